Background: an optimization exercise with open tools, aiming at small area, a short achievable clock period and few clock cycles. Do not read the settings as production practice. Where RTL was checked, it was by simulation tests only, not by an equivalence proof against the original. The runs stand in the order in which they began. Some may have run side by side, so a run need not build on the results above it, and the first need not be the original design. Not every run is shown, and edits may drop behaviour that the tests do not exercise. No functional check of the RTL was part of runs 1, 3 and 5.

==> design/flow/design.v <==
module exu(
	input wire clk,
	input wire rstn,
	input wire [19:0] ex_sig,
	input wire [31:0] ex_src1,
	input wire [31:0] ex_src2,
	input wire ex_out_valid,
	output reg [31:0] ex_result,
	output wire [2:0] ex_exception,
	output reg ex_in_valid
	);
	assign ex_exception = 3'd0;
	reg st_mul, st_fa1, st_fa2, st_dneg, st_dnorm, st_diter, st_dfix,
	    st_x0, st_lm1, st_lm2;
	wire idle = ~(st_mul | st_fa1 | st_fa2 | st_dneg | st_dnorm | st_diter |
	              st_dfix | st_x0 | st_lm1 | st_lm2);
	reg ph_sq, ph_m1;      
	reg m_ai, m_af, m_bf, m_x;  
	reg [31:0] A, B, Q;
	reg [32:0] P;
	reg [12:0] X;
	reg [7:0] EY0, EY1;
	reg SY, SWP, F1, FSUB, SGL;
	reg [4:0] cnt;
	reg sA, sB;
	reg o_fdiv, o_div, o_rem, o_sdiv;
	reg SIGX, SIGD;
	reg [4:0] osel;        
	reg os_cmp, os_sg, R0;
	wire [31:0] i1 = ex_src1;
	wire [31:0] i2 = ex_src2;
	wire eq31 = i1[30:0] == i2[30:0];
	wire lt31 = i1[30:0] < i2[30:0];
	wire gt31 = ~lt31 & ~eq31;
	wire feq = eq31 & (i1[31] == i2[31]);
	wire flt = (i1[31] & ~i2[31]) | (~i1[31] & ~i2[31] & lt31) | (i1[31] & i2[31] & gt31);
	wire flt_r = (i2[31] & ~i1[31]) | (~i2[31] & ~i1[31] & gt31) | (i2[31] & i1[31] & lt31);
	wire fle = ~flt_r;
	wire cmp_bit = (ex_sig[12] & feq) | (ex_sig[13] & flt) | (ex_sig[14] & fle) |
	               (ex_sig[15] & i2[31]) | (ex_sig[16] & ~i2[31]);
	wire is_cmp = |ex_sig[16:12];
	wire is_imul = |ex_sig[3:0];
	wire is_div = |ex_sig[7:4];
	wire is_fadd = ex_sig[8] | ex_sig[9];
	wire [8:0] ed = {1'b0, i1[30:23]} - {1'b0, i2[30:23]};
	wire [7:0] sm_i = ed[8] ? (i2[30:23] - i1[30:23]) : ed[7:0];
	wire fa_sy = gt31 ? i1[31] : (i2[31] ^ ex_sig[9]);
	wire [32:0] ma = ({33{m_ai}} & {sA & A[31], A}) |
	                 ({33{m_af}} & {10'd1, A[22:0]}) |
	                 ({33{m_bf}} & {10'd1, B[22:0]}) |
	                 ({33{m_x}}  & {9'd0, X, 11'd0});
	wire last = cnt == 5'd0;
	wire sd = last & sB & Q[7];
	wire [40:0] t;
	mstep mstep_u (.ma(ma), .d({sd, Q[7:0]}), .P(P), .t(t));
	wire [22:0] mymux = P[23] ? P[22:0] : {P[21:0], Q[31]};
	wire [31:0] dmin = A;
	wire [32:0] dsub = {1'b0, dmin} - {1'b0, Q};
	wire dge = ~dsub[32];
	wire [31:0] dr1 = dge ? dsub[31:0] : dmin;
	wire [32:0] dsub2 = {1'b0, dr1} - {2'b0, Q[31:1]};
	wire dge2 = ~dsub2[32];
	wire [31:0] dr2 = SGL ? dr1 : (dge2 ? dsub2[31:0] : dr1);
	wire [31:0] dq2 = SGL ? {1'b0, Q[31:1]} : {2'b0, Q[31:2]};
	wire [31:0] negA = ~A + 32'd1;
	wire [31:0] negB = ~B + 32'd1;
	function [5:0] clz32(input [31:0] v);
		integer k;
		begin
			clz32 = 6'd32;
			for (k = 0; k < 32; k = k + 1)
				if (v[k]) clz32 = 6'd31 - k[5:0];
		end
	endfunction
	wire [5:0] clzA = clz32(A);
	wire [5:0] clzB = clz32(B);
	wire [6:0] nsh = {1'b0, clzB} - {1'b0, clzA};
	wire [31:0] Bsh = B << nsh[4:0];
	wire [7:0] SM = EY0;
	wire [22:0] m1a = SWP ? B[22:0] : A[22:0];
	wire [22:0] m2a = SWP ? A[22:0] : B[22:0];
	wire [7:0] e1a = SWP ? B[30:23] : A[30:23];
	wire pm = A[31] ^ B[31] ^ FSUB;
	wire flag1 = (SM[7:1] == 7'd0) & pm;
	wire [24:0] m2b = {1'b1, m2a, 1'b0} >> SM;
	wire [25:0] mya2 = {2'b01, m1a, 1'b0} + ({1'b0, m2b} ^ {26{pm}}) + {25'd0, pm};
	wire [22:0] my2 = mya2[25] ? mya2[24:2] : (mya2[24] ? mya2[23:1] : mya2[22:0]);
		wire [7:0] ey2 = mya2[25] ? e1a + 8'd1 : (mya2[24] ? e1a : ((|e1a) ? e1a - 8'd1 : 8'd0));
	wire [24:0] m2c = SM[0] ? {2'b01, m2a} : {1'b1, m2a, 1'b0};
	wire [24:0] m1c = {1'b1, m1a, 1'b0} - m2c;
	function [4:0] lzc25(input [24:0] v);
		integer k;
		begin
			lzc25 = 5'd25;
			for (k = 0; k < 25; k = k + 1)
				if (v[k]) lzc25 = 5'd24 - k[4:0];
		end
	endfunction
	wire [4:0] lz = lzc25(m1c);
	wire [24:0] m1s = m1c << lz;
	wire [8:0] ey1a = {1'b0, e1a} - {4'd0, lz};
	wire [7:0] ey1 = (ey1a[8] | ~|m1c) ? 8'd0 : ey1a[7:0];
	wire [31:0] fa_res = flag1 ? {SY, ey1, m1s[23:1]} : {SY, ey2, my2};
	wire [8:0] fm_eya0 = (A[30:0] == 31'd0 || B[30:0] == 31'd0) ? 9'd0 : {1'b0, A[30:23]} + {1'b0, B[30:23]};
	wire [9:0] fm_e0 = {1'b0, fm_eya0} - 10'd127;
	wire [9:0] fm_e1 = {1'b0, fm_eya0} - 10'd126;
	wire [8:0] fd_eya0 = (P[30:23] == 8'd0) ? 9'd0 : {1'b0, P[30:23]} + 9'd126;
	wire [8:0] fd_eya1 = (P[30:23] == 8'd0) ? 9'd0 : {1'b0, P[30:23]} + 9'd127;
	wire [8:0] fd_e0 = fd_eya0 - {1'b0, B[30:23]};
	wire [8:0] fd_e1 = fd_eya1 - {1'b0, B[30:23]};
	wire [7:0] ey0_n = o_fdiv ? ((fd_eya0 > {1'b0, B[30:23]}) ? fd_e0[7:0] : 8'd0) : (fm_e0[9] ? 8'd0 : fm_e0[7:0]);
	wire [7:0] ey1_n = o_fdiv ? ((fd_eya1 > {1'b0, B[30:23]}) ? fd_e1[7:0] : 8'd0) : (fm_e1[9] ? 8'd0 : fm_e1[7:0]);
	wire [22:0] mix2 = {X[10:0], 12'd0} - mymux;
	always @(posedge clk) begin
		if (~rstn) begin
			{st_mul, st_fa1, st_fa2, st_dneg, st_dnorm, st_diter, st_dfix, st_x0, st_lm1, st_lm2} <= 10'd0;
			ex_in_valid <= 1'b0;
		end else begin
			ex_in_valid <= 1'b0;
			if (idle & ex_out_valid) begin
				A <= ex_sig[11] ? {7'd0, 1'b1, 13'd0, 11'd0} + {22'd0, 1'b1, ex_src2[22:13]} + 32'd1 : ex_src1;
				B <= ex_src2;
				sA <= ex_sig[1] | ex_sig[2];
				sB <= ex_sig[1];
				m_ai <= is_imul;
				m_af <= ex_sig[10];
				m_bf <= 1'b0;
				m_x <= 1'b0;
				ph_sq <= 1'b0;
				ph_m1 <= 1'b0;
				o_fdiv <= ex_sig[11];
				o_div <= ex_sig[4] | ex_sig[5];
				o_rem <= ex_sig[6] | ex_sig[7];
				o_sdiv <= ex_sig[4] | ex_sig[6];
				SIGX <= ex_src1[31];
				SIGD <= ex_src2[31];
				FSUB <= ex_sig[9];
				SY <= is_fadd ? fa_sy : (ex_src1[31] ^ ex_src2[31]);
				SWP <= lt31;
				EY0 <= sm_i;
				R0 <= cmp_bit;
				P <= ex_sig[11] ? {1'b0, ex_src1} : 33'd0;
				Q <= ex_sig[10] ? {8'd0, 1'b1, ex_src2[22:0]} :
				     ex_sig[11] ? {8'd0, 1'b1, ex_src2[22:13], 1'b1, 12'd0} : ex_src2;
				X <= 13'd0;
				cnt <= ex_sig[10] ? 5'd2 : ex_sig[11] ? 5'd6 : 5'd3;
				SGL <= 1'b1;
				os_cmp <= |ex_sig[14:12];
				os_sg <= ex_sig[15] | ex_sig[16];
				osel <= {ex_sig[10] | ex_sig[11], ex_sig[4] | ex_sig[5], ex_sig[6] | ex_sig[7], ex_sig[0], ~(ex_sig[0] | is_div | ex_sig[10] | ex_sig[11] | is_cmp)};
				ex_in_valid <= is_cmp;
				st_mul <= is_imul | ex_sig[10];
				st_fa1 <= is_fadd;
				st_dneg <= is_div & (ex_sig[4] | ex_sig[6]) & (ex_src1[31] | ex_src2[31]);
				st_dnorm <= is_div & ~((ex_sig[4] | ex_sig[6]) & (ex_src1[31] | ex_src2[31]));
				st_x0 <= ex_sig[11];
			end
			if (st_mul) begin
				P <= t[40:8];
				Q <= {t[7:0], Q[31:8]};
				if (~o_fdiv) EY0 <= ey0_n;
				if (~o_fdiv) EY1 <= ey1_n;
				cnt <= cnt - 5'd1;
				if (last) begin
					st_mul <= 1'b0;
					if (ph_sq) st_lm1 <= 1'b1;
					else if (ph_m1) st_lm2 <= 1'b1;
					else ex_in_valid <= 1'b1;
				end
			end
			if (st_fa1) begin
				P <= {1'b0, fa_res};
				st_fa1 <= 1'b0;
				ex_in_valid <= 1'b1;
			end
			if (st_dneg) begin
				if (o_sdiv & A[31]) A <= negA;
				if (o_sdiv & B[31]) B <= negB;
				st_dneg <= 1'b0;
				st_dnorm <= 1'b1;
			end
			if (st_dnorm) begin
				st_dnorm <= 1'b0;
				if (B == 32'd0) begin
					B <= 32'hffffffff;
					st_dfix <= 1'b1;
				end else if (nsh[6]) begin
					B <= 32'd0;
					st_dfix <= 1'b1;
				end else begin
					Q <= Bsh;
					B <= 32'd0;
					cnt <= {1'b0, nsh[4:1]};
					SGL <= ~nsh[0];
					st_diter <= 1'b1;
				end
			end
			if (st_diter) begin
				A <= dr2;
				B <= SGL ? {B[30:0], dge} : {B[29:0], dge, dge2};
				Q <= dq2;
				SGL <= 1'b0;
				cnt <= cnt - 5'd1;
				if (last) begin
					st_diter <= 1'b0;
					if ((o_sdiv & o_div & (SIGX ^ SIGD)) | (o_sdiv & o_rem & SIGX))
						st_dfix <= 1'b1;
					else
						ex_in_valid <= 1'b1;
				end
			end
			if (st_dfix) begin
				if (o_sdiv & o_div & (SIGX ^ SIGD)) B <= negB;
				if (o_sdiv & o_rem & SIGX) A <= negA;
				st_dfix <= 1'b0;
				ex_in_valid <= 1'b1;
			end
			if (st_x0) begin
				A <= dr2;
				X <= SGL ? {X[11:0], dge} : {X[10:0], dge, dge2};
				Q <= dq2;
				SGL <= 1'b0;
				EY0 <= ey0_n;
				EY1 <= ey1_n;
				cnt <= cnt - 5'd1;
				if (last) begin
					A <= P[31:0];
					P <= 33'd0;
					Q <= {16'd0, X[10:0], dge, dge2, 3'd0};
					cnt <= 5'd1;
					st_x0 <= 1'b0;
					st_mul <= 1'b1;
					m_x <= 1'b1;
					ph_sq <= 1'b1;
				end
			end
			if (st_lm1) begin
				P <= 33'd0;
				Q <= {8'd0, 1'b1, mymux};
				cnt <= 5'd2;
				m_x <= 1'b0;
				m_bf <= 1'b1;
				ph_sq <= 1'b0;
				ph_m1 <= 1'b1;
				st_lm1 <= 1'b0;
				st_mul <= 1'b1;
			end
			if (st_lm2) begin
				P <= 33'd0;
				Q <= {8'd0, 1'b1, mix2};
				cnt <= 5'd2;
				m_bf <= 1'b0;
				m_af <= 1'b1;
				ph_m1 <= 1'b0;
				st_lm2 <= 1'b0;
				st_mul <= 1'b1;
			end
		end
	end
	wire [31:0] fpack = {SY, P[23] ? EY1 : EY0, mymux};
	always @(*) begin
		ex_result = ({32{osel[0]}} & P[31:0]) |
		            ({32{osel[1]}} & Q) |
		            ({32{osel[2]}} & A) |
		            ({32{osel[3]}} & B) |
		            ({32{osel[4]}} & fpack) |
		            {os_sg & R0, {31{os_sg}} & A[30:0]} |
		            {31'd0, os_cmp & R0};
	end
endmodule
module mstep(input [32:0] ma, input [8:0] d, input [32:0] P, output [40:0] t);
wire one0 = d[0] ^ 1'b0;
wire two0 = (d[1] & ~d[0] & ~1'b0) | (~d[1] & d[0] & 1'b0);
wire neg0 = d[1];
wire pp0_0 = ((one0 & ma[0]) | (two0 & 1'b0)) ^ neg0;
wire pp0_1 = ((one0 & ma[1]) | (two0 & ma[0])) ^ neg0;
wire pp0_2 = ((one0 & ma[2]) | (two0 & ma[1])) ^ neg0;
wire pp0_3 = ((one0 & ma[3]) | (two0 & ma[2])) ^ neg0;
wire pp0_4 = ((one0 & ma[4]) | (two0 & ma[3])) ^ neg0;
wire pp0_5 = ((one0 & ma[5]) | (two0 & ma[4])) ^ neg0;
wire pp0_6 = ((one0 & ma[6]) | (two0 & ma[5])) ^ neg0;
wire pp0_7 = ((one0 & ma[7]) | (two0 & ma[6])) ^ neg0;
wire pp0_8 = ((one0 & ma[8]) | (two0 & ma[7])) ^ neg0;
wire pp0_9 = ((one0 & ma[9]) | (two0 & ma[8])) ^ neg0;
wire pp0_10 = ((one0 & ma[10]) | (two0 & ma[9])) ^ neg0;
wire pp0_11 = ((one0 & ma[11]) | (two0 & ma[10])) ^ neg0;
wire pp0_12 = ((one0 & ma[12]) | (two0 & ma[11])) ^ neg0;
wire pp0_13 = ((one0 & ma[13]) | (two0 & ma[12])) ^ neg0;
wire pp0_14 = ((one0 & ma[14]) | (two0 & ma[13])) ^ neg0;
wire pp0_15 = ((one0 & ma[15]) | (two0 & ma[14])) ^ neg0;
wire pp0_16 = ((one0 & ma[16]) | (two0 & ma[15])) ^ neg0;
wire pp0_17 = ((one0 & ma[17]) | (two0 & ma[16])) ^ neg0;
wire pp0_18 = ((one0 & ma[18]) | (two0 & ma[17])) ^ neg0;
wire pp0_19 = ((one0 & ma[19]) | (two0 & ma[18])) ^ neg0;
wire pp0_20 = ((one0 & ma[20]) | (two0 & ma[19])) ^ neg0;
wire pp0_21 = ((one0 & ma[21]) | (two0 & ma[20])) ^ neg0;
wire pp0_22 = ((one0 & ma[22]) | (two0 & ma[21])) ^ neg0;
wire pp0_23 = ((one0 & ma[23]) | (two0 & ma[22])) ^ neg0;
wire pp0_24 = ((one0 & ma[24]) | (two0 & ma[23])) ^ neg0;
wire pp0_25 = ((one0 & ma[25]) | (two0 & ma[24])) ^ neg0;
wire pp0_26 = ((one0 & ma[26]) | (two0 & ma[25])) ^ neg0;
wire pp0_27 = ((one0 & ma[27]) | (two0 & ma[26])) ^ neg0;
wire pp0_28 = ((one0 & ma[28]) | (two0 & ma[27])) ^ neg0;
wire pp0_29 = ((one0 & ma[29]) | (two0 & ma[28])) ^ neg0;
wire pp0_30 = ((one0 & ma[30]) | (two0 & ma[29])) ^ neg0;
wire pp0_31 = ((one0 & ma[31]) | (two0 & ma[30])) ^ neg0;
wire pp0_32 = ((one0 & ma[32]) | (two0 & ma[31])) ^ neg0;
wire pp0_33 = ((one0 & ma[32]) | (two0 & ma[32])) ^ neg0;
wire npp0_33 = ~pp0_33;
wire one1 = d[2] ^ d[1];
wire two1 = (d[3] & ~d[2] & ~d[1]) | (~d[3] & d[2] & d[1]);
wire neg1 = d[3];
wire pp1_0 = ((one1 & ma[0]) | (two1 & 1'b0)) ^ neg1;
wire pp1_1 = ((one1 & ma[1]) | (two1 & ma[0])) ^ neg1;
wire pp1_2 = ((one1 & ma[2]) | (two1 & ma[1])) ^ neg1;
wire pp1_3 = ((one1 & ma[3]) | (two1 & ma[2])) ^ neg1;
wire pp1_4 = ((one1 & ma[4]) | (two1 & ma[3])) ^ neg1;
wire pp1_5 = ((one1 & ma[5]) | (two1 & ma[4])) ^ neg1;
wire pp1_6 = ((one1 & ma[6]) | (two1 & ma[5])) ^ neg1;
wire pp1_7 = ((one1 & ma[7]) | (two1 & ma[6])) ^ neg1;
wire pp1_8 = ((one1 & ma[8]) | (two1 & ma[7])) ^ neg1;
wire pp1_9 = ((one1 & ma[9]) | (two1 & ma[8])) ^ neg1;
wire pp1_10 = ((one1 & ma[10]) | (two1 & ma[9])) ^ neg1;
wire pp1_11 = ((one1 & ma[11]) | (two1 & ma[10])) ^ neg1;
wire pp1_12 = ((one1 & ma[12]) | (two1 & ma[11])) ^ neg1;
wire pp1_13 = ((one1 & ma[13]) | (two1 & ma[12])) ^ neg1;
wire pp1_14 = ((one1 & ma[14]) | (two1 & ma[13])) ^ neg1;
wire pp1_15 = ((one1 & ma[15]) | (two1 & ma[14])) ^ neg1;
wire pp1_16 = ((one1 & ma[16]) | (two1 & ma[15])) ^ neg1;
wire pp1_17 = ((one1 & ma[17]) | (two1 & ma[16])) ^ neg1;
wire pp1_18 = ((one1 & ma[18]) | (two1 & ma[17])) ^ neg1;
wire pp1_19 = ((one1 & ma[19]) | (two1 & ma[18])) ^ neg1;
wire pp1_20 = ((one1 & ma[20]) | (two1 & ma[19])) ^ neg1;
wire pp1_21 = ((one1 & ma[21]) | (two1 & ma[20])) ^ neg1;
wire pp1_22 = ((one1 & ma[22]) | (two1 & ma[21])) ^ neg1;
wire pp1_23 = ((one1 & ma[23]) | (two1 & ma[22])) ^ neg1;
wire pp1_24 = ((one1 & ma[24]) | (two1 & ma[23])) ^ neg1;
wire pp1_25 = ((one1 & ma[25]) | (two1 & ma[24])) ^ neg1;
wire pp1_26 = ((one1 & ma[26]) | (two1 & ma[25])) ^ neg1;
wire pp1_27 = ((one1 & ma[27]) | (two1 & ma[26])) ^ neg1;
wire pp1_28 = ((one1 & ma[28]) | (two1 & ma[27])) ^ neg1;
wire pp1_29 = ((one1 & ma[29]) | (two1 & ma[28])) ^ neg1;
wire pp1_30 = ((one1 & ma[30]) | (two1 & ma[29])) ^ neg1;
wire pp1_31 = ((one1 & ma[31]) | (two1 & ma[30])) ^ neg1;
wire pp1_32 = ((one1 & ma[32]) | (two1 & ma[31])) ^ neg1;
wire pp1_33 = ((one1 & ma[32]) | (two1 & ma[32])) ^ neg1;
wire npp1_33 = ~pp1_33;
wire one2 = d[4] ^ d[3];
wire two2 = (d[5] & ~d[4] & ~d[3]) | (~d[5] & d[4] & d[3]);
wire neg2 = d[5];
wire pp2_0 = ((one2 & ma[0]) | (two2 & 1'b0)) ^ neg2;
wire pp2_1 = ((one2 & ma[1]) | (two2 & ma[0])) ^ neg2;
wire pp2_2 = ((one2 & ma[2]) | (two2 & ma[1])) ^ neg2;
wire pp2_3 = ((one2 & ma[3]) | (two2 & ma[2])) ^ neg2;
wire pp2_4 = ((one2 & ma[4]) | (two2 & ma[3])) ^ neg2;
wire pp2_5 = ((one2 & ma[5]) | (two2 & ma[4])) ^ neg2;
wire pp2_6 = ((one2 & ma[6]) | (two2 & ma[5])) ^ neg2;
wire pp2_7 = ((one2 & ma[7]) | (two2 & ma[6])) ^ neg2;
wire pp2_8 = ((one2 & ma[8]) | (two2 & ma[7])) ^ neg2;
wire pp2_9 = ((one2 & ma[9]) | (two2 & ma[8])) ^ neg2;
wire pp2_10 = ((one2 & ma[10]) | (two2 & ma[9])) ^ neg2;
wire pp2_11 = ((one2 & ma[11]) | (two2 & ma[10])) ^ neg2;
wire pp2_12 = ((one2 & ma[12]) | (two2 & ma[11])) ^ neg2;
wire pp2_13 = ((one2 & ma[13]) | (two2 & ma[12])) ^ neg2;
wire pp2_14 = ((one2 & ma[14]) | (two2 & ma[13])) ^ neg2;
wire pp2_15 = ((one2 & ma[15]) | (two2 & ma[14])) ^ neg2;
wire pp2_16 = ((one2 & ma[16]) | (two2 & ma[15])) ^ neg2;
wire pp2_17 = ((one2 & ma[17]) | (two2 & ma[16])) ^ neg2;
wire pp2_18 = ((one2 & ma[18]) | (two2 & ma[17])) ^ neg2;
wire pp2_19 = ((one2 & ma[19]) | (two2 & ma[18])) ^ neg2;
wire pp2_20 = ((one2 & ma[20]) | (two2 & ma[19])) ^ neg2;
wire pp2_21 = ((one2 & ma[21]) | (two2 & ma[20])) ^ neg2;
wire pp2_22 = ((one2 & ma[22]) | (two2 & ma[21])) ^ neg2;
wire pp2_23 = ((one2 & ma[23]) | (two2 & ma[22])) ^ neg2;
wire pp2_24 = ((one2 & ma[24]) | (two2 & ma[23])) ^ neg2;
wire pp2_25 = ((one2 & ma[25]) | (two2 & ma[24])) ^ neg2;
wire pp2_26 = ((one2 & ma[26]) | (two2 & ma[25])) ^ neg2;
wire pp2_27 = ((one2 & ma[27]) | (two2 & ma[26])) ^ neg2;
wire pp2_28 = ((one2 & ma[28]) | (two2 & ma[27])) ^ neg2;
wire pp2_29 = ((one2 & ma[29]) | (two2 & ma[28])) ^ neg2;
wire pp2_30 = ((one2 & ma[30]) | (two2 & ma[29])) ^ neg2;
wire pp2_31 = ((one2 & ma[31]) | (two2 & ma[30])) ^ neg2;
wire pp2_32 = ((one2 & ma[32]) | (two2 & ma[31])) ^ neg2;
wire pp2_33 = ((one2 & ma[32]) | (two2 & ma[32])) ^ neg2;
wire npp2_33 = ~pp2_33;
wire one3 = d[6] ^ d[5];
wire two3 = (d[7] & ~d[6] & ~d[5]) | (~d[7] & d[6] & d[5]);
wire neg3 = d[7];
wire pp3_0 = ((one3 & ma[0]) | (two3 & 1'b0)) ^ neg3;
wire pp3_1 = ((one3 & ma[1]) | (two3 & ma[0])) ^ neg3;
wire pp3_2 = ((one3 & ma[2]) | (two3 & ma[1])) ^ neg3;
wire pp3_3 = ((one3 & ma[3]) | (two3 & ma[2])) ^ neg3;
wire pp3_4 = ((one3 & ma[4]) | (two3 & ma[3])) ^ neg3;
wire pp3_5 = ((one3 & ma[5]) | (two3 & ma[4])) ^ neg3;
wire pp3_6 = ((one3 & ma[6]) | (two3 & ma[5])) ^ neg3;
wire pp3_7 = ((one3 & ma[7]) | (two3 & ma[6])) ^ neg3;
wire pp3_8 = ((one3 & ma[8]) | (two3 & ma[7])) ^ neg3;
wire pp3_9 = ((one3 & ma[9]) | (two3 & ma[8])) ^ neg3;
wire pp3_10 = ((one3 & ma[10]) | (two3 & ma[9])) ^ neg3;
wire pp3_11 = ((one3 & ma[11]) | (two3 & ma[10])) ^ neg3;
wire pp3_12 = ((one3 & ma[12]) | (two3 & ma[11])) ^ neg3;
wire pp3_13 = ((one3 & ma[13]) | (two3 & ma[12])) ^ neg3;
wire pp3_14 = ((one3 & ma[14]) | (two3 & ma[13])) ^ neg3;
wire pp3_15 = ((one3 & ma[15]) | (two3 & ma[14])) ^ neg3;
wire pp3_16 = ((one3 & ma[16]) | (two3 & ma[15])) ^ neg3;
wire pp3_17 = ((one3 & ma[17]) | (two3 & ma[16])) ^ neg3;
wire pp3_18 = ((one3 & ma[18]) | (two3 & ma[17])) ^ neg3;
wire pp3_19 = ((one3 & ma[19]) | (two3 & ma[18])) ^ neg3;
wire pp3_20 = ((one3 & ma[20]) | (two3 & ma[19])) ^ neg3;
wire pp3_21 = ((one3 & ma[21]) | (two3 & ma[20])) ^ neg3;
wire pp3_22 = ((one3 & ma[22]) | (two3 & ma[21])) ^ neg3;
wire pp3_23 = ((one3 & ma[23]) | (two3 & ma[22])) ^ neg3;
wire pp3_24 = ((one3 & ma[24]) | (two3 & ma[23])) ^ neg3;
wire pp3_25 = ((one3 & ma[25]) | (two3 & ma[24])) ^ neg3;
wire pp3_26 = ((one3 & ma[26]) | (two3 & ma[25])) ^ neg3;
wire pp3_27 = ((one3 & ma[27]) | (two3 & ma[26])) ^ neg3;
wire pp3_28 = ((one3 & ma[28]) | (two3 & ma[27])) ^ neg3;
wire pp3_29 = ((one3 & ma[29]) | (two3 & ma[28])) ^ neg3;
wire pp3_30 = ((one3 & ma[30]) | (two3 & ma[29])) ^ neg3;
wire pp3_31 = ((one3 & ma[31]) | (two3 & ma[30])) ^ neg3;
wire pp3_32 = ((one3 & ma[32]) | (two3 & ma[31])) ^ neg3;
wire pp3_33 = ((one3 & ma[32]) | (two3 & ma[32])) ^ neg3;
wire npp3_33 = ~pp3_33;
wire u = d[7] & ~d[8];
wire ur_0 = u & ma[0];
wire ur_1 = u & ma[1];
wire ur_2 = u & ma[2];
wire ur_3 = u & ma[3];
wire ur_4 = u & ma[4];
wire ur_5 = u & ma[5];
wire ur_6 = u & ma[6];
wire ur_7 = u & ma[7];
wire ur_8 = u & ma[8];
wire ur_9 = u & ma[9];
wire ur_10 = u & ma[10];
wire ur_11 = u & ma[11];
wire ur_12 = u & ma[12];
wire ur_13 = u & ma[13];
wire ur_14 = u & ma[14];
wire ur_15 = u & ma[15];
wire ur_16 = u & ma[16];
wire ur_17 = u & ma[17];
wire ur_18 = u & ma[18];
wire ur_19 = u & ma[19];
wire ur_20 = u & ma[20];
wire ur_21 = u & ma[21];
wire ur_22 = u & ma[22];
wire ur_23 = u & ma[23];
wire ur_24 = u & ma[24];
wire ur_25 = u & ma[25];
wire ur_26 = u & ma[26];
wire ur_27 = u & ma[27];
wire ur_28 = u & ma[28];
wire ur_29 = u & ma[29];
wire ur_30 = u & ma[30];
wire ur_31 = u & ma[31];
wire nur_32 = ~(u & ma[32]);
wire nP32 = ~P[32];
wire r1 = pp0_32 ^ pp1_30;
wire r2 = pp0_32 & pp1_30;
wire r3 = pp0_4 ^ pp1_2;
wire r4 = pp0_4 & pp1_2;
wire r5 = pp0_5 ^ pp1_3;
wire r6 = pp0_5 & pp1_3;
wire r7 = pp0_6 ^ pp1_4 ^ pp2_2;
wire r8 = (pp0_6 & pp1_4) | (pp0_6 & pp2_2) | (pp1_4 & pp2_2);
wire r9 = pp3_0 ^ neg3;
wire r10 = pp3_0 & neg3;
wire r11 = pp0_7 ^ pp1_5 ^ pp2_3;
wire r12 = (pp0_7 & pp1_5) | (pp0_7 & pp2_3) | (pp1_5 & pp2_3);
wire r13 = pp3_1 ^ P[7];
wire r14 = pp3_1 & P[7];
wire r15 = pp0_8 ^ pp1_6 ^ pp2_4;
wire r16 = (pp0_8 & pp1_6) | (pp0_8 & pp2_4) | (pp1_6 & pp2_4);
wire r17 = pp3_2 ^ ur_0 ^ P[8];
wire r18 = (pp3_2 & ur_0) | (pp3_2 & P[8]) | (ur_0 & P[8]);
wire r19 = pp0_9 ^ pp1_7 ^ pp2_5;
wire r20 = (pp0_9 & pp1_7) | (pp0_9 & pp2_5) | (pp1_7 & pp2_5);
wire r21 = pp3_3 ^ ur_1 ^ P[9];
wire r22 = (pp3_3 & ur_1) | (pp3_3 & P[9]) | (ur_1 & P[9]);
wire r23 = pp0_10 ^ pp1_8 ^ pp2_6;
wire r24 = (pp0_10 & pp1_8) | (pp0_10 & pp2_6) | (pp1_8 & pp2_6);
wire r25 = pp3_4 ^ ur_2 ^ P[10];
wire r26 = (pp3_4 & ur_2) | (pp3_4 & P[10]) | (ur_2 & P[10]);
wire r27 = pp0_11 ^ pp1_9 ^ pp2_7;
wire r28 = (pp0_11 & pp1_9) | (pp0_11 & pp2_7) | (pp1_9 & pp2_7);
wire r29 = pp3_5 ^ ur_3 ^ P[11];
wire r30 = (pp3_5 & ur_3) | (pp3_5 & P[11]) | (ur_3 & P[11]);
wire r31 = pp0_12 ^ pp1_10 ^ pp2_8;
wire r32 = (pp0_12 & pp1_10) | (pp0_12 & pp2_8) | (pp1_10 & pp2_8);
wire r33 = pp3_6 ^ ur_4 ^ P[12];
wire r34 = (pp3_6 & ur_4) | (pp3_6 & P[12]) | (ur_4 & P[12]);
wire r35 = pp0_13 ^ pp1_11 ^ pp2_9;
wire r36 = (pp0_13 & pp1_11) | (pp0_13 & pp2_9) | (pp1_11 & pp2_9);
wire r37 = pp3_7 ^ ur_5 ^ P[13];
wire r38 = (pp3_7 & ur_5) | (pp3_7 & P[13]) | (ur_5 & P[13]);
wire r39 = pp0_14 ^ pp1_12 ^ pp2_10;
wire r40 = (pp0_14 & pp1_12) | (pp0_14 & pp2_10) | (pp1_12 & pp2_10);
wire r41 = pp3_8 ^ ur_6 ^ P[14];
wire r42 = (pp3_8 & ur_6) | (pp3_8 & P[14]) | (ur_6 & P[14]);
wire r43 = pp0_15 ^ pp1_13 ^ pp2_11;
wire r44 = (pp0_15 & pp1_13) | (pp0_15 & pp2_11) | (pp1_13 & pp2_11);
wire r45 = pp3_9 ^ ur_7 ^ P[15];
wire r46 = (pp3_9 & ur_7) | (pp3_9 & P[15]) | (ur_7 & P[15]);
wire r47 = pp0_16 ^ pp1_14 ^ pp2_12;
wire r48 = (pp0_16 & pp1_14) | (pp0_16 & pp2_12) | (pp1_14 & pp2_12);
wire r49 = pp3_10 ^ ur_8 ^ P[16];
wire r50 = (pp3_10 & ur_8) | (pp3_10 & P[16]) | (ur_8 & P[16]);
wire r51 = pp0_17 ^ pp1_15 ^ pp2_13;
wire r52 = (pp0_17 & pp1_15) | (pp0_17 & pp2_13) | (pp1_15 & pp2_13);
wire r53 = pp3_11 ^ ur_9 ^ P[17];
wire r54 = (pp3_11 & ur_9) | (pp3_11 & P[17]) | (ur_9 & P[17]);
wire r55 = pp0_18 ^ pp1_16 ^ pp2_14;
wire r56 = (pp0_18 & pp1_16) | (pp0_18 & pp2_14) | (pp1_16 & pp2_14);
wire r57 = pp3_12 ^ ur_10 ^ P[18];
wire r58 = (pp3_12 & ur_10) | (pp3_12 & P[18]) | (ur_10 & P[18]);
wire r59 = pp0_19 ^ pp1_17 ^ pp2_15;
wire r60 = (pp0_19 & pp1_17) | (pp0_19 & pp2_15) | (pp1_17 & pp2_15);
wire r61 = pp3_13 ^ ur_11 ^ P[19];
wire r62 = (pp3_13 & ur_11) | (pp3_13 & P[19]) | (ur_11 & P[19]);
wire r63 = pp0_20 ^ pp1_18 ^ pp2_16;
wire r64 = (pp0_20 & pp1_18) | (pp0_20 & pp2_16) | (pp1_18 & pp2_16);
wire r65 = pp3_14 ^ ur_12 ^ P[20];
wire r66 = (pp3_14 & ur_12) | (pp3_14 & P[20]) | (ur_12 & P[20]);
wire r67 = pp0_21 ^ pp1_19 ^ pp2_17;
wire r68 = (pp0_21 & pp1_19) | (pp0_21 & pp2_17) | (pp1_19 & pp2_17);
wire r69 = pp3_15 ^ ur_13 ^ P[21];
wire r70 = (pp3_15 & ur_13) | (pp3_15 & P[21]) | (ur_13 & P[21]);
wire r71 = pp0_22 ^ pp1_20 ^ pp2_18;
wire r72 = (pp0_22 & pp1_20) | (pp0_22 & pp2_18) | (pp1_20 & pp2_18);
wire r73 = pp3_16 ^ ur_14 ^ P[22];
wire r74 = (pp3_16 & ur_14) | (pp3_16 & P[22]) | (ur_14 & P[22]);
wire r75 = pp0_23 ^ pp1_21 ^ pp2_19;
wire r76 = (pp0_23 & pp1_21) | (pp0_23 & pp2_19) | (pp1_21 & pp2_19);
wire r77 = pp3_17 ^ ur_15 ^ P[23];
wire r78 = (pp3_17 & ur_15) | (pp3_17 & P[23]) | (ur_15 & P[23]);
wire r79 = pp0_24 ^ pp1_22 ^ pp2_20;
wire r80 = (pp0_24 & pp1_22) | (pp0_24 & pp2_20) | (pp1_22 & pp2_20);
wire r81 = pp3_18 ^ ur_16 ^ P[24];
wire r82 = (pp3_18 & ur_16) | (pp3_18 & P[24]) | (ur_16 & P[24]);
wire r83 = pp0_25 ^ pp1_23 ^ pp2_21;
wire r84 = (pp0_25 & pp1_23) | (pp0_25 & pp2_21) | (pp1_23 & pp2_21);
wire r85 = pp3_19 ^ ur_17 ^ P[25];
wire r86 = (pp3_19 & ur_17) | (pp3_19 & P[25]) | (ur_17 & P[25]);
wire r87 = pp0_26 ^ pp1_24 ^ pp2_22;
wire r88 = (pp0_26 & pp1_24) | (pp0_26 & pp2_22) | (pp1_24 & pp2_22);
wire r89 = pp3_20 ^ ur_18 ^ P[26];
wire r90 = (pp3_20 & ur_18) | (pp3_20 & P[26]) | (ur_18 & P[26]);
wire r91 = pp0_27 ^ pp1_25 ^ pp2_23;
wire r92 = (pp0_27 & pp1_25) | (pp0_27 & pp2_23) | (pp1_25 & pp2_23);
wire r93 = pp3_21 ^ ur_19 ^ P[27];
wire r94 = (pp3_21 & ur_19) | (pp3_21 & P[27]) | (ur_19 & P[27]);
wire r95 = pp0_28 ^ pp1_26 ^ pp2_24;
wire r96 = (pp0_28 & pp1_26) | (pp0_28 & pp2_24) | (pp1_26 & pp2_24);
wire r97 = pp3_22 ^ ur_20 ^ P[28];
wire r98 = (pp3_22 & ur_20) | (pp3_22 & P[28]) | (ur_20 & P[28]);
wire r99 = pp0_29 ^ pp1_27 ^ pp2_25;
wire r100 = (pp0_29 & pp1_27) | (pp0_29 & pp2_25) | (pp1_27 & pp2_25);
wire r101 = pp3_23 ^ ur_21 ^ P[29];
wire r102 = (pp3_23 & ur_21) | (pp3_23 & P[29]) | (ur_21 & P[29]);
wire r103 = pp0_30 ^ pp1_28 ^ pp2_26;
wire r104 = (pp0_30 & pp1_28) | (pp0_30 & pp2_26) | (pp1_28 & pp2_26);
wire r105 = pp3_24 ^ ur_22 ^ P[30];
wire r106 = (pp3_24 & ur_22) | (pp3_24 & P[30]) | (ur_22 & P[30]);
wire r107 = pp0_31 ^ pp1_29 ^ pp2_27;
wire r108 = (pp0_31 & pp1_29) | (pp0_31 & pp2_27) | (pp1_29 & pp2_27);
wire r109 = pp3_25 ^ ur_23 ^ P[31];
wire r110 = (pp3_25 & ur_23) | (pp3_25 & P[31]) | (ur_23 & P[31]);
wire r111 = r1 ^ pp2_28 ^ pp3_26;
wire r112 = (r1 & pp2_28) | (r1 & pp3_26) | (pp2_28 & pp3_26);
wire r113 = ur_24 ^ nP32 ^ 1'b1;
wire r114 = (ur_24 & nP32) | (ur_24 & 1'b1) | (nP32 & 1'b1);
wire r115 = r2 ^ npp0_33 ^ pp1_31;
wire r116 = (r2 & npp0_33) | (r2 & pp1_31) | (npp0_33 & pp1_31);
wire r117 = pp2_29 ^ pp3_27 ^ ur_25;
wire r118 = (pp2_29 & pp3_27) | (pp2_29 & ur_25) | (pp3_27 & ur_25);
wire r119 = pp1_32 ^ pp2_30 ^ pp3_28;
wire r120 = (pp1_32 & pp2_30) | (pp1_32 & pp3_28) | (pp2_30 & pp3_28);
wire r121 = ur_26 ^ 1'b1;
wire r122 = ur_26 & 1'b1;
wire r123 = npp1_33 ^ pp2_31 ^ pp3_29;
wire r124 = (npp1_33 & pp2_31) | (npp1_33 & pp3_29) | (pp2_31 & pp3_29);
wire r125 = pp2_32 ^ pp3_30;
wire r126 = pp2_32 & pp3_30;
wire r127 = pp0_2 ^ pp1_0;
wire r128 = pp0_2 & pp1_0;
wire r129 = pp0_3 ^ pp1_1;
wire r130 = pp0_3 & pp1_1;
wire r131 = r3 ^ pp2_0 ^ neg2;
wire r132 = (r3 & pp2_0) | (r3 & neg2) | (pp2_0 & neg2);
wire r133 = r4 ^ r5 ^ pp2_1;
wire r134 = (r4 & r5) | (r4 & pp2_1) | (r5 & pp2_1);
wire r135 = r6 ^ r7 ^ r9;
wire r136 = (r6 & r7) | (r6 & r9) | (r7 & r9);
wire r137 = r8 ^ r10 ^ r11;
wire r138 = (r8 & r10) | (r8 & r11) | (r10 & r11);
wire r139 = r12 ^ r14 ^ r15;
wire r140 = (r12 & r14) | (r12 & r15) | (r14 & r15);
wire r141 = r16 ^ r18 ^ r19;
wire r142 = (r16 & r18) | (r16 & r19) | (r18 & r19);
wire r143 = r20 ^ r22 ^ r23;
wire r144 = (r20 & r22) | (r20 & r23) | (r22 & r23);
wire r145 = r24 ^ r26 ^ r27;
wire r146 = (r24 & r26) | (r24 & r27) | (r26 & r27);
wire r147 = r28 ^ r30 ^ r31;
wire r148 = (r28 & r30) | (r28 & r31) | (r30 & r31);
wire r149 = r32 ^ r34 ^ r35;
wire r150 = (r32 & r34) | (r32 & r35) | (r34 & r35);
wire r151 = r36 ^ r38 ^ r39;
wire r152 = (r36 & r38) | (r36 & r39) | (r38 & r39);
wire r153 = r40 ^ r42 ^ r43;
wire r154 = (r40 & r42) | (r40 & r43) | (r42 & r43);
wire r155 = r44 ^ r46 ^ r47;
wire r156 = (r44 & r46) | (r44 & r47) | (r46 & r47);
wire r157 = r48 ^ r50 ^ r51;
wire r158 = (r48 & r50) | (r48 & r51) | (r50 & r51);
wire r159 = r52 ^ r54 ^ r55;
wire r160 = (r52 & r54) | (r52 & r55) | (r54 & r55);
wire r161 = r56 ^ r58 ^ r59;
wire r162 = (r56 & r58) | (r56 & r59) | (r58 & r59);
wire r163 = r60 ^ r62 ^ r63;
wire r164 = (r60 & r62) | (r60 & r63) | (r62 & r63);
wire r165 = r64 ^ r66 ^ r67;
wire r166 = (r64 & r66) | (r64 & r67) | (r66 & r67);
wire r167 = r68 ^ r70 ^ r71;
wire r168 = (r68 & r70) | (r68 & r71) | (r70 & r71);
wire r169 = r72 ^ r74 ^ r75;
wire r170 = (r72 & r74) | (r72 & r75) | (r74 & r75);
wire r171 = r76 ^ r78 ^ r79;
wire r172 = (r76 & r78) | (r76 & r79) | (r78 & r79);
wire r173 = r80 ^ r82 ^ r83;
wire r174 = (r80 & r82) | (r80 & r83) | (r82 & r83);
wire r175 = r84 ^ r86 ^ r87;
wire r176 = (r84 & r86) | (r84 & r87) | (r86 & r87);
wire r177 = r88 ^ r90 ^ r91;
wire r178 = (r88 & r90) | (r88 & r91) | (r90 & r91);
wire r179 = r92 ^ r94 ^ r95;
wire r180 = (r92 & r94) | (r92 & r95) | (r94 & r95);
wire r181 = r96 ^ r98 ^ r99;
wire r182 = (r96 & r98) | (r96 & r99) | (r98 & r99);
wire r183 = r100 ^ r102 ^ r103;
wire r184 = (r100 & r102) | (r100 & r103) | (r102 & r103);
wire r185 = r104 ^ r106 ^ r107;
wire r186 = (r104 & r106) | (r104 & r107) | (r106 & r107);
wire r187 = r108 ^ r110 ^ r111;
wire r188 = (r108 & r110) | (r108 & r111) | (r110 & r111);
wire r189 = r112 ^ r114 ^ r115;
wire r190 = (r112 & r114) | (r112 & r115) | (r114 & r115);
wire r191 = r116 ^ r118 ^ r119;
wire r192 = (r116 & r118) | (r116 & r119) | (r118 & r119);
wire r193 = r120 ^ r122 ^ r123;
wire r194 = (r120 & r122) | (r120 & r123) | (r122 & r123);
wire r195 = r124 ^ r125 ^ ur_28;
wire r196 = (r124 & r125) | (r124 & ur_28) | (r125 & ur_28);
wire r197 = r126 ^ npp2_33 ^ pp3_31;
wire r198 = (r126 & npp2_33) | (r126 & pp3_31) | (npp2_33 & pp3_31);
wire r199 = pp3_32 ^ ur_30;
wire r200 = pp3_32 & ur_30;
wire r201 = pp0_0 ^ neg0;
wire r202 = pp0_0 & neg0;
wire r203 = pp0_1 ^ P[1];
wire r204 = pp0_1 & P[1];
wire r205 = r127 ^ neg1 ^ P[2];
wire r206 = (r127 & neg1) | (r127 & P[2]) | (neg1 & P[2]);
wire r207 = r128 ^ r129 ^ P[3];
wire r208 = (r128 & r129) | (r128 & P[3]) | (r129 & P[3]);
wire r209 = r130 ^ r131 ^ P[4];
wire r210 = (r130 & r131) | (r130 & P[4]) | (r131 & P[4]);
wire r211 = r132 ^ r133 ^ P[5];
wire r212 = (r132 & r133) | (r132 & P[5]) | (r133 & P[5]);
wire r213 = r134 ^ r135 ^ P[6];
wire r214 = (r134 & r135) | (r134 & P[6]) | (r135 & P[6]);
wire r215 = r136 ^ r137 ^ r13;
wire r216 = (r136 & r137) | (r136 & r13) | (r137 & r13);
wire r217 = r138 ^ r139 ^ r17;
wire r218 = (r138 & r139) | (r138 & r17) | (r139 & r17);
wire r219 = r140 ^ r141 ^ r21;
wire r220 = (r140 & r141) | (r140 & r21) | (r141 & r21);
wire r221 = r142 ^ r143 ^ r25;
wire r222 = (r142 & r143) | (r142 & r25) | (r143 & r25);
wire r223 = r144 ^ r145 ^ r29;
wire r224 = (r144 & r145) | (r144 & r29) | (r145 & r29);
wire r225 = r146 ^ r147 ^ r33;
wire r226 = (r146 & r147) | (r146 & r33) | (r147 & r33);
wire r227 = r148 ^ r149 ^ r37;
wire r228 = (r148 & r149) | (r148 & r37) | (r149 & r37);
wire r229 = r150 ^ r151 ^ r41;
wire r230 = (r150 & r151) | (r150 & r41) | (r151 & r41);
wire r231 = r152 ^ r153 ^ r45;
wire r232 = (r152 & r153) | (r152 & r45) | (r153 & r45);
wire r233 = r154 ^ r155 ^ r49;
wire r234 = (r154 & r155) | (r154 & r49) | (r155 & r49);
wire r235 = r156 ^ r157 ^ r53;
wire r236 = (r156 & r157) | (r156 & r53) | (r157 & r53);
wire r237 = r158 ^ r159 ^ r57;
wire r238 = (r158 & r159) | (r158 & r57) | (r159 & r57);
wire r239 = r160 ^ r161 ^ r61;
wire r240 = (r160 & r161) | (r160 & r61) | (r161 & r61);
wire r241 = r162 ^ r163 ^ r65;
wire r242 = (r162 & r163) | (r162 & r65) | (r163 & r65);
wire r243 = r164 ^ r165 ^ r69;
wire r244 = (r164 & r165) | (r164 & r69) | (r165 & r69);
wire r245 = r166 ^ r167 ^ r73;
wire r246 = (r166 & r167) | (r166 & r73) | (r167 & r73);
wire r247 = r168 ^ r169 ^ r77;
wire r248 = (r168 & r169) | (r168 & r77) | (r169 & r77);
wire r249 = r170 ^ r171 ^ r81;
wire r250 = (r170 & r171) | (r170 & r81) | (r171 & r81);
wire r251 = r172 ^ r173 ^ r85;
wire r252 = (r172 & r173) | (r172 & r85) | (r173 & r85);
wire r253 = r174 ^ r175 ^ r89;
wire r254 = (r174 & r175) | (r174 & r89) | (r175 & r89);
wire r255 = r176 ^ r177 ^ r93;
wire r256 = (r176 & r177) | (r176 & r93) | (r177 & r93);
wire r257 = r178 ^ r179 ^ r97;
wire r258 = (r178 & r179) | (r178 & r97) | (r179 & r97);
wire r259 = r180 ^ r181 ^ r101;
wire r260 = (r180 & r181) | (r180 & r101) | (r181 & r101);
wire r261 = r182 ^ r183 ^ r105;
wire r262 = (r182 & r183) | (r182 & r105) | (r183 & r105);
wire r263 = r184 ^ r185 ^ r109;
wire r264 = (r184 & r185) | (r184 & r109) | (r185 & r109);
wire r265 = r186 ^ r187 ^ r113;
wire r266 = (r186 & r187) | (r186 & r113) | (r187 & r113);
wire r267 = r188 ^ r189 ^ r117;
wire r268 = (r188 & r189) | (r188 & r117) | (r189 & r117);
wire r269 = r190 ^ r191 ^ r121;
wire r270 = (r190 & r191) | (r190 & r121) | (r191 & r121);
wire r271 = r192 ^ r193 ^ ur_27;
wire r272 = (r192 & r193) | (r192 & ur_27) | (r193 & ur_27);
wire r273 = r194 ^ r195 ^ 1'b1;
wire r274 = (r194 & r195) | (r194 & 1'b1) | (r195 & 1'b1);
wire r275 = r196 ^ r197 ^ ur_29;
wire r276 = (r196 & r197) | (r196 & ur_29) | (r197 & ur_29);
wire r277 = r198 ^ r199 ^ 1'b1;
wire r278 = (r198 & r199) | (r198 & 1'b1) | (r199 & 1'b1);
wire r279 = r200 ^ npp3_33 ^ ur_31;
wire r280 = (r200 & npp3_33) | (r200 & ur_31) | (npp3_33 & ur_31);
wire [40:0] sx = {r280,r278,r276,r274,r272,r270,r268,r266,r264,r262,r260,r258,r256,r254,r252,r250,r248,r246,r244,r242,r240,r238,r236,r234,r232,r230,r228,r226,r224,r222,r220,r218,r216,r214,r212,r210,r208,r206,r204,r202,r201};
wire [40:0] sy = {nur_32,r279,r277,r275,r273,r271,r269,r267,r265,r263,r261,r259,r257,r255,r253,r251,r249,r247,r245,r243,r241,r239,r237,r235,r233,r231,r229,r227,r225,r223,r221,r219,r217,r215,r213,r211,r209,r207,r205,r203,P[0]};
assign t = sx + sy;
endmodule
==> design/flow/run.sh <==
#!/bin/bash
# synth_recipe.tcl (not shown) runs the flow's synth.tcl, then flattens the netlist and writes it again
# the make line also repeats each setting of config.mk as NAME=value (left out here)
make -C /OpenROAD-flow-scripts/flow DESIGN_CONFIG=/design/flow/config.mk WORK_HOME=/design/flow/orfs CLKGATE_MAP_FILE= SYNTH_SCRIPT=/design/flow/synth_recipe.tcl finish
==> design/flow/config.mk <==
export PLATFORM = sky130hd
export DESIGN_NAME = exu
export DESIGN_NICKNAME = exu
export VERILOG_FILES = /design/flow/design.v
export SDC_FILE = /design/flow/constraint.sdc
export NUM_CORES = 4
export LEC_CHECK = 0
export ABC_CLOCK_PERIOD_IN_PS = 5000
export CAP_MARGIN = 20
export CORE_MARGIN = 2
export CORE_UTILIZATION = 50
export SETUP_SLACK_MARGIN = 4
export SLEW_MARGIN = 20
export TNS_END_PERCENT = 10
==> design/flow/constraint.sdc <==
create_clock -name core_clock -period 10.0 [get_ports {clk}]
set_input_delay 2.0000 -clock core_clock [delete_from_list [all_inputs] [get_ports {clk}]]
set_output_delay 2.0000 -clock core_clock [all_outputs]
set_load 0.01 [all_outputs]
==> summary.txt, run 1 <==
status=finished with violations; layout check faults=max-capacitance violations, max-slew violations; Max Cap Violations=1; Crit path buffers/inverters=2; largest net degree at the start of global routing=90; Critical Path Fanout Max=12; Setup TNS Final=0 ps; CTS tree=built; max incr delay on CP=1280 ps; crit share post-route=67.1%; Ys Warns=1; drt first-iter violations=9713; Via density=7.25; Critical Path AT=7100 ps; Core Region=0.0868 mm^2; area grow syn2layout=16.7%; FILL cells=8210; cts bufs inserted=17; Initial Util=50.4%; register area share after synthesis=13.2%; cell taking the most area after synthesis=edfxtp_1; port bufs=116; critical path's slowest cell=a211oi_1; H-tree Lvls=4; clock latency (worst-skew pair)=550 ps; worst-path cell chain=buf_4 > or2_4 > nand2_1 > nand2_2 > o21ai_0 > a22oi_1 > fa_1 > inv_1 > fa_1 > fa_1 > ha_1 > a21oi_1 > o21bai_1 > a21oi_1 > o21ai_1 > a221oi_2 > nand2_1 > a21oi_1 > xor2_1 > a211oi_1 > a21o_1; Longest Clk Path Bufs=2; vias in the first global route=46800; FP Rows=108; Slew @ Worst Pin=1550 ps; initial antenna violation count=20; CP Class=reg2reg; most common library cells after synthesis=nand2_1, a21oi_1, o21ai_0, clkbuf_1, nor2_1; die width=300 um; RSZ-0062 raised after global routing=yes; post-synthesis cell type count=111; Die Ht=300 um; final worst path period need=6710 ps; wire per inst=32.9 um; cell area after synthesis=0.0437 mm^2; hold buffers post-CTS=0; post-layout util=58.8%; Post-synth top flop=edfxtp_1; Detailed Routing Iterations Pass 1=10; worst hold-check path type=reg2reg; largest cells by area after synthesis=edfxtp_1, ha_1, a21oi_1; die area=0.0898 mm^2; GP Congestion=1.10; Post-synth EDFFs=186; CP required=10390 ps; first-pass GRT wire length=336 mm; Startpoint Class=flip-flop; endpoints failing hold=0; hpwl dp=171 mm; clk sinks=196; max-slew violations=2; Clock Skew=33.4 ps; CP Capture Type=flip-flop; total track usage=51.1%; gr ovfl total=0; CTS clock-pin slew for the worst setup and hold paths=90 ps; share of layout cells above drive strength 1=15.4%; # IOs=123; fin nets=6609; most frequent cell after synthesis=nand2_1; ANT nets after route=0; Remaining DRCs=0; routed wire length=240 mm; CTS root buf=clkbuf_16; slew margin rel.=-4.21%; Fmax=149 MHz; top-area cell type share of the netlist area=12.8%; setup violators final=0; ys async rst share=0%; Top delay family on crit path=compound AO/OA/AOI/OAI gates; vias=52800; Mapped Cells=6059; flops & latches, synth=196; Avg Cell Area, Syn=7.21 um^2
==> worst paths after layout <==
kind,end,slack (ps),startpoint,cells past startpoint
worst max-delay path,P[18],3290,m_af,21
worst min-delay path,st_dfix,530,st_dfix,1
worst max register to register,P[18],3290,m_af,21
worst min register to register,st_dfix,530,st_dfix,1
==> cell families after synthesis <==
kind of cell | synth area share (%)
adders and majority gates | 14.0
and+or+nand+nor | 18.6
other | 0.00858
muxes | 6.63
AOI/OAI and AO/OA | 33.5
buffers and inverters | 8.03
DFF | 13.2
xor gates and xnor gates | 5.94
==> through the flow <==
stage | instance area [um^2] | hold WS, ps | std cells | setup slack [ps]
floorplan | 44000 | 459 | 6061 | 3840
global placement | 45800 | 491 | 6974 | 2200
detailed placement | 45800 | 505 | 6974 | 2120
CTS | 50100 | 523 | 7234 | 3540
global route | 51000 | 548 | 7281 | 3220
finish | 51000 | 533 | 7283 | 3290
==> area by class of cell <==
type | count | area (um^2) | area share, %
antenna | 2 | 5.00 | 0.00981
timing repair inverter | 1 | 8.76 | 0.0172
clock inverter | 15 | 190 | 0.373
inverter | 398 | 1550 | 3.04
multi-input combinational | 4961 | 36500 | 71.5
clock buffer | 17 | 425 | 0.834
timing repair buffer | 538 | 5110 | 10.0
tap | 1155 | 1450 | 2.83
sequential | 196 | 5790 | 11.4
==> state kept, by name, summed over array words and instances, names as in the netlist, 5 cells and up <==
name	flops
A	32
B	32
EY0	8
EY1	8
P	33
Q	32
X	13
cnt	5
osel	5
==> cells in the final DEF (no fill, tap or decap), types with 36 or more instances in the layout <==
| cell type | count |
|---|---|
| a211oi_1 | 125 |
| a21o_1 | 119 |
| a21oi_1 | 562 |
| a221oi_1 | 50 |
| a222oi_1 | 42 |
| a22oi_1 | 112 |
| a31oi_1 | 45 |
| and2_1 | 38 |
| and3_1 | 53 |
| buf_4 | 354 |
| clkdlybuf4s50_1 | 114 |
| edfxtp_1 | 186 |
| fa_1 | 130 |
| ha_1 | 241 |
| inv_1 | 375 |
| mux2_2 | 39 |
| mux2i_1 | 157 |
| nand2_1 | 615 |
| nand3_1 | 124 |
| nand4_1 | 47 |
| nor2_1 | 412 |
| nor2b_1 | 48 |
| nor3_1 | 146 |
| nor4_1 | 36 |
| o211ai_1 | 105 |
| o21a_1 | 48 |
| o21ai_0 | 478 |
| o21ai_1 | 40 |
| o21bai_1 | 38 |
| o22ai_1 | 64 |
| xnor2_1 | 193 |
| xor2_1 | 84 |
==> routing by layer <==
layer | track usage (%) | part of all wire (%) | wire length, um | up-vias
met3 | 18.6 | 15 | 36300 | 1044
met2 | 71.0 | 39 | 94100 | 4261
met5 | 0 | 0.075 | 179 | -
met4 | 39.1 | 9.9 | 23800 | 26
met1 | 64.1 | 36 | 85600 | 25000
li1 | - | - | - | 22500
==> what timing repair did <==
action                                  4_1_cts  5_1_grt
gates resized for setup                     379      108
pin swaps                                   128       52
cloned                                       21        4
setup buffers                               207       43
endpoints found under the setup margin      101      100
Power of run 1 is not shown: default switching activity piles up to over one toggle a cycle in this logic, so the estimate is an artifact.
==> run 2, diff against run 1 <==
--- a/design/flow/design.v
+++ b/design/flow/design.v
@@ -101,15 +101,14 @@
 	wire [8:0] ey1a = {1'b0, e1a} - {4'd0, lz};
 	wire [7:0] ey1 = (ey1a[8] | ~|m1c) ? 8'd0 : ey1a[7:0];
 	wire [31:0] fa_res = flag1 ? {SY, ey1, m1s[23:1]} : {SY, ey2, my2};
-	wire [8:0] fm_eya0 = (A[30:0] == 31'd0 || B[30:0] == 31'd0) ? 9'd0 : {1'b0, A[30:23]} + {1'b0, B[30:23]};
-	wire [9:0] fm_e0 = {1'b0, fm_eya0} - 10'd127;
-	wire [9:0] fm_e1 = {1'b0, fm_eya0} - 10'd126;
-	wire [8:0] fd_eya0 = (P[30:23] == 8'd0) ? 9'd0 : {1'b0, P[30:23]} + 9'd126;
-	wire [8:0] fd_eya1 = (P[30:23] == 8'd0) ? 9'd0 : {1'b0, P[30:23]} + 9'd127;
-	wire [8:0] fd_e0 = fd_eya0 - {1'b0, B[30:23]};
-	wire [8:0] fd_e1 = fd_eya1 - {1'b0, B[30:23]};
-	wire [7:0] ey0_n = o_fdiv ? ((fd_eya0 > {1'b0, B[30:23]}) ? fd_e0[7:0] : 8'd0) : (fm_e0[9] ? 8'd0 : fm_e0[7:0]);
-	wire [7:0] ey1_n = o_fdiv ? ((fd_eya1 > {1'b0, B[30:23]}) ? fd_e1[7:0] : 8'd0) : (fm_e1[9] ? 8'd0 : fm_e1[7:0]);
+	wire [7:0] xe = o_fdiv ? P[30:23] : A[30:23];
+	wire fzero = o_fdiv ? (P[30:23] == 8'd0) : 1'b0;
+	wire mzero = ~o_fdiv & ((A[30:0] == 31'd0) | (B[30:0] == 31'd0));
+	wire [9:0] D0 = mzero ? 10'h381 :
+	                {2'b0, xe} + (o_fdiv ? ~{2'b0, B[30:23]} : {2'b0, B[30:23]}) + (o_fdiv ? 10'd127 : 10'h381);
+	wire [9:0] D1 = D0 + 10'd1;
+	wire [7:0] ey0_n = (D0[9] | fzero) ? 8'd0 : D0[7:0];
+	wire [7:0] ey1_n = (D1[9] | fzero) ? 8'd0 : D1[7:0];
 	wire [22:0] mix2 = {X[10:0], 12'd0} - mymux;
 	always @(posedge clk) begin
 		if (~rstn) begin
--- a/design/flow/config.mk
+++ b/design/flow/config.mk
@@ -6,9 +6,9 @@
 export NUM_CORES = 4
 export LEC_CHECK = 0
 export ABC_CLOCK_PERIOD_IN_PS = 5000
-export CAP_MARGIN = 20
+export CAP_MARGIN = 30
 export CORE_MARGIN = 2
-export CORE_UTILIZATION = 50
+export CORE_UTILIZATION = 45
 export SETUP_SLACK_MARGIN = 4
-export SLEW_MARGIN = 20
+export SLEW_MARGIN = 30
 export TNS_END_PERCENT = 10
==> summary.txt, run 2 <==
die width=312 um; Ys Warns=1; slew margin rel.=24.0%; Detailed Routing Iterations Pass 1=11; CP Capture Type=flip-flop; crit share post-route=70.2%; fin nets=6442; clock latency (worst-skew pair)=550 ps; CTS root buf=clkbuf_16; CTS clock-pin slew for the worst setup and hold paths=110 ps; Slew @ Worst Pin=1130 ps; endpoints failing hold=0; Core Region=0.0946 mm^2; Initial Util=45.3%; share of layout cells above drive strength 1=15.6%; vias in the first global route=44800; most common cell after layout, fill and taps aside=nand2_1; CTS tree=built; top-area cell type share of the netlist area=13.0%; Remaining DRCs=0; final worst path period need=7020 ps; total track usage=46.3%; port bufs=116; Die Ht=312 um; Setup TNS Final=0 ps; clk sinks=196; placed cell area=0.0452 mm^2; Fmax=142 MHz; status=complete, no violations; H-tree Lvls=4; Reg with most FFs=P; Mapped Cells=5889; Avg Cell Area, Syn=7.27 um^2; drt first-iter violations=8645; Startpoint Class=flip-flop; CP Class=reg2reg; max reg flops=33; most frequent cell after synthesis=nand2_1; flops & latches, synth=196; post-route cell area=0.0506 mm^2; # IOs=123; CP required=10320 ps; most common library cells after synthesis=nand2_1, a21oi_1, o21ai_0, clkbuf_1, inv_1; cts bufs inserted=17; wire per inst=33.2 um; largest cells by area after synthesis=edfxtp_1, ha_1, a21oi_1; vias=51200; Critical Path Fanout Max=20; setup violators final=0; largest net degree at the start of global routing=116; cell taking the most area after synthesis=edfxtp_1; ys async rst share=0%; first-pass GRT wire length=329 mm; register area share after synthesis=13.5%; routed wire length=241 mm; max-slew violations=0; FP Rows=113; RSZ-0062 raised after global routing=yes; cell area after synthesis=0.0428 mm^2; Max Cap Violations=0; die area=0.0976 mm^2; initial antenna violation count=16; Post-synth EDFFs=186; Via density=7.05; area grow syn2layout=18.2%; Critical Path AT=7340 ps; Post-synth top flop=edfxtp_1; gr ovfl total=0; hpwl dp=177 mm; GP Congestion=1.13; post-synthesis cell type count=92; ANT nets after route=0; Longest Clk Path Bufs=2; most frequent cells in the layout=nand2_1, a21oi_1, o21ai_0; Clock Skew=42.9 ps; worst hold-check path type=reg2reg
## run 2: final timing paths
path / start / end / slack [ps] / cells past startpoint
worst max-delay path: B[0] / Q[3] / 2980 / 27
worst min-delay path: P[32] / P[32] / 630 / 2
worst max register to register: B[0] / Q[3] / 2980 / 27
worst min register to register: P[32] / P[32] / 630 / 2
## run 2: through the flow
stage / utilization [%] / worst slack, ps / cells / hold WS, ps
floorplan: - / 3510 / 5891 / 460
global placement: 47.8 / 1610 / 6939 / 582
detailed placement: 47.8 / 1580 / 6939 / 596
CTS: 50.2 / 3150 / 7069 / 611
global route: 53.5 / 2780 / 7247 / 635
finish: 53.5 / 2980 / 7260 / 626
## run 2: worst max-delay path, stage by stage, from the launching register on
cell      delay (ps)
edfxtp_1         520
buf_4            360
inv_1            130
ha_1             240
inv_1             80
ha_1             140
nand2b_1          60
a211oi_1         240
nor3_1            70
nor3_1           170
nor3_1            70
o31a_1           250
o31a_1           250
o31ai_1          190
nand2_1           90
a211oi_1         560
fa_2             400
a21o_1           130
a21oi_1          120
nor2b_1          130
o21ai_0           80
a21oi_1          410
nand2_1          550
nor3_1           710
a21oi_1           80
o22ai_1          270
a211oi_1         130
o31ai_1          370
## run 2: what timing repair did
action                     in CTS  in global routing
gates cloned                    5                 17
gates resized for setup       193                318
pin swaps                      38                116
setup endpoints to repair      99                108
hold endpoints to repair        0                  0
buffers inserted               93                160
hold buffers                    0                  0
## run 2: cell families (layout without fill, tap and decap cells)
logic type                 after synthesis  count (layout)  share of synthesized area [%]
AOI/OAI and AO/OA                     2174            2174                           33.2
and+or+nand+nor                       1648            1655                           18.1
buffers and inverters                  921            1005                           8.16
adders and majority gates              386             386                           13.6
muxes                                  285             285                           7.75
xor gates and xnor gates               278             278                           5.69
DFF                                    196             196                           13.5
other                                    1              16                        0.00876
## run 2: cell type report
class                      count  area, um^2
fill                        9199       44000
multi-input combinational   4781       35600
sequential                   196        5790
timing repair buffer         561        5380
inverter                     411        1620
tap                         1265        1580
clock buffer                  17         425
clock inverter                15         199
antenna                       13        32.5
timing repair inverter         1        8.76
## run 2: metal layers
layer	track usage [%]	vias up	wire length [um]
met2	64.9	4004	96200
met4	30.4	14	20800
met5	1.74	-	292
li1	-	21900	-
met1	59.1	24300	89200
met3	17.1	949	34400
Testbench counts for the RTL of run 2, summed over its fixed seeds: cycles 125,594.
Power of run 2 is left out for the same reason.
==> run 3, diff against run 2 <==
--- a/design/flow/design.v
+++ b/design/flow/design.v
@@ -15,7 +15,7 @@
 	wire idle = ~(st_mul | st_fa1 | st_fa2 | st_dneg | st_dnorm | st_diter |
 	              st_dfix | st_x0 | st_lm1 | st_lm2);
 	reg ph_sq, ph_m1;      
-	reg m_ai, m_af, m_bf, m_x;  
+	reg [32:0] MA;         
 	reg [31:0] A, B, Q;
 	reg [32:0] P;
 	reg [12:0] X;
@@ -45,22 +45,24 @@
 	wire [8:0] ed = {1'b0, i1[30:23]} - {1'b0, i2[30:23]};
 	wire [7:0] sm_i = ed[8] ? (i2[30:23] - i1[30:23]) : ed[7:0];
 	wire fa_sy = gt31 ? i1[31] : (i2[31] ^ ex_sig[9]);
-	wire [32:0] ma = ({33{m_ai}} & {sA & A[31], A}) |
-	                 ({33{m_af}} & {10'd1, A[22:0]}) |
-	                 ({33{m_bf}} & {10'd1, B[22:0]}) |
-	                 ({33{m_x}}  & {9'd0, X, 11'd0});
+	wire [32:0] ma = MA;
 	wire last = cnt == 5'd0;
-	wire sd = last & sB & Q[7];
+	reg [3:0] BO, BT, BN;
+	reg BU;
 	wire [40:0] t;
-	mstep mstep_u (.ma(ma), .d({sd, Q[7:0]}), .P(P), .t(t));
+	mstep2 mstep_u (.ma(ma), .one(BO), .two(BT), .neg(BN), .u(BU), .P(P), .t(t));
 	wire [22:0] mymux = P[23] ? P[22:0] : {P[21:0], Q[31]};
 	wire [31:0] dmin = A;
 	wire [32:0] dsub = {1'b0, dmin} - {1'b0, Q};
 	wire dge = ~dsub[32];
+	wire [32:0] dsubh = {1'b0, dmin} - {2'b0, Q[31:1]};
+	wire [33:0] c3a = {2'b0, dmin}, c3b = ~{2'b0, Q}, c3c = ~{3'b0, Q[31:1]};
+	wire [33:0] c3s = c3a ^ c3b ^ c3c;
+	wire [33:0] c3c2 = {(c3a[32:0] & c3b[32:0]) | (c3a[32:0] & c3c[32:0]) | (c3b[32:0] & c3c[32:0]), 1'b1};
+	wire [33:0] dsub3 = c3s + c3c2 + 34'd1;
+	wire dge2 = dge ? ~dsub3[33] : ~dsubh[32];
 	wire [31:0] dr1 = dge ? dsub[31:0] : dmin;
-	wire [32:0] dsub2 = {1'b0, dr1} - {2'b0, Q[31:1]};
-	wire dge2 = ~dsub2[32];
-	wire [31:0] dr2 = SGL ? dr1 : (dge2 ? dsub2[31:0] : dr1);
+	wire [31:0] dr2 = SGL ? dr1 : (dge ? (dge2 ? dsub3[31:0] : dsub[31:0]) : (dge2 ? dsubh[31:0] : dmin));
 	wire [31:0] dq2 = SGL ? {1'b0, Q[31:1]} : {2'b0, Q[31:2]};
 	wire [31:0] negA = ~A + 32'd1;
 	wire [31:0] negB = ~B + 32'd1;
@@ -72,9 +74,15 @@
 				if (v[k]) clz32 = 6'd31 - k[5:0];
 		end
 	endfunction
-	wire [5:0] clzA = clz32(A);
-	wire [5:0] clzB = clz32(B);
-	wire [6:0] nsh = {1'b0, clzB} - {1'b0, clzA};
+	wire [31:0] Ap = (o_sdiv & A[31]) ? negA : A;
+	wire [31:0] Bp = (o_sdiv & B[31]) ? negB : B;
+	wire [31:0] lzA_in = idle ? ex_src1 : Ap;
+	wire [31:0] lzB_in = idle ? ex_src2 : Bp;
+	wire [5:0] clzA = clz32(lzA_in);
+	wire [5:0] clzB = clz32(lzB_in);
+	reg [6:0] NSH;
+	reg BZ;
+	wire [6:0] nsh = NSH;
 	wire [31:0] Bsh = B << nsh[4:0];
 	wire [7:0] SM = EY0;
 	wire [22:0] m1a = SWP ? B[22:0] : A[22:0];
@@ -110,6 +118,29 @@
 	wire [7:0] ey0_n = (D0[9] | fzero) ? 8'd0 : D0[7:0];
 	wire [7:0] ey1_n = (D1[9] | fzero) ? 8'd0 : D1[7:0];
 	wire [22:0] mix2 = {X[10:0], 12'd0} - mymux;
+	reg [7:0] dn;
+	always @(*) begin
+		if (st_mul) dn = Q[15:8];
+		else if (st_x0) dn = {X[2:0], dge, dge2, 3'd0};
+		else if (st_lm1) dn = mymux[7:0];
+		else if (st_lm2) dn = mix2[7:0];
+		else dn = ex_src2[7:0];
+	end
+	wire [8:0] dd = {dn, 1'b0};
+	wire [3:0] bo_n, bt_n, bn_n;
+	genvar gj;
+	generate for (gj = 0; gj < 4; gj = gj + 1) begin : benc
+		assign bo_n[gj] = dd[2*gj+1] ^ dd[2*gj];
+		assign bt_n[gj] = (dd[2*gj+2] & ~dd[2*gj+1] & ~dd[2*gj]) | (~dd[2*gj+2] & dd[2*gj+1] & dd[2*gj]);
+		assign bn_n[gj] = dd[2*gj+2];
+	end endgenerate
+	wire bu_n = dn[7] & ~(st_mul & (cnt == 5'd1) & sB);
+	always @(posedge clk) begin
+		BO <= bo_n;
+		BT <= bt_n;
+		BN <= bn_n;
+		BU <= bu_n;
+	end
 	always @(posedge clk) begin
 		if (~rstn) begin
 			{st_mul, st_fa1, st_fa2, st_dneg, st_dnorm, st_diter, st_dfix, st_x0, st_lm1, st_lm2} <= 10'd0;
@@ -121,10 +152,7 @@
 				B <= ex_src2;
 				sA <= ex_sig[1] | ex_sig[2];
 				sB <= ex_sig[1];
-				m_ai <= is_imul;
-				m_af <= ex_sig[10];
-				m_bf <= 1'b0;
-				m_x <= 1'b0;
+				MA <= ex_sig[10] ? {10'd1, ex_src1[22:0]} : {(ex_sig[1] | ex_sig[2]) & ex_src1[31], ex_src1};
 				ph_sq <= 1'b0;
 				ph_m1 <= 1'b0;
 				o_fdiv <= ex_sig[11];
@@ -132,6 +160,8 @@
 				o_rem <= ex_sig[6] | ex_sig[7];
 				o_sdiv <= ex_sig[4] | ex_sig[6];
 				SIGX <= ex_src1[31];
+				NSH <= {1'b0, clzB} - {1'b0, clzA};
+				BZ <= ex_src2 == 32'd0;
 				SIGD <= ex_src2[31];
 				FSUB <= ex_sig[9];
 				SY <= is_fadd ? fa_sy : (ex_src1[31] ^ ex_src2[31]);
@@ -173,14 +203,16 @@
 				ex_in_valid <= 1'b1;
 			end
 			if (st_dneg) begin
-				if (o_sdiv & A[31]) A <= negA;
-				if (o_sdiv & B[31]) B <= negB;
+				A <= Ap;
+				B <= Bp;
+				NSH <= {1'b0, clzB} - {1'b0, clzA};
+				BZ <= Bp == 32'd0;
 				st_dneg <= 1'b0;
 				st_dnorm <= 1'b1;
 			end
 			if (st_dnorm) begin
 				st_dnorm <= 1'b0;
-				if (B == 32'd0) begin
+				if (BZ) begin
 					B <= 32'hffffffff;
 					st_dfix <= 1'b1;
 				end else if (nsh[6]) begin
@@ -229,7 +261,7 @@
 					cnt <= 5'd1;
 					st_x0 <= 1'b0;
 					st_mul <= 1'b1;
-					m_x <= 1'b1;
+					MA <= {9'd0, X[10:0], dge, dge2, 11'd0};
 					ph_sq <= 1'b1;
 				end
 			end
@@ -237,8 +269,7 @@
 				P <= 33'd0;
 				Q <= {8'd0, 1'b1, mymux};
 				cnt <= 5'd2;
-				m_x <= 1'b0;
-				m_bf <= 1'b1;
+				MA <= {10'd1, B[22:0]};
 				ph_sq <= 1'b0;
 				ph_m1 <= 1'b1;
 				st_lm1 <= 1'b0;
@@ -248,8 +279,7 @@
 				P <= 33'd0;
 				Q <= {8'd0, 1'b1, mix2};
 				cnt <= 5'd2;
-				m_bf <= 1'b0;
-				m_af <= 1'b1;
+				MA <= {10'd1, A[22:0]};
 				ph_m1 <= 1'b0;
 				st_lm2 <= 1'b0;
 				st_mul <= 1'b1;
@@ -267,160 +297,147 @@
 		            {31'd0, os_cmp & R0};
 	end
 endmodule
-module mstep(input [32:0] ma, input [8:0] d, input [32:0] P, output [40:0] t);
-wire one0 = d[0] ^ 1'b0;
-wire two0 = (d[1] & ~d[0] & ~1'b0) | (~d[1] & d[0] & 1'b0);
-wire neg0 = d[1];
-wire pp0_0 = ((one0 & ma[0]) | (two0 & 1'b0)) ^ neg0;
-wire pp0_1 = ((one0 & ma[1]) | (two0 & ma[0])) ^ neg0;
-wire pp0_2 = ((one0 & ma[2]) | (two0 & ma[1])) ^ neg0;
-wire pp0_3 = ((one0 & ma[3]) | (two0 & ma[2])) ^ neg0;
-wire pp0_4 = ((one0 & ma[4]) | (two0 & ma[3])) ^ neg0;
-wire pp0_5 = ((one0 & ma[5]) | (two0 & ma[4])) ^ neg0;
-wire pp0_6 = ((one0 & ma[6]) | (two0 & ma[5])) ^ neg0;
-wire pp0_7 = ((one0 & ma[7]) | (two0 & ma[6])) ^ neg0;
-wire pp0_8 = ((one0 & ma[8]) | (two0 & ma[7])) ^ neg0;
-wire pp0_9 = ((one0 & ma[9]) | (two0 & ma[8])) ^ neg0;
-wire pp0_10 = ((one0 & ma[10]) | (two0 & ma[9])) ^ neg0;
-wire pp0_11 = ((one0 & ma[11]) | (two0 & ma[10])) ^ neg0;
-wire pp0_12 = ((one0 & ma[12]) | (two0 & ma[11])) ^ neg0;
-wire pp0_13 = ((one0 & ma[13]) | (two0 & ma[12])) ^ neg0;
-wire pp0_14 = ((one0 & ma[14]) | (two0 & ma[13])) ^ neg0;
-wire pp0_15 = ((one0 & ma[15]) | (two0 & ma[14])) ^ neg0;
-wire pp0_16 = ((one0 & ma[16]) | (two0 & ma[15])) ^ neg0;
-wire pp0_17 = ((one0 & ma[17]) | (two0 & ma[16])) ^ neg0;
-wire pp0_18 = ((one0 & ma[18]) | (two0 & ma[17])) ^ neg0;
-wire pp0_19 = ((one0 & ma[19]) | (two0 & ma[18])) ^ neg0;
-wire pp0_20 = ((one0 & ma[20]) | (two0 & ma[19])) ^ neg0;
-wire pp0_21 = ((one0 & ma[21]) | (two0 & ma[20])) ^ neg0;
-wire pp0_22 = ((one0 & ma[22]) | (two0 & ma[21])) ^ neg0;
-wire pp0_23 = ((one0 & ma[23]) | (two0 & ma[22])) ^ neg0;
-wire pp0_24 = ((one0 & ma[24]) | (two0 & ma[23])) ^ neg0;
-wire pp0_25 = ((one0 & ma[25]) | (two0 & ma[24])) ^ neg0;
-wire pp0_26 = ((one0 & ma[26]) | (two0 & ma[25])) ^ neg0;
-wire pp0_27 = ((one0 & ma[27]) | (two0 & ma[26])) ^ neg0;
-wire pp0_28 = ((one0 & ma[28]) | (two0 & ma[27])) ^ neg0;
-wire pp0_29 = ((one0 & ma[29]) | (two0 & ma[28])) ^ neg0;
-wire pp0_30 = ((one0 & ma[30]) | (two0 & ma[29])) ^ neg0;
-wire pp0_31 = ((one0 & ma[31]) | (two0 & ma[30])) ^ neg0;
-wire pp0_32 = ((one0 & ma[32]) | (two0 & ma[31])) ^ neg0;
-wire pp0_33 = ((one0 & ma[32]) | (two0 & ma[32])) ^ neg0;
+module mstep2(input [32:0] ma, input [3:0] one, input [3:0] two, input [3:0] neg, input u, input [32:0] P, output [40:0] t);
+wire pp0_0 = ((one[0] & ma[0]) | (two[0] & 1'b0)) ^ neg[0];
+wire pp0_1 = ((one[0] & ma[1]) | (two[0] & ma[0])) ^ neg[0];
+wire pp0_2 = ((one[0] & ma[2]) | (two[0] & ma[1])) ^ neg[0];
+wire pp0_3 = ((one[0] & ma[3]) | (two[0] & ma[2])) ^ neg[0];
+wire pp0_4 = ((one[0] & ma[4]) | (two[0] & ma[3])) ^ neg[0];
+wire pp0_5 = ((one[0] & ma[5]) | (two[0] & ma[4])) ^ neg[0];
+wire pp0_6 = ((one[0] & ma[6]) | (two[0] & ma[5])) ^ neg[0];
+wire pp0_7 = ((one[0] & ma[7]) | (two[0] & ma[6])) ^ neg[0];
+wire pp0_8 = ((one[0] & ma[8]) | (two[0] & ma[7])) ^ neg[0];
+wire pp0_9 = ((one[0] & ma[9]) | (two[0] & ma[8])) ^ neg[0];
+wire pp0_10 = ((one[0] & ma[10]) | (two[0] & ma[9])) ^ neg[0];
+wire pp0_11 = ((one[0] & ma[11]) | (two[0] & ma[10])) ^ neg[0];
+wire pp0_12 = ((one[0] & ma[12]) | (two[0] & ma[11])) ^ neg[0];
+wire pp0_13 = ((one[0] & ma[13]) | (two[0] & ma[12])) ^ neg[0];
+wire pp0_14 = ((one[0] & ma[14]) | (two[0] & ma[13])) ^ neg[0];
+wire pp0_15 = ((one[0] & ma[15]) | (two[0] & ma[14])) ^ neg[0];
+wire pp0_16 = ((one[0] & ma[16]) | (two[0] & ma[15])) ^ neg[0];
+wire pp0_17 = ((one[0] & ma[17]) | (two[0] & ma[16])) ^ neg[0];
+wire pp0_18 = ((one[0] & ma[18]) | (two[0] & ma[17])) ^ neg[0];
+wire pp0_19 = ((one[0] & ma[19]) | (two[0] & ma[18])) ^ neg[0];
+wire pp0_20 = ((one[0] & ma[20]) | (two[0] & ma[19])) ^ neg[0];
+wire pp0_21 = ((one[0] & ma[21]) | (two[0] & ma[20])) ^ neg[0];
+wire pp0_22 = ((one[0] & ma[22]) | (two[0] & ma[21])) ^ neg[0];
+wire pp0_23 = ((one[0] & ma[23]) | (two[0] & ma[22])) ^ neg[0];
+wire pp0_24 = ((one[0] & ma[24]) | (two[0] & ma[23])) ^ neg[0];
+wire pp0_25 = ((one[0] & ma[25]) | (two[0] & ma[24])) ^ neg[0];
+wire pp0_26 = ((one[0] & ma[26]) | (two[0] & ma[25])) ^ neg[0];
+wire pp0_27 = ((one[0] & ma[27]) | (two[0] & ma[26])) ^ neg[0];
+wire pp0_28 = ((one[0] & ma[28]) | (two[0] & ma[27])) ^ neg[0];
+wire pp0_29 = ((one[0] & ma[29]) | (two[0] & ma[28])) ^ neg[0];
+wire pp0_30 = ((one[0] & ma[30]) | (two[0] & ma[29])) ^ neg[0];
+wire pp0_31 = ((one[0] & ma[31]) | (two[0] & ma[30])) ^ neg[0];
+wire pp0_32 = ((one[0] & ma[32]) | (two[0] & ma[31])) ^ neg[0];
+wire pp0_33 = ((one[0] & ma[32]) | (two[0] & ma[32])) ^ neg[0];
 wire npp0_33 = ~pp0_33;
-wire one1 = d[2] ^ d[1];
-wire two1 = (d[3] & ~d[2] & ~d[1]) | (~d[3] & d[2] & d[1]);
-wire neg1 = d[3];
-wire pp1_0 = ((one1 & ma[0]) | (two1 & 1'b0)) ^ neg1;
-wire pp1_1 = ((one1 & ma[1]) | (two1 & ma[0])) ^ neg1;
-wire pp1_2 = ((one1 & ma[2]) | (two1 & ma[1])) ^ neg1;
-wire pp1_3 = ((one1 & ma[3]) | (two1 & ma[2])) ^ neg1;
-wire pp1_4 = ((one1 & ma[4]) | (two1 & ma[3])) ^ neg1;
-wire pp1_5 = ((one1 & ma[5]) | (two1 & ma[4])) ^ neg1;
-wire pp1_6 = ((one1 & ma[6]) | (two1 & ma[5])) ^ neg1;
-wire pp1_7 = ((one1 & ma[7]) | (two1 & ma[6])) ^ neg1;
-wire pp1_8 = ((one1 & ma[8]) | (two1 & ma[7])) ^ neg1;
-wire pp1_9 = ((one1 & ma[9]) | (two1 & ma[8])) ^ neg1;
-wire pp1_10 = ((one1 & ma[10]) | (two1 & ma[9])) ^ neg1;
-wire pp1_11 = ((one1 & ma[11]) | (two1 & ma[10])) ^ neg1;
-wire pp1_12 = ((one1 & ma[12]) | (two1 & ma[11])) ^ neg1;
-wire pp1_13 = ((one1 & ma[13]) | (two1 & ma[12])) ^ neg1;
-wire pp1_14 = ((one1 & ma[14]) | (two1 & ma[13])) ^ neg1;
-wire pp1_15 = ((one1 & ma[15]) | (two1 & ma[14])) ^ neg1;
-wire pp1_16 = ((one1 & ma[16]) | (two1 & ma[15])) ^ neg1;
-wire pp1_17 = ((one1 & ma[17]) | (two1 & ma[16])) ^ neg1;
-wire pp1_18 = ((one1 & ma[18]) | (two1 & ma[17])) ^ neg1;
-wire pp1_19 = ((one1 & ma[19]) | (two1 & ma[18])) ^ neg1;
-wire pp1_20 = ((one1 & ma[20]) | (two1 & ma[19])) ^ neg1;
-wire pp1_21 = ((one1 & ma[21]) | (two1 & ma[20])) ^ neg1;
-wire pp1_22 = ((one1 & ma[22]) | (two1 & ma[21])) ^ neg1;
-wire pp1_23 = ((one1 & ma[23]) | (two1 & ma[22])) ^ neg1;
-wire pp1_24 = ((one1 & ma[24]) | (two1 & ma[23])) ^ neg1;
-wire pp1_25 = ((one1 & ma[25]) | (two1 & ma[24])) ^ neg1;
-wire pp1_26 = ((one1 & ma[26]) | (two1 & ma[25])) ^ neg1;
-wire pp1_27 = ((one1 & ma[27]) | (two1 & ma[26])) ^ neg1;
-wire pp1_28 = ((one1 & ma[28]) | (two1 & ma[27])) ^ neg1;
-wire pp1_29 = ((one1 & ma[29]) | (two1 & ma[28])) ^ neg1;
-wire pp1_30 = ((one1 & ma[30]) | (two1 & ma[29])) ^ neg1;
-wire pp1_31 = ((one1 & ma[31]) | (two1 & ma[30])) ^ neg1;
-wire pp1_32 = ((one1 & ma[32]) | (two1 & ma[31])) ^ neg1;
-wire pp1_33 = ((one1 & ma[32]) | (two1 & ma[32])) ^ neg1;
+wire pp1_0 = ((one[1] & ma[0]) | (two[1] & 1'b0)) ^ neg[1];
+wire pp1_1 = ((one[1] & ma[1]) | (two[1] & ma[0])) ^ neg[1];
+wire pp1_2 = ((one[1] & ma[2]) | (two[1] & ma[1])) ^ neg[1];
+wire pp1_3 = ((one[1] & ma[3]) | (two[1] & ma[2])) ^ neg[1];
+wire pp1_4 = ((one[1] & ma[4]) | (two[1] & ma[3])) ^ neg[1];
+wire pp1_5 = ((one[1] & ma[5]) | (two[1] & ma[4])) ^ neg[1];
+wire pp1_6 = ((one[1] & ma[6]) | (two[1] & ma[5])) ^ neg[1];
+wire pp1_7 = ((one[1] & ma[7]) | (two[1] & ma[6])) ^ neg[1];
+wire pp1_8 = ((one[1] & ma[8]) | (two[1] & ma[7])) ^ neg[1];
+wire pp1_9 = ((one[1] & ma[9]) | (two[1] & ma[8])) ^ neg[1];
+wire pp1_10 = ((one[1] & ma[10]) | (two[1] & ma[9])) ^ neg[1];
+wire pp1_11 = ((one[1] & ma[11]) | (two[1] & ma[10])) ^ neg[1];
+wire pp1_12 = ((one[1] & ma[12]) | (two[1] & ma[11])) ^ neg[1];
+wire pp1_13 = ((one[1] & ma[13]) | (two[1] & ma[12])) ^ neg[1];
+wire pp1_14 = ((one[1] & ma[14]) | (two[1] & ma[13])) ^ neg[1];
+wire pp1_15 = ((one[1] & ma[15]) | (two[1] & ma[14])) ^ neg[1];
+wire pp1_16 = ((one[1] & ma[16]) | (two[1] & ma[15])) ^ neg[1];
+wire pp1_17 = ((one[1] & ma[17]) | (two[1] & ma[16])) ^ neg[1];
+wire pp1_18 = ((one[1] & ma[18]) | (two[1] & ma[17])) ^ neg[1];
+wire pp1_19 = ((one[1] & ma[19]) | (two[1] & ma[18])) ^ neg[1];
+wire pp1_20 = ((one[1] & ma[20]) | (two[1] & ma[19])) ^ neg[1];
+wire pp1_21 = ((one[1] & ma[21]) | (two[1] & ma[20])) ^ neg[1];
+wire pp1_22 = ((one[1] & ma[22]) | (two[1] & ma[21])) ^ neg[1];
+wire pp1_23 = ((one[1] & ma[23]) | (two[1] & ma[22])) ^ neg[1];
+wire pp1_24 = ((one[1] & ma[24]) | (two[1] & ma[23])) ^ neg[1];
+wire pp1_25 = ((one[1] & ma[25]) | (two[1] & ma[24])) ^ neg[1];
+wire pp1_26 = ((one[1] & ma[26]) | (two[1] & ma[25])) ^ neg[1];
+wire pp1_27 = ((one[1] & ma[27]) | (two[1] & ma[26])) ^ neg[1];
+wire pp1_28 = ((one[1] & ma[28]) | (two[1] & ma[27])) ^ neg[1];
+wire pp1_29 = ((one[1] & ma[29]) | (two[1] & ma[28])) ^ neg[1];
+wire pp1_30 = ((one[1] & ma[30]) | (two[1] & ma[29])) ^ neg[1];
+wire pp1_31 = ((one[1] & ma[31]) | (two[1] & ma[30])) ^ neg[1];
+wire pp1_32 = ((one[1] & ma[32]) | (two[1] & ma[31])) ^ neg[1];
+wire pp1_33 = ((one[1] & ma[32]) | (two[1] & ma[32])) ^ neg[1];
 wire npp1_33 = ~pp1_33;
-wire one2 = d[4] ^ d[3];
-wire two2 = (d[5] & ~d[4] & ~d[3]) | (~d[5] & d[4] & d[3]);
-wire neg2 = d[5];
-wire pp2_0 = ((one2 & ma[0]) | (two2 & 1'b0)) ^ neg2;
-wire pp2_1 = ((one2 & ma[1]) | (two2 & ma[0])) ^ neg2;
-wire pp2_2 = ((one2 & ma[2]) | (two2 & ma[1])) ^ neg2;
-wire pp2_3 = ((one2 & ma[3]) | (two2 & ma[2])) ^ neg2;
-wire pp2_4 = ((one2 & ma[4]) | (two2 & ma[3])) ^ neg2;
-wire pp2_5 = ((one2 & ma[5]) | (two2 & ma[4])) ^ neg2;
-wire pp2_6 = ((one2 & ma[6]) | (two2 & ma[5])) ^ neg2;
-wire pp2_7 = ((one2 & ma[7]) | (two2 & ma[6])) ^ neg2;
-wire pp2_8 = ((one2 & ma[8]) | (two2 & ma[7])) ^ neg2;
-wire pp2_9 = ((one2 & ma[9]) | (two2 & ma[8])) ^ neg2;
-wire pp2_10 = ((one2 & ma[10]) | (two2 & ma[9])) ^ neg2;
-wire pp2_11 = ((one2 & ma[11]) | (two2 & ma[10])) ^ neg2;
-wire pp2_12 = ((one2 & ma[12]) | (two2 & ma[11])) ^ neg2;
-wire pp2_13 = ((one2 & ma[13]) | (two2 & ma[12])) ^ neg2;
-wire pp2_14 = ((one2 & ma[14]) | (two2 & ma[13])) ^ neg2;
-wire pp2_15 = ((one2 & ma[15]) | (two2 & ma[14])) ^ neg2;
-wire pp2_16 = ((one2 & ma[16]) | (two2 & ma[15])) ^ neg2;
-wire pp2_17 = ((one2 & ma[17]) | (two2 & ma[16])) ^ neg2;
-wire pp2_18 = ((one2 & ma[18]) | (two2 & ma[17])) ^ neg2;
-wire pp2_19 = ((one2 & ma[19]) | (two2 & ma[18])) ^ neg2;
-wire pp2_20 = ((one2 & ma[20]) | (two2 & ma[19])) ^ neg2;
-wire pp2_21 = ((one2 & ma[21]) | (two2 & ma[20])) ^ neg2;
-wire pp2_22 = ((one2 & ma[22]) | (two2 & ma[21])) ^ neg2;
-wire pp2_23 = ((one2 & ma[23]) | (two2 & ma[22])) ^ neg2;
-wire pp2_24 = ((one2 & ma[24]) | (two2 & ma[23])) ^ neg2;
-wire pp2_25 = ((one2 & ma[25]) | (two2 & ma[24])) ^ neg2;
-wire pp2_26 = ((one2 & ma[26]) | (two2 & ma[25])) ^ neg2;
-wire pp2_27 = ((one2 & ma[27]) | (two2 & ma[26])) ^ neg2;
-wire pp2_28 = ((one2 & ma[28]) | (two2 & ma[27])) ^ neg2;
-wire pp2_29 = ((one2 & ma[29]) | (two2 & ma[28])) ^ neg2;
-wire pp2_30 = ((one2 & ma[30]) | (two2 & ma[29])) ^ neg2;
-wire pp2_31 = ((one2 & ma[31]) | (two2 & ma[30])) ^ neg2;
-wire pp2_32 = ((one2 & ma[32]) | (two2 & ma[31])) ^ neg2;
-wire pp2_33 = ((one2 & ma[32]) | (two2 & ma[32])) ^ neg2;
+wire pp2_0 = ((one[2] & ma[0]) | (two[2] & 1'b0)) ^ neg[2];
+wire pp2_1 = ((one[2] & ma[1]) | (two[2] & ma[0])) ^ neg[2];
+wire pp2_2 = ((one[2] & ma[2]) | (two[2] & ma[1])) ^ neg[2];
+wire pp2_3 = ((one[2] & ma[3]) | (two[2] & ma[2])) ^ neg[2];
+wire pp2_4 = ((one[2] & ma[4]) | (two[2] & ma[3])) ^ neg[2];
+wire pp2_5 = ((one[2] & ma[5]) | (two[2] & ma[4])) ^ neg[2];
+wire pp2_6 = ((one[2] & ma[6]) | (two[2] & ma[5])) ^ neg[2];
+wire pp2_7 = ((one[2] & ma[7]) | (two[2] & ma[6])) ^ neg[2];
+wire pp2_8 = ((one[2] & ma[8]) | (two[2] & ma[7])) ^ neg[2];
+wire pp2_9 = ((one[2] & ma[9]) | (two[2] & ma[8])) ^ neg[2];
+wire pp2_10 = ((one[2] & ma[10]) | (two[2] & ma[9])) ^ neg[2];
+wire pp2_11 = ((one[2] & ma[11]) | (two[2] & ma[10])) ^ neg[2];
+wire pp2_12 = ((one[2] & ma[12]) | (two[2] & ma[11])) ^ neg[2];
+wire pp2_13 = ((one[2] & ma[13]) | (two[2] & ma[12])) ^ neg[2];
+wire pp2_14 = ((one[2] & ma[14]) | (two[2] & ma[13])) ^ neg[2];
+wire pp2_15 = ((one[2] & ma[15]) | (two[2] & ma[14])) ^ neg[2];
+wire pp2_16 = ((one[2] & ma[16]) | (two[2] & ma[15])) ^ neg[2];
+wire pp2_17 = ((one[2] & ma[17]) | (two[2] & ma[16])) ^ neg[2];
+wire pp2_18 = ((one[2] & ma[18]) | (two[2] & ma[17])) ^ neg[2];
+wire pp2_19 = ((one[2] & ma[19]) | (two[2] & ma[18])) ^ neg[2];
+wire pp2_20 = ((one[2] & ma[20]) | (two[2] & ma[19])) ^ neg[2];
+wire pp2_21 = ((one[2] & ma[21]) | (two[2] & ma[20])) ^ neg[2];
+wire pp2_22 = ((one[2] & ma[22]) | (two[2] & ma[21])) ^ neg[2];
+wire pp2_23 = ((one[2] & ma[23]) | (two[2] & ma[22])) ^ neg[2];
+wire pp2_24 = ((one[2] & ma[24]) | (two[2] & ma[23])) ^ neg[2];
+wire pp2_25 = ((one[2] & ma[25]) | (two[2] & ma[24])) ^ neg[2];
+wire pp2_26 = ((one[2] & ma[26]) | (two[2] & ma[25])) ^ neg[2];
+wire pp2_27 = ((one[2] & ma[27]) | (two[2] & ma[26])) ^ neg[2];
+wire pp2_28 = ((one[2] & ma[28]) | (two[2] & ma[27])) ^ neg[2];
+wire pp2_29 = ((one[2] & ma[29]) | (two[2] & ma[28])) ^ neg[2];
+wire pp2_30 = ((one[2] & ma[30]) | (two[2] & ma[29])) ^ neg[2];
+wire pp2_31 = ((one[2] & ma[31]) | (two[2] & ma[30])) ^ neg[2];
+wire pp2_32 = ((one[2] & ma[32]) | (two[2] & ma[31])) ^ neg[2];
+wire pp2_33 = ((one[2] & ma[32]) | (two[2] & ma[32])) ^ neg[2];
 wire npp2_33 = ~pp2_33;
-wire one3 = d[6] ^ d[5];
-wire two3 = (d[7] & ~d[6] & ~d[5]) | (~d[7] & d[6] & d[5]);
-wire neg3 = d[7];
-wire pp3_0 = ((one3 & ma[0]) | (two3 & 1'b0)) ^ neg3;
-wire pp3_1 = ((one3 & ma[1]) | (two3 & ma[0])) ^ neg3;
-wire pp3_2 = ((one3 & ma[2]) | (two3 & ma[1])) ^ neg3;
-wire pp3_3 = ((one3 & ma[3]) | (two3 & ma[2])) ^ neg3;
-wire pp3_4 = ((one3 & ma[4]) | (two3 & ma[3])) ^ neg3;
-wire pp3_5 = ((one3 & ma[5]) | (two3 & ma[4])) ^ neg3;
-wire pp3_6 = ((one3 & ma[6]) | (two3 & ma[5])) ^ neg3;
-wire pp3_7 = ((one3 & ma[7]) | (two3 & ma[6])) ^ neg3;
-wire pp3_8 = ((one3 & ma[8]) | (two3 & ma[7])) ^ neg3;
-wire pp3_9 = ((one3 & ma[9]) | (two3 & ma[8])) ^ neg3;
-wire pp3_10 = ((one3 & ma[10]) | (two3 & ma[9])) ^ neg3;
-wire pp3_11 = ((one3 & ma[11]) | (two3 & ma[10])) ^ neg3;
-wire pp3_12 = ((one3 & ma[12]) | (two3 & ma[11])) ^ neg3;
-wire pp3_13 = ((one3 & ma[13]) | (two3 & ma[12])) ^ neg3;
-wire pp3_14 = ((one3 & ma[14]) | (two3 & ma[13])) ^ neg3;
-wire pp3_15 = ((one3 & ma[15]) | (two3 & ma[14])) ^ neg3;
-wire pp3_16 = ((one3 & ma[16]) | (two3 & ma[15])) ^ neg3;
-wire pp3_17 = ((one3 & ma[17]) | (two3 & ma[16])) ^ neg3;
-wire pp3_18 = ((one3 & ma[18]) | (two3 & ma[17])) ^ neg3;
-wire pp3_19 = ((one3 & ma[19]) | (two3 & ma[18])) ^ neg3;
-wire pp3_20 = ((one3 & ma[20]) | (two3 & ma[19])) ^ neg3;
-wire pp3_21 = ((one3 & ma[21]) | (two3 & ma[20])) ^ neg3;
-wire pp3_22 = ((one3 & ma[22]) | (two3 & ma[21])) ^ neg3;
-wire pp3_23 = ((one3 & ma[23]) | (two3 & ma[22])) ^ neg3;
-wire pp3_24 = ((one3 & ma[24]) | (two3 & ma[23])) ^ neg3;
-wire pp3_25 = ((one3 & ma[25]) | (two3 & ma[24])) ^ neg3;
-wire pp3_26 = ((one3 & ma[26]) | (two3 & ma[25])) ^ neg3;
-wire pp3_27 = ((one3 & ma[27]) | (two3 & ma[26])) ^ neg3;
-wire pp3_28 = ((one3 & ma[28]) | (two3 & ma[27])) ^ neg3;
-wire pp3_29 = ((one3 & ma[29]) | (two3 & ma[28])) ^ neg3;
-wire pp3_30 = ((one3 & ma[30]) | (two3 & ma[29])) ^ neg3;
-wire pp3_31 = ((one3 & ma[31]) | (two3 & ma[30])) ^ neg3;
-wire pp3_32 = ((one3 & ma[32]) | (two3 & ma[31])) ^ neg3;
-wire pp3_33 = ((one3 & ma[32]) | (two3 & ma[32])) ^ neg3;
+wire pp3_0 = ((one[3] & ma[0]) | (two[3] & 1'b0)) ^ neg[3];
+wire pp3_1 = ((one[3] & ma[1]) | (two[3] & ma[0])) ^ neg[3];
+wire pp3_2 = ((one[3] & ma[2]) | (two[3] & ma[1])) ^ neg[3];
+wire pp3_3 = ((one[3] & ma[3]) | (two[3] & ma[2])) ^ neg[3];
+wire pp3_4 = ((one[3] & ma[4]) | (two[3] & ma[3])) ^ neg[3];
+wire pp3_5 = ((one[3] & ma[5]) | (two[3] & ma[4])) ^ neg[3];
+wire pp3_6 = ((one[3] & ma[6]) | (two[3] & ma[5])) ^ neg[3];
+wire pp3_7 = ((one[3] & ma[7]) | (two[3] & ma[6])) ^ neg[3];
+wire pp3_8 = ((one[3] & ma[8]) | (two[3] & ma[7])) ^ neg[3];
+wire pp3_9 = ((one[3] & ma[9]) | (two[3] & ma[8])) ^ neg[3];
+wire pp3_10 = ((one[3] & ma[10]) | (two[3] & ma[9])) ^ neg[3];
+wire pp3_11 = ((one[3] & ma[11]) | (two[3] & ma[10])) ^ neg[3];
+wire pp3_12 = ((one[3] & ma[12]) | (two[3] & ma[11])) ^ neg[3];
+wire pp3_13 = ((one[3] & ma[13]) | (two[3] & ma[12])) ^ neg[3];
+wire pp3_14 = ((one[3] & ma[14]) | (two[3] & ma[13])) ^ neg[3];
+wire pp3_15 = ((one[3] & ma[15]) | (two[3] & ma[14])) ^ neg[3];
+wire pp3_16 = ((one[3] & ma[16]) | (two[3] & ma[15])) ^ neg[3];
+wire pp3_17 = ((one[3] & ma[17]) | (two[3] & ma[16])) ^ neg[3];
+wire pp3_18 = ((one[3] & ma[18]) | (two[3] & ma[17])) ^ neg[3];
+wire pp3_19 = ((one[3] & ma[19]) | (two[3] & ma[18])) ^ neg[3];
+wire pp3_20 = ((one[3] & ma[20]) | (two[3] & ma[19])) ^ neg[3];
+wire pp3_21 = ((one[3] & ma[21]) | (two[3] & ma[20])) ^ neg[3];
+wire pp3_22 = ((one[3] & ma[22]) | (two[3] & ma[21])) ^ neg[3];
+wire pp3_23 = ((one[3] & ma[23]) | (two[3] & ma[22])) ^ neg[3];
+wire pp3_24 = ((one[3] & ma[24]) | (two[3] & ma[23])) ^ neg[3];
+wire pp3_25 = ((one[3] & ma[25]) | (two[3] & ma[24])) ^ neg[3];
+wire pp3_26 = ((one[3] & ma[26]) | (two[3] & ma[25])) ^ neg[3];
+wire pp3_27 = ((one[3] & ma[27]) | (two[3] & ma[26])) ^ neg[3];
+wire pp3_28 = ((one[3] & ma[28]) | (two[3] & ma[27])) ^ neg[3];
+wire pp3_29 = ((one[3] & ma[29]) | (two[3] & ma[28])) ^ neg[3];
+wire pp3_30 = ((one[3] & ma[30]) | (two[3] & ma[29])) ^ neg[3];
+wire pp3_31 = ((one[3] & ma[31]) | (two[3] & ma[30])) ^ neg[3];
+wire pp3_32 = ((one[3] & ma[32]) | (two[3] & ma[31])) ^ neg[3];
+wire pp3_33 = ((one[3] & ma[32]) | (two[3] & ma[32])) ^ neg[3];
 wire npp3_33 = ~pp3_33;
-wire u = d[7] & ~d[8];
 wire ur_0 = u & ma[0];
 wire ur_1 = u & ma[1];
 wire ur_2 = u & ma[2];
@@ -463,8 +480,8 @@
 wire r6 = pp0_5 & pp1_3;
 wire r7 = pp0_6 ^ pp1_4 ^ pp2_2;
 wire r8 = (pp0_6 & pp1_4) | (pp0_6 & pp2_2) | (pp1_4 & pp2_2);
-wire r9 = pp3_0 ^ neg3;
-wire r10 = pp3_0 & neg3;
+wire r9 = pp3_0 ^ neg[3];
+wire r10 = pp3_0 & neg[3];
 wire r11 = pp0_7 ^ pp1_5 ^ pp2_3;
 wire r12 = (pp0_7 & pp1_5) | (pp0_7 & pp2_3) | (pp1_5 & pp2_3);
 wire r13 = pp3_1 ^ P[7];
@@ -585,8 +602,8 @@
 wire r128 = pp0_2 & pp1_0;
 wire r129 = pp0_3 ^ pp1_1;
 wire r130 = pp0_3 & pp1_1;
-wire r131 = r3 ^ pp2_0 ^ neg2;
-wire r132 = (r3 & pp2_0) | (r3 & neg2) | (pp2_0 & neg2);
+wire r131 = r3 ^ pp2_0 ^ neg[2];
+wire r132 = (r3 & pp2_0) | (r3 & neg[2]) | (pp2_0 & neg[2]);
 wire r133 = r4 ^ r5 ^ pp2_1;
 wire r134 = (r4 & r5) | (r4 & pp2_1) | (r5 & pp2_1);
 wire r135 = r6 ^ r7 ^ r9;
@@ -655,12 +672,12 @@
 wire r198 = (r126 & npp2_33) | (r126 & pp3_31) | (npp2_33 & pp3_31);
 wire r199 = pp3_32 ^ ur_30;
 wire r200 = pp3_32 & ur_30;
-wire r201 = pp0_0 ^ neg0;
-wire r202 = pp0_0 & neg0;
+wire r201 = pp0_0 ^ neg[0];
+wire r202 = pp0_0 & neg[0];
 wire r203 = pp0_1 ^ P[1];
 wire r204 = pp0_1 & P[1];
-wire r205 = r127 ^ neg1 ^ P[2];
-wire r206 = (r127 & neg1) | (r127 & P[2]) | (neg1 & P[2]);
+wire r205 = r127 ^ neg[1] ^ P[2];
+wire r206 = (r127 & neg[1]) | (r127 & P[2]) | (neg[1] & P[2]);
 wire r207 = r128 ^ r129 ^ P[3];
 wire r208 = (r128 & r129) | (r128 & P[3]) | (r129 & P[3]);
 wire r209 = r130 ^ r131 ^ P[4];
==> summary.txt, run 3 <==
cell area after synthesis=0.0466 mm^2; met2 WL=95.8 mm; crit share post-route=65.2%; share of layout cells above drive strength 1=13.1%; Post-synth top flop=edfxtp_1; hold buffers post-CTS=0; largest net degree at the start of global routing=96; Slew @ Worst Pin=1180 ps; reg2reg start=B[2]; RSZ-0062 raised after global routing=yes; R2R Path End=P[23]; register area share after synthesis=15.2%; cts bufs inserted=35; wire per inst=32.2 um; endpoints failing hold=0; CTS tree=built; clock latency (worst-skew pair)=620 ps; area grow syn2layout=15.0%; worst-path cell chain=clkdlybuf4s50_1 > buf_6 > clkinvlp_4 > o21ai_0 > a21oi_1 > o211ai_1 > buf_4 > o21ai_0 > o21ai_0 > a41oi_1 > o21ai_1 > a21o_1 > a21boi_0 > o311a_1 > a221o_1 > ha_1 > fa_1 > nor2b_1 > o21ai_0 > nand2b_1 > a21o_1 > a21oi_1; # IOs=123; first-pass GRT wire length=346 mm; Initial Util=45.2%; Die Ht=326 um; FILL cells=10100; Reg2Reg Setup Slack=3480 ps; Critical Path Fanout Max=4; multiplexer share of the synthesized area=7.79%; Detailed Routing Iterations Pass 1=11; status=complete, no violations; most frequent cells in the layout=nand2_1, a21oi_1, nor2_1; Largest regs=MA: 33 flops, P: 33 flops; Clock Skew=49.0 ps; uppermost layer routed=met5; top-area cell type share of the netlist area=14.2%; final worst path period need=6520 ps; Multi-input gate area=0.0376 mm^2; CTS clock-pin slew for the worst setup and hold paths=70 ps; Ys Warns=1; fin nets=6737; storage element area=0.00709 mm^2; Via density=6.88; initial antenna violation count=16; max incr delay on CP=480 ps; Min-Delay Path Depth=1; critical path's slowest cell=clkdlybuf4s50_1; FP Rows=118; Fmax=153 MHz; most common cell after layout, fill and taps aside=nand2_1; Max Cap Violations=0; ys async rst share=0%; Top delay family on crit path=compound AO/OA/AOI/OAI gates; Avg Cell Area, Syn=7.57 um^2; slew margin rel.=20.8%; gr ovfl total=0; Critical Path AT=6900 ps; dpl cells=7354; clk sinks=243; drt first-iter violations=8440; CP Class=in2reg; Startpoint Class=input pin; flops & latches, synth=243; end point of the worst hold path=st_lm2; max-slew violations=0; total track usage=44.5%; cell taking the most area after synthesis=edfxtp_1; Hold Startpoint=ph_sq; Post-synth EDFFs=220; GP Congestion=1.07; adder-cell area share of the yosys netlist=14.6%; Synth Area in Compound Gates=28.5%; hpwl dp=185 mm; Synth Area in XOR/XNOR=9.39%; vias in the first global route=47600; most used cell, CP=o21ai_0; M1 WL=92.9 mm; non-filler cells, final=7632; Longest Clk Path Bufs=3; Mapped Cells=6165; post-synthesis cell type count=104; largest family of logic cells by synthesized area=compound AO/OA/AOI/OAI gates; Reg2Reg Depth=29; Remaining DRCs=0; routed wire length=246 mm; largest cells by area after synthesis=edfxtp_1, ha_1, fa_1; CP Capture Type=flip-flop; post-synthesis simple-gate area fraction=17.4%; ANT nets after route=0; most common library cells after synthesis=nand2_1, a21oi_1, nor2_1, clkbuf_1, inv_1; CP required=10380 ps; Core Region=0.103 mm^2; port bufs=116; vias=52500; Crit path buffers/inverters=4; most frequent cell after synthesis=nand2_1; die width=326 um; H-tree Lvls=2; CTS root buf=clkbuf_16; routed wl met3=35.5 mm; Setup TNS Final=0 ps; setup violators final=0; die area=0.106 mm^2; worst hold-check path type=reg2reg
run 3: cell types whose count changed after synthesis, moves of 32 or more:
cell	previous run	this run
a211oi_1	153	110
edfxtp_1	186	220
fa_1	134	166
nor2_1	359	494
o211ai_1	102	57
o21ai_0	481	385
xnor2_1	194	289
xor2_1	84	211
run 3: cells by family (layout without fill, tap and decap cells):
group,Yosys count,in the layout
AOI/OAI and AO/OA,2025,2025
muxes,304,304
other,1,21
xor gates and xnor gates,500,500
buffers and inverters,888,955
and+or+nand+nor,1761,1761
DFF,243,243
adders and majority gates,443,443
run 3: through the flow:
stage | area [um^2] | utilization [%] | hold WS, ps | setup WS (ps)
finish | 53600 | 52.0 | 497 | 3480
global placement | 49200 | 47.7 | 473 | 2000
detailed placement | 49300 | 47.8 | 474 | 2110
CTS | 52800 | 51.2 | 488 | 3800
floorplan | 46700 | - | 456 | 4010
global route | 53600 | 51.9 | 523 | 3390
run 3: worst max-delay path by stage:
stage             end  startpoint  slack, ps  cells past startpoint
2_1_floorplan   P[21]         SWP       4010                     25
3_3_place_gp    P[30]       BN[1]       2000                     20
3_5_place_dp    P[28]        B[3]       2110                     27
4_1_cts         P[28]      EY0[0]       3800                     26
5_1_grt         P[23]      EY0[0]       3390                     29
6_report       NSH[6]  ex_src2[4]       3480                     22
run 3: final cells by class:
| type | instances | share of cell area (%) |
|---|---|---|
| multi-input cells | 5036 | 70.0 |
| flip-flops and latches | 243 | 13.2 |
| repair buffers | 487 | 8.24 |
| well taps | 1380 | 3.22 |
| inverters | 404 | 2.89 |
| clock buffers | 45 | 1.88 |
| clock inverters | 19 | 0.425 |
| diodes | 18 | 0.0840 |
run 3: per-layer routing:
metal / global-route usage, % / vias to the layer above
met2: 60.5 / 3802
met5: 0 / -
met1: 57.1 / 25300
li1: - / 22600
met3: 16.7 / 780
met4: 32.4 / 14
run 3: what timing repair did:
item	in CTS	in global routing
pin swaps	68	51
cloned	5	1
buffers inserted	139	50
gates resized for setup	235	59
endpoints found under the setup margin	57	77
Power of run 3 is left out for the same reason.
==> run 4, diff against run 3 <==
--- a/design/flow/design.v
+++ b/design/flow/design.v
@@ -47,10 +47,9 @@
 	wire fa_sy = gt31 ? i1[31] : (i2[31] ^ ex_sig[9]);
 	wire [32:0] ma = MA;
 	wire last = cnt == 5'd0;
-	reg [3:0] BO, BT, BN;
-	reg BU;
+	wire sd = last & sB & Q[7];
 	wire [40:0] t;
-	mstep2 mstep_u (.ma(ma), .one(BO), .two(BT), .neg(BN), .u(BU), .P(P), .t(t));
+	mstep mstep_u (.ma(ma), .d({sd, Q[7:0]}), .P(P), .t(t));
 	wire [22:0] mymux = P[23] ? P[22:0] : {P[21:0], Q[31]};
 	wire [31:0] dmin = A;
 	wire [32:0] dsub = {1'b0, dmin} - {1'b0, Q};
@@ -74,15 +73,9 @@
 				if (v[k]) clz32 = 6'd31 - k[5:0];
 		end
 	endfunction
-	wire [31:0] Ap = (o_sdiv & A[31]) ? negA : A;
-	wire [31:0] Bp = (o_sdiv & B[31]) ? negB : B;
-	wire [31:0] lzA_in = idle ? ex_src1 : Ap;
-	wire [31:0] lzB_in = idle ? ex_src2 : Bp;
-	wire [5:0] clzA = clz32(lzA_in);
-	wire [5:0] clzB = clz32(lzB_in);
-	reg [6:0] NSH;
-	reg BZ;
-	wire [6:0] nsh = NSH;
+	wire [5:0] clzA = clz32(A);
+	wire [5:0] clzB = clz32(B);
+	wire [6:0] nsh = {1'b0, clzB} - {1'b0, clzA};
 	wire [31:0] Bsh = B << nsh[4:0];
 	wire [7:0] SM = EY0;
 	wire [22:0] m1a = SWP ? B[22:0] : A[22:0];
@@ -118,29 +111,6 @@
 	wire [7:0] ey0_n = (D0[9] | fzero) ? 8'd0 : D0[7:0];
 	wire [7:0] ey1_n = (D1[9] | fzero) ? 8'd0 : D1[7:0];
 	wire [22:0] mix2 = {X[10:0], 12'd0} - mymux;
-	reg [7:0] dn;
-	always @(*) begin
-		if (st_mul) dn = Q[15:8];
-		else if (st_x0) dn = {X[2:0], dge, dge2, 3'd0};
-		else if (st_lm1) dn = mymux[7:0];
-		else if (st_lm2) dn = mix2[7:0];
-		else dn = ex_src2[7:0];
-	end
-	wire [8:0] dd = {dn, 1'b0};
-	wire [3:0] bo_n, bt_n, bn_n;
-	genvar gj;
-	generate for (gj = 0; gj < 4; gj = gj + 1) begin : benc
-		assign bo_n[gj] = dd[2*gj+1] ^ dd[2*gj];
-		assign bt_n[gj] = (dd[2*gj+2] & ~dd[2*gj+1] & ~dd[2*gj]) | (~dd[2*gj+2] & dd[2*gj+1] & dd[2*gj]);
-		assign bn_n[gj] = dd[2*gj+2];
-	end endgenerate
-	wire bu_n = dn[7] & ~(st_mul & (cnt == 5'd1) & sB);
-	always @(posedge clk) begin
-		BO <= bo_n;
-		BT <= bt_n;
-		BN <= bn_n;
-		BU <= bu_n;
-	end
 	always @(posedge clk) begin
 		if (~rstn) begin
 			{st_mul, st_fa1, st_fa2, st_dneg, st_dnorm, st_diter, st_dfix, st_x0, st_lm1, st_lm2} <= 10'd0;
@@ -160,8 +130,6 @@
 				o_rem <= ex_sig[6] | ex_sig[7];
 				o_sdiv <= ex_sig[4] | ex_sig[6];
 				SIGX <= ex_src1[31];
-				NSH <= {1'b0, clzB} - {1'b0, clzA};
-				BZ <= ex_src2 == 32'd0;
 				SIGD <= ex_src2[31];
 				FSUB <= ex_sig[9];
 				SY <= is_fadd ? fa_sy : (ex_src1[31] ^ ex_src2[31]);
@@ -203,16 +171,14 @@
 				ex_in_valid <= 1'b1;
 			end
 			if (st_dneg) begin
-				A <= Ap;
-				B <= Bp;
-				NSH <= {1'b0, clzB} - {1'b0, clzA};
-				BZ <= Bp == 32'd0;
+				if (o_sdiv & A[31]) A <= negA;
+				if (o_sdiv & B[31]) B <= negB;
 				st_dneg <= 1'b0;
 				st_dnorm <= 1'b1;
 			end
 			if (st_dnorm) begin
 				st_dnorm <= 1'b0;
-				if (BZ) begin
+				if (B == 32'd0) begin
 					B <= 32'hffffffff;
 					st_dfix <= 1'b1;
 				end else if (nsh[6]) begin
@@ -297,147 +263,160 @@
 		            {31'd0, os_cmp & R0};
 	end
 endmodule
-module mstep2(input [32:0] ma, input [3:0] one, input [3:0] two, input [3:0] neg, input u, input [32:0] P, output [40:0] t);
-wire pp0_0 = ((one[0] & ma[0]) | (two[0] & 1'b0)) ^ neg[0];
-wire pp0_1 = ((one[0] & ma[1]) | (two[0] & ma[0])) ^ neg[0];
-wire pp0_2 = ((one[0] & ma[2]) | (two[0] & ma[1])) ^ neg[0];
-wire pp0_3 = ((one[0] & ma[3]) | (two[0] & ma[2])) ^ neg[0];
-wire pp0_4 = ((one[0] & ma[4]) | (two[0] & ma[3])) ^ neg[0];
-wire pp0_5 = ((one[0] & ma[5]) | (two[0] & ma[4])) ^ neg[0];
-wire pp0_6 = ((one[0] & ma[6]) | (two[0] & ma[5])) ^ neg[0];
-wire pp0_7 = ((one[0] & ma[7]) | (two[0] & ma[6])) ^ neg[0];
-wire pp0_8 = ((one[0] & ma[8]) | (two[0] & ma[7])) ^ neg[0];
-wire pp0_9 = ((one[0] & ma[9]) | (two[0] & ma[8])) ^ neg[0];
-wire pp0_10 = ((one[0] & ma[10]) | (two[0] & ma[9])) ^ neg[0];
-wire pp0_11 = ((one[0] & ma[11]) | (two[0] & ma[10])) ^ neg[0];
-wire pp0_12 = ((one[0] & ma[12]) | (two[0] & ma[11])) ^ neg[0];
-wire pp0_13 = ((one[0] & ma[13]) | (two[0] & ma[12])) ^ neg[0];
-wire pp0_14 = ((one[0] & ma[14]) | (two[0] & ma[13])) ^ neg[0];
-wire pp0_15 = ((one[0] & ma[15]) | (two[0] & ma[14])) ^ neg[0];
-wire pp0_16 = ((one[0] & ma[16]) | (two[0] & ma[15])) ^ neg[0];
-wire pp0_17 = ((one[0] & ma[17]) | (two[0] & ma[16])) ^ neg[0];
-wire pp0_18 = ((one[0] & ma[18]) | (two[0] & ma[17])) ^ neg[0];
-wire pp0_19 = ((one[0] & ma[19]) | (two[0] & ma[18])) ^ neg[0];
-wire pp0_20 = ((one[0] & ma[20]) | (two[0] & ma[19])) ^ neg[0];
-wire pp0_21 = ((one[0] & ma[21]) | (two[0] & ma[20])) ^ neg[0];
-wire pp0_22 = ((one[0] & ma[22]) | (two[0] & ma[21])) ^ neg[0];
-wire pp0_23 = ((one[0] & ma[23]) | (two[0] & ma[22])) ^ neg[0];
-wire pp0_24 = ((one[0] & ma[24]) | (two[0] & ma[23])) ^ neg[0];
-wire pp0_25 = ((one[0] & ma[25]) | (two[0] & ma[24])) ^ neg[0];
-wire pp0_26 = ((one[0] & ma[26]) | (two[0] & ma[25])) ^ neg[0];
-wire pp0_27 = ((one[0] & ma[27]) | (two[0] & ma[26])) ^ neg[0];
-wire pp0_28 = ((one[0] & ma[28]) | (two[0] & ma[27])) ^ neg[0];
-wire pp0_29 = ((one[0] & ma[29]) | (two[0] & ma[28])) ^ neg[0];
-wire pp0_30 = ((one[0] & ma[30]) | (two[0] & ma[29])) ^ neg[0];
-wire pp0_31 = ((one[0] & ma[31]) | (two[0] & ma[30])) ^ neg[0];
-wire pp0_32 = ((one[0] & ma[32]) | (two[0] & ma[31])) ^ neg[0];
-wire pp0_33 = ((one[0] & ma[32]) | (two[0] & ma[32])) ^ neg[0];
+module mstep(input [32:0] ma, input [8:0] d, input [32:0] P, output [40:0] t);
+wire one0 = d[0] ^ 1'b0;
+wire two0 = (d[1] & ~d[0] & ~1'b0) | (~d[1] & d[0] & 1'b0);
+wire neg0 = d[1];
+wire pp0_0 = ((one0 & ma[0]) | (two0 & 1'b0)) ^ neg0;
+wire pp0_1 = ((one0 & ma[1]) | (two0 & ma[0])) ^ neg0;
+wire pp0_2 = ((one0 & ma[2]) | (two0 & ma[1])) ^ neg0;
+wire pp0_3 = ((one0 & ma[3]) | (two0 & ma[2])) ^ neg0;
+wire pp0_4 = ((one0 & ma[4]) | (two0 & ma[3])) ^ neg0;
+wire pp0_5 = ((one0 & ma[5]) | (two0 & ma[4])) ^ neg0;
+wire pp0_6 = ((one0 & ma[6]) | (two0 & ma[5])) ^ neg0;
+wire pp0_7 = ((one0 & ma[7]) | (two0 & ma[6])) ^ neg0;
+wire pp0_8 = ((one0 & ma[8]) | (two0 & ma[7])) ^ neg0;
+wire pp0_9 = ((one0 & ma[9]) | (two0 & ma[8])) ^ neg0;
+wire pp0_10 = ((one0 & ma[10]) | (two0 & ma[9])) ^ neg0;
+wire pp0_11 = ((one0 & ma[11]) | (two0 & ma[10])) ^ neg0;
+wire pp0_12 = ((one0 & ma[12]) | (two0 & ma[11])) ^ neg0;
+wire pp0_13 = ((one0 & ma[13]) | (two0 & ma[12])) ^ neg0;
+wire pp0_14 = ((one0 & ma[14]) | (two0 & ma[13])) ^ neg0;
+wire pp0_15 = ((one0 & ma[15]) | (two0 & ma[14])) ^ neg0;
+wire pp0_16 = ((one0 & ma[16]) | (two0 & ma[15])) ^ neg0;
+wire pp0_17 = ((one0 & ma[17]) | (two0 & ma[16])) ^ neg0;
+wire pp0_18 = ((one0 & ma[18]) | (two0 & ma[17])) ^ neg0;
+wire pp0_19 = ((one0 & ma[19]) | (two0 & ma[18])) ^ neg0;
+wire pp0_20 = ((one0 & ma[20]) | (two0 & ma[19])) ^ neg0;
+wire pp0_21 = ((one0 & ma[21]) | (two0 & ma[20])) ^ neg0;
+wire pp0_22 = ((one0 & ma[22]) | (two0 & ma[21])) ^ neg0;
+wire pp0_23 = ((one0 & ma[23]) | (two0 & ma[22])) ^ neg0;
+wire pp0_24 = ((one0 & ma[24]) | (two0 & ma[23])) ^ neg0;
+wire pp0_25 = ((one0 & ma[25]) | (two0 & ma[24])) ^ neg0;
+wire pp0_26 = ((one0 & ma[26]) | (two0 & ma[25])) ^ neg0;
+wire pp0_27 = ((one0 & ma[27]) | (two0 & ma[26])) ^ neg0;
+wire pp0_28 = ((one0 & ma[28]) | (two0 & ma[27])) ^ neg0;
+wire pp0_29 = ((one0 & ma[29]) | (two0 & ma[28])) ^ neg0;
+wire pp0_30 = ((one0 & ma[30]) | (two0 & ma[29])) ^ neg0;
+wire pp0_31 = ((one0 & ma[31]) | (two0 & ma[30])) ^ neg0;
+wire pp0_32 = ((one0 & ma[32]) | (two0 & ma[31])) ^ neg0;
+wire pp0_33 = ((one0 & ma[32]) | (two0 & ma[32])) ^ neg0;
 wire npp0_33 = ~pp0_33;
-wire pp1_0 = ((one[1] & ma[0]) | (two[1] & 1'b0)) ^ neg[1];
-wire pp1_1 = ((one[1] & ma[1]) | (two[1] & ma[0])) ^ neg[1];
-wire pp1_2 = ((one[1] & ma[2]) | (two[1] & ma[1])) ^ neg[1];
-wire pp1_3 = ((one[1] & ma[3]) | (two[1] & ma[2])) ^ neg[1];
-wire pp1_4 = ((one[1] & ma[4]) | (two[1] & ma[3])) ^ neg[1];
-wire pp1_5 = ((one[1] & ma[5]) | (two[1] & ma[4])) ^ neg[1];
-wire pp1_6 = ((one[1] & ma[6]) | (two[1] & ma[5])) ^ neg[1];
-wire pp1_7 = ((one[1] & ma[7]) | (two[1] & ma[6])) ^ neg[1];
-wire pp1_8 = ((one[1] & ma[8]) | (two[1] & ma[7])) ^ neg[1];
-wire pp1_9 = ((one[1] & ma[9]) | (two[1] & ma[8])) ^ neg[1];
-wire pp1_10 = ((one[1] & ma[10]) | (two[1] & ma[9])) ^ neg[1];
-wire pp1_11 = ((one[1] & ma[11]) | (two[1] & ma[10])) ^ neg[1];
-wire pp1_12 = ((one[1] & ma[12]) | (two[1] & ma[11])) ^ neg[1];
-wire pp1_13 = ((one[1] & ma[13]) | (two[1] & ma[12])) ^ neg[1];
-wire pp1_14 = ((one[1] & ma[14]) | (two[1] & ma[13])) ^ neg[1];
-wire pp1_15 = ((one[1] & ma[15]) | (two[1] & ma[14])) ^ neg[1];
-wire pp1_16 = ((one[1] & ma[16]) | (two[1] & ma[15])) ^ neg[1];
-wire pp1_17 = ((one[1] & ma[17]) | (two[1] & ma[16])) ^ neg[1];
-wire pp1_18 = ((one[1] & ma[18]) | (two[1] & ma[17])) ^ neg[1];
-wire pp1_19 = ((one[1] & ma[19]) | (two[1] & ma[18])) ^ neg[1];
-wire pp1_20 = ((one[1] & ma[20]) | (two[1] & ma[19])) ^ neg[1];
-wire pp1_21 = ((one[1] & ma[21]) | (two[1] & ma[20])) ^ neg[1];
-wire pp1_22 = ((one[1] & ma[22]) | (two[1] & ma[21])) ^ neg[1];
-wire pp1_23 = ((one[1] & ma[23]) | (two[1] & ma[22])) ^ neg[1];
-wire pp1_24 = ((one[1] & ma[24]) | (two[1] & ma[23])) ^ neg[1];
-wire pp1_25 = ((one[1] & ma[25]) | (two[1] & ma[24])) ^ neg[1];
-wire pp1_26 = ((one[1] & ma[26]) | (two[1] & ma[25])) ^ neg[1];
-wire pp1_27 = ((one[1] & ma[27]) | (two[1] & ma[26])) ^ neg[1];
-wire pp1_28 = ((one[1] & ma[28]) | (two[1] & ma[27])) ^ neg[1];
-wire pp1_29 = ((one[1] & ma[29]) | (two[1] & ma[28])) ^ neg[1];
-wire pp1_30 = ((one[1] & ma[30]) | (two[1] & ma[29])) ^ neg[1];
-wire pp1_31 = ((one[1] & ma[31]) | (two[1] & ma[30])) ^ neg[1];
-wire pp1_32 = ((one[1] & ma[32]) | (two[1] & ma[31])) ^ neg[1];
-wire pp1_33 = ((one[1] & ma[32]) | (two[1] & ma[32])) ^ neg[1];
+wire one1 = d[2] ^ d[1];
+wire two1 = (d[3] & ~d[2] & ~d[1]) | (~d[3] & d[2] & d[1]);
+wire neg1 = d[3];
+wire pp1_0 = ((one1 & ma[0]) | (two1 & 1'b0)) ^ neg1;
+wire pp1_1 = ((one1 & ma[1]) | (two1 & ma[0])) ^ neg1;
+wire pp1_2 = ((one1 & ma[2]) | (two1 & ma[1])) ^ neg1;
+wire pp1_3 = ((one1 & ma[3]) | (two1 & ma[2])) ^ neg1;
+wire pp1_4 = ((one1 & ma[4]) | (two1 & ma[3])) ^ neg1;
+wire pp1_5 = ((one1 & ma[5]) | (two1 & ma[4])) ^ neg1;
+wire pp1_6 = ((one1 & ma[6]) | (two1 & ma[5])) ^ neg1;
+wire pp1_7 = ((one1 & ma[7]) | (two1 & ma[6])) ^ neg1;
+wire pp1_8 = ((one1 & ma[8]) | (two1 & ma[7])) ^ neg1;
+wire pp1_9 = ((one1 & ma[9]) | (two1 & ma[8])) ^ neg1;
+wire pp1_10 = ((one1 & ma[10]) | (two1 & ma[9])) ^ neg1;
+wire pp1_11 = ((one1 & ma[11]) | (two1 & ma[10])) ^ neg1;
+wire pp1_12 = ((one1 & ma[12]) | (two1 & ma[11])) ^ neg1;
+wire pp1_13 = ((one1 & ma[13]) | (two1 & ma[12])) ^ neg1;
+wire pp1_14 = ((one1 & ma[14]) | (two1 & ma[13])) ^ neg1;
+wire pp1_15 = ((one1 & ma[15]) | (two1 & ma[14])) ^ neg1;
+wire pp1_16 = ((one1 & ma[16]) | (two1 & ma[15])) ^ neg1;
+wire pp1_17 = ((one1 & ma[17]) | (two1 & ma[16])) ^ neg1;
+wire pp1_18 = ((one1 & ma[18]) | (two1 & ma[17])) ^ neg1;
+wire pp1_19 = ((one1 & ma[19]) | (two1 & ma[18])) ^ neg1;
+wire pp1_20 = ((one1 & ma[20]) | (two1 & ma[19])) ^ neg1;
+wire pp1_21 = ((one1 & ma[21]) | (two1 & ma[20])) ^ neg1;
+wire pp1_22 = ((one1 & ma[22]) | (two1 & ma[21])) ^ neg1;
+wire pp1_23 = ((one1 & ma[23]) | (two1 & ma[22])) ^ neg1;
+wire pp1_24 = ((one1 & ma[24]) | (two1 & ma[23])) ^ neg1;
+wire pp1_25 = ((one1 & ma[25]) | (two1 & ma[24])) ^ neg1;
+wire pp1_26 = ((one1 & ma[26]) | (two1 & ma[25])) ^ neg1;
+wire pp1_27 = ((one1 & ma[27]) | (two1 & ma[26])) ^ neg1;
+wire pp1_28 = ((one1 & ma[28]) | (two1 & ma[27])) ^ neg1;
+wire pp1_29 = ((one1 & ma[29]) | (two1 & ma[28])) ^ neg1;
+wire pp1_30 = ((one1 & ma[30]) | (two1 & ma[29])) ^ neg1;
+wire pp1_31 = ((one1 & ma[31]) | (two1 & ma[30])) ^ neg1;
+wire pp1_32 = ((one1 & ma[32]) | (two1 & ma[31])) ^ neg1;
+wire pp1_33 = ((one1 & ma[32]) | (two1 & ma[32])) ^ neg1;
 wire npp1_33 = ~pp1_33;
-wire pp2_0 = ((one[2] & ma[0]) | (two[2] & 1'b0)) ^ neg[2];
-wire pp2_1 = ((one[2] & ma[1]) | (two[2] & ma[0])) ^ neg[2];
-wire pp2_2 = ((one[2] & ma[2]) | (two[2] & ma[1])) ^ neg[2];
-wire pp2_3 = ((one[2] & ma[3]) | (two[2] & ma[2])) ^ neg[2];
-wire pp2_4 = ((one[2] & ma[4]) | (two[2] & ma[3])) ^ neg[2];
-wire pp2_5 = ((one[2] & ma[5]) | (two[2] & ma[4])) ^ neg[2];
-wire pp2_6 = ((one[2] & ma[6]) | (two[2] & ma[5])) ^ neg[2];
-wire pp2_7 = ((one[2] & ma[7]) | (two[2] & ma[6])) ^ neg[2];
-wire pp2_8 = ((one[2] & ma[8]) | (two[2] & ma[7])) ^ neg[2];
-wire pp2_9 = ((one[2] & ma[9]) | (two[2] & ma[8])) ^ neg[2];
-wire pp2_10 = ((one[2] & ma[10]) | (two[2] & ma[9])) ^ neg[2];
-wire pp2_11 = ((one[2] & ma[11]) | (two[2] & ma[10])) ^ neg[2];
-wire pp2_12 = ((one[2] & ma[12]) | (two[2] & ma[11])) ^ neg[2];
-wire pp2_13 = ((one[2] & ma[13]) | (two[2] & ma[12])) ^ neg[2];
-wire pp2_14 = ((one[2] & ma[14]) | (two[2] & ma[13])) ^ neg[2];
-wire pp2_15 = ((one[2] & ma[15]) | (two[2] & ma[14])) ^ neg[2];
-wire pp2_16 = ((one[2] & ma[16]) | (two[2] & ma[15])) ^ neg[2];
-wire pp2_17 = ((one[2] & ma[17]) | (two[2] & ma[16])) ^ neg[2];
-wire pp2_18 = ((one[2] & ma[18]) | (two[2] & ma[17])) ^ neg[2];
-wire pp2_19 = ((one[2] & ma[19]) | (two[2] & ma[18])) ^ neg[2];
-wire pp2_20 = ((one[2] & ma[20]) | (two[2] & ma[19])) ^ neg[2];
-wire pp2_21 = ((one[2] & ma[21]) | (two[2] & ma[20])) ^ neg[2];
-wire pp2_22 = ((one[2] & ma[22]) | (two[2] & ma[21])) ^ neg[2];
-wire pp2_23 = ((one[2] & ma[23]) | (two[2] & ma[22])) ^ neg[2];
-wire pp2_24 = ((one[2] & ma[24]) | (two[2] & ma[23])) ^ neg[2];
-wire pp2_25 = ((one[2] & ma[25]) | (two[2] & ma[24])) ^ neg[2];
-wire pp2_26 = ((one[2] & ma[26]) | (two[2] & ma[25])) ^ neg[2];
-wire pp2_27 = ((one[2] & ma[27]) | (two[2] & ma[26])) ^ neg[2];
-wire pp2_28 = ((one[2] & ma[28]) | (two[2] & ma[27])) ^ neg[2];
-wire pp2_29 = ((one[2] & ma[29]) | (two[2] & ma[28])) ^ neg[2];
-wire pp2_30 = ((one[2] & ma[30]) | (two[2] & ma[29])) ^ neg[2];
-wire pp2_31 = ((one[2] & ma[31]) | (two[2] & ma[30])) ^ neg[2];
-wire pp2_32 = ((one[2] & ma[32]) | (two[2] & ma[31])) ^ neg[2];
-wire pp2_33 = ((one[2] & ma[32]) | (two[2] & ma[32])) ^ neg[2];
+wire one2 = d[4] ^ d[3];
+wire two2 = (d[5] & ~d[4] & ~d[3]) | (~d[5] & d[4] & d[3]);
+wire neg2 = d[5];
+wire pp2_0 = ((one2 & ma[0]) | (two2 & 1'b0)) ^ neg2;
+wire pp2_1 = ((one2 & ma[1]) | (two2 & ma[0])) ^ neg2;
+wire pp2_2 = ((one2 & ma[2]) | (two2 & ma[1])) ^ neg2;
+wire pp2_3 = ((one2 & ma[3]) | (two2 & ma[2])) ^ neg2;
+wire pp2_4 = ((one2 & ma[4]) | (two2 & ma[3])) ^ neg2;
+wire pp2_5 = ((one2 & ma[5]) | (two2 & ma[4])) ^ neg2;
+wire pp2_6 = ((one2 & ma[6]) | (two2 & ma[5])) ^ neg2;
+wire pp2_7 = ((one2 & ma[7]) | (two2 & ma[6])) ^ neg2;
+wire pp2_8 = ((one2 & ma[8]) | (two2 & ma[7])) ^ neg2;
+wire pp2_9 = ((one2 & ma[9]) | (two2 & ma[8])) ^ neg2;
+wire pp2_10 = ((one2 & ma[10]) | (two2 & ma[9])) ^ neg2;
+wire pp2_11 = ((one2 & ma[11]) | (two2 & ma[10])) ^ neg2;
+wire pp2_12 = ((one2 & ma[12]) | (two2 & ma[11])) ^ neg2;
+wire pp2_13 = ((one2 & ma[13]) | (two2 & ma[12])) ^ neg2;
+wire pp2_14 = ((one2 & ma[14]) | (two2 & ma[13])) ^ neg2;
+wire pp2_15 = ((one2 & ma[15]) | (two2 & ma[14])) ^ neg2;
+wire pp2_16 = ((one2 & ma[16]) | (two2 & ma[15])) ^ neg2;
+wire pp2_17 = ((one2 & ma[17]) | (two2 & ma[16])) ^ neg2;
+wire pp2_18 = ((one2 & ma[18]) | (two2 & ma[17])) ^ neg2;
+wire pp2_19 = ((one2 & ma[19]) | (two2 & ma[18])) ^ neg2;
+wire pp2_20 = ((one2 & ma[20]) | (two2 & ma[19])) ^ neg2;
+wire pp2_21 = ((one2 & ma[21]) | (two2 & ma[20])) ^ neg2;
+wire pp2_22 = ((one2 & ma[22]) | (two2 & ma[21])) ^ neg2;
+wire pp2_23 = ((one2 & ma[23]) | (two2 & ma[22])) ^ neg2;
+wire pp2_24 = ((one2 & ma[24]) | (two2 & ma[23])) ^ neg2;
+wire pp2_25 = ((one2 & ma[25]) | (two2 & ma[24])) ^ neg2;
+wire pp2_26 = ((one2 & ma[26]) | (two2 & ma[25])) ^ neg2;
+wire pp2_27 = ((one2 & ma[27]) | (two2 & ma[26])) ^ neg2;
+wire pp2_28 = ((one2 & ma[28]) | (two2 & ma[27])) ^ neg2;
+wire pp2_29 = ((one2 & ma[29]) | (two2 & ma[28])) ^ neg2;
+wire pp2_30 = ((one2 & ma[30]) | (two2 & ma[29])) ^ neg2;
+wire pp2_31 = ((one2 & ma[31]) | (two2 & ma[30])) ^ neg2;
+wire pp2_32 = ((one2 & ma[32]) | (two2 & ma[31])) ^ neg2;
+wire pp2_33 = ((one2 & ma[32]) | (two2 & ma[32])) ^ neg2;
 wire npp2_33 = ~pp2_33;
-wire pp3_0 = ((one[3] & ma[0]) | (two[3] & 1'b0)) ^ neg[3];
-wire pp3_1 = ((one[3] & ma[1]) | (two[3] & ma[0])) ^ neg[3];
-wire pp3_2 = ((one[3] & ma[2]) | (two[3] & ma[1])) ^ neg[3];
-wire pp3_3 = ((one[3] & ma[3]) | (two[3] & ma[2])) ^ neg[3];
-wire pp3_4 = ((one[3] & ma[4]) | (two[3] & ma[3])) ^ neg[3];
-wire pp3_5 = ((one[3] & ma[5]) | (two[3] & ma[4])) ^ neg[3];
-wire pp3_6 = ((one[3] & ma[6]) | (two[3] & ma[5])) ^ neg[3];
-wire pp3_7 = ((one[3] & ma[7]) | (two[3] & ma[6])) ^ neg[3];
-wire pp3_8 = ((one[3] & ma[8]) | (two[3] & ma[7])) ^ neg[3];
-wire pp3_9 = ((one[3] & ma[9]) | (two[3] & ma[8])) ^ neg[3];
-wire pp3_10 = ((one[3] & ma[10]) | (two[3] & ma[9])) ^ neg[3];
-wire pp3_11 = ((one[3] & ma[11]) | (two[3] & ma[10])) ^ neg[3];
-wire pp3_12 = ((one[3] & ma[12]) | (two[3] & ma[11])) ^ neg[3];
-wire pp3_13 = ((one[3] & ma[13]) | (two[3] & ma[12])) ^ neg[3];
-wire pp3_14 = ((one[3] & ma[14]) | (two[3] & ma[13])) ^ neg[3];
-wire pp3_15 = ((one[3] & ma[15]) | (two[3] & ma[14])) ^ neg[3];
-wire pp3_16 = ((one[3] & ma[16]) | (two[3] & ma[15])) ^ neg[3];
-wire pp3_17 = ((one[3] & ma[17]) | (two[3] & ma[16])) ^ neg[3];
-wire pp3_18 = ((one[3] & ma[18]) | (two[3] & ma[17])) ^ neg[3];
-wire pp3_19 = ((one[3] & ma[19]) | (two[3] & ma[18])) ^ neg[3];
-wire pp3_20 = ((one[3] & ma[20]) | (two[3] & ma[19])) ^ neg[3];
-wire pp3_21 = ((one[3] & ma[21]) | (two[3] & ma[20])) ^ neg[3];
-wire pp3_22 = ((one[3] & ma[22]) | (two[3] & ma[21])) ^ neg[3];
-wire pp3_23 = ((one[3] & ma[23]) | (two[3] & ma[22])) ^ neg[3];
-wire pp3_24 = ((one[3] & ma[24]) | (two[3] & ma[23])) ^ neg[3];
-wire pp3_25 = ((one[3] & ma[25]) | (two[3] & ma[24])) ^ neg[3];
-wire pp3_26 = ((one[3] & ma[26]) | (two[3] & ma[25])) ^ neg[3];
-wire pp3_27 = ((one[3] & ma[27]) | (two[3] & ma[26])) ^ neg[3];
-wire pp3_28 = ((one[3] & ma[28]) | (two[3] & ma[27])) ^ neg[3];
-wire pp3_29 = ((one[3] & ma[29]) | (two[3] & ma[28])) ^ neg[3];
-wire pp3_30 = ((one[3] & ma[30]) | (two[3] & ma[29])) ^ neg[3];
-wire pp3_31 = ((one[3] & ma[31]) | (two[3] & ma[30])) ^ neg[3];
-wire pp3_32 = ((one[3] & ma[32]) | (two[3] & ma[31])) ^ neg[3];
-wire pp3_33 = ((one[3] & ma[32]) | (two[3] & ma[32])) ^ neg[3];
+wire one3 = d[6] ^ d[5];
+wire two3 = (d[7] & ~d[6] & ~d[5]) | (~d[7] & d[6] & d[5]);
+wire neg3 = d[7];
+wire pp3_0 = ((one3 & ma[0]) | (two3 & 1'b0)) ^ neg3;
+wire pp3_1 = ((one3 & ma[1]) | (two3 & ma[0])) ^ neg3;
+wire pp3_2 = ((one3 & ma[2]) | (two3 & ma[1])) ^ neg3;
+wire pp3_3 = ((one3 & ma[3]) | (two3 & ma[2])) ^ neg3;
+wire pp3_4 = ((one3 & ma[4]) | (two3 & ma[3])) ^ neg3;
+wire pp3_5 = ((one3 & ma[5]) | (two3 & ma[4])) ^ neg3;
+wire pp3_6 = ((one3 & ma[6]) | (two3 & ma[5])) ^ neg3;
+wire pp3_7 = ((one3 & ma[7]) | (two3 & ma[6])) ^ neg3;
+wire pp3_8 = ((one3 & ma[8]) | (two3 & ma[7])) ^ neg3;
+wire pp3_9 = ((one3 & ma[9]) | (two3 & ma[8])) ^ neg3;
+wire pp3_10 = ((one3 & ma[10]) | (two3 & ma[9])) ^ neg3;
+wire pp3_11 = ((one3 & ma[11]) | (two3 & ma[10])) ^ neg3;
+wire pp3_12 = ((one3 & ma[12]) | (two3 & ma[11])) ^ neg3;
+wire pp3_13 = ((one3 & ma[13]) | (two3 & ma[12])) ^ neg3;
+wire pp3_14 = ((one3 & ma[14]) | (two3 & ma[13])) ^ neg3;
+wire pp3_15 = ((one3 & ma[15]) | (two3 & ma[14])) ^ neg3;
+wire pp3_16 = ((one3 & ma[16]) | (two3 & ma[15])) ^ neg3;
+wire pp3_17 = ((one3 & ma[17]) | (two3 & ma[16])) ^ neg3;
+wire pp3_18 = ((one3 & ma[18]) | (two3 & ma[17])) ^ neg3;
+wire pp3_19 = ((one3 & ma[19]) | (two3 & ma[18])) ^ neg3;
+wire pp3_20 = ((one3 & ma[20]) | (two3 & ma[19])) ^ neg3;
+wire pp3_21 = ((one3 & ma[21]) | (two3 & ma[20])) ^ neg3;
+wire pp3_22 = ((one3 & ma[22]) | (two3 & ma[21])) ^ neg3;
+wire pp3_23 = ((one3 & ma[23]) | (two3 & ma[22])) ^ neg3;
+wire pp3_24 = ((one3 & ma[24]) | (two3 & ma[23])) ^ neg3;
+wire pp3_25 = ((one3 & ma[25]) | (two3 & ma[24])) ^ neg3;
+wire pp3_26 = ((one3 & ma[26]) | (two3 & ma[25])) ^ neg3;
+wire pp3_27 = ((one3 & ma[27]) | (two3 & ma[26])) ^ neg3;
+wire pp3_28 = ((one3 & ma[28]) | (two3 & ma[27])) ^ neg3;
+wire pp3_29 = ((one3 & ma[29]) | (two3 & ma[28])) ^ neg3;
+wire pp3_30 = ((one3 & ma[30]) | (two3 & ma[29])) ^ neg3;
+wire pp3_31 = ((one3 & ma[31]) | (two3 & ma[30])) ^ neg3;
+wire pp3_32 = ((one3 & ma[32]) | (two3 & ma[31])) ^ neg3;
+wire pp3_33 = ((one3 & ma[32]) | (two3 & ma[32])) ^ neg3;
 wire npp3_33 = ~pp3_33;
+wire u = d[7] & ~d[8];
 wire ur_0 = u & ma[0];
 wire ur_1 = u & ma[1];
 wire ur_2 = u & ma[2];
@@ -480,8 +459,8 @@
 wire r6 = pp0_5 & pp1_3;
 wire r7 = pp0_6 ^ pp1_4 ^ pp2_2;
 wire r8 = (pp0_6 & pp1_4) | (pp0_6 & pp2_2) | (pp1_4 & pp2_2);
-wire r9 = pp3_0 ^ neg[3];
-wire r10 = pp3_0 & neg[3];
+wire r9 = pp3_0 ^ neg3;
+wire r10 = pp3_0 & neg3;
 wire r11 = pp0_7 ^ pp1_5 ^ pp2_3;
 wire r12 = (pp0_7 & pp1_5) | (pp0_7 & pp2_3) | (pp1_5 & pp2_3);
 wire r13 = pp3_1 ^ P[7];
@@ -602,8 +581,8 @@
 wire r128 = pp0_2 & pp1_0;
 wire r129 = pp0_3 ^ pp1_1;
 wire r130 = pp0_3 & pp1_1;
-wire r131 = r3 ^ pp2_0 ^ neg[2];
-wire r132 = (r3 & pp2_0) | (r3 & neg[2]) | (pp2_0 & neg[2]);
+wire r131 = r3 ^ pp2_0 ^ neg2;
+wire r132 = (r3 & pp2_0) | (r3 & neg2) | (pp2_0 & neg2);
 wire r133 = r4 ^ r5 ^ pp2_1;
 wire r134 = (r4 & r5) | (r4 & pp2_1) | (r5 & pp2_1);
 wire r135 = r6 ^ r7 ^ r9;
@@ -672,12 +651,12 @@
 wire r198 = (r126 & npp2_33) | (r126 & pp3_31) | (npp2_33 & pp3_31);
 wire r199 = pp3_32 ^ ur_30;
 wire r200 = pp3_32 & ur_30;
-wire r201 = pp0_0 ^ neg[0];
-wire r202 = pp0_0 & neg[0];
+wire r201 = pp0_0 ^ neg0;
+wire r202 = pp0_0 & neg0;
 wire r203 = pp0_1 ^ P[1];
 wire r204 = pp0_1 & P[1];
-wire r205 = r127 ^ neg[1] ^ P[2];
-wire r206 = (r127 & neg[1]) | (r127 & P[2]) | (neg[1] & P[2]);
+wire r205 = r127 ^ neg1 ^ P[2];
+wire r206 = (r127 & neg1) | (r127 & P[2]) | (neg1 & P[2]);
 wire r207 = r128 ^ r129 ^ P[3];
 wire r208 = (r128 & r129) | (r128 & P[3]) | (r129 & P[3]);
 wire r209 = r130 ^ r131 ^ P[4];
==> summary.txt, run 4 <==
Top delay family on crit path=compound AO/OA/AOI/OAI gates; ANT nets after route=0; largest net degree at the start of global routing=115; most common library cells after synthesis=nand2_1, a21oi_1, inv_1, clkbuf_1, nor2_1; Mapped Cells=5760; CTS clock-pin slew for the worst setup and hold paths=80 ps; slew margin rel.=29.7%; flops & latches, synth=223; final worst path period need=6410 ps; Max Cap Violations=0; FP Rows=114; drt first-iter violations=7591; routed wire length=237 mm; hpwl dp=176 mm; post-route cell area=0.0506 mm^2; port bufs=116; Reg2Reg Depth=25; CP Class=reg2reg; total track usage=45.5%; gr ovfl total=0; GP Congestion=1.06; clk sinks=223; Die Ht=316 um; Fmax=156 MHz; register area share after synthesis=15.0%; vias=49100; cts bufs inserted=30; die area=0.100 mm^2; Setup TNS Final=0 ps; Ys Warns=1; CTS root buf=clkbuf_16; Critical Path End=P[31]; clock latency (worst-skew pair)=640 ps; Slew @ Worst Pin=1050 ps; Post-synth EDFFs=213; Post-synth top flop=edfxtp_1; Clock Skew=31.2 ps; most frequent cells in the layout=nand2_1, a21oi_1, inv_1; Core Region=0.0967 mm^2; vias in the first global route=44400; Critical Path AT=6810 ps; ys async rst share=0%; max incr delay on CP=550 ps; cell taking the most area after synthesis=edfxtp_1; largest cells by area after synthesis=edfxtp_1, ha_1, fa_1; placed cell area=0.0465 mm^2; post-layout util=52.3%; H-tree Lvls=1; CP Launch Point=Q[4]; most common cell after layout, fill and taps aside=nand2_1; initial antenna violation count=22; Longest Clk Path Bufs=3; Initial Util=45.4%; Reg2Reg Setup Slack=3590 ps; wire per inst=33.4 um; Min-Delay Path Depth=1; Largest regs=MA: 33 flops, P: 33 flops; R2R Path End=P[31]; fin nets=6322; top-area cell type share of the netlist area=14.6%; die width=316 um; Crit path buffers/inverters=4; CP Capture Type=flip-flop; share of layout cells above drive strength 1=12.7%; most frequent cell after synthesis=nand2_1; post-synthesis cell type count=103; status=complete, no violations; endpoints failing hold=0; # IOs=123; crit share post-route=64.1%; max-slew violations=0; cell area after synthesis=0.0439 mm^2; Critical Path Fanout Max=8; Startpoint Class=flip-flop; Stages on worst setup path=25; Remaining DRCs=0; Detailed Routing Iterations Pass 1=7; RSZ-0062 raised after global routing=yes; area grow syn2layout=15.4%; FILL cells=9490; setup violators final=0; CTS tree=built; reg2reg start=Q[4]; first-pass GRT wire length=328 mm; CP required=10400 ps; hold buffers post-CTS=0; critical path's slowest cell=fa_1; Via density=6.93; worst hold-check path type=reg2reg; Avg Cell Area, Syn=7.61 um^2
run 4: cell count changes after synthesis, sizes merged, moves of 21 or more:
cell,delta
xor2,-130
o311ai,-25
nor2,-117
xnor2,+32
a21oi,-91
a221oi,-21
a211oi,+64
nor3,-26
nand2,+23
o21ai,-21
o22ai,-33
o211ai,+33
clkbuf,-31
run 4: per-stage QoR:
stage	instances	setup slack (ps)	hold WS [ps]
after global placement	6869	2130	475
after CTS	7020	3690	497
after floorplan	5762	3920	451
after detailed placement	6869	2090	487
after global routing	7082	3460	506
final	7090	3590	502
run 4: kinds of logic after synthesis:
logic type,synth area share [%]
AO/OA/AOI/OAI,28.7
AND/OR/NAND/NOR,16.9
buffers and inverters,7.52
adder cells (fa/ha/maj),15.8
XOR/XNOR,8.04
multiplexers,8.08
flip-flops,15.0
other,0.00855
run 4: how the worst min path moves through the flow:
stage                from     end  slack, ps
CTS                 ph_sq  st_lm2        500
global route        ph_sq  st_lm2        510
finish              ph_sq  st_lm2        500
floorplan           ph_sq  st_lm2        450
global placement    ph_sq  st_lm2        470
detailed placement  ph_sq  st_lm2        490
run 4: area by class of cell:
| class | count | area [um^2] | share of cell area (%) |
|---|---|---|---|
| Clock inverter | 18 | 243 | 0.480 |
| Timing Repair inverter | 2 | 17.5 | 0.0346 |
| Multi-Input combinational cell | 4674 | 35500 | 70.2 |
| Tap cell | 1276 | 1600 | 3.15 |
| Inverter | 419 | 1660 | 3.28 |
| Timing Repair Buffer | 432 | 4090 | 8.08 |
| Sequential cell | 223 | 6610 | 13.1 |
| Clock buffer | 38 | 832 | 1.64 |
| Antenna cell | 8 | 20.0 | 0.0395 |
run 4: worst reg2reg max path, stage by stage (launching register included):
cell and delay, ps:
edfxtp_1 490, clkinvlp_4 170, buf_6 140, ha_4 340, a22oi_2 120, xnor2_2 160, fa_1 500, inv_1 50
fa_1 450, fa_1 550, ha_4 220, a21o_1 160, a2111o_1 390, a21oi_2 170, nor3_1 50, a31oi_1 140
buf_4 160, a31oi_4 120, o2111ai_4 270, a31oi_4 150, o2111ai_4 250, a31oi_4 140, a221oi_2 350, xor2_2 300
a2111oi_2 120, a21o_1 190
run 4: per-layer routing:
metal	vias up	wire length, um	track usage (%)
met3	804	34400	17.4
met1	23600	90100	58.9
met2	3594	92400	62.9
li1	21100	-	-
met5	-	751	1.56
met4	30	19300	29.1
run 4: what timing repair did:
item | in CTS | in global routing
endpoints found under the setup margin | 108 | 107
buffers inserted | 87 | 55
cloned | 8 | 5
gates resized for setup | 166 | 186
pin swaps | 36 | 90
Testbench counts for the RTL of run 4, summed over its fixed seeds: cycles 125,594.
Power of run 4 is left out for the same reason.
==> run 5, diff against run 4 <==
--- a/design/flow/design.v
+++ b/design/flow/design.v
@@ -20,7 +20,7 @@
 	reg [32:0] P;
 	reg [12:0] X;
 	reg [7:0] EY0, EY1;
-	reg SY, SWP, F1, FSUB, SGL;
+	reg SY, SGL;
 	reg [4:0] cnt;
 	reg sA, sB;
 	reg o_fdiv, o_div, o_rem, o_sdiv;
@@ -78,10 +78,10 @@
 	wire [6:0] nsh = {1'b0, clzB} - {1'b0, clzA};
 	wire [31:0] Bsh = B << nsh[4:0];
 	wire [7:0] SM = EY0;
-	wire [22:0] m1a = SWP ? B[22:0] : A[22:0];
-	wire [22:0] m2a = SWP ? A[22:0] : B[22:0];
-	wire [7:0] e1a = SWP ? B[30:23] : A[30:23];
-	wire pm = A[31] ^ B[31] ^ FSUB;
+	wire [22:0] m1a = A[22:0];
+	wire [22:0] m2a = B[22:0];
+	wire [7:0] e1a = A[30:23];
+	wire pm = A[31] ^ B[31];
 	wire flag1 = (SM[7:1] == 7'd0) & pm;
 	wire [24:0] m2b = {1'b1, m2a, 1'b0} >> SM;
 	wire [25:0] mya2 = {2'b01, m1a, 1'b0} + ({1'b0, m2b} ^ {26{pm}}) + {25'd0, pm};
@@ -118,8 +118,9 @@
 		end else begin
 			ex_in_valid <= 1'b0;
 			if (idle & ex_out_valid) begin
-				A <= ex_sig[11] ? {7'd0, 1'b1, 13'd0, 11'd0} + {22'd0, 1'b1, ex_src2[22:13]} + 32'd1 : ex_src1;
-				B <= ex_src2;
+				A <= ex_sig[11] ? {7'd0, 1'b1, 13'd0, 11'd0} + {22'd0, 1'b1, ex_src2[22:13]} + 32'd1 :
+				     (is_fadd & lt31) ? {ex_src2[31] ^ ex_sig[9], ex_src2[30:0]} : ex_src1;
+				B <= (is_fadd & lt31) ? ex_src1 : is_fadd ? {ex_src2[31] ^ ex_sig[9], ex_src2[30:0]} : ex_src2;
 				sA <= ex_sig[1] | ex_sig[2];
 				sB <= ex_sig[1];
 				MA <= ex_sig[10] ? {10'd1, ex_src1[22:0]} : {(ex_sig[1] | ex_sig[2]) & ex_src1[31], ex_src1};
@@ -131,9 +132,7 @@
 				o_sdiv <= ex_sig[4] | ex_sig[6];
 				SIGX <= ex_src1[31];
 				SIGD <= ex_src2[31];
-				FSUB <= ex_sig[9];
 				SY <= is_fadd ? fa_sy : (ex_src1[31] ^ ex_src2[31]);
-				SWP <= lt31;
 				EY0 <= sm_i;
 				R0 <= cmp_bit;
 				P <= ex_sig[11] ? {1'b0, ex_src1} : 33'd0;
==> summary.txt, run 5 <==
cts bufs inserted=29; most frequent cells in the layout=nand2_1, a21oi_1, nor2_1; Top delay family on crit path=compound AO/OA/AOI/OAI gates; area grow syn2layout=17.2%; largest cells by area after synthesis=edfxtp_1, ha_1, fa_1; slew margin rel.=28.5%; post-synthesis cell type count=106; vias=50000; register area share after synthesis=15.0%; final worst path period need=6940 ps; Post-synth top flop=edfxtp_1; ANT nets after route=0; Post-synth EDFFs=211; cell area after synthesis=0.0436 mm^2; Mapped Cells=5777; Crit path buffers/inverters=3; Ys Warns=1; clock latency (worst-skew pair)=650 ps; GP Congestion=1.05; most common library cells after synthesis=a21oi_1, nand2_1, nor2_1, clkbuf_1, o21ai_0; CP required=10360 ps; worst-path cell chain=clkinvlp_4 > ha_4 > buf_6 > a22oi_2 > xnor2_1 > fa_1 > inv_2 > fa_1 > fa_1 > ha_4 > a21o_1 > a21o_1 > a2111oi_4 > o311ai_4 > o221ai_4 > o21ai_2 > a41oi_2 > a21oi_2 > a211oi_2 > nor3_4 > a221oi_2 > xor2_2 > a2111oi_2 > a31o_2; critical path's slowest cell=fa_1; flops & latches, synth=221; first-pass GRT wire length=337 mm; Avg Cell Area, Syn=7.54 um^2; vias in the first global route=45200; hpwl dp=182 mm; die area=0.0993 mm^2; CP Class=reg2reg; crit share post-route=69.4%; endpoints failing hold=0; Initial Util=45.3%; Slew @ Worst Pin=1060 ps; Reg2Reg Setup Slack=3060 ps; fin nets=6388; most used cell, CP=fa_1; RSZ-0062 raised after global routing=yes; setup violators final=0; drt first-iter violations=7334; H-tree Lvls=1; Critical Path AT=7300 ps; Detailed Routing Iterations Pass 1=9; die width=315 um; Largest regs=MA: 33 flops, P: 33 flops; Critical Path Fanout Max=4; Max Cap Violations=0; status=complete, no violations; most common cell after layout, fill and taps aside=nand2_1; ys async rst share=0%; worst hold-check path type=reg2reg; gr ovfl total=0; max-slew violations=0; initial antenna violation count=22; # IOs=123; wire per inst=34.0 um; Die Ht=315 um; Clock Skew=43.9 ps; cell taking the most area after synthesis=edfxtp_1; routed wire length=244 mm; max incr delay on CP=550 ps; share of layout cells above drive strength 1=13.7%; clk sinks=221; most frequent cell after synthesis=a21oi_1; CTS clock-pin slew for the worst setup and hold paths=60 ps; Longest Clk Path Bufs=3; CTS root buf=clkbuf_16; port bufs=116; Startpoint Class=flip-flop; Via density=6.98; CP Capture Type=flip-flop; top-area cell type share of the netlist area=14.5%; Core Region=0.0963 mm^2; FP Rows=114; largest net degree at the start of global routing=108; Fmax=144 MHz; Remaining DRCs=0; CTS tree=built; Setup TNS Final=0 ps; total track usage=47.0%
[run 5: cell types whose count changed after synthesis, sizes merged, moves of 20 or more]
cell	before	now
a221oi	44	15
o22ai	26	48
nand3	103	125
mux4	34	3
a21oi	491	556
mux2i	223	243
nand2	612	543
a22oi	153	128
a221o	13	49
inv	416	357
nor2	377	436
xnor2	321	296
[run 5: cells by family (layout without fill, tap and decap cells)]
family	Yosys count	after routing	synth area share [%]
compound gates	1995	1996	30.3
buf+inv	816	900	7.15
flops	221	221	15.0
simple gates	1617	1620	17.1
other cells	1	20	0.00861
fa+ha+maj	453	453	15.9
xor+xnor	390	392	7.84
mux	284	284	6.74
[run 5: layer usage]
metal / wire length (um) / up-vias / global-route usage (%)
met5: 237 / - / 0
li1: - / 21400 / -
met3: 32200 / 783 / 15.0
met1: 92600 / 24300 / 60.5
met4: 20700 / 10 / 31.6
met2: 98100 / 3573 / 66.7
[run 5: layout make-up]
| cell class | instances | area, um^2 |
|---|---|---|
| Timing Repair inverter | 4 | 25.0 |
| Tap cell | 1276 | 1600 |
| Antenna cell | 17 | 42.5 |
| Fill cell | 9422 | 45200 |
| Clock inverter | 14 | 123 |
| Timing Repair Buffer | 482 | 4550 |
| Multi-Input combinational cell | 4748 | 36000 |
| Sequential cell | 221 | 6550 |
| Inverter | 362 | 1420 |
| Clock buffer | 38 | 779 |
[run 5: worst reg2reg max path: stages (launching register included)]
cell,delay [ps]
edfxtp_1,540
clkinvlp_4,280
ha_4,380
buf_6,150
a22oi_2,80
xnor2_1,180
fa_1,550
inv_2,50
fa_1,460
fa_1,550
ha_4,210
a21o_1,160
a21o_1,190
a2111oi_4,460
o311ai_4,230
o221ai_4,150
o21ai_2,100
a41oi_2,240
a21oi_2,140
a211oi_2,370
nor3_4,90
a221oi_2,330
xor2_2,380
a2111oi_2,130
a31o_2,260
[run 5: worst paths after layout]
check              from  endpoint  cells after the start
setup reg to reg   Q[2]     P[31]                     24
setup / recovery   Q[2]     P[31]                     24
hold reg to reg   ph_sq    st_lm2                      1
hold / removal    ph_sq    st_lm2                      1
[run 5: stage by stage]
step / instance area, um^2 / std cells / setup slack [ps] / hold slack (ps) / util, %
6_report: 51100 / 7162 / 3060 / 499 / 53.0
5_1_grt: 51000 / 7146 / 3040 / 513 / 53.0
4_1_cts: 49800 / 7078 / 3200 / 494 / 51.7
3_5_place_dp: 46400 / 6897 / 1750 / 486 / 48.2
3_3_place_gp: 46300 / 6896 / 1740 / 483 / 48.1
2_1_floorplan: 43900 / 5779 / 3970 / 458 / -
[run 5: timing repair]
action / CTS / global route
gates resized for setup: 265 / 144
cloned: 11 / 6
pin swaps: 79 / 31
hold buffers: 0 / 0
setup endpoints to repair: 135 / 140
setup buffers: 118 / 61
Power of run 5 is left out for the same reason.
==> run 6, diff against run 5 <==
--- a/design/flow/design.v
+++ b/design/flow/design.v
@@ -20,7 +20,7 @@
 	reg [32:0] P;
 	reg [12:0] X;
 	reg [7:0] EY0, EY1;
-	reg SY, SGL;
+	reg SY, SWP, F1, FSUB, SGL;
 	reg [4:0] cnt;
 	reg sA, sB;
 	reg o_fdiv, o_div, o_rem, o_sdiv;
@@ -78,10 +78,10 @@
 	wire [6:0] nsh = {1'b0, clzB} - {1'b0, clzA};
 	wire [31:0] Bsh = B << nsh[4:0];
 	wire [7:0] SM = EY0;
-	wire [22:0] m1a = A[22:0];
-	wire [22:0] m2a = B[22:0];
-	wire [7:0] e1a = A[30:23];
-	wire pm = A[31] ^ B[31];
+	wire [22:0] m1a = SWP ? B[22:0] : A[22:0];
+	wire [22:0] m2a = SWP ? A[22:0] : B[22:0];
+	wire [7:0] e1a = SWP ? B[30:23] : A[30:23];
+	wire pm = A[31] ^ B[31] ^ FSUB;
 	wire flag1 = (SM[7:1] == 7'd0) & pm;
 	wire [24:0] m2b = {1'b1, m2a, 1'b0} >> SM;
 	wire [25:0] mya2 = {2'b01, m1a, 1'b0} + ({1'b0, m2b} ^ {26{pm}}) + {25'd0, pm};
@@ -118,9 +118,8 @@
 		end else begin
 			ex_in_valid <= 1'b0;
 			if (idle & ex_out_valid) begin
-				A <= ex_sig[11] ? {7'd0, 1'b1, 13'd0, 11'd0} + {22'd0, 1'b1, ex_src2[22:13]} + 32'd1 :
-				     (is_fadd & lt31) ? {ex_src2[31] ^ ex_sig[9], ex_src2[30:0]} : ex_src1;
-				B <= (is_fadd & lt31) ? ex_src1 : is_fadd ? {ex_src2[31] ^ ex_sig[9], ex_src2[30:0]} : ex_src2;
+				A <= ex_sig[11] ? {7'd0, 1'b1, 13'd0, 11'd0} + {22'd0, 1'b1, ex_src2[22:13]} + 32'd1 : ex_src1;
+				B <= ex_src2;
 				sA <= ex_sig[1] | ex_sig[2];
 				sB <= ex_sig[1];
 				MA <= ex_sig[10] ? {10'd1, ex_src1[22:0]} : {(ex_sig[1] | ex_sig[2]) & ex_src1[31], ex_src1};
@@ -132,7 +131,9 @@
 				o_sdiv <= ex_sig[4] | ex_sig[6];
 				SIGX <= ex_src1[31];
 				SIGD <= ex_src2[31];
+				FSUB <= ex_sig[9];
 				SY <= is_fadd ? fa_sy : (ex_src1[31] ^ ex_src2[31]);
+				SWP <= lt31;
 				EY0 <= sm_i;
 				R0 <= cmp_bit;
 				P <= ex_sig[11] ? {1'b0, ex_src1} : 33'd0;
==> design/flow/flow/run.sh (new file) <==
#!/bin/bash
# The standard layout (standard.sh: ORFS synthesis to finish, unchanged
# scripts and settings), with two changes to how the layout is made:
#  - port buffers are buf_2 cells (buffer_ports otherwise picks the slow
#    clkdlybuf4s50 delay cell for every input and output port);
#  - the resizer may swap cells of different footprints when it repairs
#    timing (the platform sets MATCH_CELL_FOOTPRINT = 1).
# make's full output goes to orfs_make.log in the work folder; ORFS keeps
# each tool's log under orfs/logs/.
set -euo pipefail
bash standard.sh MATCH_CELL_FOOTPRINT=0 "BUFFER_PORTS_ARGS=-buffer_cell sky130_fd_sc_hd__buf_2" finish > orfs_make.log 2>&1
==> design/flow/standard.sh (new file) <==
#!/bin/bash
# synth_recipe.tcl (not shown) runs the flow's synth.tcl, then flattens the netlist and writes it again
# the make line also repeats each setting of config.mk as NAME=value (left out here)
make -C /OpenROAD-flow-scripts/flow DESIGN_CONFIG=/design/flow/config.mk WORK_HOME=/design/flow/orfs CLKGATE_MAP_FILE= SYNTH_SCRIPT=/design/flow/synth_recipe.tcl "${@:-finish}"
removed: design/flow/run.sh
==> summary.txt, run 6 <==
placed cell area=0.0459 mm^2; largest net degree at the start of global routing=124; hold buffers post-CTS=0; area grow syn2layout=13.7%; reg2reg start=Q[1]; most frequent cells in the layout=nand2_1, a21oi_1, inv_1; cts bufs inserted=29; FILL cells=9563; Longest Clk Path Bufs=3; worst hold-check path type=reg2reg; largest family of logic cells by synthesized area=compound AO/OA/AOI/OAI gates; largest cells by area after synthesis=edfxtp_1, ha_1, fa_1; share of layout cells above drive strength 1=14.6%; uppermost layer routed=met5; post-layout util=51.6%; H-tree Lvls=1; cell area after synthesis=0.0439 mm^2; setup violators final=0; Synth Area in Compound Gates=28.7%; RSZ-0062 raised after global routing=yes; port bufs=116; CP Class=reg2reg; Ys Warns=1; hold slack=484 ps; CP required=10360 ps; critical path's slowest cell=fa_1; ys async rst share=0%; clk sinks=223; GP Congestion=1.08; post-synthesis simple-gate area fraction=16.9%; vias in the first global route=44000; die width=316 um; Post-synth EDFFs=213; Via density=6.93; register area share after synthesis=15.0%; CTS root buf=clkbuf_16; Initial Util=45.4%; gr ovfl total=0; endpoints failing hold=0; clock latency (worst-skew pair)=650 ps; slew margin rel.=21.5%; Max Cap Violations=0; # IOs=123; Setup TNS Final=0 ps; post-route cell area=0.0499 mm^2; CTS clock-pin slew for the worst setup and hold paths=70 ps; cell taking the most area after synthesis=edfxtp_1; post-synthesis cell type count=103; most frequent cell after synthesis=nand2_1; CTS tree=built; Post-synth top flop=edfxtp_1; fin nets=6314; Die Ht=316 um; vias=49100; Startpoint Class=flip-flop; most common cell after layout, fill and taps aside=nand2_1; drt first-iter violations=7441; Core Region=0.0967 mm^2; Crit path buffers/inverters=5; total track usage=44.4%; Detailed Routing Iterations Pass 1=12; Hold Startpoint=ph_sq; first-pass GRT wire length=321 mm; Top delay family on crit path=compound AO/OA/AOI/OAI gates; CP Capture Type=flip-flop; Synth Area in XOR/XNOR=8.04%; Mapped Cells=5760; ANT nets after route=0; Slew @ Worst Pin=1180 ps; Multi-input gate area=0.0356 mm^2; routed wire length=231 mm; wire per inst=32.6 um; CP Launch Point=Q[1]; die area=0.100 mm^2; Critical Path Fanout Max=5; met2 WL=90.8 mm; max-slew violations=0; routed wl met3=32.9 mm; storage element area=0.00661 mm^2; flops & latches, synth=223; Remaining DRCs=0; crit share post-route=65.4%; status=complete, no violations; top-area cell type share of the netlist area=14.6%; Clock Skew=37.9 ps; M1 WL=88.6 mm; multiplexer share of the synthesized area=8.08%; Critical Path AT=6900 ps; final worst path period need=6540 ps; Avg Cell Area, Syn=7.61 um^2; initial antenna violation count=12; Fmax=153 MHz; Largest regs=MA: 33 flops, P: 33 flops; hpwl dp=172 mm; most common library cells after synthesis=nand2_1, a21oi_1, inv_1, clkbuf_1, nor2_1; FP Rows=114; adder-cell area share of the yosys netlist=15.8%; max incr delay on CP=530 ps
## run 6: layout make-up
| class | count | share of cell area [%] |
|---|---|---|
| Clock inverter | 22 | 0.449 |
| Timing Repair Buffer | 427 | 6.95 |
| Multi-Input combinational cell | 4674 | 71.3 |
| Sequential cell | 223 | 13.3 |
| Antenna cell | 10 | 0.0502 |
| Inverter | 419 | 3.28 |
| Clock buffer | 32 | 1.50 |
| Tap cell | 1276 | 3.20 |
## run 6: logic make-up after synthesis
logic type / Yosys count
buffers and inverters: 867
adder cells (fa/ha/maj): 453
multiplexers: 305
AND/OR/NAND/NOR: 1605
flip-flops: 223
XOR/XNOR: 402
other: 1
AO/OA/AOI/OAI: 1904
## run 6: worst reg2reg max path: stages (launching register included)
cell and delay, ps:
edfxtp_1 400, buf_4 170, inv_2 100, nand3_1 140, o21ai_4 130, buf_12 160
a22oi_2 70, xnor2_2 180, fa_1 510, inv_1 50, fa_1 450, fa_1 530
ha_4 210, a21o_1 170, a2111o_1 450, a21oi_2 150, nor3_1 70, a31oi_2 270
a31oi_4 170, o2111ai_4 270, a31oi_4 150, o2111ai_4 270, a31oi_4 150, buf_4 170
o21a_1 190, nor2_4 140, mux2i_4 380, o22ai_2 150
## run 6: final timing paths
kind                            endpoint  slack [ps]  cells past startpoint
worst max-delay path               P[29]        3460                     27
worst min-delay path              st_lm2         480                      1
worst max register to register     P[29]        3460                     27
worst min register to register    st_lm2         480                      1
## run 6: timing repair
| action | in CTS | in global routing |
|---|---|---|
| resized for setup | 230 | 114 |
| buffers inserted | 98 | 48 |
| setup endpoints to repair | 107 | 106 |
| pin swaps | 69 | 53 |
| cloned | 4 | 4 |
## run 6: layer usage
layer,global-route usage (%),up-vias
met5,0.473,-
met4,26.8,16
met3,16.1,812
met2,62.2,3690
met1,57.9,23500
li1,-,21000
## run 6: metrics by stage
step / instances / worst slack (ps)
after floorplan: 5762 / 3980
after global placement: 6864 / 2030
after detailed placement: 6864 / 1970
after CTS: 7020 / 3530
after global routing: 7073 / 3290
final: 7083 / 3460
Testbench counts for the RTL of run 6, summed over its fixed seeds: cycles 125,594.
Power of run 6 is left out for the same reason.
==> run 7, diff against run 6 <==
--- a/design/flow/design.v
+++ b/design/flow/design.v
@@ -180,10 +180,16 @@
 				st_dnorm <= 1'b0;
 				if (B == 32'd0) begin
 					B <= 32'hffffffff;
-					st_dfix <= 1'b1;
+					if (o_sdiv & ((o_div & (SIGX ^ SIGD)) | (o_rem & SIGX)))
+						st_dfix <= 1'b1;
+					else
+						ex_in_valid <= 1'b1;
 				end else if (nsh[6]) begin
 					B <= 32'd0;
-					st_dfix <= 1'b1;
+					if (o_sdiv & o_rem & SIGX)
+						st_dfix <= 1'b1;
+					else
+						ex_in_valid <= 1'b1;
 				end else begin
 					Q <= Bsh;
 					B <= 32'd0;
==> design/flow/run.sh (new file) <==
#!/bin/bash
# synth_recipe.tcl (not shown) runs the flow's synth.tcl, then flattens the netlist and writes it again
# the make line also repeats each setting of config.mk as NAME=value (left out here)
make -C /OpenROAD-flow-scripts/flow DESIGN_CONFIG=/design/flow/config.mk WORK_HOME=/design/flow/orfs CLKGATE_MAP_FILE= SYNTH_SCRIPT=/design/flow/synth_recipe.tcl finish
removed: design/flow/flow/run.sh
removed: design/flow/standard.sh
==> summary.txt, run 7 <==
FP Rows=114; FILL cells=9281; most frequent cells in the layout=nand2_1, a21oi_1, inv_1; CP Class=reg2reg; crit share post-route=61.8%; most common cell after layout, fill and taps aside=nand2_1; hold buffers post-CTS=0; Fmax=162 MHz; port bufs=116; Via density=6.88; Top delay family on crit path=adder cells; initial antenna violation count=13; most frequent cell after synthesis=nand2_1; Initial Util=45.2%; critical path's slowest cell=fa_1; final worst path period need=6180 ps; Post-synth EDFFs=213; register area share after synthesis=15.2%; CP required=10470 ps; Crit path buffers/inverters=5; drt first-iter violations=7061; die area=0.0992 mm^2; routed wire length=229 mm; Ys Warns=1; ys async rst share=0%; Critical Path AT=6650 ps; cell taking the most area after synthesis=edfxtp_1; Detailed Routing Iterations Pass 1=13; CP Capture Type=flip-flop; Mapped Cells=5723; dpl cells=6832; CTS root buf=clkbuf_16; RSZ-0062 raised after global routing=yes; Avg Cell Area, Syn=7.60 um^2; vias in the first global route=44100; worst hold-check path type=reg2reg; Core Region=0.0963 mm^2; fin nets=6350; cell area after synthesis=0.0435 mm^2; Startpoint Class=flip-flop; status=complete, no violations; largest net degree at the start of global routing=181; clock latency (worst-skew pair)=640 ps; endpoints failing hold=0; slew margin rel.=25.3%; flops & latches, synth=223; # IOs=123; hpwl dp=166 mm; die width=315 um; first-pass GRT wire length=317 mm; vias=49000; Max Cap Violations=0; Reg2Reg Setup Slack=3820 ps; CTS clock-pin slew for the worst setup and hold paths=60 ps; Longest Clk Path Bufs=3; Die Ht=315 um; cts bufs inserted=31; GP Congestion=1.10; gr ovfl total=0; non-filler cells, final=7121; Clock Skew=17.7 ps; post-synthesis cell type count=100; setup violators final=0; wire per inst=32.1 um; Post-synth top flop=edfxtp_1; share of layout cells above drive strength 1=14.0%; CTS tree=built; most common library cells after synthesis=nand2_1, a21oi_1, inv_1, nor2_1, clkbuf_1; Remaining DRCs=0; max-slew violations=0; ANT nets after route=0; Slew @ Worst Pin=1110 ps; H-tree Lvls=1; largest cells by area after synthesis=edfxtp_1, ha_1, fa_1; Critical Path Fanout Max=6; top-area cell type share of the netlist area=14.7%; Setup TNS Final=0 ps; Largest regs=MA: 33 flops, P: 33 flops; clk sinks=223; area grow syn2layout=17.3%; max incr delay on CP=530 ps; total track usage=43.8%
[run 7: cell count changes after synthesis, moves of 17 or more]
cell | previous run | this run
a211oi_1 | 173 | 156
a21oi_1 | 490 | 554
a221o_1 | 13 | 34
a221oi_1 | 44 | 22
a311oi_1 | 37 | 16
a31oi_1 | 59 | 79
nand2_1 | 611 | 574
nand4_1 | 47 | 23
o21ai_0 | 361 | 331
o22ai_1 | 26 | 46
[run 7: final timing paths]
check / start / to / cells after the start
min reg2reg: ph_sq / st_lm2 / 1
max: Q[3] / P[27] / 25
min: ph_sq / st_lm2 / 1
max reg2reg: Q[3] / P[27] / 25
[run 7: what timing repair did]
item / 4_1_cts / 5_1_grt
cloned: 13 / 10
pin swaps: 39 / 106
hold endpoints to repair: 0 / 0
endpoints found under the setup margin: 106 / 92
resized for setup: 209 / 192
setup buffers: 109 / 89
[run 7: layer usage]
layer	vias to the layer above	track usage, %	wire length, um
li1	21100	-	-
met1	23400	56.7	86600
met2	3715	60.8	89600
met3	800	17.1	34300
met4	16	26.9	18100
met5	-	0	182
[run 7: through the flow]
stage / utilization, % / area, um^2 / hold WS [ps] / setup slack [ps]
2_1_floorplan: - / 43800 / 457 / 3810
3_3_place_gp: 47.8 / 46100 / 497 / 2220
3_5_place_dp: 47.8 / 46100 / 498 / 2220
4_1_cts: 51.1 / 49200 / 511 / 3750
5_1_grt: 53.0 / 51000 / 530 / 3700
6_report: 53.0 / 51100 / 521 / 3820
[run 7: final cells by class]
| class | count | area (um^2) | share of cell area (%) |
|---|---|---|---|
| timing repair buffer | 490 | 4860 | 9.53 |
| tap | 1276 | 1600 | 3.13 |
| inverter | 423 | 1690 | 3.30 |
| clock buffer | 38 | 842 | 1.65 |
| sequential | 223 | 6610 | 12.9 |
| clock inverter | 19 | 188 | 0.368 |
| multi-input combinational | 4641 | 35300 | 69.0 |
| antenna | 11 | 27.5 | 0.0539 |
[run 7: logic make-up (layout without fill, tap and decap cells)]
| kind of cell | Yosys count | count (layout) | share of synthesized area, % |
|---|---|---|---|
| muxes | 310 | 310 | 8.18 |
| buffers and inverters | 864 | 970 | 7.54 |
| other | 1 | 14 | 0.00862 |
| DFF | 223 | 223 | 15.2 |
| xor gates and xnor gates | 401 | 401 | 8.10 |
| and+or+nand+nor | 1555 | 1556 | 16.4 |
| adders and majority gates | 453 | 453 | 15.9 |
| AOI/OAI and AO/OA | 1916 | 1918 | 28.7 |
[run 7: worst reg2reg max path, stage by stage (launching register included)]
cell       delay (ps)
edfxtp_1          410
bufinv_16         240
buf_12            110
ha_4              210
buf_8             150
a22oi_2           210
xnor2_2           100
fa_1              530
inv_1              60
fa_2              530
fa_2              460
ha_4              320
and4_4            210
and2_4            140
nand3_2            90
o2111ai_2         230
a31oi_2           110
buf_4             180
nor4b_4           350
o211ai_1          180
a21boi_2          250
o21a_1            170
nor2_2             50
xnor2_2           370
a211oi_2          170
nor3_1            200
Testbench counts for the RTL of run 7, summed over its fixed seeds: cycles 123,756.
Power of run 7 is left out for the same reason.
==> run 8, diff against run 7 <==
--- a/design/flow/config.mk
+++ b/design/flow/config.mk
@@ -9,6 +9,6 @@
 export CAP_MARGIN = 30
 export CORE_MARGIN = 2
 export CORE_UTILIZATION = 45
-export SETUP_SLACK_MARGIN = 4
+export SETUP_SLACK_MARGIN = 4.5
 export SLEW_MARGIN = 30
 export TNS_END_PERCENT = 10
==> summary.txt, run 8 <==
Slew @ Worst Pin=1070 ps; top-area cell type share of the netlist area=14.7%; H-tree Lvls=1; most frequent cells in the layout=nand2_1, a21oi_1, inv_1; placed cell area=0.0461 mm^2; most common cell after layout, fill and taps aside=nand2_1; max-slew violations=0; CTS root buf=clkbuf_16; gr ovfl total=0; port bufs=116; critical path's slowest cell=fa_1; area grow syn2layout=19.0%; GP Congestion=1.06; CP Class=reg2reg; total track usage=44.7%; vias=49300; wire per inst=32.5 um; Core Region=0.0963 mm^2; endpoints failing hold=0; CP Capture Type=flip-flop; Die Ht=315 um; Clock Skew=25.8 ps; Via density=6.91; Reg2Reg Setup Slack=3760 ps; ys async rst share=0%; FP Rows=114; cell taking the most area after synthesis=edfxtp_1; vias in the first global route=44200; Startpoint Class=flip-flop; CTS tree=built; CTS clock-pin slew for the worst setup and hold paths=70 ps; die area=0.0992 mm^2; worst hold-check path type=reg2reg; fin nets=6363; post-synthesis cell type count=100; Ys Warns=1; initial antenna violation count=14; Avg Cell Area, Syn=7.60 um^2; RSZ-0062 raised after global routing=yes; CP required=10350 ps; flops & latches, synth=223; Setup TNS Final=0 ps; Top delay family on crit path=adder cells; setup violators final=0; drt first-iter violations=7422; largest net degree at the start of global routing=140; first-pass GRT wire length=323 mm; Mapped Cells=5723; share of layout cells above drive strength 1=15.2%; Crit path buffers/inverters=5; Largest regs=MA: 33 flops, P: 33 flops; hpwl dp=169 mm; cell area after synthesis=0.0435 mm^2; routed wire length=232 mm; crit share post-route=62.4%; Critical Path AT=6600 ps; die width=315 um; status=complete, no violations; clock latency (worst-skew pair)=640 ps; cts bufs inserted=31; register area share after synthesis=15.2%; slew margin rel.=28.6%; Fmax=160 MHz; clk sinks=223; most frequent cell after synthesis=nand2_1; Critical Path Fanout Max=5; post-route cell area=0.0518 mm^2; max incr delay on CP=560 ps; Initial Util=45.2%; Max Cap Violations=0; Remaining DRCs=0; most common library cells after synthesis=nand2_1, a21oi_1, inv_1, nor2_1, clkbuf_1; Detailed Routing Iterations Pass 1=9; Post-synth EDFFs=213; ANT nets after route=0; final worst path period need=6240 ps; Post-synth top flop=edfxtp_1; largest cells by area after synthesis=edfxtp_1, ha_1, fa_1; # IOs=123; most used cell, CP=fa_1; Longest Clk Path Bufs=3
-- run 8: cell counts after synthesis --
Identical to the previous run, type by type.
-- run 8: worst reg2reg max path, stage by stage, from the launching register on --
cell,delay (ps)
edfxtp_1,380
buf_6,130
clkinvlp_4,150
ha_4,290
buf_4,150
buf_12,130
a22oi_2,200
xnor2_2,110
fa_1,560
inv_2,50
fa_1,540
fa_1,470
ha_4,300
and4_4,210
and2_4,160
nand3_4,80
o2111ai_4,220
a31oi_4,140
nor4b_4,400
o211ai_1,230
a21boi_2,260
o41ai_4,130
mux2_4,230
o2111ai_4,150
a21oi_2,220
a211oi_2,60
-- run 8: worst paths after layout --
check                              end   from  cells past startpoint
worst max-delay path             P[29]   Q[2]                     25
worst min-delay path            st_lm2  ph_sq                      1
worst max register to register   P[29]   Q[2]                     25
worst min register to register  st_lm2  ph_sq                      1
-- run 8: per-stage QoR --
stage / hold slack (ps) / std cells / worst slack (ps) / util, %
after detailed placement: 485 / 6831 / 2230 / 47.9
after floorplan: 457 / 5725 / 3810 / -
after global routing: 515 / 7124 / 3620 / 53.8
after global placement: 478 / 6830 / 2300 / 47.9
after CTS: 495 / 7042 / 3950 / 52.3
final: 504 / 7131 / 3760 / 53.8
-- run 8: what timing repair did --
action | in CTS | in global routing
gates cloned | 19 | 8
hold buffers | 0 | 0
buffers inserted | 134 | 74
setup endpoints to repair | 111 | 105
pin swaps | 120 | 93
gates resized for setup | 325 | 153
-- run 8: metal layers --
metal / up-vias / wire (um) / track usage, % / part of all wire [%]
met5: - / 70 / 0 / 0.030
met4: 12 / 17100 / 26.5 / 7.4
met3: 763 / 34500 / 16.1 / 15
met2: 3695 / 91000 / 61.7 / 39
met1: 23700 / 89000 / 59.4 / 38
li1: 21100 / - / - / -
-- run 8: cell families after synthesis --
logic type               synth area share, %
XOR/XNOR                                8.10
flip-flops                              15.2
AO/OA/AOI/OAI                           28.7
adder cells (fa/ha/maj)                 15.9
other                                0.00862
buffers and inverters                   7.54
AND/OR/NAND/NOR                         16.4
multiplexers                            8.18
-- run 8: area by class of cell --
class	count	area, um^2
fillers	9253	44500
multi-input cells	4638	35600
flip-flops and latches	223	6610
repair buffers	503	5110
inverters	423	1730
well taps	1276	1600
clock buffers	37	818
clock inverters	21	274
repair inverters	3	26.3
diodes	7	17.5
Power of run 8 is left out for the same reason.
==> run 9, diff against run 8 <==
--- a/design/flow/config.mk
+++ b/design/flow/config.mk
@@ -8,7 +8,8 @@
 export ABC_CLOCK_PERIOD_IN_PS = 5000
 export CAP_MARGIN = 30
 export CORE_MARGIN = 2
-export CORE_UTILIZATION = 45
-export SETUP_SLACK_MARGIN = 4.5
+export CORE_UTILIZATION = 50
+export PLACE_DENSITY = 0.7
+export SETUP_SLACK_MARGIN = 4
 export SLEW_MARGIN = 30
 export TNS_END_PERCENT = 10
==> summary.txt, run 9 <==
status=complete, no violations; vias in the first global route=44600; Critical Path AT=6800 ps; ys async rst share=0%; post-layout util=58.6%; Top delay family on crit path=compound AO/OA/AOI/OAI gates; die width=299 um; largest net degree at the start of global routing=105; first-pass GRT wire length=320 mm; ANT nets after route=0; crit share post-route=64.4%; setup violators final=0; GP Congestion=1.10; CP Class=reg2reg; slew margin rel.=10.9%; CTS clock-pin slew for the worst setup and hold paths=70 ps; Detailed Routing Iterations Pass 1=10; drt first-iter violations=7936; CP Capture Type=flip-flop; Via density=7.08; FILL cells=8034; placed cell area=0.0459 mm^2; max-slew violations=0; CP required=10360 ps; most common cell after layout, fill and taps aside=nand2_1; Fmax=155 MHz; CTS root buf=clkbuf_16; critical path's slowest cell=fa_2; cell area after synthesis=0.0435 mm^2; Post-synth top flop=edfxtp_1; wire per inst=33.0 um; most used cell, CP=nand2_1; Longest Clk Path Bufs=3; dpl cells=6712; Slew @ Worst Pin=1330 ps; most frequent cell after synthesis=nand2_1; Die Ht=299 um; max incr delay on CP=590 ps; clock latency (worst-skew pair)=650 ps; fin nets=6310; Crit path buffers/inverters=5; post-synthesis cell type count=100; final worst path period need=6440 ps; vias=49300; endpoints failing hold=0; Critical Path Fanout Max=6; gr ovfl total=0; port bufs=116; top-area cell type share of the netlist area=14.7%; worst-path cell chain=clkinvlp_4 > ha_4 > buf_12 > buf_16 > a22oi_2 > xnor2_2 > fa_1 > inv_2 > fa_2 > fa_2 > ha_4 > buf_4 > a2111oi_2 > o21ai_1 > o21ai_2 > a31oi_4 > nand2_1 > nand2_1 > a21oi_1 > nor2b_1 > o21ai_0 > nand2_1 > a311oi_2 > a211oi_1; flops & latches, synth=223; Ys Warns=1; area grow syn2layout=16.4%; worst hold-check path type=reg2reg; Clock Skew=23.0 ps; # IOs=123; Largest regs=MA: 33 flops, P: 33 flops; H-tree Lvls=1; FP Rows=108; total track usage=48.8%; register area share after synthesis=15.2%; Max Cap Violations=0; non-filler cells, final=6958; hpwl dp=169 mm; most frequent cells in the layout=nand2_1, a21oi_1, inv_1; Startpoint Class=flip-flop; share of layout cells above drive strength 1=13.9%; clk sinks=223; CTS tree=built; Post-synth EDFFs=213; Initial Util=50.3%; Remaining DRCs=0; RSZ-0062 raised after global routing=yes; Avg Cell Area, Syn=7.60 um^2; die area=0.0894 mm^2; Mapped Cells=5723; largest cells by area after synthesis=edfxtp_1, ha_1, fa_1; cts bufs inserted=31; cell taking the most area after synthesis=edfxtp_1; initial antenna violation count=16; Setup TNS Final=0 ps; most common library cells after synthesis=nand2_1, a21oi_1, inv_1, nor2_1, clkbuf_1; Core Region=0.0865 mm^2; hold buffers post-CTS=0; routed wire length=230 mm; post-route cell area=0.0507 mm^2
run 9: cell count changes in the layout (fill, tap and decap cells not counted), moves of 5 or more:
cell,previous run,this run
a211oi_2,14,9
a21oi_1,516,521
buf_12,41,27
buf_4,305,269
clkinvlp_4,14,9
o21ai_0,282,296
o21ai_1,39,30
run 9: stage by stage:
stage	hold WS, ps	worst slack [ps]
global placement	483	2280
floorplan	457	3810
finish	536	3560
global route	558	3560
CTS	503	3820
detailed placement	490	2150
run 9: layout make-up:
class / count / area (um^2) / area share (%)
Clock buffer: 37 / 818 / 1.61
Inverter: 423 / 1680 / 3.31
Multi-Input combinational cell: 4640 / 35500 / 70.0
Sequential cell: 223 / 6610 / 13.0
Antenna cell: 9 / 22.5 / 0.0444
Tap cell: 1155 / 1450 / 2.85
Clock inverter: 20 / 230 / 0.454
Timing Repair inverter: 2 / 15.0 / 0.0296
Timing Repair Buffer: 449 / 4380 / 8.65
run 9: cells by family after synthesis:
family | share of synthesized area, %
multiplexers | 8.18
other | 0.00862
AND/OR/NAND/NOR | 16.4
buffers and inverters | 7.54
adder cells (fa/ha/maj) | 15.9
AO/OA/AOI/OAI | 28.7
flip-flops | 15.2
XOR/XNOR | 8.10
run 9: path summary, 6_finish.rpt:
kind | start | to | slack [ps] | cells after the start
min | ph_sq | st_lm2 | 540 | 1
min reg2reg | ph_sq | st_lm2 | 540 | 1
max reg2reg | Q[2] | P[24] | 3560 | 24
max | Q[2] | P[24] | 3560 | 24
run 9: what timing repair did:
action | 4_1_cts | 5_1_grt
gates resized for setup | 251 | 151
pin swaps | 51 | 116
buffers inserted | 89 | 71
setup endpoints to repair | 108 | 91
cloned | 15 | 5
run 9: routing by layer:
layer,global-route usage [%],up-vias,wire length (um)
li1,-,21000,-
met1,63.9,23500,86200
met2,67.7,3891,90300
met3,16.5,867,33400
met4,32.8,14,19500
met5,0,-,299
run 9: worst reg2reg max path, stage by stage (launching register included):
cell and delay, ps:
edfxtp_1 480, clkinvlp_4 230, ha_4 290, buf_12 140, buf_16 150, a22oi_2 250, xnor2_2 120, fa_1 540
inv_2 60, fa_2 590, fa_2 470, ha_4 190, buf_4 130, a2111oi_2 450, o21ai_1 200, o21ai_2 200
a31oi_4 150, nand2_1 90, nand2_1 100, a21oi_1 260, nor2b_1 80, o21ai_0 220, nand2_1 140, a311oi_2 560
a211oi_1 100
Power of run 9 is left out for the same reason.
==> run 10, diff against run 9 <==
--- a/design/flow/design.v
+++ b/design/flow/design.v
@@ -27,6 +27,7 @@
 	reg SIGX, SIGD;
 	reg [4:0] osel;        
 	reg os_cmp, os_sg, R0;
+	reg [1:0] mw;
 	wire [31:0] i1 = ex_src1;
 	wire [31:0] i2 = ex_src2;
 	wire eq31 = i1[30:0] == i2[30:0];
@@ -45,6 +46,9 @@
 	wire [8:0] ed = {1'b0, i1[30:23]} - {1'b0, i2[30:23]};
 	wire [7:0] sm_i = ed[8] ? (i2[30:23] - i1[30:23]) : ed[7:0];
 	wire fa_sy = gt31 ? i1[31] : (i2[31] ^ ex_sig[9]);
+	wire [1:0] msteps = (i2[31:7] == {25{i2[31]}}) ? 2'd0 :
+	                    (i2[31:15] == {17{i2[31]}}) ? 2'd1 :
+	                    (i2[31:23] == {9{i2[31]}}) ? 2'd2 : 2'd3;
 	wire [32:0] ma = MA;
 	wire last = cnt == 5'd0;
 	wire sd = last & sB & Q[7];
@@ -121,8 +125,8 @@
 				A <= ex_sig[11] ? {7'd0, 1'b1, 13'd0, 11'd0} + {22'd0, 1'b1, ex_src2[22:13]} + 32'd1 : ex_src1;
 				B <= ex_src2;
 				sA <= ex_sig[1] | ex_sig[2];
-				sB <= ex_sig[1];
-				MA <= ex_sig[10] ? {10'd1, ex_src1[22:0]} : {(ex_sig[1] | ex_sig[2]) & ex_src1[31], ex_src1};
+				sB <= ex_sig[0] | ex_sig[1];
+				MA <= ex_sig[10] ? {10'd1, ex_src1[22:0]} : {(ex_sig[0] | ex_sig[1] | ex_sig[2]) & ex_src1[31], ex_src1};
 				ph_sq <= 1'b0;
 				ph_m1 <= 1'b0;
 				o_fdiv <= ex_sig[11];
@@ -140,7 +144,8 @@
 				Q <= ex_sig[10] ? {8'd0, 1'b1, ex_src2[22:0]} :
 				     ex_sig[11] ? {8'd0, 1'b1, ex_src2[22:13], 1'b1, 12'd0} : ex_src2;
 				X <= 13'd0;
-				cnt <= ex_sig[10] ? 5'd2 : ex_sig[11] ? 5'd6 : 5'd3;
+				cnt <= ex_sig[10] ? 5'd2 : ex_sig[11] ? 5'd6 : ex_sig[0] ? {3'd0, msteps} : 5'd3;
+				mw <= ex_sig[0] ? msteps : 2'd3;
 				SGL <= 1'b1;
 				os_cmp <= |ex_sig[14:12];
 				os_sg <= ex_sig[15] | ex_sig[16];
@@ -261,7 +266,10 @@
 	wire [31:0] fpack = {SY, P[23] ? EY1 : EY0, mymux};
 	always @(*) begin
 		ex_result = ({32{osel[0]}} & P[31:0]) |
-		            ({32{osel[1]}} & Q) |
+		            ({32{osel[1] & (mw == 2'd3)}} & Q) |
+		            ({32{osel[1] & (mw == 2'd2)}} & {P[7:0], Q[31:8]}) |
+		            ({32{osel[1] & (mw == 2'd1)}} & {P[15:0], Q[31:16]}) |
+		            ({32{osel[1] & (mw == 2'd0)}} & {P[23:0], Q[31:24]}) |
 		            ({32{osel[2]}} & A) |
 		            ({32{osel[3]}} & B) |
 		            ({32{osel[4]}} & fpack) |
--- a/design/flow/config.mk
+++ b/design/flow/config.mk
@@ -8,8 +8,7 @@
 export ABC_CLOCK_PERIOD_IN_PS = 5000
 export CAP_MARGIN = 30
 export CORE_MARGIN = 2
-export CORE_UTILIZATION = 50
-export PLACE_DENSITY = 0.7
+export CORE_UTILIZATION = 45
 export SETUP_SLACK_MARGIN = 4
 export SLEW_MARGIN = 30
 export TNS_END_PERCENT = 10
==> summary.txt, run 10 <==
status=complete, no violations; Setup TNS Final=0 ps; cell taking the most area after synthesis=edfxtp_1; clk sinks=225; RSZ-0062 raised after global routing=yes; Stages on worst setup path=33; ANT nets after route=0; fin nets=6693; die width=320 um; wire per inst=34.9 um; Ys Warns=1; GP Congestion=1.08; Mapped Cells=6046; initial antenna violation count=24; most common library cells after synthesis=nand2_1, a21oi_1, inv_1, nor2_1, clkbuf_1; drt first-iter violations=9167; FP Rows=115; FILL cells=9733; largest net degree at the start of global routing=138; H-tree Lvls=2; Reg2Reg Setup Slack=3770 ps; hold buffers post-CTS=0; flops & latches, synth=225; CTS root buf=clkbuf_16; routed wire length=262 mm; max incr delay on CP=570 ps; Multi-input gate area=0.0368 mm^2; register area share after synthesis=14.8%; most frequent cells in the layout=nand2_1, a21oi_1, inv_1; Remaining DRCs=0; vias=52900; Clock Skew=35.3 ps; Largest regs=MA: 33 flops, P: 33 flops; CP Capture Type=flip-flop; area grow syn2layout=18.5%; Core Region=0.0987 mm^2; Slew @ Worst Pin=1160 ps; final worst path period need=6230 ps; Critical Path AT=6680 ps; storage element area=0.00667 mm^2; reg2reg start=A[1]; post-synthesis cell type count=117; Initial Util=45.6%; CTS clock-pin slew for the worst setup and hold paths=70 ps; cell area after synthesis=0.0450 mm^2; hpwl dp=191 mm; cts bufs inserted=35; Post-synth EDFFs=215; Critical Path Fanout Max=8; Die Ht=320 um; endpoints failing hold=0; Via density=7.06; Top delay family on crit path=compound AO/OA/AOI/OAI gates; ys async rst share=0%; Detailed Routing Iterations Pass 1=13; clock latency (worst-skew pair)=610 ps; critical path's slowest cell=fa_2; port bufs=116; Crit path buffers/inverters=4; Critical Path End=Q[21]; slew margin rel.=22.8%; most common cell after layout, fill and taps aside=nand2_1; first-pass GRT wire length=363 mm; share of layout cells above drive strength 1=15.6%; Longest Clk Path Bufs=3; Fmax=161 MHz; gr ovfl total=0; die area=0.103 mm^2; R2R Path End=Q[21]; CTS tree=built; most frequent cell after synthesis=nand2_1; worst hold-check path type=reg2reg; Max Cap Violations=0; Avg Cell Area, Syn=7.44 um^2; max-slew violations=0; crit share post-route=62.3%; CP Class=reg2reg; top-area cell type share of the netlist area=14.3%; setup violators final=0; largest cells by area after synthesis=edfxtp_1, ha_1, fa_1; Post-synth top flop=edfxtp_1; Startpoint Class=flip-flop; # IOs=123; Reg2Reg Depth=33; vias in the first global route=47500; CP Launch Point=A[1]; total track usage=49.3%; CP required=10450 ps
-- run 10: final cells by class --
type	count	share of cell area (%)
antenna	30	0.141
timing repair buffer	548	9.92
clock inverter	19	0.429
clock buffer	43	1.78
multi-input combinational	4905	68.9
sequential	225	12.5
tap	1287	3.02
inverter	437	3.25
timing repair inverter	1	0.0141
-- run 10: timing repair --
action	4_1_cts	5_1_grt
gates cloned	12	4
endpoints found under the hold margin	0	0
gates resized for setup	287	178
endpoints found under the setup margin	108	102
buffers inserted	155	70
pin swaps	139	123
-- run 10: how the worst min path moves through the flow --
stage	from	to	cells past startpoint
final	ph_sq	st_lm2	1
after global routing	ph_sq	st_lm2	1
after CTS	ph_sq	st_lm2	1
after global placement	ph_sq	st_lm2	1
after floorplan	ph_sq	st_lm2	1
after detailed placement	ph_sq	st_lm2	1
-- run 10: metrics by stage --
step | hold WS, ps | std cells | instance area, um^2 | util [%] | worst slack, ps
finish | 507 | 7495 | 53300 | 54.0 | 3770
global route | 513 | 7467 | 53300 | 54.0 | 3620
CTS | 492 | 7389 | 51800 | 52.4 | 3820
detailed placement | 489 | 7160 | 47600 | 48.2 | 2250
global placement | 484 | 7158 | 47600 | 48.2 | 2270
floorplan | 457 | 6048 | 45300 | - | 3990
-- run 10: kinds of logic (layout without fill, tap and decap cells) --
group | Yosys count | count (layout) | share of synthesized area, %
AOI/OAI and AO/OA | 1975 | 1975 | 28.8
and+or+nand+nor | 1822 | 1823 | 18.8
buffers and inverters | 919 | 1048 | 7.86
adders and majority gates | 453 | 453 | 15.4
xor gates and xnor gates | 398 | 398 | 7.76
muxes | 253 | 253 | 6.65
DFF | 225 | 225 | 14.8
other | 1 | 33 | 0.00833
-- run 10: per-layer routing --
layer  routed length [um]  up-vias  global-route usage (%)  share of wire [%]
li1                     -    22200                       -                  -
met1               101000    25600                    65.7                 39
met2               100000     4166                    66.7                 38
met3                39700      880                    18.6                 15
met4                20000       25                    29.7                7.6
met5                  221        -                   0.804              0.084
Testbench counts for the RTL of run 10, summed over its fixed seeds: cycles 119,400.
Power of run 10 is left out for the same reason.
==> run 11, diff against run 10 <==
--- a/design/flow/design.v
+++ b/design/flow/design.v
@@ -27,7 +27,6 @@
 	reg SIGX, SIGD;
 	reg [4:0] osel;        
 	reg os_cmp, os_sg, R0;
-	reg [1:0] mw;
 	wire [31:0] i1 = ex_src1;
 	wire [31:0] i2 = ex_src2;
 	wire eq31 = i1[30:0] == i2[30:0];
@@ -46,9 +45,6 @@
 	wire [8:0] ed = {1'b0, i1[30:23]} - {1'b0, i2[30:23]};
 	wire [7:0] sm_i = ed[8] ? (i2[30:23] - i1[30:23]) : ed[7:0];
 	wire fa_sy = gt31 ? i1[31] : (i2[31] ^ ex_sig[9]);
-	wire [1:0] msteps = (i2[31:7] == {25{i2[31]}}) ? 2'd0 :
-	                    (i2[31:15] == {17{i2[31]}}) ? 2'd1 :
-	                    (i2[31:23] == {9{i2[31]}}) ? 2'd2 : 2'd3;
 	wire [32:0] ma = MA;
 	wire last = cnt == 5'd0;
 	wire sd = last & sB & Q[7];
@@ -122,11 +118,11 @@
 		end else begin
 			ex_in_valid <= 1'b0;
 			if (idle & ex_out_valid) begin
-				A <= ex_sig[11] ? {7'd0, 1'b1, 13'd0, 11'd0} + {22'd0, 1'b1, ex_src2[22:13]} + 32'd1 : ex_src1;
+				A <= ex_sig[11] ? 32'd8385537 + {22'd0, ex_src2[22:13]} - {9'd0, ex_src2[22:13], 13'd0} : ex_src1;
 				B <= ex_src2;
 				sA <= ex_sig[1] | ex_sig[2];
-				sB <= ex_sig[0] | ex_sig[1];
-				MA <= ex_sig[10] ? {10'd1, ex_src1[22:0]} : {(ex_sig[0] | ex_sig[1] | ex_sig[2]) & ex_src1[31], ex_src1};
+				sB <= ex_sig[1];
+				MA <= ex_sig[10] ? {10'd1, ex_src1[22:0]} : {(ex_sig[1] | ex_sig[2]) & ex_src1[31], ex_src1};
 				ph_sq <= 1'b0;
 				ph_m1 <= 1'b0;
 				o_fdiv <= ex_sig[11];
@@ -142,11 +138,10 @@
 				R0 <= cmp_bit;
 				P <= ex_sig[11] ? {1'b0, ex_src1} : 33'd0;
 				Q <= ex_sig[10] ? {8'd0, 1'b1, ex_src2[22:0]} :
-				     ex_sig[11] ? {8'd0, 1'b1, ex_src2[22:13], 1'b1, 12'd0} : ex_src2;
-				X <= 13'd0;
-				cnt <= ex_sig[10] ? 5'd2 : ex_sig[11] ? 5'd6 : ex_sig[0] ? {3'd0, msteps} : 5'd3;
-				mw <= ex_sig[0] ? msteps : 2'd3;
-				SGL <= 1'b1;
+				     ex_sig[11] ? {9'd0, 1'b1, ex_src2[22:13], 1'b1, 11'd0} : ex_src2;
+				X <= 13'd1;
+				cnt <= ex_sig[10] ? 5'd2 : ex_sig[11] ? 5'd5 : 5'd3;
+				SGL <= 1'b0;
 				os_cmp <= |ex_sig[14:12];
 				os_sg <= ex_sig[15] | ex_sig[16];
 				osel <= {ex_sig[10] | ex_sig[11], ex_sig[4] | ex_sig[5], ex_sig[6] | ex_sig[7], ex_sig[0], ~(ex_sig[0] | is_div | ex_sig[10] | ex_sig[11] | is_cmp)};
@@ -266,10 +261,7 @@
 	wire [31:0] fpack = {SY, P[23] ? EY1 : EY0, mymux};
 	always @(*) begin
 		ex_result = ({32{osel[0]}} & P[31:0]) |
-		            ({32{osel[1] & (mw == 2'd3)}} & Q) |
-		            ({32{osel[1] & (mw == 2'd2)}} & {P[7:0], Q[31:8]}) |
-		            ({32{osel[1] & (mw == 2'd1)}} & {P[15:0], Q[31:16]}) |
-		            ({32{osel[1] & (mw == 2'd0)}} & {P[23:0], Q[31:24]}) |
+		            ({32{osel[1]}} & Q) |
 		            ({32{osel[2]}} & A) |
 		            ({32{osel[3]}} & B) |
 		            ({32{osel[4]}} & fpack) |
==> summary.txt, run 11 <==
status=complete, no violations; worst hold-check path type=reg2reg; setup violators final=0; hpwl dp=187 mm; total track usage=46.9%; Detailed Routing Iterations Pass 1=10; port bufs=116; Reg2Reg Setup Slack=3810 ps; Initial Util=45.3%; most common cell after layout, fill and taps aside=nand2_1; hold buffers post-CTS=0; largest net degree at the start of global routing=97; flops & latches, synth=223; clk sinks=223; Longest Clk Path Bufs=3; Setup TNS Final=0 ps; CTS tree=built; CP Class=reg2reg; FP Rows=116; share of layout cells above drive strength 1=14.9%; H-tree Lvls=2; Remaining DRCs=0; area grow syn2layout=17.5%; Critical Path AT=6520 ps; ANT nets after route=0; initial antenna violation count=27; cell area after synthesis=0.0452 mm^2; Critical Path End=P[23]; Fmax=162 MHz; max-slew violations=0; setup ws final=3810 ps; worst slack at placement=2330 ps; final worst path period need=6190 ps; CTS root buf=clkbuf_16; die area=0.103 mm^2; Slew @ Worst Pin=1070 ps; CP required=10330 ps; CP Capture Type=flip-flop; reg2reg start=A[8]; Post-synth EDFFs=213; RSZ-0062 raised after global routing=yes; Largest regs=MA: 33 flops, P: 33 flops; slew margin rel.=28.3%; Clock Skew=52.2 ps; Via density=7.00; vias=51700; Max Cap Violations=0; Hold Startpoint=ph_sq; Core Region=0.0999 mm^2; Startpoint Class=flip-flop; routed wire length=252 mm; ys async rst share=0%; first-pass GRT wire length=349 mm; most common library cells after synthesis=nand2_1, a21oi_1, inv_1, nor2_1, clkbuf_1; # IOs=123; FILL cells=9653; vias in the first global route=46300; post-synthesis cell type count=113; register area share after synthesis=14.6%; Reg2Reg Depth=24; gr ovfl total=0; R2R Path End=P[23]; Die Ht=321 um; GP Congestion=1.05; Post-synth top flop=edfxtp_1; wire per inst=34.1 um; most frequent cell after synthesis=nand2_1; clock latency (worst-skew pair)=640 ps; largest cells by area after synthesis=edfxtp_1, ha_1, fa_1; CP Launch Point=A[8]; cell taking the most area after synthesis=edfxtp_1; Critical Path Fanout Max=30; endpoints failing hold=0; Mapped Cells=5970; CTS clock-pin slew for the worst setup and hold paths=60 ps; top-area cell type share of the netlist area=14.2%; cts bufs inserted=34; drt first-iter violations=8378; Ys Warns=1; most frequent cells in the layout=nand2_1, a21oi_1, inv_1; die width=321 um; Avg Cell Area, Syn=7.57 um^2; Min-Delay Path Depth=1; fin nets=6610; crit share post-route=61.9%
[run 11: routing by layer]
layer | vias up | wire length [um] | GRT usage, %
met4 | 28 | 19500 | 29.4
met1 | 24900 | 97900 | 63.5
li1 | 22100 | - | -
met2 | 3943 | 98200 | 64.2
met5 | - | 357 | 0.426
met3 | 845 | 36300 | 14.7
[run 11: area by class of cell]
class,instances,area [um^2],area share (%)
antenna,18,45.0,0.0848
clock buffer,43,926,1.74
clock inverter,18,205,0.386
inverter,426,1670,3.14
multi-input combinational,4865,37100,69.9
sequential,223,6610,12.4
tap,1298,1620,3.06
timing repair buffer,499,4920,9.27
timing repair inverter,1,6.26,0.0118
[run 11: logic make-up after synthesis]
| group | count (synthesis) | synth area share (%) |
|---|---|---|
| compound gates | 2076 | 30.2 |
| flops | 223 | 14.6 |
| simple gates | 1646 | 17.0 |
| buf+inv | 885 | 7.66 |
| mux | 262 | 6.79 |
| other cells | 1 | 0.00830 |
| fa+ha+maj | 473 | 15.9 |
| xor+xnor | 404 | 7.83 |
[run 11: what timing repair did]
| item | CTS | global route |
|---|---|---|
| gates resized for setup | 281 | 190 |
| pin swaps | 92 | 112 |
| setup buffers | 133 | 58 |
| setup endpoints to repair | 106 | 92 |
| cloned | 13 | 4 |
[run 11: how the worst min path moves through the flow]
stage	slack, ps	endpoint
floorplan	460	st_lm2
CTS	490	st_lm2
finish	500	st_lm2
global route	530	st_lm2
detailed placement	490	st_lm2
global placement	480	st_lm2
[run 11: per-stage QoR]
step / instances / hold WS (ps) / util, % / area [um^2]
6_report: 7391 / 501 / 53.2 / 53100
2_1_floorplan: 5972 / 456 / - / 45300
3_5_place_dp: 7104 / 486 / 47.8 / 47700
4_1_cts: 7311 / 494 / 51.7 / 51700
3_3_place_gp: 7102 / 484 / 47.7 / 47700
5_1_grt: 7373 / 530 / 53.1 / 53100
[run 11: worst max-delay path, cell delays in order (launching register included)]
cell	delay (ps)
edfxtp_1	570
buf_6	230
mux4_2	510
inv_2	90
ha_2	310
a22o_4	270
or4_4	500
o211ai_1	320
a21boi_2	130
nor3_4	330
o31ai_4	180
nor2_2	180
buf_6	140
inv_1	60
buf_12	170
fa_2	380
a21o_1	180
a21oi_2	160
nor2b_1	80
nor3_2	220
nand3_2	140
o311ai_1	270
o21ai_0	160
a31oi_1	230
nor3_1	60
Testbench counts for the RTL of run 11, summed over its fixed seeds: cycles 122,462.
Power of run 11 is left out for the same reason.
==> run 12, diff against run 11 <==
==> design/flow/flow/run.sh (new file) <==
#!/bin/bash
# The standard layout (standard.sh: ORFS synthesis to finish, unchanged
# scripts and settings), with two changes to how the layout is made:
#  - port buffers are buf_2 cells (buffer_ports otherwise picks the slow
#    clkdlybuf4s50 delay cell for every input and output port);
#  - the resizer may swap cells of different footprints when it repairs
#    timing (the platform sets MATCH_CELL_FOOTPRINT = 1).
# make's full output goes to orfs_make.log in the work folder; ORFS keeps
# each tool's log under orfs/logs/.
set -euo pipefail
bash standard.sh MATCH_CELL_FOOTPRINT=0 "BUFFER_PORTS_ARGS=-buffer_cell sky130_fd_sc_hd__buf_2" finish > orfs_make.log 2>&1
==> design/flow/standard.sh (new file) <==
#!/bin/bash
# synth_recipe.tcl (not shown) runs the flow's synth.tcl, then flattens the netlist and writes it again
# the make line also repeats each setting of config.mk as NAME=value (left out here)
make -C /OpenROAD-flow-scripts/flow DESIGN_CONFIG=/design/flow/config.mk WORK_HOME=/design/flow/orfs CLKGATE_MAP_FILE= SYNTH_SCRIPT=/design/flow/synth_recipe.tcl "${@:-finish}"
removed: design/flow/run.sh
==> summary.txt, run 12 <==
area grow syn2layout=14.3%; status=complete, no violations; critical path's slowest cell=fa_2; most common cell after layout, fill and taps aside=nand2_1; clk sinks=223; Startpoint Class=flip-flop; hold buffers post-CTS=0; CTS tree=built; setup violators final=0; # IOs=123; Ys Warns=1; Core Region=0.0999 mm^2; Detailed Routing Iterations Pass 1=12; largest net degree at the start of global routing=70; initial antenna violation count=13; register area share after synthesis=14.6%; gr ovfl total=0; endpoints failing hold=0; flops & latches, synth=223; max incr delay on CP=690 ps; FP Rows=116; most common library cells after synthesis=nand2_1, a21oi_1, inv_1, nor2_1, clkbuf_1; RSZ-0062 raised after global routing=yes; max-slew violations=0; ys async rst share=0%; final worst path period need=6220 ps; cts bufs inserted=34; H-tree Lvls=2; Longest Clk Path Bufs=3; Mapped Cells=5970; most frequent cell after synthesis=nand2_1; CP required=10280 ps; most frequent cells in the layout=nand2_1, a21oi_1, inv_1; Largest regs=MA: 33 flops, P: 33 flops; hpwl dp=175 mm; GP Congestion=1.06; port bufs=116; die width=321 um; die area=0.103 mm^2; first-pass GRT wire length=330 mm; Critical Path Fanout Max=8; Clock Skew=43.0 ps; share of layout cells above drive strength 1=15.0%; routed wire length=236 mm; CTS root buf=clkbuf_16; slew margin rel.=33.5%; post-synthesis cell type count=113; vias in the first global route=45600; Die Ht=321 um; worst hold-check path type=reg2reg; Critical Path AT=6510 ps; drt first-iter violations=8622; fin nets=6559; Post-synth top flop=edfxtp_1; Fmax=161 MHz; Setup TNS Final=0 ps; Slew @ Worst Pin=997 ps; Initial Util=45.3%; Max Cap Violations=0; crit share post-route=62.2%; Via density=6.94; CP Class=reg2reg; Avg Cell Area, Syn=7.57 um^2; clock latency (worst-skew pair)=610 ps; wire per inst=32.2 um; CP Capture Type=flip-flop; ANT nets after route=0; Remaining DRCs=0; Post-synth EDFFs=213; largest cells by area after synthesis=edfxtp_1, ha_1, fa_1; top-area cell type share of the netlist area=14.2%; cell area after synthesis=0.0452 mm^2; CTS clock-pin slew for the worst setup and hold paths=60 ps; total track usage=43.8%; cell taking the most area after synthesis=edfxtp_1; vias=50900
[run 12: repair_timing]
item,CTS,global route
buffers inserted,102,63
pin swaps,45,86
cloned,16,7
resized for setup,238,165
setup endpoints to repair,107,83
[run 12: path summary, 6_finish.rpt]
path,start,depth (start not counted),end,slack [ps]
worst min register to register,ph_sq,1,st_lm2,510
worst min-delay path,ph_sq,1,st_lm2,510
worst max-delay path,A[3],26,Q[14],3780
worst max register to register,A[3],26,Q[14],3780
[run 12: area by class of cell]
cell class / instances / area (um^2)
repair inverters: 7 / 58.8
flip-flops and latches: 223 / 6610
clock inverters: 19 / 278
diodes: 12 / 30.0
fillers: 9697 / 48200
inverters: 426 / 1720
multi-input cells: 4865 / 36700
clock buffers: 40 / 873
well taps: 1298 / 1620
repair buffers: 442 / 3720
[run 12: kinds of logic (layout without fill, tap and decap cells)]
family / Yosys count / in the layout / share of synthesized area (%)
compound gates: 2076 / 2076 / 30.2
flops: 223 / 223 / 14.6
mux: 262 / 262 / 6.79
other cells: 1 / 15 / 0.00830
simple gates: 1646 / 1647 / 17.0
fa+ha+maj: 473 / 473 / 15.9
buf+inv: 885 / 934 / 7.66
xor+xnor: 404 / 404 / 7.83
[run 12: through the flow]
stage	cells	util (%)	hold WS [ps]	worst slack, ps	area [um^2]
5_1_grt	7320	51.7	525	3700	51600
6_report	7332	51.7	506	3780	51600
3_5_place_dp	7072	46.9	499	1920	46900
4_1_cts	7249	50.3	506	3870	50200
2_1_floorplan	5972	-	456	3990	45300
3_3_place_gp	7072	46.9	489	2290	46900
[run 12: critical path: cells and delay by family, from the launching register on]
family | cells | cell delay (ps)
and+or+nand+nor | 1 | 150
AOI/OAI and AO/OA | 18 | 3220
adders and majority gates | 2 | 820
DFF | 1 | 470
buffers and inverters | 2 | 240
muxes | 3 | 970
[run 12: metal layers]
layer | track usage, % | up-vias | part of all wire, %
met5 | 0 | - | 0.18
met4 | 27.4 | 12 | 7.8
met3 | 15.9 | 820 | 15
met2 | 60.1 | 3912 | 39
met1 | 57.8 | 24300 | 38
li1 | - | 21900 | -
Power of run 12 is left out for the same reason.
==> run 13, diff against run 12 <==
==> design/flow/run.sh (new file) <==
#!/bin/bash
# synth_recipe.tcl (not shown) runs the flow's synth.tcl, then flattens the netlist and writes it again
# the make line also repeats each setting of config.mk as NAME=value (left out here)
make -C /OpenROAD-flow-scripts/flow DESIGN_CONFIG=/design/flow/config.mk WORK_HOME=/design/flow/orfs CLKGATE_MAP_FILE= SYNTH_SCRIPT=/design/flow/synth_recipe.tcl finish
--- a/design/flow/config.mk
+++ b/design/flow/config.mk
@@ -11,4 +11,4 @@
 export CORE_UTILIZATION = 45
 export SETUP_SLACK_MARGIN = 4
 export SLEW_MARGIN = 30
-export TNS_END_PERCENT = 10
+export TNS_END_PERCENT = 0
removed: design/flow/flow/run.sh
removed: design/flow/standard.sh
==> summary.txt, run 13 <==
status=complete, no violations; CP Class=reg2reg; gr ovfl total=0; cell taking the most area after synthesis=edfxtp_1; Post-synth EDFFs=213; CP Capture Type=flip-flop; most frequent cells in the layout=nand2_1, a21oi_1, inv_1; FP Rows=116; Detailed Routing Iterations Pass 1=7; crit share post-route=62.2%; CP required=10330 ps; cell area after synthesis=0.0452 mm^2; Post-synth top flop=edfxtp_1; post-synthesis cell type count=113; Slew @ Worst Pin=1160 ps; ANT nets after route=0; endpoints failing hold=0; Largest regs=MA: 33 flops, P: 33 flops; Ys Warns=1; Startpoint Class=flip-flop; wire per inst=34.1 um; Mapped Cells=5970; FILL cells=9680; most common library cells after synthesis=nand2_1, a21oi_1, inv_1, nor2_1, clkbuf_1; Initial Util=45.3%; clock latency (worst-skew pair)=640 ps; Core Region=0.0999 mm^2; flops & latches, synth=223; port bufs=116; Crit path buffers/inverters=5; vias in the first global route=46100; fin nets=6584; CTS tree=built; initial antenna violation count=27; Longest Clk Path Bufs=3; register area share after synthesis=14.6%; Max Cap Violations=0; Avg Cell Area, Syn=7.57 um^2; Setup TNS Final=0 ps; routed wire length=251 mm; CTS clock-pin slew for the worst setup and hold paths=60 ps; Clock Skew=57.0 ps; most used cell, CP=a21o_1; largest cells by area after synthesis=edfxtp_1, ha_1, fa_1; ys async rst share=0%; max incr delay on CP=570 ps; die area=0.103 mm^2; vias=51500; Top delay family on crit path=compound AO/OA/AOI/OAI gates; top-area cell type share of the netlist area=14.2%; Critical Path Fanout Max=30; Via density=6.99; Remaining DRCs=0; CTS root buf=clkbuf_16; final worst path period need=6220 ps; area grow syn2layout=16.7%; worst hold-check path type=reg2reg; Critical Path AT=6550 ps; most common cell after layout, fill and taps aside=nand2_1; clk sinks=223; setup violators final=0; most frequent cell after synthesis=nand2_1; largest net degree at the start of global routing=97; # IOs=123; die width=321 um; critical path's slowest cell=o21ai_1; Die Ht=321 um; cts bufs inserted=34; hold buffers post-CTS=0; Fmax=161 MHz; first-pass GRT wire length=348 mm; H-tree Lvls=2; slew margin rel.=22.2%; GP Congestion=1.05; share of layout cells above drive strength 1=14.2%; worst-path cell chain=buf_4 > clkinvlp_4 > o21ai_1 > ha_1 > a21o_1 > a211oi_1 > o31a_1 > a21oi_4 > and4_4 > o31ai_4 > nor2_2 > buf_6 > inv_1 > buf_8 > ha_1 > a21o_1 > a21o_1 > a21o_1 > a21oi_2 > nand2_1 > xor2_1 > a22oi_1 > o211a_1 > nor3_1; drt first-iter violations=8227; RSZ-0062 raised after global routing=yes; total track usage=46.8%; max-slew violations=0; hpwl dp=187 mm
==> run 13: final timing paths <==
kind / depth (start not counted) / start / slack (ps) / to
worst max-delay path: 24 / A[16] / 3780 / P[30]
worst max register to register: 24 / A[16] / 3780 / P[30]
worst min-delay path: 1 / ph_sq / 510 / st_lm2
worst min register to register: 1 / ph_sq / 510 / st_lm2
==> run 13: cell families after synthesis <==
family / share of synthesized area (%)
AO/OA/AOI/OAI: 30.2
AND/OR/NAND/NOR: 17.0
buffers and inverters: 7.66
adder cells (fa/ha/maj): 15.9
XOR/XNOR: 7.83
multiplexers: 6.79
flip-flops: 14.6
other: 0.00830
==> run 13: area by class of cell <==
class                           count  area (um^2)  share of cell area [%]
Clock inverter                     18          205                   0.389
Timing Repair inverter              1         6.26                  0.0119
Antenna cell                       18         45.0                  0.0854
Multi-Input combinational cell   4865        37000                    70.2
Inverter                          426         1670                    3.17
Clock buffer                       43          926                    1.76
Timing Repair Buffer              473         4630                    8.78
Sequential cell                   223         6610                    12.5
Tap cell                         1298         1620                    3.08
==> run 13: through the flow <==
| step | std cells | util, % | setup slack, ps | cell area, um^2 | hold slack, ps |
|---|---|---|---|---|---|
| final | 7365 | 52.8 | 3780 | 52700 | 506 |
| after global routing | 7349 | 52.8 | 3680 | 52700 | 530 |
| after CTS | 7301 | 51.6 | 3900 | 51500 | 494 |
| after detailed placement | 7104 | 47.8 | 2330 | 47700 | 486 |
| after global placement | 7102 | 47.7 | 2390 | 47700 | 484 |
| after floorplan | 5972 | - | 3970 | 45300 | 456 |
==> run 13: what timing repair did <==
| item | CTS | global route |
|---|---|---|
| setup endpoints to repair | 106 | 91 |
| gates cloned | 12 | 3 |
| resized for setup | 266 | 167 |
| setup buffers | 124 | 43 |
| pin swaps | 77 | 100 |
==> run 13: metal layers <==
metal	routed length, um	vias to the layer above	track usage (%)	share of wire (%)
met1	98900	24900	63.3	39
met5	223	-	0.757	0.089
met3	35300	800	14.7	14
li1	-	22000	-	-
met4	19200	24	29.3	7.6
met2	97800	3846	64.1	39
Power of run 13 is left out for the same reason.
==> run 14, diff against run 13 <==
==> design/flow/flow/run.sh (new file) <==
#!/bin/bash
# The standard layout (standard.sh: ORFS synthesis to finish, unchanged
# scripts and settings), with two changes to how the layout is made:
#  - port buffers are buf_2 cells (buffer_ports otherwise picks the slow
#    clkdlybuf4s50 delay cell for every input and output port);
#  - the resizer may swap cells of different footprints when it repairs
#    timing (the platform sets MATCH_CELL_FOOTPRINT = 1).
# make's full output goes to orfs_make.log in the work folder; ORFS keeps
# each tool's log under orfs/logs/.
set -euo pipefail
bash standard.sh MATCH_CELL_FOOTPRINT=0 "BUFFER_PORTS_ARGS=-buffer_cell sky130_fd_sc_hd__buf_2" finish > orfs_make.log 2>&1
==> design/flow/standard.sh (new file) <==
#!/bin/bash
# synth_recipe.tcl (not shown) runs the flow's synth.tcl, then flattens the netlist and writes it again
# the make line also repeats each setting of config.mk as NAME=value (left out here)
make -C /OpenROAD-flow-scripts/flow DESIGN_CONFIG=/design/flow/config.mk WORK_HOME=/design/flow/orfs CLKGATE_MAP_FILE= SYNTH_SCRIPT=/design/flow/synth_recipe.tcl "${@:-finish}"
removed: design/flow/run.sh
==> summary.txt, run 14 <==
status=complete, no violations; Crit path buffers/inverters=5; wire per inst=32.1 um; total track usage=43.6%; Synth Area in Compound Gates=30.2%; CTS root buf=clkbuf_16; post-synthesis cell type count=113; clock latency (worst-skew pair)=610 ps; CTS clock-pin slew for the worst setup and hold paths=70 ps; Synth Area in XOR/XNOR=7.83%; Top delay family on crit path=compound AO/OA/AOI/OAI gates; die width=321 um; top-area cell type share of the netlist area=14.2%; crit share post-route=63.0%; Fmax=159 MHz; Hold Startpoint=ph_sq; Via density=6.96; area grow syn2layout=13.3%; CTS tree=built; critical path's slowest cell=fa_2; most common library cells after synthesis=nand2_1, a21oi_1, inv_1, nor2_1, clkbuf_1; most frequent cell after synthesis=nand2_1; largest net degree at the start of global routing=70; flops & latches, synth=223; Ys Warns=1; most common cell after layout, fill and taps aside=nand2_1; GP Congestion=1.06; max incr delay on CP=730 ps; Remaining DRCs=0; Largest regs=MA: 33 flops, P: 33 flops; largest cells by area after synthesis=edfxtp_1, ha_1, fa_1; ANT nets after route=0; initial antenna violation count=21; Post-synth EDFFs=213; RSZ-0062 raised after global routing=yes; port bufs=116; Avg Cell Area, Syn=7.57 um^2; CP Capture Type=flip-flop; reg2reg start=A[0]; Mapped Cells=5970; hold buffers post-CTS=0; Reg2Reg Depth=25; routed wire length=235 mm; Critical Path AT=6590 ps; post-synthesis simple-gate area fraction=17.0%; slew margin rel.=33.5%; Min-Delay Path Depth=1; largest family of logic cells by synthesized area=compound AO/OA/AOI/OAI gates; Post-synth top flop=edfxtp_1; Max Cap Violations=0; vias in the first global route=45500; CP required=10290 ps; worst hold-check path type=reg2reg; setup violators final=0; cts bufs inserted=34; die area=0.103 mm^2; register area share after synthesis=14.6%; Critical Path Fanout Max=6; endpoints failing hold=0; Core Region=0.0999 mm^2; gr ovfl total=0; Startpoint Class=flip-flop; Slew @ Worst Pin=987 ps; H-tree Lvls=2; Die Ht=321 um; hpwl dp=175 mm; drt first-iter violations=8726; first-pass GRT wire length=329 mm; max-slew violations=0; fin nets=6533; Stages on worst setup path=25; cell area after synthesis=0.0452 mm^2; Longest Clk Path Bufs=3; # IOs=123; final worst path period need=6300 ps; Detailed Routing Iterations Pass 1=10; multiplexer share of the synthesized area=6.79%; Initial Util=45.3%; CP Launch Point=A[0]; most frequent cells in the layout=nand2_1, a21oi_1, inv_1; cell taking the most area after synthesis=edfxtp_1; vias=50900; FP Rows=116; clk sinks=223; Setup TNS Final=0 ps; adder-cell area share of the yosys netlist=15.9%; Clock Skew=39.2 ps; ys async rst share=0%; share of layout cells above drive strength 1=14.4%; CP Class=reg2reg
-- run 14: metal layers --
metal,vias to the layer above,routed length (um),track usage [%]
met2,3929,91400,60.1
met4,4,18400,26.7
met1,24300,89400,57.6
li1,21800,-,-
met3,811,35800,15.9
met5,-,32,0
-- run 14: kinds of logic after synthesis --
kind of cell,count (synthesis)
buffers and inverters,885
flip-flops,223
AND/OR/NAND/NOR,1646
AO/OA/AOI/OAI,2076
XOR/XNOR,404
adder cells (fa/ha/maj),473
multiplexers,262
other,1
-- run 14: worst reg2reg max path, stage by stage, from the launching register on --
cell and delay (ps):
edfxtp_1 400, buf_8 210, clkinvlp_4 150, buf_12 160
ha_1 240, inv_1 70, ha_1 130, a211oi_1 80
o31a_1 300, o31ai_1 220, nand2_1 130, a21boi_0 290
o31ai_2 130, a21boi_1 210, o31ai_2 90, buf_4 190
fa_2 730, mux4_2 590, mux2i_4 250, mux2i_4 150
a311oi_4 400, a211oi_2 70, a211oi_2 520, a21oi_1 80
nor2_1 150, a21oi_1 60
-- run 14: what timing repair did --
item                                    4_1_cts  5_1_grt
resized for setup                           199      175
pin swaps                                    32       74
endpoints found under the setup margin      107       90
gates cloned                                 14        7
buffers inserted                             84       57
-- run 14: metrics by stage --
stage | instances | util [%] | hold slack, ps | setup WS, ps | area, um^2
after detailed placement | 7072 | 46.9 | 499 | 1920 | 46900
after global routing | 7294 | 51.2 | 525 | 3660 | 51200
after global placement | 7072 | 46.9 | 489 | 2290 | 46900
final | 7312 | 51.3 | 508 | 3700 | 51200
after CTS | 7229 | 49.9 | 506 | 3860 | 49800
after floorplan | 5972 | - | 456 | 3990 | 45300
-- run 14: layout make-up --
type                    count  area, um^2
well taps                1298        1620
repair buffers            417        3480
clock inverters            19         278
diodes                     18        45.0
repair inverters            7        58.8
flip-flops and latches    223        6610
inverters                 426        1720
multi-input cells        4864       36500
fillers                  9728       48600
clock buffers              40         873
-- run 14: path summary, 6_finish.rpt --
check	endpoint	slack (ps)
worst min register to register	st_lm2	510
worst min-delay path	st_lm2	510
worst max-delay path	Q[14]	3700
worst max register to register	Q[14]	3700
Power of run 14 is left out for the same reason.
==> run 15, diff against run 14 <==
--- a/design/flow/design.v
+++ b/design/flow/design.v
@@ -118,7 +118,7 @@
 		end else begin
 			ex_in_valid <= 1'b0;
 			if (idle & ex_out_valid) begin
-				A <= ex_sig[11] ? 32'd8385537 + {22'd0, ex_src2[22:13]} - {9'd0, ex_src2[22:13], 13'd0} : ex_src1;
+				A <= ex_sig[11] ? {7'd0, 1'b1, 13'd0, 11'd0} + {22'd0, 1'b1, ex_src2[22:13]} + 32'd1 : ex_src1;
 				B <= ex_src2;
 				sA <= ex_sig[1] | ex_sig[2];
 				sB <= ex_sig[1];
@@ -138,10 +138,10 @@
 				R0 <= cmp_bit;
 				P <= ex_sig[11] ? {1'b0, ex_src1} : 33'd0;
 				Q <= ex_sig[10] ? {8'd0, 1'b1, ex_src2[22:0]} :
-				     ex_sig[11] ? {9'd0, 1'b1, ex_src2[22:13], 1'b1, 11'd0} : ex_src2;
-				X <= 13'd1;
-				cnt <= ex_sig[10] ? 5'd2 : ex_sig[11] ? 5'd5 : 5'd3;
-				SGL <= 1'b0;
+				     ex_sig[11] ? {8'd0, 1'b1, ex_src2[22:13], 1'b1, 12'd0} : ex_src2;
+				X <= 13'd0;
+				cnt <= ex_sig[10] ? 5'd2 : ex_sig[11] ? 5'd6 : 5'd3;
+				SGL <= 1'b1;
 				os_cmp <= |ex_sig[14:12];
 				os_sg <= ex_sig[15] | ex_sig[16];
 				osel <= {ex_sig[10] | ex_sig[11], ex_sig[4] | ex_sig[5], ex_sig[6] | ex_sig[7], ex_sig[0], ~(ex_sig[0] | is_div | ex_sig[10] | ex_sig[11] | is_cmp)};
==> design/flow/run.sh (new file) <==
#!/bin/bash
# synth_recipe.tcl (not shown) runs the flow's synth.tcl, then flattens the netlist and writes it again
# the make line also repeats each setting of config.mk as NAME=value (left out here)
make -C /OpenROAD-flow-scripts/flow DESIGN_CONFIG=/design/flow/config.mk WORK_HOME=/design/flow/orfs CLKGATE_MAP_FILE= SYNTH_SCRIPT=/design/flow/synth_recipe.tcl finish
removed: design/flow/flow/run.sh
removed: design/flow/standard.sh
==> summary.txt, run 15 <==
CP required=10370 ps; setup violators final=0; Mapped Cells=5723; fin nets=6270; Largest regs=MA: 33 flops, P: 33 flops; ys async rst share=0%; cell taking the most area after synthesis=edfxtp_1; FILL cells=9417; final worst path period need=6290 ps; top-area cell type share of the netlist area=14.7%; Remaining DRCs=0; hpwl dp=166 mm; drt first-iter violations=7220; M1 WL=86.8 mm; CTS clock-pin slew for the worst setup and hold paths=70 ps; max incr delay on CP=430 ps; CTS root buf=clkbuf_16; FP Rows=114; Slew @ Worst Pin=1170 ps; Reg2Reg Setup Slack=3710 ps; share of layout cells above drive strength 1=11.8%; vias=48200; most frequent cells in the layout=nand2_1, a21oi_1, inv_1; Setup TNS Final=0 ps; cts bufs inserted=31; R2R Path End=Q[12]; routed wire length=226 mm; uppermost layer routed=met5; Via density=6.85; Die Ht=315 um; Max Cap Violations=0; Critical Path AT=6650 ps; Post-synth top flop=edfxtp_1; CP Launch Point=A[0]; crit share post-route=62.9%; Critical Path End=Q[12]; RSZ-0062 raised after global routing=yes; port bufs=116; most common cell after layout, fill and taps aside=nand2_1; ANT nets after route=0; most frequent cell after synthesis=nand2_1; die area=0.0992 mm^2; Detailed Routing Iterations Pass 1=14; worst hold-check path type=reg2reg; routed wl met3=33.0 mm; Fmax=159 MHz; gr ovfl total=0; Longest Clk Path Bufs=3; GP Congestion=1.10; clk sinks=223; vias in the first global route=43700; CP Class=reg2reg; CP Capture Type=flip-flop; # IOs=123; max-slew violations=0; clock latency (worst-skew pair)=650 ps; Avg Cell Area, Syn=7.60 um^2; endpoints failing hold=0; H-tree Lvls=1; critical path's slowest cell=fa_2; largest cells by area after synthesis=edfxtp_1, ha_1, fa_1; total track usage=43.4%; initial antenna violation count=11; setup ws final=3710 ps; Critical Path Fanout Max=15; placed cell area=0.0461 mm^2; hold buffers post-CTS=0; first-pass GRT wire length=314 mm; Core Region=0.0963 mm^2; post-route cell area=0.0499 mm^2; Clock Skew=19.8 ps; Startpoint Class=flip-flop; status=complete, no violations; Initial Util=45.2%; slew margin rel.=20.8%; Ys Warns=1; post-synthesis cell type count=100; Post-synth EDFFs=213; CTS tree=built; wire per inst=32.1 um; worst slack at placement=2220 ps; reg2reg start=A[0]; cell area after synthesis=0.0435 mm^2; largest net degree at the start of global routing=181; met2 WL=89.2 mm; die width=315 um; area grow syn2layout=14.5%; register area share after synthesis=15.2%; most common library cells after synthesis=nand2_1, a21oi_1, inv_1, nor2_1, clkbuf_1; Reg2Reg Depth=28; hold slack=517 ps; flops & latches, synth=223
## run 15: cell count changes in the layout (fill, tap and decap cells not counted), moves of 13 or more
cell,before,now
mux2_2,39,54
ha_1,281,266
nor3_1,144,125
mux2i_1,185,217
a211oi_1,160,145
buf_2,116,3
o21ai_0,348,309
o221ai_1,17,32
clkdlybuf4s50_1,0,114
nand3_1,115,101
a21o_1,120,107
nor2b_1,58,44
## run 15: logic make-up (layout without fill, tap and decap cells)
group           Yosys count  in the layout  synth area share (%)
xor+xnor                401            401                  8.10
simple gates           1555           1556                  16.4
mux                     310            310                  8.18
compound gates         1916           1918                  28.7
fa+ha+maj               453            453                  15.9
flops                   223            223                  15.2
buf+inv                 864            890                  7.54
other cells               1             11               0.00862
## run 15: timing repair
item,in CTS,in global routing
gates resized for setup,149,147
buffers inserted,80,43
gates cloned,7,11
endpoints found under the setup margin,106,102
pin swaps,22,61
## run 15: how the worst min path moves through the flow
stage	cells past startpoint	endpoint	startpoint	slack, ps
4_1_cts	1	st_lm2	ph_sq	510
6_report	1	st_lm2	ph_sq	520
3_5_place_dp	1	st_lm2	ph_sq	500
3_3_place_gp	1	st_lm2	ph_sq	500
2_1_floorplan	1	st_lm2	ph_sq	460
5_1_grt	1	st_lm2	ph_sq	530
## run 15: layout make-up
| cell class | count | area (um^2) | area share, % |
|---|---|---|---|
| Timing Repair Buffer | 410 | 4010 | 8.04 |
| Inverter | 423 | 1670 | 3.35 |
| Multi-Input combinational cell | 4641 | 34900 | 70.0 |
| Clock inverter | 19 | 188 | 0.376 |
| Clock buffer | 38 | 842 | 1.69 |
| Sequential cell | 223 | 6610 | 13.2 |
| Antenna cell | 8 | 20.0 | 0.0402 |
| Tap cell | 1276 | 1600 | 3.20 |
## run 15: per-stage QoR
| step | util (%) | instances |
|---|---|---|
| after floorplan | - | 5725 |
| after global placement | 47.8 | 6832 |
| after detailed placement | 47.8 | 6832 |
| after CTS | 50.4 | 6976 |
| after global routing | 51.8 | 7030 |
| final | 51.8 | 7038 |
## run 15: layer usage
metal  GRT usage (%)  vias up
li1                -    20900
met1            57.1    23100
met2            60.3     3524
met3            15.8      713
met4            25.9       10
met5               0        -
## run 15: critical path: cells and delay by family, from the launching register on
kind	cells	cell delay, ps
buffers and inverters	5	800
flip-flops	1	340
AND/OR/NAND/NOR	4	450
AO/OA/AOI/OAI	16	3470
adder cells (fa/ha/maj)	3	900
Testbench counts for the RTL of run 15, summed over its fixed seeds: cycles 123,756.
Power of run 15 is left out for the same reason.

-- separate check: timing with driven ports --
How much do the figures lean on ideal ports? The routed layouts below were timed once more, with nothing changed but the port constraints.
Step 1: set_driving_cell puts a clkbuf_16 on clk and a buf_2 on each other input, an assumption about the parent block.
Step 2 moves the port delays by t, midway between the first and last clock arrival at a register: inputs arrive t later, outputs are due t later. That takes back most of the time a late clock gives input paths.
Slacks: ideal / step 1 / step 2; pairs: ideal / step 1.
| run | shift t [ns] | setup slack, ns | worst setup path after step 2 | worst register clock-pin slew, ns | worst slew at a driven data input, ns |
|---|---|---|---|---|---|
| run 1 | 0.609 | 3.288 / 3.288 / 3.288 | register to register | 0.10 / 0.10 | 0.09 |
| run 2 | 0.601 | 2.977 / 2.977 / 2.977 | register to register | 0.12 / 0.12 | 0.04 |
| run 3 | 0.674 | 3.482 / 3.485 / 2.857 | input to register | 0.07 / 0.07 | 0.06 |
| run 4 | 0.702 | 3.591 / 3.591 / 3.288 | input to register | 0.08 / 0.08 | 0.09 |
| run 5 | 0.699 | 3.062 / 3.062 / 2.930 | input to register | 0.08 / 0.08 | 0.05 |
| run 6 | 0.708 | 3.459 / 3.459 / 3.459 | register to register | 0.07 / 0.07 | 0.18 |
| run 7 | 0.709 | 3.821 / 3.821 / 3.327 | input to register | 0.07 / 0.07 | 0.05 |
| run 8 | 0.703 | 3.756 / 3.756 / 3.589 | input to register | 0.07 / 0.07 | 0.06 |
| run 9 | 0.706 | 3.561 / 3.561 / 3.551 | input to register | 0.07 / 0.07 | 0.05 |
| run 10 | 0.667 | 3.774 / 3.774 / 3.503 | input to register | 0.07 / 0.07 | 0.04 |
| run 11 | 0.678 | 3.808 / 3.808 / 3.573 | input to register | 0.07 / 0.07 | 0.04 |
| run 12 | 0.657 | 3.778 / 3.778 / 3.688 | input to register | 0.07 / 0.07 | 0.04 |
| run 13 | 0.680 | 3.777 / 3.777 / 3.588 | input to register | 0.07 / 0.07 | 0.04 |
| run 14 | 0.672 | 3.704 / 3.704 / 3.637 | input to register | 0.07 / 0.07 | 0.04 |
| run 15 | 0.711 | 3.713 / 3.713 / 3.434 | input to register | 0.07 / 0.07 | 0.05 |
The setup slack of run 3, which loses most, moves by +0.003 ns with the drivers and by -0.625 ns with both steps.
